Context: an optimization exercise on an open-source flow, tuned for small area, a short achievable clock period and few clock cycles. The choices shown serve that exercise and are no tape-out recipe. RTL that was checked went through simulation tests only; none was proved equivalent to the original. Order is by start time. A run may have started before the one above it ended, and the first run may already hold edits. The series may have gaps, and a smaller design here may also do less where the tests do not look. Only the layout flow was run in run 2; the RTL was not checked for function there. The flow treats the clock pin as an ideal source. Dropping or thinning the clock tree relies on that and would not hold on a real chip. Power is estimated from default activity; no workload was simulated.

==> flow/design.v <==
module recognize_operands #(parameter bit EN_OUT_FF = 1'b0) (
  input                           CLK             ,
  input                           RSTn            ,
  input               [1:0][ 5:0] DI_TYPE         ,  
  input               [1:0][15:0] DI              ,
  input                           DVI             ,
  output logic signed [6:0]       LARGEST_EXPONENT,
  output logic                    LARGEST_SIGN    ,
  output logic        [6:0]       SHIFT           ,
  output logic        [1:0][10:0] SIGNIFICANDS
);
  logic signed [1:0][ 6:0] true_exponent   ;
  logic signed [1:0][ 6:0] foo             ;
  logic signed [6:0]       largest_exponent;
  logic        [1:0][10:0] significand     ;
  logic        [6:0]       shift           ;
  logic                    sign            ;
  always_comb begin
    true_exponent[0] = signed'({1'b0, DI[0][14:10]}) - 15;
    true_exponent[1] = signed'({1'b0, DI[1][14:10]}) - 15;
    foo[0] = signed'({1'b0, DI[0][14:10]}) - 14 - DI_TYPE[0][5];
    foo[1] = signed'({1'b0, DI[1][14:10]}) - 14 - DI_TYPE[1][5];
    if (signed'(true_exponent[0]) < signed'(true_exponent[1])) begin
      if (DI_TYPE[1][5])
        largest_exponent = true_exponent[1] + 1;
      else
        largest_exponent = true_exponent[1] + 2;
      sign = DI[1][15];
      shift          = foo[1] - foo[0];
      significand[0] = {DI_TYPE[1][5], DI[1][9:0]};
      significand[1] = {DI_TYPE[0][5], DI[0][9:0]};
    end else begin
      if (DI_TYPE[0][5])
        largest_exponent = true_exponent[0] + 1;
      else
        largest_exponent = true_exponent[0] + 2;
      sign = DI[0][15];
      shift          = foo[0] - foo[1];
      significand[0] = {DI_TYPE[0][5], DI[0][9:0]};
      significand[1] = {DI_TYPE[1][5], DI[1][9:0]};
    end
  end
  generate
    if (EN_OUT_FF)
      always_ff @( posedge CLK)
 begin
          if (DVI) begin
            LARGEST_EXPONENT <= largest_exponent;
            LARGEST_SIGN     <= sign;
            SHIFT            <= shift;
            SIGNIFICANDS     <= significand;
          end
        end
    else
      always_comb begin
        LARGEST_EXPONENT = largest_exponent;
        LARGEST_SIGN     = sign;
        SHIFT            = shift;
        SIGNIFICANDS     = significand;
      end
  endgenerate
endmodule
module pre_add_norm #(parameter bit EN_OUT_FF = 1'b0) (
  input                           CLK              ,
  input                           RSTn             ,
  input                           DVI              ,
  input               [1:0][10:0] SIGNIFICANDS     ,
  input               [6:0]       SHIFT            ,
  output logic signed [1:0][41:0] TRUE_SIGNIFICANDS
);
  logic signed [1:0][41:0] true_significands;
  always_comb begin
    true_significands[0][41]    = 1'b0;  
    true_significands[0][40]    = 1'b0;  
    true_significands[0][39:29] = SIGNIFICANDS[0];  
    true_significands[0][28:0]  = 'b0;
    true_significands[1][41]   = 1'b0;  
    true_significands[1][40]   = 1'b0;  
    true_significands[1][39:0] = {SIGNIFICANDS[1], 29'd0} >> SHIFT;  
  end
  generate
    if (EN_OUT_FF)
      always_ff @( posedge CLK)
 begin
          if (DVI)
            TRUE_SIGNIFICANDS <= true_significands;
        end
    else
      always_comb
        TRUE_SIGNIFICANDS = true_significands;
  endgenerate
endmodule
module sig_add_abs #(parameter bit EN_OUT_FF = 1'b0) (
  input                            CLK                ,
  input                            RSTn               ,
  input                            DVI                ,
  input                            LARGEST_SIGN       ,
  input               [ 1:0]       OP_SIGNS           ,
  input        signed [ 1:0][41:0] SIGNIFICANDS       ,
  output logic                     SIGN               ,
  output logic signed [41:0]       SUM_OF_SIGNIFICANDS
);
  logic signed [41:0] presum             ;
  logic signed [41:0] sum_of_significands;
  logic               final_sign         ;
  always_comb begin : sig_add_abs
    if (OP_SIGNS[0] ^ OP_SIGNS[1])
      presum = SIGNIFICANDS[0] - SIGNIFICANDS[1];
    else
      presum = SIGNIFICANDS[0] + SIGNIFICANDS[1];
    if (presum[41])
      sum_of_significands = -presum;
    else
      sum_of_significands = presum;
    final_sign = presum[41] ^ LARGEST_SIGN;
  end
  generate
    if (EN_OUT_FF)
      always_ff @( posedge CLK)
 begin
          if (DVI) begin
            SIGN                <= final_sign;
            SUM_OF_SIGNIFICANDS <= sum_of_significands;
          end
        end
    else
      always_comb begin
        SIGN = final_sign;
        SUM_OF_SIGNIFICANDS = sum_of_significands;
      end
  endgenerate
endmodule
module post_add_norm #(parameter bit EN_OUT_FF = 1'b0) (
  input                      CLK                ,
  input                      RSTn               ,
  input                      DVI                ,
  input        signed [ 6:0] LARGEST_EXPONENT   ,
  input        signed [41:0] SUM_OF_SIGNIFICANDS,
  output logic signed [ 6:0] ACTUAL_EXPONENT    ,
  output logic        [10:0] ACTUAL_SIGNIFICAND ,
  output logic        [ 9:0] ACTUAL_OUTPUT_DATA
);
  logic [ 3:0] skip1      ;
  logic [ 5:0] stage1_exp ;
  logic [19:0] stage1_data;
  logic [ 7:0] skip2      ;
  logic [ 5:0] stage2_exp ;
  logic [10:0] stage2_data;
  logic signed [ 6:0] actual_exponent   ;
  logic        [10:0] actual_significand;
  logic        [ 9:0] output_data       ;
  always_comb begin
    for (int i = 0; i < 4; i++)
      if (SUM_OF_SIGNIFICANDS[40 - i*8 -: 8] == {8{SUM_OF_SIGNIFICANDS[41]}})
        skip1[3-i] = 1'b1;
      else
        skip1[3-i] = 1'b0;
    casez (skip1)
      4'b1111: begin
        stage1_data = {SUM_OF_SIGNIFICANDS[9:0], {10{1'b0}}};
        stage1_exp = 6'd32;
      end
      4'b111?: begin
        stage1_data = {SUM_OF_SIGNIFICANDS[17:0], {2{1'b0}}};
        stage1_exp = 6'd24;
      end
      4'b11??: begin
        stage1_data = SUM_OF_SIGNIFICANDS[25 -: 20];
        stage1_exp = 6'd16;
      end
      4'b1???: begin
        stage1_data = SUM_OF_SIGNIFICANDS[33 -: 20];
        stage1_exp = 6'd8;
      end
      default: begin
        stage1_data = SUM_OF_SIGNIFICANDS[41 -: 20];
        stage1_exp = 6'd0;
      end
    endcase
  end
  for (genvar i = 1; i < 9; i++)
    always_comb
      if (stage1_data[18 -: i] == {i{stage1_data[19]}})
        skip2[8-i] = 1'b1;
      else
        skip2[8-i] = 1'b0;
  always_comb begin
    casez (skip2)
      8'b11111111: begin
        stage2_data = stage1_data[10 -: 11];
        stage2_exp = 8;
      end
      8'b1111111?: begin
        stage2_data = stage1_data[11 -: 11];
        stage2_exp = 7;
      end
      8'b111111??: begin
        stage2_data = stage1_data[12 -: 11];
        stage2_exp = 6;
      end
      8'b11111???: begin
        stage2_data = stage1_data[13 -: 11];
        stage2_exp = 5;
      end
      8'b1111????: begin
        stage2_data = stage1_data[14 -: 11];
        stage2_exp = 4;
      end
      8'b111?????: begin
        stage2_data = stage1_data[15 -: 11];
        stage2_exp = 3;
      end
      8'b11??????: begin
        stage2_data = stage1_data[16 -: 11];
        stage2_exp = 2;
      end
      8'b1???????: begin
        stage2_data = stage1_data[17 -: 11];
        stage2_exp = 1;
      end
      default: begin
        stage2_data = stage1_data[18 -: 11];
        stage2_exp = 0;
      end
    endcase
    actual_exponent = LARGEST_EXPONENT - stage1_exp - stage2_exp;
    actual_significand = stage2_data;
    case (actual_exponent)
      -7'd24 : output_data = actual_significand[10:1] >> 9;
      -7'd23 : output_data = actual_significand[10:1] >> 8;
      -7'd22 : output_data = actual_significand[10:1] >> 7;
      -7'd21 : output_data = actual_significand[10:1] >> 6;
      -7'd20 : output_data = actual_significand[10:1] >> 5;
      -7'd19 : output_data = actual_significand[10:1] >> 4;
      -7'd18 : output_data = actual_significand[10:1] >> 3;
      -7'd17 : output_data = actual_significand[10:1] >> 2;
      -7'd16 : output_data = actual_significand[10:1] >> 1;
      -7'd15 : output_data = actual_significand[10:1];
      default: output_data = actual_significand[ 9:0];
    endcase
  end
  generate
    if (EN_OUT_FF)
      always_ff @( posedge CLK)
 begin
          if (DVI) begin
            ACTUAL_EXPONENT    <= actual_exponent;
            ACTUAL_SIGNIFICAND <= actual_significand;
            ACTUAL_OUTPUT_DATA <= output_data;
          end
        end
    else
      always_comb begin
        ACTUAL_EXPONENT    = actual_exponent;
        ACTUAL_SIGNIFICAND = actual_significand;
        ACTUAL_OUTPUT_DATA = output_data;
      end
  endgenerate
endmodule
module final_result #(parameter bit EN_OUT_FF = 1'b0) (
  input                      CLK                ,
  input                      RSTn               ,
  input                      DVI                ,
  input               [ 2:0] EXTREME_TYPE       ,
  input                      EXTREME_SIGN       ,
  input                      ACTUAL_SIGN        ,
  input        signed [41:0] SUM_OF_SIGNIFICANDS,
  input        signed [ 6:0] ACTUAL_EXPONENT    ,
  input               [10:0] ACTUAL_SIGNIFICAND ,
  input               [ 9:0] ACTUAL_OUTPUT_DATA ,
  output logic        [15:0] DO                 ,
  output logic        [ 5:0] DO_TYPE
);
  logic overflow, zero, subnormal;
  logic [15:0] output_data ;
  logic [ 5:0] output_type ;
  always_comb begin
    if (((signed'(ACTUAL_EXPONENT) == 7'sd15) && (&ACTUAL_SIGNIFICAND) && |SUM_OF_SIGNIFICANDS[28:0]) || (signed'(ACTUAL_EXPONENT) > 7'sd15))
      overflow = 1'b1;
    else
      overflow = 1'b0;
    if (((signed'(ACTUAL_EXPONENT) == -7'sd24) && (ACTUAL_OUTPUT_DATA[9:0] == 'b0) && (SUM_OF_SIGNIFICANDS == 'b0)) || (signed'(ACTUAL_EXPONENT) < -7'sd24))
      zero = 1'b1;
    else
      zero = 1'b0;
    if (ACTUAL_EXPONENT < -14)
      subnormal = 1'b1;
    else
      subnormal = 1'b0;
    if (|EXTREME_TYPE)
      output_data[15] = EXTREME_SIGN;
    else
      output_data[15] = ACTUAL_SIGN;
    if (EXTREME_TYPE[0]) begin
      output_data[14:10] = 5'b11111;
      output_data[ 9: 0] = 10'hFFF;
      output_type = 6'b000001;
    end else if (EXTREME_TYPE[1]) begin
      output_data[14:10] = 5'b11111;
      output_data[    9] = 1'b1;
      output_data[ 8: 0] = 10'hFFF;
      output_type = 6'b000010;;
    end else if (overflow || EXTREME_TYPE[2]) begin
      output_data[14:10] = 5'b11111;
      output_data[ 9: 0] = 10'h000;
      output_type = 6'b000100;
    end else if (zero) begin
      output_data[14:0] = 15'h0000;
      output_type = 6'b001000;
    end else if (subnormal) begin
      output_data[14:10] = 5'b00000;
      output_data[ 9: 0] = ACTUAL_OUTPUT_DATA;
      output_type = 6'b010000;
    end else begin
      output_data[14:10] = ACTUAL_EXPONENT + 15;
      output_data[ 9: 0] = ACTUAL_OUTPUT_DATA;
      output_type = 6'b100000;
    end
  end
  generate
    if (EN_OUT_FF)
      always_ff @( posedge CLK)
 begin
          if (DVI) begin
            DO      <= output_data;
            DO_TYPE <= output_type;
          end
        end
    else
      always_comb begin
        DO      = output_data;
        DO_TYPE = output_type;
      end
  endgenerate
endmodule
module add #(parameter SYNC_STAGES = 0) (
  input                     CLK    ,
  input                     RSTn   ,
  input                     DVI    ,
  input        [ 1:0][ 5:0] DI_TYPE,  
  input        [ 1:0][15:0] DI     ,
  output logic              DVO    ,
  output logic [ 5:0]       DO_TYPE,
  output logic [15:0]       DO
);
  localparam EN_FINAL_FF = SYNC_STAGES > 0 ? 1'b1 : 1'b0;
  localparam EN_POST_FF  = SYNC_STAGES > 1 ? 1'b1 : 1'b0;
  localparam EN_ADD_FF   = SYNC_STAGES > 2 ? 1'b1 : 1'b0;
  localparam EN_PRE_FF   = SYNC_STAGES > 3 ? 1'b1 : 1'b0;
  localparam EN_RECON_FF = SYNC_STAGES > 4 ? 1'b1 : 1'b0;
  logic signed [ 6:0]       largest_exponent    ;
  logic        [ 1:0][10:0] significand         ;
  logic        [ 6:0]       shift               ;
  logic signed [ 1:0][41:0] true_significands   ;
  logic signed [41:0]       sum_of_significands ;
  logic signed [41:0]       sum_of_significands_;
  logic signed [ 6:0] actual_exponent   ;
  logic        [10:0] actual_significand;
  logic [1:0][1:0] op_signs ;
  logic [1:0]      op_signs_;
  logic sign_pp     ;
  logic sign        ;
  logic largest_sign;
  logic [9:0] output_data;
  logic       actual_sign;
  logic       final_sign ;
  logic [2:0]      extreme_type   ;
  logic [2:0]      extreme_type_  ;
  logic [3:0][2:0] extreme_type_pp;
  logic            extreme_sign   ;
  logic            extreme_sign_  ;
  logic [3:0]      extreme_sign_pp;
  logic signed [1:0][6:0] largest_exponent_pp;
  logic signed [6:0]      largest_exponent_  ;
  logic recon_dv;
  logic pre_dv  ;
  logic add_dv  ;
  logic post_dv ;
  logic final_dv;
  always_comb begin : extr_val_detect
    if (DI_TYPE[0][0] || DI_TYPE[1][0])
      extreme_type[0] = 1'b1;
    else
      extreme_type[0] = 1'b0;
    if ((DI_TYPE[0][1] || DI_TYPE[1][1]) || (DI_TYPE[0][2] && DI_TYPE[1][2] && (DI[0][15] ^ DI[1][15])))
      extreme_type[1] = 1'b1;
    else
      extreme_type[1] = 1'b0;
    if ((DI_TYPE[0][2] && DI_TYPE[1][2] && (DI[0][15] ~^ DI[1][15])) || (DI_TYPE[0][2] || DI_TYPE[1][2]))
      extreme_type[2] = 1'b1;
    else
      extreme_type[2] = 1'b0;
    if (|DI_TYPE[0][2:0])
      extreme_sign = DI[0][15];
    else
      extreme_sign = DI[1][15];
  end
  always_ff @(posedge CLK) begin
    extreme_type_pp <= {extreme_type_pp[2:0], extreme_type};
    extreme_sign_pp <= {extreme_sign_pp[2:0], extreme_sign};
  end
  always_ff @(posedge CLK)
    op_signs <= {op_signs[0], {DI[1][15], DI[0][15]}};
  recognize_operands #(EN_RECON_FF) op_recon (
    .CLK             (CLK             ),
    .RSTn            (RSTn            ),
    .DI_TYPE         (DI_TYPE         ),
    .DI              (DI              ),
    .DVI             (recon_dv        ),
    .LARGEST_EXPONENT(largest_exponent),
    .LARGEST_SIGN    (sign            ),
    .SHIFT           (shift           ),
    .SIGNIFICANDS    (significand     )
  );
  always_ff @(posedge CLK)
    sign_pp <= sign;
  always_ff @(posedge CLK)
    largest_exponent_pp <= {largest_exponent_pp[0], largest_exponent};
  pre_add_norm #(EN_PRE_FF) pre_norm (
    .CLK              (CLK              ),
    .RSTn             (RSTn             ),
    .DVI              (pre_dv           ),
    .SIGNIFICANDS     (significand      ),
    .SHIFT            (shift            ),
    .TRUE_SIGNIFICANDS(true_significands)
  );
  generate
    if (SYNC_STAGES > 4)
      always_comb begin
        op_signs_    = op_signs[1];
        largest_sign = sign_pp;
      end
    else if (SYNC_STAGES > 3)
      always_comb begin
        op_signs_    = op_signs[0];
        largest_sign = sign_pp;
      end
    else
      always_comb begin
        op_signs_    = {DI[1][15], DI[0][15]};
        largest_sign = sign;
      end
  endgenerate
  sig_add_abs #(EN_ADD_FF) add_abs (
    .CLK                (CLK                ),
    .RSTn               (RSTn               ),
    .DVI                (add_dv             ),
    .LARGEST_SIGN       (largest_sign       ),
    .OP_SIGNS           (op_signs_          ),
    .SIGNIFICANDS       (true_significands  ),
    .SIGN               (final_sign         ),
    .SUM_OF_SIGNIFICANDS(sum_of_significands)
  );
  generate
    if (SYNC_STAGES > 3)
      always_comb
        largest_exponent_ = largest_exponent_pp[1];
    else if (SYNC_STAGES > 2)
      always_comb
        largest_exponent_ = largest_exponent_pp[0];
    else
      always_comb
        largest_exponent_ = largest_exponent;
  endgenerate
  post_add_norm #(EN_POST_FF) post_norm (
    .CLK                (CLK                ),
    .RSTn               (RSTn               ),
    .DVI                (post_dv            ),
    .LARGEST_EXPONENT   (largest_exponent_  ),
    .SUM_OF_SIGNIFICANDS(sum_of_significands),
    .ACTUAL_EXPONENT    (actual_exponent    ),
    .ACTUAL_SIGNIFICAND (actual_significand ),
    .ACTUAL_OUTPUT_DATA (output_data        )
  );
  generate
    if (SYNC_STAGES > 1)
      always_ff @(posedge CLK)
        actual_sign <= final_sign;
    else
      always_comb
        actual_sign = final_sign;
  endgenerate
  generate
    if (SYNC_STAGES > 4)
      always_comb begin
        extreme_type_ = extreme_type_pp[3];
        extreme_sign_ = extreme_sign_pp[3];
      end
    else if (SYNC_STAGES > 3)
      always_comb begin
        extreme_type_ = extreme_type_pp[2];
        extreme_sign_ = extreme_sign_pp[2];
      end
    else if (SYNC_STAGES > 2)
      always_comb begin
        extreme_type_ = extreme_type_pp[1];
        extreme_sign_ = extreme_sign_pp[1];
      end
    else if (SYNC_STAGES > 1)
      always_comb begin
        extreme_type_ = extreme_type_pp[0];
        extreme_sign_ = extreme_sign_pp[0];
      end
    else
      always_comb begin
        extreme_type_ = extreme_type;
        extreme_sign_ = extreme_sign;
      end
  endgenerate
  generate
    if (SYNC_STAGES > 2)
      always_ff @(posedge CLK)
        sum_of_significands_ <= sum_of_significands;
    else
      always_comb
        sum_of_significands_ = sum_of_significands;
  endgenerate
  final_result #(EN_FINAL_FF) final_res (
    .CLK                (CLK                 ),
    .RSTn               (RSTn                ),
    .DVI                (final_dv            ),
    .EXTREME_TYPE       (extreme_type_       ),
    .EXTREME_SIGN       (extreme_sign_       ),
    .ACTUAL_SIGN        (actual_sign         ),
    .SUM_OF_SIGNIFICANDS(sum_of_significands_),
    .ACTUAL_EXPONENT    (actual_exponent     ),
    .ACTUAL_SIGNIFICAND (actual_significand  ),
    .ACTUAL_OUTPUT_DATA (output_data         ),
    .DO                 (DO                  ),
    .DO_TYPE            (DO_TYPE             )
  );
  logic [5:0] dv_pp;
  always_comb
    dv_pp[0] = DVI;
  always_ff @(negedge RSTn, posedge CLK)
    if (!RSTn)
      dv_pp[5:1] <= 'b0;
    else
      dv_pp[5:1] <= dv_pp[4:0];
  generate
    if (SYNC_STAGES > 4)
      always_comb begin
        DVO = dv_pp[5];
        recon_dv = dv_pp[0];
        pre_dv   = dv_pp[1];
        add_dv   = dv_pp[2];
        post_dv  = dv_pp[3];
        final_dv = dv_pp[4];
      end
    else if (SYNC_STAGES > 3)
      always_comb begin
        DVO = dv_pp[4];
        recon_dv = 1'b0;
        pre_dv   = dv_pp[0];
        add_dv   = dv_pp[1];
        post_dv  = dv_pp[2];
        final_dv = dv_pp[3];
      end
    else if (SYNC_STAGES > 2)
      always_comb begin
        DVO = dv_pp[3];
        recon_dv = 1'b0;
        pre_dv   = 1'b0;
        add_dv   = dv_pp[0];
        post_dv  = dv_pp[1];
        final_dv = dv_pp[2];
      end
    else if (SYNC_STAGES > 1)
      always_comb begin
        DVO = dv_pp[2];
        recon_dv = 1'b0;
        pre_dv   = 1'b0;
        add_dv   = 1'b0;
        post_dv  = dv_pp[0];
        final_dv = dv_pp[1];
      end
    else if (SYNC_STAGES > 0)
      always_comb begin
        DVO = dv_pp[1];
        recon_dv = 1'b0;
        pre_dv   = 1'b0;
        add_dv   = 1'b0;
        post_dv  = 1'b0;
        final_dv = dv_pp[0];
      end
    else
      always_comb begin
        DVO = dv_pp[0];
        recon_dv = 1'b0;
        pre_dv   = 1'b0;
        add_dv   = 1'b0;
        post_dv  = 1'b0;
        final_dv = 1'b0;
      end
  endgenerate
endmodule
module fadd (
  input               CLK   ,
  input               RSTn  ,
  input               DVI   ,
  input        [15:0] A     ,
  input        [15:0] B     ,
  output              DVO   ,
  output       [ 5:0] S_TYPE,  
  output       [15:0] S
);
  logic [1:0][15:0] di;
  logic [1:0][ 5:0] di_type;
  always_comb begin
    di[0] = A;
    di[1] = B;
    for (int i = 0; i < 2; i++) begin
      di_type[i][0] =  (&di[i][14:10]) & (|di[i][9:0]) & ~di[i][9];  
      di_type[i][1] =  (&di[i][14:10]) &   di[i][9];                 
      di_type[i][2] =  (&di[i][14:10]) & ~(|di[i][9:0]);             
      di_type[i][3] = ~(|di[i][14:10]) & ~(|di[i][9:0]);             
      di_type[i][4] = ~(|di[i][14:10]) &  (|di[i][9:0]);             
      di_type[i][5] = ~(&di[i][14:10]) &  (|di[i][14:10]);           
    end
  end
  add #(5) core (
    .CLK    (CLK    ),
    .RSTn   (RSTn   ),
    .DVI    (DVI    ),
    .DI_TYPE(di_type),
    .DI     (di     ),
    .DVO    (DVO    ),
    .DO_TYPE(S_TYPE ),
    .DO     (S      )
  );
endmodule
==> flow/run.sh <==
#!/bin/bash
# synth_recipe.tcl (not shown) runs the flow's synth.tcl, then flattens the netlist and writes it again
# the make line also repeats each setting of config.mk as NAME=value (left out here)
make -C /OpenROAD-flow-scripts/flow DESIGN_CONFIG=/design/flow/config.mk WORK_HOME=/design/flow/orfs CLKGATE_MAP_FILE= SYNTH_SCRIPT=/design/flow/synth_recipe.tcl finish
==> flow/config.mk <==
export PLATFORM = sky130hd
export DESIGN_NAME = fadd
export DESIGN_NICKNAME = fadd
export VERILOG_FILES = /design/flow/design.v
export SDC_FILE = /design/flow/constraint.sdc
export NUM_CORES = 8
export LEC_CHECK = 0
export CAP_MARGIN = 20
export CORE_MARGIN = 2
export CORE_UTILIZATION = 40
export SLEW_MARGIN = 20
==> flow/constraint.sdc <==
create_clock -name core_clock -period 6.5 [get_ports {CLK}]
set_input_delay 1.3000 -clock core_clock [delete_from_list [all_inputs] [get_ports {CLK}]]
set_output_delay 1.3000 -clock core_clock [all_outputs]
set_load 0.01 [all_outputs]
==> run_results.csv, run 1 <==
group,metric,value,unit
outcome,outcome,"no timing/DRC/antenna violations",
synthesis,yosysSeqAreaShare,42.90,%
clock_tree,cts_buffer_depth,3,
sta,setup-tns-final,0,ns
synthesis,synthCells,1720,
synthesis,synthTopCellsByCount,"edfxtp_1 (181), nor2_1 (149), nand2_1 (117)",
placed_design,placedCellCount,2306,
layout,fin_area,19250,um2
synthesis,yosysMostFrequentCell,"edfxtp_1",
floorplan,rows,74,
clock_tree,cts_tree,"done",
clock_tree,hold_buffers,0,
clock_tree,path_clk_slew,0.06,ns
grt,grt_overflow,0,
synthesis,yosysUniqueCellTypes,102,
clock_tree,cts-htree-levels,1,
worst_setup_path,crit_path_end_kind,"register",
routing,vias,13620,
synthesis,synthFlopType,"edfxtp_1",
synthesis,synth_edf_count,181,
sta,min_period,6.248,ns
grt,grt_pass1_wl,71630,um
sta,min_period_over_period,96.12,%
sta,rsz0062_at_grt,"false",
clock_tree,cts_made_buffers,29,
placed_design,numPortBuffers,57,
sta,fmax,0.1601,GHz
sta,tightest_slew,1.169,ns
job,cap_violations,0,
sta,relSlewSlack,22.09,%
worst_setup_path,start_kind,"register",
power_and_ir_drop,peakVddDrop,0.1888,mV
layout,antenna_cells,0,
worst_setup_path,slowest_delay,0.59,ns
synthesis,syn-num-nets,1828,
worst_setup_path,crit_type,"reg2reg",
worst_setup_path,cp_cell_sequence,"or4_4 -> or4_4 -> a222oi_1 -> buf_4 -> buf_4 -> a31oi_4 -> and2_4 -> nor4_4 -> o221a_2 -> inv_2 -> fa_1 -> ha_4 -> a21boi_1 -> o21ai_1 -> a21boi_2 -> or3b_4 -> a2111o_1 -> nor4_1 -> a221oi_1 -> a31oi_1",
synthesis,netlist.area_leader.share,32.74,%
clock_tree,cts.sinks,264,
grt,first_global_vias,13142,
power_and_ir_drop,p_leak,7.259,nW
layout,instances_no_fill,2368,
grt,grtUsageTotal,20.42,%
placed_design,placed_area,18110,um2
clock_tree,clockRootBuffer,"clkbuf_16",
layout,nets,1921,
sta,setup_violations,0,
routing,drc,0,
sta,timing.hold.ws,0.3262,ns
sta,final.setup_skew,0.01592,ns
floorplan,die_h,207.7,um
power_and_ir_drop,p_seq_share,39.1,%
floorplan,die_area,43150,um2
routing,wire_per_inst,19.21,um
clock_tree,clock_latency,0.58,ns
worst_setup_path,critPathMaxFanout,7,
placed_design,dpl.hpwl,34420,um
floorplan,start_util,40.56,%
layout,layout-drive-gt1-share,13.40,%
synthesis,synth_area_leaders,"edfxtp_1 (33%), dfxtp_1 (9.4%), ha_1 (5.1%)",
worst_hold_path,hold_path.class,"reg2reg",
power_and_ir_drop,powerDensity,326.2,nW/um2
worst_setup_path,crit_slowest_cell,"nor4_1",
synthesis,ys_ff_latch,264,
synthesis,yosysTopAreaCell,"edfxtp_1",
floorplan,pin_count,58,
power_and_ir_drop,p_clk_share,26.6,%
power_and_ir_drop,combPwrFrac,34.3,%
routing,antenna_left,0,
grt,grt_max_degree,53,
worst_setup_path,required,6.92,ns
floorplan,core_area,40920,um2
synthesis,synth_warnings,9,
sta,finalHoldViolCount,0,
sta,slew_viol_final,0,
placed_design,globalplace.congestion,0.9427,
synthesis,synth_area,16600,um2
layout,syn_to_final_growth,15.93,%
grt,antenna_found_initial,1,
power_and_ir_drop,power.switching,0.002266,W
power_and_ir_drop,switching_share,36.09,%
floorplan,die_w,207.7,um
routing,dr.pass1.iters,5,
synthesis,syn_avg_cell_area,9.652,um2
routing,wirelength,45480,um
routing,drtIter0Drc,961,
layout,postLayoutCoreUtil,47.03,%
worst_setup_path,cp.arrival,6.66,ns
synthesis,ys_async_sr_fraction,1.894,%
routing,viasPerCell,5.752,
power_and_ir_drop,p_int,0.004013,W
layout,fillers,3900,
[flip-flops by register name, summed over array words and instances, names as in the netlist]
name	flops
core.pre_norm.TRUE_SIGNIFICANDS	51
core.final_res.DO	16
core.op_recon.LARGEST_SIGN	1
core.dv_pp	5
core.actual_sign	1
core.op_recon.SHIFT	7
core.add_abs.SIGN	1
core.largest_exponent_pp	14
core.post_norm.ACTUAL_OUTPUT_DATA	10
core.post_norm.ACTUAL_EXPONENT	7
core.extreme_type_pp	12
core.op_signs	4
core.add_abs.SUM_OF_SIGNIFICANDS	42
core.extreme_sign_pp	4
core.sign_pp	1
core.sum_of_significands_	42
core.op_recon.SIGNIFICANDS	22
core.op_recon.LARGEST_EXPONENT	7
core.post_norm.ACTUAL_SIGNIFICAND	11
core.final_res.DO_TYPE	6
[worst paths after layout]
check	cells past startpoint	end	slack (ns)	from
max	20	core.post_norm.ACTUAL_OUTPUT_DATA[0]$_DFFE_PP_	0.25	core.add_abs.SUM_OF_SIGNIFICANDS[22]$_DFFE_PP_
min	0	core.extreme_type_pp[9]$_DFF_P_	0.33	core.extreme_type_pp[6]$_DFF_P_
max reg2reg	20	core.post_norm.ACTUAL_OUTPUT_DATA[0]$_DFFE_PP_	0.25	core.add_abs.SUM_OF_SIGNIFICANDS[22]$_DFFE_PP_
min reg2reg	0	core.extreme_type_pp[9]$_DFF_P_	0.33	core.extreme_type_pp[6]$_DFF_P_
max in group asynchronous	1	core.dv_pp[1]$_DFF_PN0_	5.30	RSTn
min in group asynchronous	1	core.dv_pp[4]$_DFF_PN0_	0.96	RSTn
[routing by layer]
metal | track usage (%) | vias up | part of all wire, %
met5 | 0 | - | 0.029
met4 | 8.902 | 2 | 4.1
met3 | 2.753 | 100 | 5.4
met2 | 34.61 | 463 | 48
met1 | 26.09 | 6442 | 42
li1 | - | 6613 | -
[cell usage in the layout, fill, tap and decap left out, types with 33 or more instances in the layout]
cell,Yosys,final
clkbuf_16,0,33
nand3_1,50,50
mux2i_1,43,43
inv_1,93,93
clkdlybuf4s50_1,0,56
a21oi_1,102,102
nor4_1,35,35
o21ai_0,78,74
edfxtp_1,181,181
nor2_1,149,148
buf_4,5,93
o22ai_1,36,36
mux2_2,37,37
dfxtp_1,78,78
xnor2_1,72,71
nand2_1,117,116
nor3_1,77,75
xor2_1,41,40
ha_1,68,67
[final cells by class]
class                      count  area, um2  share of cell area, %
tap                          532      665.6                  3.459
clock inverter                14      121.4                 0.6306
sequential                   264       7126                  37.02
inverter                      98      367.9                  1.911
clock buffer                  40      882.1                  4.583
multi-input combinational   1268       8803                  45.74
timing repair buffer         152       1280                  6.651
[power by group through the flow]
| stage | combinational [W] | sequential (W) | clock (W) |
|---|---|---|---|
| after floorplan | 0.00148 | 0.00238 | 0 |
| after global placement | 0.00209 | 0.00248 | 0 |
| after detailed placement | 0.00210 | 0.00249 | 0 |
| after CTS | 0.00211 | 0.00246 | 0.00171 |
| after global routing | 0.00235 | 0.00249 | 0.00177 |
| final | 0.00215 | 0.00245 | 0.00167 |
[through the flow]
step / setup slack, ns / power, W
2_1_floorplan: 0.001491 / 0.003858
3_3_place_gp: 0.02770 / 0.004573
3_5_place_dp: -0.02203 / 0.004586
4_1_cts: 0.02185 / 0.006274
5_1_grt: 0.03146 / 0.006614
6_report: 0.2524 / 0.006278
[cell families (layout without fill, tap and decap cells)]
family / after synthesis / count (layout) / share of synthesized area (%)
AND/OR/NAND/NOR: 564 / 564 / 17.36
AO/OA/AOI/OAI: 437 / 437 / 18.26
flip-flops: 264 / 264 / 42.90
buffers and inverters: 188 / 304 / 4.665
XOR/XNOR: 113 / 113 / 5.962
multiplexers: 80 / 80 / 5.102
adder cells (fa/ha/maj): 73 / 73 / 5.728
other: 1 / 1 / 0.02259
[critical path, delay by kind of cell, from the launching register on]
family	cells	cell delay [ns]
simple gates	6	2.46
compound gates	9	2.06
fa+ha+maj	2	0.78
buf+inv	3	0.41
flops	1	0.38
[repair_timing]
item / 4_1_cts / 5_1_grt
gates resized for setup: 1 / 21
setup endpoints to repair: 4 / 10
hold endpoints to repair: 0 / 0
buffers inserted: 4 / 3
pin swaps: 2 / 11
Testbench counts, summed over its fixed seeds: cycles 4,136.
==> inputs of run 2 (changes only) <==
==> flow/design.v (replaced) <==
module fadd (
  input               CLK   ,
  input               RSTn  ,
  input               DVI   ,
  input        [15:0] A     ,
  input        [15:0] B     ,
  output logic        DVO   ,
  output logic [ 5:0] S_TYPE,  
  output logic [15:0] S
);
  logic        ea_max, eb_max, a_nan, b_nan, a_snan, b_snan, a_inf, b_inf;
  logic [ 1:0] spec;        
  logic        swap;        
  logic [ 4:0] eff_a, eff_b, d_ab, d_ba, sh, eff_l;
  logic [10:0] sig_a, sig_b, sig_l, sig_s;
  logic [11:0] ys;
  logic        sticky, esub, sign;
  logic [13:0] x;
  always_comb begin
    ea_max = &A[14:10];
    eb_max = &B[14:10];
    a_nan  = ea_max & (|A[9:0]);
    b_nan  = eb_max & (|B[9:0]);
    a_snan = a_nan & ~A[9];
    b_snan = b_nan & ~B[9];
    a_inf  = ea_max & ~(|A[9:0]);
    b_inf  = eb_max & ~(|B[9:0]);
    if (a_snan | b_snan)
      spec = 2'b01;
    else if (a_nan | b_nan | (a_inf & b_inf & (A[15] ^ B[15])))
      spec = 2'b10;
    else if (a_inf | b_inf)
      spec = 2'b11;
    else
      spec = 2'b00;
    swap  = B[14:0] > A[14:0];
    eff_a = {A[14:11], A[10] | ~(|A[14:10])};
    eff_b = {B[14:11], B[10] | ~(|B[14:10])};
    d_ab  = eff_a - eff_b;
    d_ba  = eff_b - eff_a;
    sig_a = {|A[14:10], A[9:0]};
    sig_b = {|B[14:10], B[9:0]};
    if (swap) begin
      sh    = d_ba;
      eff_l = eff_b;
      sig_l = sig_b;
      sig_s = sig_a;
      sign  = B[15];
    end else begin
      sh    = d_ab;
      eff_l = eff_a;
      sig_l = sig_a;
      sig_s = sig_b;
      sign  = A[15];
    end
    if (spec != 2'b00)
      sign = ea_max ? A[15] : B[15];
    esub = A[15] ^ B[15];
    ys     = {sig_s, 1'b0} >> sh;
    sticky = 1'b0;
    for (int i = 0; i < 12; i++)
      if (i < sh)
        sticky = sticky | (i == 0 ? 1'b0 : sig_s[i-1]);
    if (esub)
      x = {1'b0, sig_l, 2'b00} - {1'b0, ys, sticky};
    else
      x = {1'b0, sig_l, 2'b00} + {1'b0, ys, sticky};
  end
  logic [13:0] x_r;
  logic [ 4:0] eff_r;
  logic [ 1:0] spec_r;
  logic        sign_r;
  always_ff @(posedge CLK) begin
    x_r    <= x;
    eff_r  <= eff_l;
    spec_r <= spec;
    sign_r <= sign;
  end
  always_ff @(negedge RSTn, posedge CLK)
    if (!RSTn)
      DVO <= 1'b0;
    else
      DVO <= DVI;
  logic [12:0] w, wm, n;
  logic [ 3:0] k;
  logic [ 4:0] e_n;
  logic        ovf, rem;
  always_comb begin
    w  = x_r[13:1];
    wm = w;
    for (int i = 0; i < 13; i++)
      if (eff_r == 5'(12 - i))
        wm[i] = 1'b1;
    k = 4'd13;
    for (int i = 0; i < 13; i++)
      if (wm[i])
        k = 4'(12 - i);
    n   = w << k;
    e_n = n[12] ? eff_r + 5'd1 - 5'(k) : 5'd0;
    rem = (|n[1:0]) | x_r[0];
    ovf = (eff_r == 5'd30 && x_r[13]) || (e_n == 5'd30 && (&n[11:2]) && rem);
    S[15] = sign_r;
    case (spec_r)
      2'b01: begin S[14:0] = 15'h7FFF; S_TYPE = 6'b000001; end
      2'b10: begin S[14:0] = 15'h7FFF; S_TYPE = 6'b000010; end
      2'b11: begin S[14:0] = 15'h7C00; S_TYPE = 6'b000100; end
      default:
        if (ovf) begin
          S[14:0] = 15'h7C00; S_TYPE = 6'b000100;
        end else begin
          S[14:0] = {e_n, n[11:2]};
          if (n[12])
            S_TYPE = 6'b100000;
          else if (|n[11:2])
            S_TYPE = 6'b010000;
          else
            S_TYPE = 6'b001000;
        end
    endcase
  end
endmodule
==> run_results.csv, run 2 <==
group,metric,value,unit
outcome,outcome,"no timing/DRC/antenna violations",
worst_setup_path,required,6.64,ns
grt,grtUsageTotal,24.00,%
synthesis,netlist.area_leader.share,14.20,%
routing,drc,0,
synthesis,synthTopCellsByCount,"nand2_1 (73), inv_1 (61), a21oi_1 (58)",
layout,multi_input_area,4272,um2
sta,tightest_slew,0.7284,ns
sta,finalHoldViolCount,0,
layout,antenna_cells,0,
worst_setup_path,crit_top_cell,"a21o_1",
sta,min_period,6.378,ns
worst_setup_path,crit_path_end_kind,"register",
layout,reg_top3,"x_r x14, eff_r x5, spec_r x2",
clock_tree,hold_buffers,0,
synthesis,synth_edf_count,0,
synthesis,syn_avg_cell_area,6.954,um2
layout,fillers,1132,
clock_tree,cts_tree,"done",
layout,postLayoutCoreUtil,56.70,%
worst_setup_path,critPathMaxFanout,3,
routing,vias,5659,
clock_tree,cts-htree-levels,1,
placed_design,dpl.hpwl,13500,um
synthesis,ys_ff_latch,23,
synthesis,yosysUniqueCellTypes,78,
synthesis,synth_area_leaders,"ha_1 (14%), dfxtp_1 (9.1%), a21oi_1 (6.0%)",
synthesis,yosysSeqAreaShare,9.602,%
power_and_ir_drop,p_seq_share,13.4,%
power_and_ir_drop,peakVddDrop,0.1202,mV
power_and_ir_drop,power.switching,0.0009791,W
layout,regMostFlops,"x_r",
power_and_ir_drop,totalPowerFinal,0.002059,W
grt,grt_pass1_wl,25760,um
job,cap_violations,0,
grt,grt_max_degree,21,
grt,antenna_found_initial,0,
worst_setup_path,cp_top_family,"compound AO/OA/AOI/OAI gates",
worst_setup_path,crit_slowest_cell,"or4_4",
floorplan,die_h,114.1,um
clock_tree,path_clk_slew,0.06,ns
sta,fmax,0.1568,GHz
clock_tree,cts.sinks,23,
worst_setup_path,crit_path_end,"x_r[12]$_DFF_P_",
layout,layout-drive-gt1-share,23.74,%
sta,setup_slack,0.1223,ns
routing,viasPerCell,5.670,
layout,final_common_cell,"buf_4",
floorplan,start_util,40.69,%
floorplan,die_w,114.1,um
floorplan,core_area,11910,um2
floorplan,die_area,13010,um2
power_and_ir_drop,combPwrFrac,80.1,%
sta,rsz0062_at_grt,"true",
layout,nets,946,
routing,drtIter0Drc,323,
worst_setup_path,crit_type,"in2reg",
worst_setup_path,crit_start,"B[13]",
synthesis,yosysTopAreaCell,"ha_1",
worst_setup_path,start_kind,"input port",
grt,first_global_vias,5406,
worst_setup_path,path_depth,31,
power_and_ir_drop,powerDensity,304.8,nW/um2
layout,regArea,465.4,um2
power_and_ir_drop,switching_share,47.56,%
layout,final_cell_mix,"buf_4 (120), nand2_1 (71), inv_1 (59), nor2_1 (51), clkdlybuf4s50_1 (51)",
synthesis,synthCells,697,
routing,wirelength,16120,um
placed_design,placedCellCount,989,
layout,largest_register_ffs,14,
sta,setup_violations,0,
synthesis,synth_area,4847,um2
power_and_ir_drop,p_clk_share,6.4,%
placed_design,numPortBuffers,57,
synthesis,ys_async_sr_fraction,4.348,%
layout,syn_to_final_growth,39.34,%
sta,setup-tns-final,0,ns
synthesis,synth_warnings,1,
placed_design,globalplace.congestion,0.9503,
floorplan,rows,40,
power_and_ir_drop,p_leak,3.083,nW
clock_tree,cts_made_buffers,3,
power_and_ir_drop,p_int,0.001080,W
routing,wire_per_inst,16.15,um
worst_setup_path,cp.arrival,6.51,ns
grt,grt_overflow,0,
synthesis,syn-num-nets,791,
worst_setup_path,crit_buf_inv,5,
placed_design,pre_cts_ws,-0.2363,ns
synthesis,yosysMostFrequentCell,"nand2_1",
synthesis,synthFlopType,"dfxtp_1",
sta,slew_viol_final,0,
routing,dr.pass1.iters,5,
sta,relSlewSlack,51.44,%
sta,min_period_over_period,98.12,%
worst_hold_path,hold_path.class,"in2async",
layout,instances_no_fill,998,
clock_tree,clockRootBuffer,"clkbuf_16",
floorplan,pin_count,58,
routing,antenna_left,0,
worst_setup_path,slowest_delay,0.57,ns
clock_tree,cts_buffer_depth,2,
## run 2: cell types whose count changed after synthesis, sizes merged, moves of 46 or more
cell    change
clkbuf     -46
dfxtp      -56
edfxtp    -181
nor2       -94
nor3       -62
xnor2      -57
## run 2: power groups by stage
stage                     Clock [W]  Combinational (W)  Sequential, W
after floorplan                   0           0.000980       0.000237
after global placement            0            0.00156       0.000275
after detailed placement          0            0.00157       0.000274
after CTS                  0.000136            0.00159       0.000271
after global routing       0.000143            0.00181       0.000282
final                      0.000132            0.00165       0.000276
## run 2: kinds of logic (layout without fill, tap and decap cells)
group | count (synthesis) | after routing | synth area share, %
flops | 23 | 23 | 9.602
fa+ha+maj | 59 | 59 | 15.85
buf+inv | 91 | 245 | 7.408
simple gates | 242 | 242 | 24.52
xor+xnor | 20 | 20 | 3.769
compound gates | 230 | 230 | 31.73
mux | 32 | 32 | 7.124
## run 2: final cells by class
| class | count | area share [%] |
|---|---|---|
| timing repair buffer | 179 | 22.47 |
| sequential | 23 | 6.891 |
| clock inverter | 1 | 0.1112 |
| clock buffer | 3 | 1.112 |
| multi-input combinational | 583 | 63.25 |
| inverter | 62 | 3.446 |
| tap | 147 | 2.723 |
## run 2: per-stage QoR
step	area, um2	hold WS (ns)
after floorplan	4847	1.004
after global placement	6366	1.449
after detailed placement	6366	1.451
after CTS	6472	1.179
after global routing	6754	1.185
final	6754	1.184
## run 2: how the worst min path moves through the flow
stage                    end  cells after the start
3_5_place_dp   DVO$_DFF_PN0_                      1
6_report       DVO$_DFF_PN0_                      1
4_1_cts        DVO$_DFF_PN0_                      1
2_1_floorplan  DVO$_DFF_PN0_                      0
3_3_place_gp   DVO$_DFF_PN0_                      1
5_1_grt        DVO$_DFF_PN0_                      1
## run 2: layer usage
layer  GRT usage [%]  vias to the layer above  part of all wire [%]
met2           42.82                      147                    48
met1           31.29                     2638                    46
met5               0                        -                     0
met3           1.906                       27                   3.6
li1                -                     2847                     -
met4           6.016                        0                   2.2
## run 2: repair_timing
action,CTS,global route
pin swaps,1,32
gates resized for setup,2,65
endpoints found under the hold margin,0,0
endpoints found under the setup margin,1,21
buffers inserted,1,4
==> inputs of run 3 (changes only) <==
==> flow/design.v (replaced) <==
module fadd (
  input               CLK   ,
  input               RSTn  ,
  input               DVI   ,
  input        [15:0] A     ,
  input        [15:0] B     ,
  output logic        DVO   ,
  output logic [ 5:0] S_TYPE,  
  output logic [15:0] S
);
  localparam logic [4:0] CUTS = 5'b10110;
  logic        ea_max, eb_max, a_nan, b_nan, a_inf, b_inf, swap;
  logic [ 1:0] s0_spec;       
  logic        s0_sign, s0_esub;
  logic [ 4:0] eff_a, eff_b, d_ab, d_ba, s0_sh, s0_eff;
  logic [10:0] sig_a, sig_b, s0_sigl, s0_sigs;
  always_comb begin
    ea_max = &A[14:10];
    eb_max = &B[14:10];
    a_nan  = ea_max & (|A[9:0]);
    b_nan  = eb_max & (|B[9:0]);
    a_inf  = ea_max & ~(|A[9:0]);
    b_inf  = eb_max & ~(|B[9:0]);
    if ((a_nan & ~A[9]) | (b_nan & ~B[9]))
      s0_spec = 2'b01;
    else if (a_nan | b_nan | (a_inf & b_inf & (A[15] ^ B[15])))
      s0_spec = 2'b10;
    else if (a_inf | b_inf)
      s0_spec = 2'b11;
    else
      s0_spec = 2'b00;
    swap  = B[14:0] > A[14:0];
    eff_a = {A[14:11], A[10] | ~(|A[14:10])};
    eff_b = {B[14:11], B[10] | ~(|B[14:10])};
    d_ab  = eff_a - eff_b;
    d_ba  = eff_b - eff_a;
    sig_a = {|A[14:10], A[9:0]};
    sig_b = {|B[14:10], B[9:0]};
    s0_sh   = swap ? d_ba  : d_ab;
    s0_eff  = swap ? eff_b : eff_a;
    s0_sigl = swap ? sig_b : sig_a;
    s0_sigs = swap ? sig_a : sig_b;
    if (s0_spec != 2'b00)
      s0_sign = ea_max ? A[15] : B[15];
    else
      s0_sign = swap ? B[15] : A[15];
    s0_esub = A[15] ^ B[15];
  end
  logic [ 1:0] c1_spec;
  logic        c1_sign, c1_esub;
  logic [ 4:0] c1_sh, c1_eff;
  logic [10:0] c1_sigl, c1_sigs;
  if (CUTS[0]) begin : g_c1
    always_ff @(posedge CLK) begin
      c1_spec <= s0_spec; c1_sign <= s0_sign; c1_esub <= s0_esub;
      c1_sh   <= s0_sh;   c1_eff  <= s0_eff;
      c1_sigl <= s0_sigl; c1_sigs <= s0_sigs;
    end
  end else begin : g_n1
    always_comb begin
      c1_spec = s0_spec; c1_sign = s0_sign; c1_esub = s0_esub;
      c1_sh   = s0_sh;   c1_eff  = s0_eff;
      c1_sigl = s0_sigl; c1_sigs = s0_sigs;
    end
  end
  logic [11:0] s1_ys;
  logic        s1_sticky;
  always_comb begin
    s1_ys     = {c1_sigs, 1'b0} >> c1_sh;
    s1_sticky = 1'b0;
    for (int i = 0; i < 11; i++)
      if (5'(i + 1) < c1_sh)
        s1_sticky = s1_sticky | c1_sigs[i];
  end
  logic [ 1:0] c2_spec;
  logic        c2_sign, c2_esub, c2_sticky;
  logic [ 4:0] c2_eff;
  logic [10:0] c2_sigl;
  logic [11:0] c2_ys;
  if (CUTS[1]) begin : g_c2
    always_ff @(posedge CLK) begin
      c2_spec <= c1_spec; c2_sign <= c1_sign; c2_esub <= c1_esub;
      c2_eff  <= c1_eff;  c2_sigl <= c1_sigl;
      c2_ys   <= s1_ys;   c2_sticky <= s1_sticky;
    end
  end else begin : g_n2
    always_comb begin
      c2_spec = c1_spec; c2_sign = c1_sign; c2_esub = c1_esub;
      c2_eff  = c1_eff;  c2_sigl = c1_sigl;
      c2_ys   = s1_ys;   c2_sticky = s1_sticky;
    end
  end
  logic [13:0] s2_x;
  always_comb
    if (c2_esub)
      s2_x = {1'b0, c2_sigl, 2'b00} - {1'b0, c2_ys, c2_sticky};
    else
      s2_x = {1'b0, c2_sigl, 2'b00} + {1'b0, c2_ys, c2_sticky};
  logic [ 1:0] c3_spec;
  logic        c3_sign;
  logic [ 4:0] c3_eff;
  logic [13:0] c3_x;
  if (CUTS[2]) begin : g_c3
    always_ff @(posedge CLK) begin
      c3_spec <= c2_spec; c3_sign <= c2_sign; c3_eff <= c2_eff; c3_x <= s2_x;
    end
  end else begin : g_n3
    always_comb begin
      c3_spec = c2_spec; c3_sign = c2_sign; c3_eff = c2_eff; c3_x = s2_x;
    end
  end
  logic [12:0] wm;
  logic [ 3:0] s3_k;
  always_comb begin
    wm = c3_x[13:1];
    for (int i = 0; i < 13; i++)
      if (c3_eff == 5'(12 - i))
        wm[i] = 1'b1;
    s3_k = 4'd13;
    for (int i = 0; i < 13; i++)
      if (wm[i])
        s3_k = 4'(12 - i);
  end
  logic [ 1:0] c4_spec;
  logic        c4_sign;
  logic [ 4:0] c4_eff;
  logic [13:0] c4_x;
  logic [ 3:0] c4_k;
  if (CUTS[3]) begin : g_c4
    always_ff @(posedge CLK) begin
      c4_spec <= c3_spec; c4_sign <= c3_sign; c4_eff <= c3_eff; c4_x <= c3_x; c4_k <= s3_k;
    end
  end else begin : g_n4
    always_comb begin
      c4_spec = c3_spec; c4_sign = c3_sign; c4_eff = c3_eff; c4_x = c3_x; c4_k = s3_k;
    end
  end
  logic [12:0] n;
  logic [ 4:0] e_n;
  logic        ovf;
  logic [15:0] s4_s;
  logic [ 5:0] s4_t;
  always_comb begin
    n   = c4_x[13:1] << c4_k;
    e_n = n[12] ? c4_eff + 5'd1 - 5'(c4_k) : 5'd0;
    ovf = (c4_eff == 5'd30 && c4_x[13]) ||
          (e_n == 5'd30 && (&n[11:2]) && ((|n[1:0]) | c4_x[0]));
    s4_s[15] = c4_sign;
    case (c4_spec)
      2'b01: begin s4_s[14:0] = 15'h7FFF; s4_t = 6'b000001; end
      2'b10: begin s4_s[14:0] = 15'h7FFF; s4_t = 6'b000010; end
      2'b11: begin s4_s[14:0] = 15'h7C00; s4_t = 6'b000100; end
      default:
        if (ovf) begin
          s4_s[14:0] = 15'h7C00; s4_t = 6'b000100;
        end else begin
          s4_s[14:0] = {e_n, n[11:2]};
          if (n[12])
            s4_t = 6'b100000;
          else if (|n[11:2])
            s4_t = 6'b010000;
          else
            s4_t = 6'b001000;
        end
    endcase
  end
  if (CUTS[4]) begin : g_c5
    always_ff @(posedge CLK) begin
      S <= s4_s; S_TYPE <= s4_t;
    end
  end else begin : g_n5
    always_comb begin
      S = s4_s; S_TYPE = s4_t;
    end
  end
  localparam int LAT = int'(CUTS[0]) + int'(CUTS[1]) + int'(CUTS[2]) + int'(CUTS[3]) + int'(CUTS[4]);
  logic [LAT:0] dv;
  always_comb dv[0] = DVI;
  always_ff @(negedge RSTn, posedge CLK)
    if (!RSTn)
      dv[LAT:1] <= '0;
    else
      dv[LAT:1] <= dv[LAT-1:0];
  always_comb DVO = dv[LAT];
endmodule
==> flow/flow/run.sh (new file) <==
#!/bin/bash
# The standard layout, with smaller, faster buffers (buf_2) on the ports.
set -o pipefail
bash standard.sh "BUFFER_PORTS_ARGS=-buffer_cell sky130_fd_sc_hd__buf_2" finish > orfs_flow.log 2>&1
==> flow/standard.sh (new file) <==
#!/bin/bash
# synth_recipe.tcl (not shown) runs the flow's synth.tcl, then flattens the netlist and writes it again
# the make line also repeats each setting of config.mk as NAME=value (left out here)
make -C /OpenROAD-flow-scripts/flow DESIGN_CONFIG=/design/flow/config.mk WORK_HOME=/design/flow/orfs CLKGATE_MAP_FILE= SYNTH_SCRIPT=/design/flow/synth_recipe.tcl "${@:-finish}"
--- a/flow/config.mk
+++ b/flow/config.mk
@@ -6,6 +6,9 @@
 export NUM_CORES = 8
 export LEC_CHECK = 0
+export ABC_AREA = 1
 export CAP_MARGIN = 20
 export CORE_MARGIN = 2
-export CORE_UTILIZATION = 40
+export CORE_UTILIZATION = 60
+export GPL_TIMING_DRIVEN = 0
+export SETUP_SLACK_MARGIN = 2.5
 export SLEW_MARGIN = 20
removed: flow/run.sh
==> run_results.csv, run 3 <==
group,metric,value,unit
sta,min_period_over_period,58.78,%
synthesis,netlist.area_leader.share,27.47,%
worst_setup_path,crit_slowest_cell,"ha_1",
worst_setup_path,start_kind,"input port",
grt,grt_overflow,0,
grt,grtUsageTotal,27.39,%
power_and_ir_drop,p_leak,3.330,nW
layout,largest_register_ffs,16,
routing,viasPerCell,5.388,
sta,fmax,0.2617,GHz
layout,syn_to_final_growth,12.15,%
layout,postLayoutCoreUtil,68.76,%
clock_tree,cts_setup_buffers,0,
placed_design,placedCellCount,979,
layout,antenna_cells,0,
routing,wire_per_inst,13.35,um
synthesis,synth_warnings,1,
layout,layout-drive-gt1-share,13.69,%
synthesis,syn-num-nets,905,
placed_design,dpl.hpwl,10970,um
floorplan,pin_count,58,
synthesis,synthTopCellsByCount,"nand2_1 (175), inv_1 (129), dfxtp_1 (77)",
sta,setup_slack,2.679,ns
synthesis,ys_ff_latch,80,
sta,timing.hold.ws,0.3093,ns
floorplan,die_area,10140,um2
layout,final_cell_mix,"nand2_1 (174), inv_1 (129), dfxtp_1 (73), o21ai_0 (64), buf_2 (61)",
layout,reg_top3,"S x16, c3_x x14, c2_ys x12",
routing,wirelength,13280,um
worst_setup_path,slowest_delay,0.30,ns
synthesis,yosysMostFrequentCell,"nand2_1",
worst_setup_path,crit_type,"in2reg",
grt,first_global_vias,5099,
floorplan,rows,35,
worst_setup_path,crit_path_end_kind,"register",
clock_tree,clock_latency,0.36,ns
layout,regMostFlops,"S",
grt,grt_max_degree,16,
sta,slew_viol_final,0,
worst_setup_path,required,6.76,ns
placed_design,numPortBuffers,57,
layout,regArea,1624,um2
sta,setup-tns-final,0,ns
sta,min_period,3.821,ns
worst_setup_path,r2r_cells,22,
routing,dr.pass1.iters,5,
sta,relSlewSlack,58.32,%
floorplan,core_area,9153,um2
clock_tree,path_clk_slew,0.09,ns
clock_tree,cts_tree,"done",
sta,setup_violations,0,
clock_tree,cts_buffer_depth,2,
clock_tree,clockRootBuffer,"clkbuf_8",
power_and_ir_drop,peakVddDrop,0.1710,mV
layout,fillers,825,
power_and_ir_drop,powerDensity,397.4,nW/um2
routing,drc,0,
synthesis,synth_area_leaders,"dfxtp_1 (27%), ha_1 (12%), nand2_1 (12%)",
sta,tightest_slew,0.6195,ns
job,cap_violations,0,
worst_setup_path,cp.arrival,4.08,ns
sta,final.setup_skew,0.02053,ns
synthesis,synthFlopType,"dfxtp_1",
sta,finalHoldViolCount,0,
placed_design,globalplace.congestion,0.9545,
synthesis,synthCells,811,
routing,vias,5361,
outcome,outcome,"no timing/DRC/antenna violations",
worst_setup_path,critPathMaxFanout,10,
placed_design,pre_cts_ws,2.127,ns
routing,antenna_left,0,
sta,rsz0062_at_grt,"true",
floorplan,die_w,100.7,um
synthesis,yosysUniqueCellTypes,46,
layout,multi_input_area,3407,um2
floorplan,die_h,100.7,um
clock_tree,cts-htree-levels,3,
worst_hold_path,hold_path.class,"reg2reg",
worst_setup_path,cp_cell_sequence,"buf_2 -> inv_1 -> ha_1 -> nand2_1 -> o21ai_0 -> a21oi_1 -> or2_2 -> a21boi_0 -> nor2_1 -> o21ai_1 -> nand2_1 -> buf_2 -> clkbuf_2 -> nand2_1 -> o21ai_0 -> o21ai_0 -> mux2i_1 -> o221ai_1",
synthesis,syn_avg_cell_area,6.919,um2
grt,grt_pass1_wl,22290,um
grt,antenna_found_initial,0,
worst_hold_path,holdPathStages,0,
floorplan,start_util,61.31,%
layout,instances_no_fill,995,
synthesis,yosysTopAreaCell,"dfxtp_1",
layout,nets,973,
synthesis,synth_edf_count,0,
clock_tree,cts_made_buffers,9,
routing,drtIter0Drc,202,
synthesis,synth_area,5612,um2
clock_tree,cts.sinks,80,
synthesis,ys_async_sr_fraction,3.750,%
synthesis,yosysSeqAreaShare,28.81,%
layout,final_common_cell,"nand2_1",
[run 3: changes by cell type in the layout (fill, tap and decap cells not counted), moves of 16 or more]
cell | previous run | this run
buf_2 | 0 | 61
mux2i_1 | 20 | 4
clkdlybuf4s50_1 | 51 | 0
a21o_1 | 21 | 1
dfxtp_1 | 22 | 73
inv_1 | 59 | 129
nand2_1 | 71 | 174
nand3_1 | 20 | 53
o21ai_0 | 47 | 64
buf_4 | 120 | 0
[run 3: final timing paths]
| kind | slack [ns] | to | from |
|---|---|---|---|
| min in group asynchronous | 0.71 | dv[1]$_DFF_PN0_ | RSTn |
| hold / removal | 0.31 | c3_eff[0]$_DFF_P_ | c2_eff[0]$_DFF_P_ |
| max in group asynchronous | 5.69 | dv[3]$_DFF_PN0_ | RSTn |
| setup reg to reg | 2.74 | S[8]$_DFF_P_ | c3_eff[4]$_DFF_P_ |
| setup / recovery | 2.68 | c2_ys[1]$_SDFF_PP0_ | A[2] |
| hold reg to reg | 0.31 | c3_eff[0]$_DFF_P_ | c2_eff[0]$_DFF_P_ |
[run 3: per-stage QoR]
stage | power [W] | cell area (um2)
after floorplan | 0.001750 | 5612
after global placement | 0.002048 | 6036
after detailed placement | 0.002080 | 6036
after CTS | 0.002491 | 6255
after global routing | 0.002751 | 6294
final | 0.002501 | 6294
[run 3: per-layer routing]
metal,wire length [um],vias up,track usage (%)
met2,6567,128,48.72
met1,5875,2436,33.12
met3,509,25,4.508
met5,0,-,0
met4,332,0,10.01
li1,-,2772,-
[run 3: critical path: cells and delay by family]
family / cells / cell delay (ns)
AOI/OAI and AO/OA: 7 / 1.16
and+or+nand+nor: 5 / 0.60
buffers and inverters: 4 / 0.56
adders and majority gates: 1 / 0.30
muxes: 1 / 0.16
[run 3: what timing repair did]
action,CTS,global route
pin swaps,0,1
resized for setup,1,24
hold buffers,0,0
endpoints found under the hold margin,0,0
setup endpoints to repair,1,40
[run 3: power breakdown]
group | switching [W] | internal, W | leakage [nW]
logic | 0.000872 | 0.000510 | 2.54
clock network | 0.000187 | 0.000219 | 0.107
registers | 0.0000747 | 0.000639 | 0.678
total | 0.00113 | 0.00137 | 3.33
[run 3: cell families (layout without fill, tap and decap cells)]
group	Yosys count	count (layout)	synth area share, %
and+or+nand+nor	338	338	27.25
buffers and inverters	156	229	10.93
AOI/OAI and AO/OA	154	154	15.50
DFF	80	80	28.81
adders and majority gates	59	59	13.69
xor gates and xnor gates	20	20	3.122
muxes	4	4	0.7135
[run 3: cell type report]
cell class / count / share of cell area (%)
plain buffers: 21 / 1.809
clock buffers: 10 / 2.028
clock inverters: 6 / 1.431
inverters: 135 / 8.052
multi-input cells: 575 / 54.14
flip-flops and latches: 80 / 25.81
well taps: 111 / 2.207
repair buffers: 57 / 4.533
Testbench counts for the RTL of run 3, summed over its fixed seeds: cycles 4,120.
==> inputs of run 4 (changes only) <==
--- a/flow/design.v
+++ b/flow/design.v
@@ -9,5 +9,5 @@
   output logic [15:0] S
 );
-  localparam logic [4:0] CUTS = 5'b10110;
+  localparam logic [4:0] CUTS = 5'b11111;
   logic        ea_max, eb_max, a_nan, b_nan, a_inf, b_inf, swap;
   logic [ 1:0] s0_spec;       
@@ -93,8 +93,5 @@
   logic [13:0] s2_x;
   always_comb
-    if (c2_esub)
-      s2_x = {1'b0, c2_sigl, 2'b00} - {1'b0, c2_ys, c2_sticky};
-    else
-      s2_x = {1'b0, c2_sigl, 2'b00} + {1'b0, c2_ys, c2_sticky};
+    s2_x = {1'b0, c2_sigl, 2'b00} + ({1'b0, c2_ys, c2_sticky} ^ {14{c2_esub}}) + 14'(c2_esub);
   logic [ 1:0] c3_spec;
   logic        c3_sign;
@@ -110,7 +107,13 @@
     end
   end
-  logic [12:0] wm;
+  logic [12:0] wm, lim;
   logic [ 3:0] s3_k;
+  logic        s3_sub, s3_ovf;
   always_comb begin
+    lim = '0;
+    for (int i = 0; i < 13; i++)
+      if (c3_eff >= 5'(12 - i))
+        lim[i] = 1'b1;
+    s3_sub = ~(|(c3_x[13:1] & lim));
     wm = c3_x[13:1];
     for (int i = 0; i < 13; i++)
@@ -121,29 +124,31 @@
       if (wm[i])
         s3_k = 4'(12 - i);
+    s3_ovf = (c3_x[13] & (c3_eff == 5'd30)) |
+             (c3_x[13] & (c3_eff == 5'd29) & (&c3_x[12:3]) & (|c3_x[2:0])) |
+             (~c3_x[13] & c3_x[12] & (c3_eff == 5'd30) & (&c3_x[11:2]) & (|c3_x[1:0]));
   end
   logic [ 1:0] c4_spec;
-  logic        c4_sign;
+  logic        c4_sign, c4_sub, c4_ovf;
   logic [ 4:0] c4_eff;
-  logic [13:0] c4_x;
+  logic [12:0] c4_w;
   logic [ 3:0] c4_k;
   if (CUTS[3]) begin : g_c4
     always_ff @(posedge CLK) begin
-      c4_spec <= c3_spec; c4_sign <= c3_sign; c4_eff <= c3_eff; c4_x <= c3_x; c4_k <= s3_k;
+      c4_spec <= c3_spec; c4_sign <= c3_sign; c4_eff <= c3_eff; c4_w <= c3_x[13:1];
+      c4_k <= s3_k; c4_sub <= s3_sub; c4_ovf <= s3_ovf;
     end
   end else begin : g_n4
     always_comb begin
-      c4_spec = c3_spec; c4_sign = c3_sign; c4_eff = c3_eff; c4_x = c3_x; c4_k = s3_k;
+      c4_spec = c3_spec; c4_sign = c3_sign; c4_eff = c3_eff; c4_w = c3_x[13:1];
+      c4_k = s3_k; c4_sub = s3_sub; c4_ovf = s3_ovf;
     end
   end
   logic [12:0] n;
   logic [ 4:0] e_n;
-  logic        ovf;
   logic [15:0] s4_s;
   logic [ 5:0] s4_t;
   always_comb begin
-    n   = c4_x[13:1] << c4_k;
-    e_n = n[12] ? c4_eff + 5'd1 - 5'(c4_k) : 5'd0;
-    ovf = (c4_eff == 5'd30 && c4_x[13]) ||
-          (e_n == 5'd30 && (&n[11:2]) && ((|n[1:0]) | c4_x[0]));
+    n   = c4_w << c4_k;
+    e_n = c4_sub ? 5'd0 : c4_eff + 5'd1 - {1'b0, c4_k};
     s4_s[15] = c4_sign;
     case (c4_spec)
@@ -152,9 +157,9 @@
       2'b11: begin s4_s[14:0] = 15'h7C00; s4_t = 6'b000100; end
       default:
-        if (ovf) begin
+        if (c4_ovf) begin
           s4_s[14:0] = 15'h7C00; s4_t = 6'b000100;
         end else begin
           s4_s[14:0] = {e_n, n[11:2]};
-          if (n[12])
+          if (!c4_sub)
             s4_t = 6'b100000;
           else if (|n[11:2])
==> flow/flow/run.sh (replaced) <==
#!/bin/bash
# The standard layout, except: no full/half-adder cell extraction before ABC
# (ADDER_MAP_FILE empty), smaller, faster buffers (buf_2) on the ports, and
# a clock tree of clkbuf_8 without dummy loads.
set -o pipefail
bash standard.sh ADDER_MAP_FILE= \
  "BUFFER_PORTS_ARGS=-buffer_cell sky130_fd_sc_hd__buf_2" \
  "CTS_ARGS=-sink_clustering_enable -repair_clock_nets -buf_list sky130_fd_sc_hd__clkbuf_8 -dont_use_dummy_load" \
  finish > orfs_flow.log 2>&1
--- a/flow/config.mk
+++ b/flow/config.mk
@@ -10,5 +10,5 @@
 export CORE_MARGIN = 2
 export CORE_UTILIZATION = 60
+export CTS_BUF_LIST = sky130_fd_sc_hd__clkbuf_8
 export GPL_TIMING_DRIVEN = 0
-export SETUP_SLACK_MARGIN = 2.5
 export SLEW_MARGIN = 20
==> run_results.csv, run 4 <==
group,metric,value,unit
worst_setup_path,required,6.81,ns
worst_hold_path,hold_path.class,"reg2reg",
synthesis,syn-num-nets,952,
sta,setup_slack,3.926,ns
floorplan,die_area,12040,um2
sta,setup_violations,0,
layout,reg_top3,"S x16, c3_x x14",
synthesis,synth_warnings,1,
grt,grt_max_degree,17,
floorplan,die_w,109.7,um
power_and_ir_drop,p_leak,3.620,nW
synthesis,synthTopCellsByCount,"nand2_1 (239), dfxtp_1 (139), inv_1 (107)",
clock_tree,cts_setup_buffers,0,
synthesis,ys_async_sr_fraction,3.472,%
synthesis,synthFlopType,"dfxtp_1",
worst_hold_path,holdPathStages,0,
power_and_ir_drop,totalPowerFinal,0.002845,W
floorplan,core_area,10890,um2
clock_tree,clock_latency,0.45,ns
routing,dr.pass1.iters,8,
sta,fmax,0.3885,GHz
worst_setup_path,crit_path_end_kind,"register",
grt,grt_overflow,0,
sta,final.setup_skew,0.02517,ns
routing,vias,5898,
clock_tree,cts-htree-levels,4,
routing,drtIter0Drc,414,
clock_tree,cts_made_buffers,17,
outcome,outcome,"no timing/DRC/antenna violations",
power_and_ir_drop,powerDensity,384.4,nW/um2
synthesis,ys_ff_latch,144,
sta,min_period,2.574,ns
grt,grt_pass1_wl,24940,um
grt,first_global_vias,5611,
job,cap_violations,0,
grt,antenna_found_initial,0,
clock_tree,path_clk_slew,0.08,ns
sta,slew_viol_final,0,
clock_tree,cts_buffer_depth,2,
synthesis,synthCells,917,
routing,viasPerCell,5.215,
synthesis,syn_avg_cell_area,7.315,um2
clock_tree,cts_resized,0,
worst_setup_path,cp.arrival,2.88,ns
sta,setup-tns-final,0,ns
synthesis,synth_edf_count,0,
power_and_ir_drop,peakVddDrop,0.2279,mV
routing,drc,0,
synthesis,netlist.area_leader.share,41.48,%
placed_design,globalplace.congestion,0.9575,
clock_tree,hold_buffers,0,
layout,nets,1028,
worst_setup_path,crit_type,"in2reg",
synthesis,synth_area,6708,um2
layout,largest_register_ffs,16,
synthesis,yosysMostFrequentCell,"nand2_1",
floorplan,pin_count,58,
worst_setup_path,start_kind,"input port",
routing,wire_per_inst,13.12,um
synthesis,yosysTopAreaCell,"dfxtp_1",
floorplan,start_util,61.61,%
sta,rsz0062_at_grt,"false",
worst_setup_path,r2r_cells,9,
layout,antenna_cells,0,
layout,syn_to_final_growth,10.35,%
clock_tree,cts_tree,"done",
clock_tree,cts.sinks,144,
placed_design,dpl.hpwl,11850,um
layout,layout-drive-gt1-share,16.85,%
grt,grtUsageTotal,26.77,%
sta,min_period_over_period,39.60,%
routing,wirelength,14840,um
routing,antenna_left,0,
placed_design,numPortBuffers,57,
layout,final_cell_mix,"nand2_1 (239), dfxtp_1 (139), inv_1 (107), nor2_1 (88), o21ai_0 (62)",
synthesis,yosysSeqAreaShare,43.35,%
placed_design,pre_cts_ws,3.522,ns
sta,relSlewSlack,58.86,%
floorplan,rows,38,
floorplan,die_h,109.7,um
layout,final_common_cell,"nand2_1",
worst_setup_path,critPathMaxFanout,10,
synthesis,yosysUniqueCellTypes,50,
clock_tree,clockRootBuffer,"clkbuf_8",
sta,finalHoldViolCount,0,
layout,regMostFlops,"S",
sta,tightest_slew,0.6115,ns
synthesis,synth_area_leaders,"dfxtp_1 (41%), nand2_1 (13%), inv_1 (6.0%)",
[run 4: cell count changes after synthesis, sizes merged, moves of 21 or more]
cell and change:
nand3 -24, dfxtp +62, ha -55, nand2 +71, nor2 +36, o21ai +21
[run 4: final timing paths]
path	startpoint	to	slack [ns]
worst max-delay path	A[6]	c1_sigs[9]$_DFF_P_	3.93
min in group asynchronous	RSTn	dv[4]$_DFF_PN0_	0.66
worst max register to register	c2_esub$_DFF_P_	c3_x[13]$_DFF_P_	4.57
worst min register to register	c1_eff[2]$_DFF_P_	c2_eff[2]$_DFF_P_	0.30
worst min-delay path	c1_eff[2]$_DFF_P_	c2_eff[2]$_DFF_P_	0.30
max in group asynchronous	RSTn	dv[3]$_DFF_PN0_	5.72
[run 4: cells by family after synthesis]
kind of cell	after synthesis	synth area share [%]
AOI/OAI and AO/OA	160	14.33
xor gates and xnor gates	31	4.719
and+or+nand+nor	435	27.98
DFF	144	43.35
muxes	2	0.2985
buffers and inverters	145	9.326
[run 4: routing by layer]
metal	part of all wire, %	vias to the layer above	track usage (%)
met1	45	2614	32.61
li1	-	3066	-
met3	4.7	33	5.513
met5	0	-	0
met2	48	185	46.12
met4	2.6	0	10.76
[run 4: through the flow]
stage | instance area (um2) | util, % | cells | hold WS, ns
2_1_floorplan | 6708 | - | 917 | 0.3096
3_3_place_gp | 7168 | 65.84 | 1114 | 0.3097
3_5_place_dp | 7168 | 65.84 | 1114 | 0.3121
4_1_cts | 7402 | 67.98 | 1131 | 0.3091
5_1_grt | 7402 | 67.98 | 1131 | 0.3198
6_report | 7402 | 67.98 | 1131 | 0.3041
[run 4: area by class of cell]
type	instances	area [um2]
plain buffers	22	156.4
multi-input cells	628	3174
flip-flops and latches	144	2908
clock buffers	17	234.0
repair buffers	57	285.3
well taps	140	175.2
fillers	924	3486
inverters	123	469.2
[run 4: report_power, final]
group	switching [W]	total (W)	internal, W
Combinational	0.000686	0.00110	0.000417
Clock	0.000270	0.000500	0.000229
Sequential	0.000130	0.00124	0.00111
[run 4: worst max-delay path, stage by stage]
cell and delay, ns:
buf_2 0.11, inv_1 0.07, nand2_1 0.08, nand2_1 0.08, nor3_1 0.42, nand2_1 0.10
nand2_1 0.09, nand2_1 0.05, nand2_1 0.07, nand2_2 0.06, buf_6 0.15, buf_6 0.16
nand2_1 0.07, o21ai_2 0.06
Testbench counts for the RTL of run 4, summed over its fixed seeds: cycles 4,136.
==> inputs of run 5 (changes only) <==
==> flow/design.v (replaced) <==
module fadd (
  input               CLK   ,
  input               RSTn  ,
  input               DVI   ,
  input        [15:0] A     ,
  input        [15:0] B     ,
  output logic        DVO   ,
  output logic [ 5:0] S_TYPE,  
  output logic [15:0] S
);
  localparam logic [4:0] CUTS = 5'b11111;
  logic        ea_max, eb_max, a_nan, b_nan, a_inf, b_inf;
  logic [ 1:0] s0_spec;       
  logic        s0_swap;       
  logic        s0_sign, s0_esub;
  always_comb begin
    ea_max = &A[14:10];
    eb_max = &B[14:10];
    a_nan  = ea_max & (|A[9:0]);
    b_nan  = eb_max & (|B[9:0]);
    a_inf  = ea_max & ~(|A[9:0]);
    b_inf  = eb_max & ~(|B[9:0]);
    if ((a_nan & ~A[9]) | (b_nan & ~B[9]))
      s0_spec = 2'b01;
    else if (a_nan | b_nan | (a_inf & b_inf & (A[15] ^ B[15])))
      s0_spec = 2'b10;
    else if (a_inf | b_inf)
      s0_spec = 2'b11;
    else
      s0_spec = 2'b00;
    s0_swap = B[14:0] > A[14:0];
    if (s0_spec != 2'b00)
      s0_sign = ea_max ? A[15] : B[15];
    else
      s0_sign = s0_swap ? B[15] : A[15];
    s0_esub = A[15] ^ B[15];
  end
  logic [ 1:0] c1_spec;
  logic        c1_sign, c1_esub, c1_swap;
  logic [14:0] c1_a, c1_b;
  if (CUTS[0]) begin : g_c1
    always_ff @(posedge CLK) begin
      c1_spec <= s0_spec; c1_sign <= s0_sign; c1_esub <= s0_esub;
      c1_swap <= s0_swap; c1_a <= A[14:0]; c1_b <= B[14:0];
    end
  end else begin : g_n1
    always_comb begin
      c1_spec = s0_spec; c1_sign = s0_sign; c1_esub = s0_esub;
      c1_swap = s0_swap; c1_a = A[14:0]; c1_b = B[14:0];
    end
  end
  logic [ 4:0] eff_a, eff_b, d_ab, d_ba, d_l, s1_eff;
  logic [ 3:0] sh;            
  logic [10:0] sig_a, sig_b, s1_sigl, sigs;
  logic [11:0] s1_ys;
  logic        s1_sticky;
  always_comb begin
    eff_a = {c1_a[14:11], c1_a[10] | ~(|c1_a[14:10])};
    eff_b = {c1_b[14:11], c1_b[10] | ~(|c1_b[14:10])};
    d_ab  = eff_a - eff_b;
    d_ba  = eff_b - eff_a;
    sig_a = {|c1_a[14:10], c1_a[9:0]};
    sig_b = {|c1_b[14:10], c1_b[9:0]};
    d_l     = c1_swap ? d_ba  : d_ab;
    sh      = d_l[3:0] | {4{d_l[4]}};
    s1_eff  = c1_swap ? eff_b : eff_a;
    s1_sigl = c1_swap ? sig_b : sig_a;
    sigs    = c1_swap ? sig_a : sig_b;
    s1_ys     = {sigs, 1'b0} >> sh;
    s1_sticky = 1'b0;
    for (int i = 0; i < 11; i++)
      if (4'(i + 1) < sh)
        s1_sticky = s1_sticky | sigs[i];
  end
  logic [ 1:0] c2_spec;
  logic        c2_sign, c2_esub, c2_sticky;
  logic [ 4:0] c2_eff;
  logic [10:0] c2_sigl;
  logic [11:0] c2_ys;
  if (CUTS[1]) begin : g_c2
    always_ff @(posedge CLK) begin
      c2_spec <= c1_spec; c2_sign <= c1_sign; c2_esub <= c1_esub;
      c2_eff  <= s1_eff;  c2_sigl <= s1_sigl;
      c2_ys   <= s1_ys;   c2_sticky <= s1_sticky;
    end
  end else begin : g_n2
    always_comb begin
      c2_spec = c1_spec; c2_sign = c1_sign; c2_esub = c1_esub;
      c2_eff  = s1_eff;  c2_sigl = s1_sigl;
      c2_ys   = s1_ys;   c2_sticky = s1_sticky;
    end
  end
  logic [14:0] s2_sum;
  logic [13:0] s2_x;
  logic [ 4:0] s2_effp1;
  always_comb begin
    s2_sum   = {1'b0, c2_sigl, 2'b00, 1'b1} + {c2_esub, {c2_ys, c2_sticky} ^ {13{c2_esub}}, c2_esub};
    s2_x     = s2_sum[14:1];
    s2_effp1 = c2_eff + 5'd1;
  end
  logic [ 1:0] c3_spec;
  logic        c3_sign;
  logic [ 4:0] c3_effp1;      
  logic [13:0] c3_x;
  if (CUTS[2]) begin : g_c3
    always_ff @(posedge CLK) begin
      c3_spec <= c2_spec; c3_sign <= c2_sign; c3_effp1 <= s2_effp1; c3_x <= s2_x;
    end
  end else begin : g_n3
    always_comb begin
      c3_spec = c2_spec; c3_sign = c2_sign; c3_effp1 = s2_effp1; c3_x = s2_x;
    end
  end
  logic [12:0] wm, lim;
  logic [ 3:0] s3_k;
  logic        s3_sub, s3_ovf, s3_zero;
  always_comb begin
    lim = '0;
    for (int i = 0; i < 13; i++)
      if (c3_effp1 >= 5'(13 - i))
        lim[i] = 1'b1;
    s3_sub = ~(|(c3_x[13:1] & lim));
    wm = c3_x[13:1];
    for (int i = 0; i < 13; i++)
      if (c3_effp1 == 5'(13 - i))
        wm[i] = 1'b1;
    s3_k = 4'd13;
    for (int i = 0; i < 13; i++)
      if (wm[i])
        s3_k = 4'(12 - i);
    s3_ovf = (c3_x[13] & (c3_effp1 == 5'd31)) |
             (c3_x[13] & (c3_effp1 == 5'd30) & (&c3_x[12:3]) & (|c3_x[2:0])) |
             (~c3_x[13] & c3_x[12] & (c3_effp1 == 5'd31) & (&c3_x[11:2]) & (|c3_x[1:0]));
    s3_zero = ~(|c3_x[13:1]);
  end
  logic [ 1:0] c4_spec;
  logic        c4_sign, c4_sub, c4_ovf, c4_zero;
  logic [ 4:0] c4_effp1;
  logic [12:0] c4_w;
  logic [ 3:0] c4_k;
  if (CUTS[3]) begin : g_c4
    always_ff @(posedge CLK) begin
      c4_spec <= c3_spec; c4_sign <= c3_sign; c4_effp1 <= c3_effp1; c4_w <= c3_x[13:1];
      c4_k <= s3_k; c4_sub <= s3_sub; c4_ovf <= s3_ovf; c4_zero <= s3_zero;
    end
  end else begin : g_n4
    always_comb begin
      c4_spec = c3_spec; c4_sign = c3_sign; c4_effp1 = c3_effp1; c4_w = c3_x[13:1];
      c4_k = s3_k; c4_sub = s3_sub; c4_ovf = s3_ovf; c4_zero = s3_zero;
    end
  end
  logic [12:0] n;
  logic [ 4:0] e_n;
  logic [15:0] s4_s;
  logic [ 5:0] s4_t;
  always_comb begin
    n   = c4_w << c4_k;
    e_n = c4_sub ? 5'd0 : c4_effp1 - {1'b0, c4_k};
    s4_s[15] = c4_sign;
    case (c4_spec)
      2'b01: begin s4_s[14:0] = 15'h7FFF; s4_t = 6'b000001; end
      2'b10: begin s4_s[14:0] = 15'h7FFF; s4_t = 6'b000010; end
      2'b11: begin s4_s[14:0] = 15'h7C00; s4_t = 6'b000100; end
      default:
        if (c4_ovf) begin
          s4_s[14:0] = 15'h7C00; s4_t = 6'b000100;
        end else begin
          s4_s[14:0] = {e_n, n[11:2]};
          if (!c4_sub)
            s4_t = 6'b100000;
          else if (!c4_zero)
            s4_t = 6'b010000;
          else
            s4_t = 6'b001000;
        end
    endcase
  end
  if (CUTS[4]) begin : g_c5
    always_ff @(posedge CLK) begin
      S <= s4_s; S_TYPE <= s4_t;
    end
  end else begin : g_n5
    always_comb begin
      S = s4_s; S_TYPE = s4_t;
    end
  end
  localparam int LAT = int'(CUTS[0]) + int'(CUTS[1]) + int'(CUTS[2]) + int'(CUTS[3]) + int'(CUTS[4]);
  logic [LAT:0] dv;
  always_comb dv[0] = DVI;
  always_ff @(negedge RSTn, posedge CLK)
    if (!RSTn)
      dv[LAT:1] <= '0;
    else
      dv[LAT:1] <= dv[LAT-1:0];
  always_comb DVO = dv[LAT];
endmodule
--- a/flow/config.mk
+++ b/flow/config.mk
@@ -12,3 +12,4 @@
 export CTS_BUF_LIST = sky130_fd_sc_hd__clkbuf_8
 export GPL_TIMING_DRIVEN = 0
+export SETUP_SLACK_MARGIN = 4.2
 export SLEW_MARGIN = 20
==> run_results.csv, run 5 <==
group,metric,value,unit
layout,nets,1045,
sta,final.setup_skew,0.02702,ns
worst_hold_path,hold_path.class,"reg2reg",
floorplan,rows,38,
worst_setup_path,cp.arrival,2.65,ns
floorplan,pin_count,58,
sta,min_period,2.310,ns
sta,min_period_over_period,35.53,%
worst_setup_path,cp_cell_sequence,"buf_2 -> inv_1 -> nand2_1 -> o21ai_0 -> nor3b_1 -> nand2_1 -> nor4_2 -> nand4_1 -> nand2_2 -> nand2_1 -> nand2_1 -> o21bai_1",
clock_tree,cts-htree-levels,4,
worst_setup_path,crit_path_end_kind,"register",
floorplan,core_area,10890,um2
layout,antenna_cells,0,
sta,setup_slack,4.190,ns
clock_tree,cts_made_buffers,17,
synthesis,synth_edf_count,0,
grt,first_global_vias,5699,
clock_tree,cts_tree,"done",
clock_tree,path_clk_slew,0.08,ns
placed_design,globalplace.congestion,0.9165,
grt,grtUsageTotal,28.00,%
floorplan,die_h,109.9,um
layout,fin_area,7537,um2
power_and_ir_drop,powerDensity,366.3,nW/um2
worst_setup_path,cp_top_family,"simple AND/OR/NAND/NOR gates",
worst_setup_path,required,6.84,ns
floorplan,die_area,12080,um2
routing,viasPerCell,5.399,
sta,finalHoldViolCount,0,
placed_design,placedCellCount,1130,
clock_tree,hold_buffers,0,
sta,tightest_slew,0.7213,ns
synthesis,synthTopCellsByCount,"nand2_1 (226), dfxtp_1 (139), inv_1 (131)",
worst_setup_path,crit_buf_inv,2,
synthesis,ys_async_sr_fraction,3.472,%
worst_setup_path,critPathMaxFanout,3,
job,cap_violations,0,
layout,largest_register_ffs,16,
grt,grt_max_degree,17,
sta,relSlewSlack,51.41,%
power_and_ir_drop,peakVddDrop,0.2492,mV
layout,layout-drive-gt1-share,14.48,%
power_and_ir_drop,p_leak,3.721,nW
synthesis,synthCells,933,
routing,drtIter0Drc,419,
sta,slew_viol_final,0,
synthesis,syn-num-nets,968,
worst_setup_path,crit_top_cell,"nand2_1",
layout,instances_no_fill,1148,
floorplan,die_w,109.9,um
clock_tree,cts_buffer_depth,2,
synthesis,yosysSeqAreaShare,43.22,%
synthesis,yosysUniqueCellTypes,50,
routing,wirelength,16120,um
synthesis,netlist.area_leader.share,41.36,%
layout,reg_top3,"S x16, c1_a x15, c1_b x15",
worst_setup_path,crit_type,"in2reg",
layout,final_common_cell,"nand2_1",
worst_setup_path,slowest_delay,0.29,ns
sta,setup-tns-final,0,ns
synthesis,synth_area_leaders,"dfxtp_1 (41%), nand2_1 (13%), inv_1 (7.3%)",
grt,grt_pass1_wl,25830,um
worst_setup_path,start_kind,"input port",
layout,syn_to_final_growth,12.03,%
sta,fmax,0.4330,GHz
synthesis,yosysMostFrequentCell,"nand2_1",
routing,wire_per_inst,14.05,um
placed_design,placed_area,7207,um2
layout,final_cell_mix,"nand2_1 (224), dfxtp_1 (133), inv_1 (130), nor2_1 (83), o21ai_0 (60)",
clock_tree,cts.sinks,144,
clock_tree,clock_latency,0.46,ns
sta,rsz0062_at_grt,"true",
clock_tree,clockRootBuffer,"clkbuf_8",
grt,antenna_found_initial,0,
routing,dr.pass1.iters,6,
synthesis,yosysTopAreaCell,"dfxtp_1",
outcome,outcome,"no timing/DRC/antenna violations",
placed_design,dpl.hpwl,12570,um
synthesis,synth_area,6728,um2
synthesis,syn_avg_cell_area,7.211,um2
placed_design,pre_cts_ws,3.622,ns
routing,drc,0,
floorplan,start_util,61.79,%
worst_setup_path,rrSetupSlack,4.35,ns
synthesis,ys_ff_latch,144,
sta,setup_violations,0,
routing,vias,6198,
routing,antenna_left,0,
grt,grt_overflow,0,
placed_design,numPortBuffers,57,
layout,regMostFlops,"S",
synthesis,synth_warnings,1,
synthesis,synthFlopType,"dfxtp_1",
worst_setup_path,crit_slowest_cell,"nor4_2",
run 5: cell count changes after synthesis, sizes merged, moves of 5 or more:
cell	delta
nand2	-23
o21ai	-27
o22ai	-5
o211ai	+15
or2	-5
a21oi	+5
inv	+15
xnor2	+11
nand3	+25
run 5: routing by layer:
metal  vias up  part of all wire (%)  global-route usage, %
met4         0                   4.4                  16.37
met2       234                    51                  50.44
met5         -                     0                      0
li1       3142                     -                      -
met1      2778                    39                  30.67
met3        44                   5.4                  4.742
run 5: worst reg2reg max path, delay by kind of cell, from the launching register on:
family | cells | cell delay [ns]
simple gates | 15 | 1.60
flops | 1 | 0.33
compound gates | 1 | 0.07
buf+inv | 1 | 0.09
run 5: cell families after synthesis:
family | after synthesis | share of synthesized area [%]
AOI/OAI and AO/OA | 148 | 13.28
xor gates and xnor gates | 39 | 5.077
buffers and inverters | 158 | 9.522
DFF | 144 | 43.22
muxes | 4 | 0.5952
and+or+nand+nor | 440 | 28.31
run 5: where the power goes:
group	internal (W)	total, W	switching, W
Sequential	0.00109	0.00121	0.000119
Combinational	0.000383	0.00105	0.000667
Clock	0.000230	0.000505	0.000275
Total	0.00170	0.00276	0.00106
run 5: repair_timing:
item | in CTS | in global routing
resized for setup | 2 | 30
endpoints found under the setup margin | 1 | 20
pin swaps | 0 | 7
buffers inserted | 0 | 1
run 5: path summary, 6_finish.rpt:
check | start | end | cells after the start
worst max-delay path | A[3] | c1_sign$_DFF_P_ | 12
worst min-delay path | c4_sign$_DFF_P_ | S[15]$_DFF_P_ | 0
worst max register to register | c1_b[12]$_DFF_P_ | c2_ys[0]$_DFF_P_ | 17
worst min register to register | c4_sign$_DFF_P_ | S[15]$_DFF_P_ | 0
max in group asynchronous | RSTn | dv[4]$_DFF_PN0_ | 1
min in group asynchronous | RSTn | dv[1]$_DFF_PN0_ | 1
run 5: area by class of cell:
type / count / area, um2
plain buffers: 22 / 133.9
clock buffers: 17 / 234.0
fillers: 884 / 3351
inverters: 136 / 510.5
multi-input cells: 631 / 3276
flip-flops and latches: 144 / 2915
well taps: 140 / 175.2
repair buffers: 58 / 292.8
run 5: stage by stage:
stage                     util (%)  total power [W]  hold slack, ns
after detailed placement     66.19         0.002249          0.3128
after global routing         69.23         0.002958          0.3348
after global placement       66.19         0.002223          0.3108
after CTS                    68.42         0.002747          0.3302
after floorplan                  -         0.001954          0.3096
final                        69.23         0.002761          0.3299
Testbench counts for the RTL of run 5, summed over its fixed seeds: cycles 4,136.
==> inputs of run 6 (changes only) <==
--- a/flow/design.v
+++ b/flow/design.v
@@ -10,44 +10,21 @@
 );
   localparam logic [4:0] CUTS = 5'b11111;
-  logic        ea_max, eb_max, a_nan, b_nan, a_inf, b_inf;
-  logic [ 1:0] s0_spec;       
   logic        s0_swap;       
-  logic        s0_sign, s0_esub;
-  always_comb begin
-    ea_max = &A[14:10];
-    eb_max = &B[14:10];
-    a_nan  = ea_max & (|A[9:0]);
-    b_nan  = eb_max & (|B[9:0]);
-    a_inf  = ea_max & ~(|A[9:0]);
-    b_inf  = eb_max & ~(|B[9:0]);
-    if ((a_nan & ~A[9]) | (b_nan & ~B[9]))
-      s0_spec = 2'b01;
-    else if (a_nan | b_nan | (a_inf & b_inf & (A[15] ^ B[15])))
-      s0_spec = 2'b10;
-    else if (a_inf | b_inf)
-      s0_spec = 2'b11;
-    else
-      s0_spec = 2'b00;
+  always_comb
     s0_swap = B[14:0] > A[14:0];
-    if (s0_spec != 2'b00)
-      s0_sign = ea_max ? A[15] : B[15];
-    else
-      s0_sign = s0_swap ? B[15] : A[15];
-    s0_esub = A[15] ^ B[15];
-  end
-  logic [ 1:0] c1_spec;
-  logic        c1_sign, c1_esub, c1_swap;
-  logic [14:0] c1_a, c1_b;
+  logic        c1_swap;
+  logic [15:0] c1_a, c1_b;
   if (CUTS[0]) begin : g_c1
     always_ff @(posedge CLK) begin
-      c1_spec <= s0_spec; c1_sign <= s0_sign; c1_esub <= s0_esub;
-      c1_swap <= s0_swap; c1_a <= A[14:0]; c1_b <= B[14:0];
+      c1_swap <= s0_swap; c1_a <= A; c1_b <= B;
     end
   end else begin : g_n1
     always_comb begin
-      c1_spec = s0_spec; c1_sign = s0_sign; c1_esub = s0_esub;
-      c1_swap = s0_swap; c1_a = A[14:0]; c1_b = B[14:0];
+      c1_swap = s0_swap; c1_a = A; c1_b = B;
     end
   end
+  logic        ea_max, eb_max, a_nan, b_nan, a_inf, b_inf;
+  logic [ 1:0] s1_spec;       
+  logic        s1_sign, s1_esub;
   logic [ 4:0] eff_a, eff_b, d_ab, d_ba, d_l, s1_eff;
   logic [ 3:0] sh;            
@@ -56,4 +33,23 @@
   logic        s1_sticky;
   always_comb begin
+    ea_max = &c1_a[14:10];
+    eb_max = &c1_b[14:10];
+    a_nan  = ea_max & (|c1_a[9:0]);
+    b_nan  = eb_max & (|c1_b[9:0]);
+    a_inf  = ea_max & ~(|c1_a[9:0]);
+    b_inf  = eb_max & ~(|c1_b[9:0]);
+    if ((a_nan & ~c1_a[9]) | (b_nan & ~c1_b[9]))
+      s1_spec = 2'b01;
+    else if (a_nan | b_nan | (a_inf & b_inf & (c1_a[15] ^ c1_b[15])))
+      s1_spec = 2'b10;
+    else if (a_inf | b_inf)
+      s1_spec = 2'b11;
+    else
+      s1_spec = 2'b00;
+    if (s1_spec != 2'b00)
+      s1_sign = ea_max ? c1_a[15] : c1_b[15];
+    else
+      s1_sign = c1_swap ? c1_b[15] : c1_a[15];
+    s1_esub = c1_a[15] ^ c1_b[15];
     eff_a = {c1_a[14:11], c1_a[10] | ~(|c1_a[14:10])};
     eff_b = {c1_b[14:11], c1_b[10] | ~(|c1_b[14:10])};
@@ -80,5 +76,5 @@
   if (CUTS[1]) begin : g_c2
     always_ff @(posedge CLK) begin
-      c2_spec <= c1_spec; c2_sign <= c1_sign; c2_esub <= c1_esub;
+      c2_spec <= s1_spec; c2_sign <= s1_sign; c2_esub <= s1_esub;
       c2_eff  <= s1_eff;  c2_sigl <= s1_sigl;
       c2_ys   <= s1_ys;   c2_sticky <= s1_sticky;
@@ -86,5 +82,5 @@
   end else begin : g_n2
     always_comb begin
-      c2_spec = c1_spec; c2_sign = c1_sign; c2_esub = c1_esub;
+      c2_spec = s1_spec; c2_sign = s1_sign; c2_esub = s1_esub;
       c2_eff  = s1_eff;  c2_sigl = s1_sigl;
       c2_ys   = s1_ys;   c2_sticky = s1_sticky;
==> run_results.csv, run 6 <==
group,metric,value,unit
clock_tree,clockRootBuffer,"clkbuf_8",
synthesis,synth_area,6649,um2
routing,wirelength,15470,um
sta,min_period,2.228,ns
clock_tree,cts_buffer_depth,2,
outcome,outcome,"no timing/DRC/antenna violations",
worst_setup_path,crit_path_end_kind,"register",
synthesis,synth_edf_count,0,
sta,slew_viol_final,0,
layout,layout-drive-gt1-share,16.42,%
clock_tree,path_clk_slew,0.08,ns
worst_setup_path,cp_cell_sequence,"nor2_4 -> nand3_2 -> nand2_2 -> nand3_2 -> nand2_1 -> nand2_2 -> nand2_2 -> nand2_4 -> nand2_4 -> nand2_4 -> nand2_8 -> nand2_8 -> buf_8 -> nand2_4 -> o21ai_2 -> nand2_1 -> o21ai_2 -> nand2_1 -> nand3_2",
worst_setup_path,rrSetupSlack,4.27,ns
synthesis,yosysSeqAreaShare,43.13,%
routing,wire_per_inst,13.44,um
floorplan,die_h,109.3,um
sta,relSlewSlack,41.38,%
synthesis,ys_async_sr_fraction,3.521,%
layout,instances_no_fill,1151,
clock_tree,cts.sinks,142,
floorplan,die_w,109.3,um
worst_setup_path,crit_top_cell,"nand2_4",
worst_hold_path,min_from,"c3_x[3]$_DFF_P_",
sta,setup_violations,0,
floorplan,start_util,61.33,%
grt,grt_max_degree,17,
worst_setup_path,r2r_cells,19,
routing,drc,0,
power_and_ir_drop,p_leak,3.718,nW
worst_setup_path,crit_slowest_cell,"dfxtp_2",
sta,fmax,0.4488,GHz
sta,tightest_slew,0.8701,ns
worst_setup_path,r2r_start,"c1_b[13]$_DFF_P_",
sta,final.setup_skew,0.02808,ns
sta,setup-tns-final,0,ns
synthesis,yosysMostFrequentCell,"nand2_1",
worst_hold_path,holdPathEnd,"c4_w[2]$_DFF_P_",
layout,final_common_cell,"nand2_1",
grt,grt_pass1_wl,25140,um
clock_tree,cts_made_buffers,17,
layout,antenna_cells,0,
placed_design,pre_cts_ws,3.978,ns
routing,dr.pass1.iters,5,
job,cap_violations,0,
worst_setup_path,start_kind,"register",
synthesis,synthTopCellsByCount,"nand2_1 (239), dfxtp_1 (137), inv_1 (114)",
sta,setup_slack,4.272,ns
floorplan,core_area,10840,um2
worst_setup_path,slowest_delay,0.36,ns
worst_setup_path,required,6.81,ns
placed_design,numPortBuffers,57,
synthesis,yosysTopAreaCell,"dfxtp_1",
floorplan,rows,38,
layout,syn_to_final_growth,13.83,%
floorplan,pin_count,58,
worst_setup_path,critPathMaxFanout,6,
power_and_ir_drop,peakVddDrop,0.2444,mV
routing,drtIter0Drc,461,
clock_tree,cts_tree,"done",
sta,rsz0062_at_grt,"true",
routing,viasPerCell,5.331,
power_and_ir_drop,powerDensity,366.4,nW/um2
worst_setup_path,crit_type,"reg2reg",
placed_design,globalplace.congestion,0.9511,
sta,min_period_over_period,34.28,%
worst_setup_path,cp.arrival,2.54,ns
synthesis,synth_warnings,1,
placed_design,placedCellCount,1122,
routing,vias,6136,
synthesis,syn_avg_cell_area,7.188,um2
grt,antenna_found_initial,0,
clock_tree,clock_latency,0.45,ns
layout,final_cell_mix,"nand2_1 (235), dfxtp_1 (130), inv_1 (114), nor2_1 (84), o21ai_0 (61)",
sta,finalHoldViolCount,0,
synthesis,yosysUniqueCellTypes,43,
grt,grt_overflow,0,
grt,first_global_vias,5616,
floorplan,die_area,11940,um2
placed_design,dpl.hpwl,12190,um
synthesis,synth_area_leaders,"dfxtp_1 (41%), nand2_1 (13%), inv_1 (6.4%)",
synthesis,synthCells,925,
synthesis,syn-num-nets,960,
worst_hold_path,hold_path.class,"reg2reg",
routing,antenna_left,0,
synthesis,synthFlopType,"dfxtp_1",
layout,nets,1048,
worst_hold_path,holdPathStages,0,
clock_tree,cts-htree-levels,4,
worst_setup_path,worstReg2RegEnd,"c2_ys[1]$_DFF_P_",
grt,grtUsageTotal,27.33,%
synthesis,netlist.area_leader.share,41.25,%
layout,reg_top3,"S x16, c1_a x16, c1_b x16",
synthesis,ys_ff_latch,142,
==> run 6: cell count changes after synthesis, sizes merged, moves of 3 or more <==
| cell | delta |
|---|---|
| nand3b | +3 |
| inv | -13 |
| a21oi | -5 |
| nor3 | -4 |
| nand2 | +22 |
| or2 | +4 |
| o211ai | -5 |
| a211oi | -3 |
==> run 6: final cells by class <==
type                            count  area, um2
Clock buffer                       17      234.0
Multi-Input combinational cell    639       3304
Buffer                             21      121.4
Fill cell                         910       3272
Timing Repair Buffer               69      392.9
Sequential cell                   142       2879
Tap cell                          140      175.2
Inverter                          123      461.7
==> run 6: worst max path at each step <==
stage / from / end / slack (ns) / cells past startpoint
2_1_floorplan: B[1] / c1_swap$_DFF_P_ / 4.21 / 10
3_3_place_gp: A[1] / c1_swap$_DFF_P_ / 3.99 / 10
3_5_place_dp: A[1] / c1_swap$_DFF_P_ / 3.98 / 10
4_1_cts: c1_b[12]$_DFF_P_ / c2_ys[1]$_DFF_P_ / 4.23 / 19
5_1_grt: c1_b[13]$_DFF_P_ / c2_ys[0]$_DFF_P_ / 4.11 / 18
6_report: c1_b[13]$_DFF_P_ / c2_ys[1]$_DFF_P_ / 4.27 / 19
==> run 6: kinds of logic (layout without fill, tap and decap cells) <==
logic type | after synthesis | in the layout | synth area share (%)
AND/OR/NAND/NOR | 461 | 461 | 30.62
XOR/XNOR | 40 | 40 | 5.269
flip-flops | 142 | 142 | 43.13
buffers and inverters | 144 | 230 | 8.675
AO/OA/AOI/OAI | 134 | 134 | 11.69
multiplexers | 4 | 4 | 0.6210
==> run 6: stage by stage <==
step                      instance area (um2)  utilization (%)  hold slack (ns)  power (W)
after floorplan                          6649                -           0.3096   0.001947
after global placement                   7109            65.58           0.3099   0.002210
after detailed placement                 7109            65.58           0.3121   0.002238
after CTS                                7367            67.96           0.3210   0.002736
after global routing                     7569            69.82           0.3252   0.002972
final                                    7569            69.82           0.3194   0.002773
==> run 6: per-layer routing <==
layer | global-route usage, % | routed length [um]
met1 | 31.37 | 6315
met2 | 49.65 | 7955
met3 | 6.216 | 852
met4 | 9.584 | 345
met5 | 0 | 0
==> run 6: where the power goes <==
part,internal [W],switching (W),leakage [nW]
Clock,0.000229,0.000264,0.122
Combinational,0.000400,0.000687,2.39
Sequential,0.00107,0.000118,1.20
==> run 6: worst max-delay path: cells and delay by family (launching register included) <==
family	cells	cell delay, ns
AO/OA/AOI/OAI	2	0.14
buffers and inverters	1	0.14
flip-flops	1	0.36
AND/OR/NAND/NOR	16	1.45
==> run 6: timing repair <==
action | CTS | global route
endpoints found under the setup margin | 2 | 14
cloned | 0 | 1
pin swaps | 2 | 17
buffers inserted | 2 | 9
hold buffers | 0 | 0
gates resized for setup | 3 | 32
Testbench counts for the RTL of run 6, summed over its fixed seeds: cycles 4,136.
==> inputs of run 7 (changes only) <==
==> flow/design.v (replaced) <==
module fadd_compare (
  input        [15:0] A   ,
  input        [15:0] B   ,
  output logic        SWAP   
);
  always_comb
    SWAP = B[14:0] > A[14:0];
endmodule
module fadd_align (
  input        [15:0] A     ,
  input        [15:0] B     ,
  input               SWAP  ,  
  output logic [ 1:0] SPEC  ,  
  output logic        SIGN  ,  
  output logic        ESUB  ,  
  output logic [ 4:0] EFF   ,  
  output logic [10:0] SIGL  ,  
  output logic [11:0] YS    ,  
  output logic        STICKY
);
  logic        ea_max, eb_max, a_nan, b_nan, a_inf, b_inf;
  logic [ 4:0] eff_a, eff_b, d_ab, d_ba, d_l;
  logic [ 3:0] sh;              
  logic [10:0] sig_a, sig_b, sigs;
  always_comb begin
    ea_max = &A[14:10];
    eb_max = &B[14:10];
    a_nan  = ea_max & (|A[9:0]);
    b_nan  = eb_max & (|B[9:0]);
    a_inf  = ea_max & ~(|A[9:0]);
    b_inf  = eb_max & ~(|B[9:0]);
    if ((a_nan & ~A[9]) | (b_nan & ~B[9]))
      SPEC = 2'b01;
    else if (a_nan | b_nan | (a_inf & b_inf & (A[15] ^ B[15])))
      SPEC = 2'b10;
    else if (a_inf | b_inf)
      SPEC = 2'b11;
    else
      SPEC = 2'b00;
    if (SPEC != 2'b00)
      SIGN = ea_max ? A[15] : B[15];
    else
      SIGN = SWAP ? B[15] : A[15];
    ESUB = A[15] ^ B[15];
    eff_a = {A[14:11], A[10] | ~(|A[14:10])};
    eff_b = {B[14:11], B[10] | ~(|B[14:10])};
    d_ab  = eff_a - eff_b;
    d_ba  = eff_b - eff_a;
    sig_a = {|A[14:10], A[9:0]};
    sig_b = {|B[14:10], B[9:0]};
    d_l   = SWAP ? d_ba  : d_ab;
    sh    = d_l[3:0] | {4{d_l[4]}};
    EFF   = SWAP ? eff_b : eff_a;
    SIGL  = SWAP ? sig_b : sig_a;
    sigs  = SWAP ? sig_a : sig_b;
    YS     = {sigs, 1'b0} >> sh;
    STICKY = 1'b0;
    for (int i = 0; i < 11; i++)
      if (4'(i + 1) < sh)
        STICKY = STICKY | sigs[i];
  end
endmodule
module fadd_sum (
  input        [10:0] SIGL  ,
  input        [11:0] YS    ,
  input               STICKY,
  input               ESUB  ,
  input        [ 4:0] EFF   ,
  output logic [13:0] X     ,
  output logic [ 4:0] EFFP1    
);
  logic [14:0] sum;
  always_comb begin
    sum   = {1'b0, SIGL, 2'b00, 1'b1} + {ESUB, {YS, STICKY} ^ {13{ESUB}}, ESUB};
    X     = sum[14:1];
    EFFP1 = EFF + 5'd1;
  end
endmodule
module fadd_count (
  input        [13:0] X     ,
  input        [ 4:0] EFFP1 ,  
  output logic [ 3:0] K     ,  
  output logic        SUB   ,  
  output logic        OVF   ,  
  output logic        ZERO     
);
  logic [12:0] wm, lim;
  always_comb begin
    lim = '0;
    for (int i = 0; i < 13; i++)
      if (EFFP1 >= 5'(13 - i))
        lim[i] = 1'b1;
    SUB  = ~(|(X[13:1] & lim));
    ZERO = ~(|X[13:1]);
    wm = X[13:1];
    for (int i = 0; i < 13; i++)
      if (EFFP1 == 5'(13 - i))
        wm[i] = 1'b1;
    K = 4'd13;
    for (int i = 0; i < 13; i++)
      if (wm[i])
        K = 4'(12 - i);
    OVF = (X[13] & (EFFP1 == 5'd31)) |
          (X[13] & (EFFP1 == 5'd30) & (&X[12:3]) & (|X[2:0])) |
          (~X[13] & X[12] & (EFFP1 == 5'd31) & (&X[11:2]) & (|X[1:0]));
  end
endmodule
module fadd_pack (
  input        [12:0] W     ,  
  input        [ 3:0] K     ,
  input        [ 4:0] EFFP1 ,
  input               SUB   ,
  input               OVF   ,
  input               ZERO  ,
  input        [ 1:0] SPEC  ,
  input               SIGN  ,
  output logic [15:0] S     ,
  output logic [ 5:0] S_TYPE
);
  logic [12:0] n;
  logic [ 4:0] e_n;
  always_comb begin
    n   = W << K;
    e_n = SUB ? 5'd0 : EFFP1 - {1'b0, K};
    S[15] = SIGN;
    case (SPEC)
      2'b01: begin S[14:0] = 15'h7FFF; S_TYPE = 6'b000001; end
      2'b10: begin S[14:0] = 15'h7FFF; S_TYPE = 6'b000010; end
      2'b11: begin S[14:0] = 15'h7C00; S_TYPE = 6'b000100; end
      default:
        if (OVF) begin
          S[14:0] = 15'h7C00; S_TYPE = 6'b000100;
        end else begin
          S[14:0] = {e_n, n[11:2]};
          if (!SUB)
            S_TYPE = 6'b100000;
          else if (!ZERO)
            S_TYPE = 6'b010000;
          else
            S_TYPE = 6'b001000;
        end
    endcase
  end
endmodule
module fadd (
  input               CLK   ,
  input               RSTn  ,
  input               DVI   ,
  input        [15:0] A     ,
  input        [15:0] B     ,
  output logic        DVO   ,
  output logic [ 5:0] S_TYPE,  
  output logic [15:0] S
);
  logic        s0_swap;
  logic        c1_swap;
  logic [15:0] c1_a, c1_b;
  fadd_compare u_compare (.A(A), .B(B), .SWAP(s0_swap));
  always_ff @(posedge CLK) begin
    c1_swap <= s0_swap;
    c1_a    <= A;
    c1_b    <= B;
  end
  logic [ 1:0] s1_spec, c2_spec;
  logic        s1_sign, c2_sign, s1_esub, c2_esub, s1_sticky, c2_sticky;
  logic [ 4:0] s1_eff, c2_eff;
  logic [10:0] s1_sigl, c2_sigl;
  logic [11:0] s1_ys, c2_ys;
  fadd_align u_align (
    .A(c1_a), .B(c1_b), .SWAP(c1_swap),
    .SPEC(s1_spec), .SIGN(s1_sign), .ESUB(s1_esub), .EFF(s1_eff),
    .SIGL(s1_sigl), .YS(s1_ys), .STICKY(s1_sticky)
  );
  always_ff @(posedge CLK) begin
    c2_spec   <= s1_spec;
    c2_sign   <= s1_sign;
    c2_esub   <= s1_esub;
    c2_eff    <= s1_eff;
    c2_sigl   <= s1_sigl;
    c2_ys     <= s1_ys;
    c2_sticky <= s1_sticky;
  end
  logic [13:0] s2_x, c3_x;
  logic [ 4:0] s2_effp1, c3_effp1;
  logic [ 1:0] c3_spec;
  logic        c3_sign;
  fadd_sum u_sum (
    .SIGL(c2_sigl), .YS(c2_ys), .STICKY(c2_sticky), .ESUB(c2_esub), .EFF(c2_eff),
    .X(s2_x), .EFFP1(s2_effp1)
  );
  always_ff @(posedge CLK) begin
    c3_spec  <= c2_spec;
    c3_sign  <= c2_sign;
    c3_effp1 <= s2_effp1;
    c3_x     <= s2_x;
  end
  logic [ 3:0] s3_k, c4_k;
  logic        s3_sub, c4_sub, s3_ovf, c4_ovf, s3_zero, c4_zero, c4_sign;
  logic [ 1:0] c4_spec;
  logic [ 4:0] c4_effp1;
  logic [12:0] c4_w;
  fadd_count u_count (
    .X(c3_x), .EFFP1(c3_effp1),
    .K(s3_k), .SUB(s3_sub), .OVF(s3_ovf), .ZERO(s3_zero)
  );
  always_ff @(posedge CLK) begin
    c4_spec  <= c3_spec;
    c4_sign  <= c3_sign;
    c4_effp1 <= c3_effp1;
    c4_w     <= c3_x[13:1];
    c4_k     <= s3_k;
    c4_sub   <= s3_sub;
    c4_ovf   <= s3_ovf;
    c4_zero  <= s3_zero;
  end
  logic [15:0] s4_s;
  logic [ 5:0] s4_t;
  fadd_pack u_pack (
    .W(c4_w), .K(c4_k), .EFFP1(c4_effp1), .SUB(c4_sub), .OVF(c4_ovf), .ZERO(c4_zero),
    .SPEC(c4_spec), .SIGN(c4_sign), .S(s4_s), .S_TYPE(s4_t)
  );
  always_ff @(posedge CLK) begin
    S      <= s4_s;
    S_TYPE <= s4_t;
  end
  logic [5:1] dv;
  always_ff @(negedge RSTn, posedge CLK)
    if (!RSTn)
      dv <= '0;
    else
      dv <= {dv[4:1], DVI};
  always_comb DVO = dv[5];
endmodule
==> flow/flow/run.sh (replaced) <==
#!/bin/bash
# The standard layout (standard.sh), except:
#  - no full/half-adder cell extraction before ABC (ADDER_MAP_FILE empty);
#  - the ports are buffered by flow/pre_gpl.tcl at the start of global
#    placement: buf_1 on the inputs, buf_2 on the outputs;
#  - the clock tree is built of clkbuf_8, with a clkbuf_16 at its root and
#    no dummy loads.
set -o pipefail
bash standard.sh ADDER_MAP_FILE= \
  DONT_BUFFER_PORTS=1 "PRE_GLOBAL_PLACE_TCL=$PWD/flow/pre_gpl.tcl" \
  "CTS_ARGS=-sink_clustering_enable -repair_clock_nets -buf_list sky130_fd_sc_hd__clkbuf_8 -root_buf sky130_fd_sc_hd__clkbuf_16 -dont_use_dummy_load" \
  finish > orfs_flow.log 2>&1
==> flow/flow/pre_gpl.tcl (new file) <==
# Buffer every port: the inputs with buf_1, the outputs with buf_2.
buffer_ports -inputs -buffer_cell sky130_fd_sc_hd__buf_1
buffer_ports -outputs -buffer_cell sky130_fd_sc_hd__buf_2
==> run_results.csv, run 7 <==
group,metric,value,unit
sta,setup_violations,0,
power_and_ir_drop,powerDensity,362.1,nW/um2
grt,grt_max_degree,17,
sta,final.setup_skew,0.02126,ns
layout,final_cell_mix,"nand2_1 (227), inv_1 (132), dfxtp_1 (129), nor2_1 (88), o21ai_0 (78)",
layout,antenna_cells,0,
worst_setup_path,cp_top_family,"flip-flops",
grt,grt_overflow,0,
routing,wirelength,14950,um
layout,layout-drive-gt1-share,13.88,%
synthesis,yosysUniqueCellTypes,50,
placed_design,placedCellCount,1143,
placed_design,placed_area,7169,um2
worst_setup_path,cp.arrival,0.88,ns
synthesis,ys_ff_latch,142,
synthesis,yosysMostFrequentCell,"nand2_1",
power_and_ir_drop,peakVddDrop,0.3014,mV
sta,setup-tns-final,0,ns
synthesis,ys_async_sr_fraction,3.521,%
synthesis,synth_warnings,6,
floorplan,die_w,110.1,um
grt,first_global_vias,5189,
placed_design,numPortBuffers,57,
layout,reg_top3,"S x16, c1_a x16, c1_b x16",
worst_setup_path,crit_type,"reg2out",
synthesis,synth_edf_count,0,
clock_tree,cts_tree,"done",
sta,rsz0062_at_grt,"true",
worst_setup_path,critPathMaxFanout,1,
floorplan,rows,38,
clock_tree,cts_made_buffers,17,
sta,min_period,2.177,ns
synthesis,synthFlopType,"dfxtp_1",
routing,vias,6040,
placed_design,dpl.hpwl,11680,um
routing,viasPerCell,5.193,
power_and_ir_drop,p_leak,3.681,nW
sta,relSlewSlack,55.35,%
synthesis,synthCells,946,
sta,finalHoldViolCount,0,
layout,final_common_cell,"nand2_1",
worst_setup_path,slowest_delay,0.37,ns
clock_tree,cts-htree-levels,4,
synthesis,yosysTopAreaCell,"dfxtp_1",
synthesis,synth_area,6751,um2
worst_setup_path,crit_slowest_cell,"dfrtp_1",
sta,slew_viol_final,0,
routing,drtIter0Drc,422,
sta,fmax,0.4593,GHz
placed_design,globalplace.congestion,0.9806,
routing,antenna_left,0,
layout,fillers,927,
floorplan,pin_count,58,
layout,instances_no_fill,1163,
worst_setup_path,crit_path_end_kind,"primary output",
synthesis,syn_avg_cell_area,7.137,um2
layout,nets,1060,
worst_setup_path,start_kind,"register",
routing,drc,0,
synthesis,syn-num-nets,981,
synthesis,netlist.area_leader.share,40.62,%
routing,wire_per_inst,12.85,um
layout,syn_to_final_growth,12.44,%
floorplan,die_h,110.1,um
worst_setup_path,crit_buf_inv,1,
outcome,outcome,"no timing/DRC/antenna violations",
grt,grtUsageTotal,26.06,%
synthesis,synthTopCellsByCount,"nand2_1 (238), dfxtp_1 (137), inv_1 (135)",
clock_tree,clockRootBuffer,"clkbuf_16",
worst_hold_path,hold_path.class,"reg2reg",
floorplan,core_area,10890,um2
job,cap_violations,0,
grt,grt_pass1_wl,24210,um
clock_tree,cts.sinks,142,
grt,antenna_found_initial,0,
worst_setup_path,required,5.20,ns
worst_setup_path,cp_cell_sequence,"buf_2",
floorplan,start_util,62.01,%
sta,min_period_over_period,33.49,%
sta,tightest_slew,0.6627,ns
clock_tree,cts_buffer_depth,2,
routing,dr.pass1.iters,5,
clock_tree,path_clk_slew,0.07,ns
clock_tree,clock_latency,0.38,ns
floorplan,die_area,12120,um2
synthesis,yosysSeqAreaShare,42.48,%
layout,fin_area,7591,um2
synthesis,synth_area_leaders,"dfxtp_1 (41%), nand2_1 (13%), inv_1 (7.5%)",
==> run 7: report_power, final <==
group / internal, W / leakage (nW) / switching, W
clock network: 0.000246 / 0.127 / 0.000273
logic: 0.000382 / 2.35 / 0.000665
registers: 0.00107 / 1.21 / 0.000112
==> run 7: cell families after synthesis <==
kind of cell	after synthesis	synth area share, %
buf+inv	163	9.730
xor+xnor	34	4.689
simple gates	448	29.24
flops	142	42.48
mux	2	0.2965
compound gates	157	13.57
==> run 7: layer usage <==
layer	global-route usage, %	up-vias	part of all wire [%]
li1	-	3156	-
met2	43.56	173	48
met3	6.937	26	5.5
met5	0	-	0
met4	8.590	0	1.7
met1	32.58	2685	44
==> run 7: per-stage QoR <==
| stage | utilization, % | power (W) | hold WS [ns] | setup slack (ns) |
|---|---|---|---|---|
| after floorplan | - | 0.001942 | 0.3096 | 4.278 |
| after global placement | 65.85 | 0.002212 | 0.3096 | 3.994 |
| after detailed placement | 65.85 | 0.002218 | 0.3121 | 3.979 |
| after CTS | 68.10 | 0.002734 | 0.3161 | 4.254 |
| after global routing | 69.72 | 0.002959 | 0.3192 | 4.180 |
| final | 69.72 | 0.002749 | 0.3135 | 4.323 |
==> run 7: final timing paths <==
check	startpoint	endpoint	slack [ns]	depth (start not counted)
worst min-delay path	c2_sign$_DFF_P_	c3_sign$_DFF_P_	0.31	0
max in group asynchronous	RSTn	dv[5]$_DFF_PN0_	5.53	1
worst min register to register	c2_sign$_DFF_P_	c3_sign$_DFF_P_	0.31	0
min in group asynchronous	RSTn	dv[1]$_DFF_PN0_	0.75	1
worst max-delay path	dv[5]$_DFF_PN0_	DVO	4.32	1
worst max register to register	c1_a[14]$_DFF_P_	c2_ys[3]$_DFF_P_	4.36	19
==> run 7: what timing repair did <==
item / in CTS / in global routing
hold buffers: 0 / 0
gates resized for setup: 0 / 57
endpoints found under the setup margin: 0 / 10
setup buffers: 0 / 3
==> run 7: cell type report <==
| type | count | area (um2) | area share (%) |
|---|---|---|---|
| well taps | 140 | 175.2 | 2.308 |
| flip-flops and latches | 142 | 2883 | 37.98 |
| clock buffers | 17 | 245.2 | 3.231 |
| plain buffers | 21 | 125.1 | 1.648 |
| inverters | 142 | 540.5 | 7.120 |
| repair buffers | 60 | 301.5 | 3.972 |
| multi-input cells | 641 | 3321 | 43.74 |
Testbench counts for the RTL of run 7, summed over its fixed seeds: cycles 4,136.
==> inputs of run 8 (changes only) <==
==> flow/design.v (replaced) <==
module fadd (
  input               CLK   ,
  input               RSTn  ,
  input               DVI   ,
  input        [15:0] A     ,
  input        [15:0] B     ,
  output logic        DVO   ,
  output logic [ 5:0] S_TYPE,  
  output logic [15:0] S
);
  localparam logic [3:0] CUTS = 4'b1111;
  logic        s0_swap;       
  always_comb
    s0_swap = B[14:0] > A[14:0];
  logic        c1_swap;
  logic [15:0] c1_a, c1_b;
  if (CUTS[0]) begin : g_c1
    always_ff @(posedge CLK) begin
      c1_swap <= s0_swap; c1_a <= A; c1_b <= B;
    end
  end else begin : g_n1
    always_comb begin
      c1_swap = s0_swap; c1_a = A; c1_b = B;
    end
  end
  logic        ea_max, eb_max, a_nan, b_nan, a_inf, b_inf;
  logic [ 1:0] s1_spec;       
  logic        s1_sign, s1_esub;
  logic [ 4:0] eff_a, eff_b, d_ab, d_ba, d_l, s1_eff;
  logic [ 3:0] sh;            
  logic [10:0] sig_a, sig_b, s1_sigl, sigs;
  logic [11:0] s1_ys;
  logic        s1_sticky;
  always_comb begin
    ea_max = &c1_a[14:10];
    eb_max = &c1_b[14:10];
    a_nan  = ea_max & (|c1_a[9:0]);
    b_nan  = eb_max & (|c1_b[9:0]);
    a_inf  = ea_max & ~(|c1_a[9:0]);
    b_inf  = eb_max & ~(|c1_b[9:0]);
    if ((a_nan & ~c1_a[9]) | (b_nan & ~c1_b[9]))
      s1_spec = 2'b01;
    else if (a_nan | b_nan | (a_inf & b_inf & (c1_a[15] ^ c1_b[15])))
      s1_spec = 2'b10;
    else if (a_inf | b_inf)
      s1_spec = 2'b11;
    else
      s1_spec = 2'b00;
    if (s1_spec != 2'b00)
      s1_sign = ea_max ? c1_a[15] : c1_b[15];
    else
      s1_sign = c1_swap ? c1_b[15] : c1_a[15];
    s1_esub = c1_a[15] ^ c1_b[15];
    eff_a = {c1_a[14:11], c1_a[10] | ~(|c1_a[14:10])};
    eff_b = {c1_b[14:11], c1_b[10] | ~(|c1_b[14:10])};
    d_ab  = eff_a - eff_b;
    d_ba  = eff_b - eff_a;
    sig_a = {|c1_a[14:10], c1_a[9:0]};
    sig_b = {|c1_b[14:10], c1_b[9:0]};
    d_l     = c1_swap ? d_ba  : d_ab;
    sh      = d_l[3:0] | {4{d_l[4]}};
    s1_eff  = c1_swap ? eff_b : eff_a;
    s1_sigl = c1_swap ? sig_b : sig_a;
    sigs    = c1_swap ? sig_a : sig_b;
    s1_ys     = {sigs, 1'b0} >> sh;
    s1_sticky = 1'b0;
    for (int i = 0; i < 11; i++)
      if (4'(i + 1) < sh)
        s1_sticky = s1_sticky | sigs[i];
  end
  logic [ 1:0] c2_spec;
  logic        c2_sign, c2_esub, c2_sticky;
  logic [ 4:0] c2_eff;
  logic [10:0] c2_sigl;
  logic [11:0] c2_ys;
  if (CUTS[1]) begin : g_c2
    always_ff @(posedge CLK) begin
      c2_spec <= s1_spec; c2_sign <= s1_sign; c2_esub <= s1_esub;
      c2_eff  <= s1_eff;  c2_sigl <= s1_sigl;
      c2_ys   <= s1_ys;   c2_sticky <= s1_sticky;
    end
  end else begin : g_n2
    always_comb begin
      c2_spec = s1_spec; c2_sign = s1_sign; c2_esub = s1_esub;
      c2_eff  = s1_eff;  c2_sigl = s1_sigl;
      c2_ys   = s1_ys;   c2_sticky = s1_sticky;
    end
  end
  logic [14:0] s2_sum;
  logic [13:0] s2_x;
  logic [ 4:0] s2_effp1;
  logic [11:0] p, q, f;
  logic [ 3:0] s2_kp;
  always_comb begin
    s2_sum   = {1'b0, c2_sigl, 2'b00, 1'b1} + {c2_esub, {c2_ys, c2_sticky} ^ {13{c2_esub}}, c2_esub};
    s2_x     = s2_sum[14:1];
    s2_effp1 = c2_eff + 5'd1;
    p = {c2_sigl, 1'b0};
    q = c2_ys;
    for (int i = 0; i < 12; i++)
      f[i] = (p[i] ^ q[i]) & (i == 0 ? 1'b1 : (p[i-1] | ~q[i-1]));
    for (int i = 0; i < 12; i++)
      if (c2_eff == 5'(12 - i))
        f[i] = 1'b1;
    s2_kp = 4'd13;
    for (int i = 0; i < 12; i++)
      if (f[i])
        s2_kp = 4'(12 - i);
    if (!c2_esub)
      s2_kp = {3'd0, ~c2_sigl[10]};
  end
  logic [ 1:0] c3_spec;
  logic        c3_sign;
  logic [ 4:0] c3_effp1;      
  logic [13:0] c3_x;
  logic [ 3:0] c3_kp;
  if (CUTS[2]) begin : g_c3
    always_ff @(posedge CLK) begin
      c3_spec <= c2_spec; c3_sign <= c2_sign; c3_effp1 <= s2_effp1; c3_x <= s2_x; c3_kp <= s2_kp;
    end
  end else begin : g_n3
    always_comb begin
      c3_spec = c2_spec; c3_sign = c2_sign; c3_effp1 = s2_effp1; c3_x = s2_x; c3_kp = s2_kp;
    end
  end
  logic [12:0] w, lim, n;
  logic        sub, ovf, zero, corr;
  logic [ 4:0] e_n;
  logic [15:0] s3_s;
  logic [ 5:0] s3_t;
  always_comb begin
    w = c3_x[13:1];
    lim = '0;
    for (int i = 0; i < 13; i++)
      if (c3_effp1 >= 5'(13 - i))
        lim[i] = 1'b1;
    sub  = ~(|(w & lim));
    zero = ~(|w);
    ovf  = (c3_x[13] & (c3_effp1 == 5'd31)) |
           (c3_x[13] & (c3_effp1 == 5'd30) & (&c3_x[12:3]) & (|c3_x[2:0])) |
           (~c3_x[13] & c3_x[12] & (c3_effp1 == 5'd31) & (&c3_x[11:2]) & (|c3_x[1:0]));
    n    = w << c3_kp;
    corr = ~n[12] & ~sub;
    if (corr)
      n = {n[11:0], 1'b0};
    e_n = sub ? 5'd0 : c3_effp1 + {1'b1, ~c3_kp} + {4'd0, ~corr};
    s3_s[15] = c3_sign;
    case (c3_spec)
      2'b01: begin s3_s[14:0] = 15'h7FFF; s3_t = 6'b000001; end
      2'b10: begin s3_s[14:0] = 15'h7FFF; s3_t = 6'b000010; end
      2'b11: begin s3_s[14:0] = 15'h7C00; s3_t = 6'b000100; end
      default:
        if (ovf) begin
          s3_s[14:0] = 15'h7C00; s3_t = 6'b000100;
        end else begin
          s3_s[14:0] = {e_n, n[11:2]};
          if (!sub)
            s3_t = 6'b100000;
          else if (!zero)
            s3_t = 6'b010000;
          else
            s3_t = 6'b001000;
        end
    endcase
  end
  if (CUTS[3]) begin : g_c4
    always_ff @(posedge CLK) begin
      S <= s3_s; S_TYPE <= s3_t;
    end
  end else begin : g_n4
    always_comb begin
      S = s3_s; S_TYPE = s3_t;
    end
  end
  localparam int LAT = int'(CUTS[0]) + int'(CUTS[1]) + int'(CUTS[2]) + int'(CUTS[3]);
  logic [LAT:0] dv;
  always_comb dv[0] = DVI;
  always_ff @(negedge RSTn, posedge CLK)
    if (!RSTn)
      dv[LAT:1] <= '0;
    else
      dv[LAT:1] <= dv[LAT-1:0];
  always_comb DVO = dv[LAT];
endmodule
--- a/flow/config.mk
+++ b/flow/config.mk
@@ -12,4 +12,4 @@
 export CTS_BUF_LIST = sky130_fd_sc_hd__clkbuf_8
 export GPL_TIMING_DRIVEN = 0
-export SETUP_SLACK_MARGIN = 4.2
+export SETUP_SLACK_MARGIN = 4.0
 export SLEW_MARGIN = 20
==> run_results.csv, run 8 <==
group,metric,value,unit
grt,antenna_found_initial,0,
synthesis,synthCells,1031,
worst_setup_path,cp.arrival,2.44,ns
synthesis,synth_edf_count,0,
layout,fillers,1047,
synthesis,syn-num-nets,1066,
synthesis,yosysSeqAreaShare,35.71,%
worst_setup_path,required,6.73,ns
layout,final_cell_mix,"nand2_1 (323), inv_1 (134), dfxtp_1 (114), nor2_1 (98), o21ai_0 (70)",
power_and_ir_drop,totalPowerFinal,0.002459,W
placed_design,numPortBuffers,57,
worst_setup_path,rrSetupSlack,4.30,ns
routing,wire_per_inst,12.83,um
clock_tree,clockRootBuffer,"clkbuf_16",
grt,grtUsageTotal,28.84,%
grt,grt_util_met3,6.046,%
synthesis,ys_ff_latch,118,
worst_hold_path,holdPathEnd,"S[15]$_DFF_P_",
clock_tree,cts_made_buffers,17,
sta,min_period_over_period,33.92,%
floorplan,rows,38,
floorplan,die_area,11980,um2
routing,viasPerCell,5.182,
outcome,outcome,"no timing/DRC/antenna violations",
grt,first_global_vias,5926,
synthesis,synth_warnings,1,
power_and_ir_drop,power.switching,0.0009870,W
grt,grt_max_degree,17,
synthesis,synth_area,6671,um2
clock_tree,cts.sinks,118,
worst_setup_path,crit_top_cell,"nand2_2",
grt,met1_usage,33.32,%
layout,antenna_cells,0,
routing,drtIter0Drc,379,
routing,antenna_left,0,
placed_design,globalplace.congestion,0.9495,
power_and_ir_drop,p_seq_share,40.1,%
floorplan,die_w,109.4,um
sta,tightest_slew,0.7568,ns
grt,grt_overflow,0,
sta,setup_violations,0,
sta,finalHoldViolCount,0,
layout,final_common_cell,"nand2_1",
sta,relSlewSlack,49.08,%
routing,drc,0,
routing,dr.pass1.iters,5,
synthesis,syn_avg_cell_area,6.471,um2
routing,vias,6451,
synthesis,synthTopCellsByCount,"nand2_1 (323), inv_1 (134), dfxtp_1 (114)",
worst_setup_path,critPathMaxFanout,10,
synthesis,netlist.area_leader.share,34.21,%
sta,rsz0062_at_grt,"false",
synthesis,yosysUniqueCellTypes,51,
worst_setup_path,crit_slowest_cell,"dfxtp_1",
floorplan,die_h,109.4,um
power_and_ir_drop,p_clk_share,19.8,%
sta,timing.hold.ws,0.3291,ns
grt,grt_pass1_wl,26650,um
synthesis,yosysTopAreaCell,"dfxtp_1",
synthesis,synth_area_leaders,"dfxtp_1 (34%), nand2_1 (18%), inv_1 (7.5%)",
sta,final.setup_skew,0.03238,ns
synthesis,synthFlopType,"dfxtp_1",
placed_design,pre_cts_ws,3.971,ns
worst_setup_path,slowest_delay,0.30,ns
clock_tree,clock_latency,0.37,ns
worst_setup_path,r2r_cells,13,
clock_tree,cts_setup_buffers,0,
worst_setup_path,r2r_start,"c1_swap$_DFF_P_",
worst_setup_path,worstReg2RegEnd,"c2_ys[0]$_DFF_P_",
sta,setup-tns-final,0,ns
placed_design,dpl.hpwl,12860,um
sta,fmax,0.4536,GHz
grt,grt.busiest_layer,"met2",
clock_tree,cts_buffer_depth,2,
worst_hold_path,min_from,"c3_sign$_DFF_P_",
clock_tree,path_clk_slew,0.07,ns
sta,setup_slack,4.295,ns
worst_hold_path,holdPathStages,0,
clock_tree,cts_tree,"done",
power_and_ir_drop,powerDensity,335.0,nW/um2
floorplan,core_area,10840,um2
power_and_ir_drop,combPwrFrac,40.1,%
floorplan,pin_count,58,
power_and_ir_drop,switching_share,40.14,%
layout,reg_top3,"S x16, c1_a x16, c1_b x16",
power_and_ir_drop,p_int,0.001472,W
sta,slew_viol_final,0,
grt,grt_use_met2,50.49,%
job,cap_violations,0,
worst_setup_path,crit_path_end_kind,"register",
worst_setup_path,cp_cell_sequence,"buf_2 -> clkinvlp_4 -> a21oi_1 -> nand2_2 -> nand2_1 -> nand2_2 -> nand2_4 -> nand2_4 -> buf_6 -> nand2_2 -> o21ai_0 -> o21ai_0 -> nand3_1",
synthesis,yosysMostFrequentCell,"nand2_1",
worst_setup_path,start_kind,"register",
layout,layout-drive-gt1-share,9.321,%
power_and_ir_drop,p_leak,3.739,nW
sta,min_period,2.205,ns
floorplan,start_util,61.54,%
routing,wirelength,15970,um
worst_hold_path,hold_path.class,"reg2reg",
power_and_ir_drop,peakVddDrop,0.2009,mV
clock_tree,cts-htree-levels,4,
worst_setup_path,crit_type,"reg2reg",
layout,syn_to_final_growth,9.996,%
synthesis,ys_async_sr_fraction,3.390,%
layout,nets,1142,
==> run 8: layer usage <==
layer | vias to the layer above | share of wire, %
met5 | - | 0
met3 | 43 | 4.6
met1 | 2812 | 44
met4 | 0 | 3.4
li1 | 3421 | -
met2 | 175 | 49
==> run 8: area by class of cell <==
cell class              count  area [um2]  share of cell area (%)
clock buffers              17       245.2                   3.342
plain buffers              23       128.9                   1.756
well taps                 140       175.2                   2.387
flip-flops and latches    118        2382                   32.46
inverters                 142       539.3                   7.349
repair buffers             57       242.7                   3.308
multi-input cells         748        3625                   49.39
==> run 8: worst max-delay path, delay by kind of cell, from the launching register on <==
family                 cells  cell delay (ns)
DFF                        1             0.30
AOI/OAI and AO/OA          3             0.48
buffers and inverters      3             0.66
and+or+nand+nor            7             0.62
==> run 8: metrics by stage <==
step                      utilization [%]  instance area (um2)  instances
after CTS                           67.66                 7335       1245
after floorplan                         -                 6671       1031
after global routing                67.69                 7338       1245
after detailed placement            65.40                 7089       1228
final                               67.69                 7338       1245
after global placement              65.40                 7089       1228
==> run 8: cell families after synthesis <==
| logic type | count (synthesis) | share of synthesized area, % |
|---|---|---|
| muxes | 1 | 0.1500 |
| DFF | 118 | 35.71 |
| AOI/OAI and AO/OA | 155 | 13.73 |
| and+or+nand+nor | 563 | 36.53 |
| xor gates and xnor gates | 29 | 3.920 |
| buffers and inverters | 165 | 9.958 |
==> run 8: worst max path at each step <==
stage                              startpoint          endpoint  slack (ns)  cells past startpoint
after detailed placement                 B[2]   c1_swap$_DFF_P_        3.97                     11
after global routing      c3_effp1[3]$_DFF_P_     S[14]$_DFF_P_        4.01                     18
after CTS                     c1_swap$_DFF_P_  c2_ys[0]$_DFF_P_        4.25                     13
final                         c1_swap$_DFF_P_  c2_ys[0]$_DFF_P_        4.30                     13
after global placement                   B[2]   c1_swap$_DFF_P_        3.99                     11
after floorplan                          B[1]   c1_swap$_DFF_P_        4.21                     10
==> run 8: power groups by stage <==
stage | combinational [W] | clock, W | sequential (W)
floorplan | 0.000730 | 0 | 0.000984
global placement | 0.000969 | 0 | 0.000997
detailed placement | 0.000978 | 0 | 0.000999
CTS | 0.000982 | 0.000493 | 0.000984
global route | 0.00115 | 0.000523 | 0.00100
finish | 0.000987 | 0.000487 | 0.000985
==> run 8: what timing repair did <==
| item | CTS | global route |
|---|---|---|
| resized for setup | 0 | 1 |
| setup endpoints to repair | 0 | 2 |
| hold buffers | 0 | 0 |
Testbench counts for the RTL of run 8, summed over its fixed seeds: cycles 4,128.
==> inputs of run 9 (changes only) <==
==> flow/design.v (replaced) <==
module fadd_compare (
  input        [15:0] A   ,
  input        [15:0] B   ,
  output logic        SWAP   
);
  always_comb
    SWAP = B[14:0] > A[14:0];
endmodule
module fadd_align (
  input        [15:0] A     ,
  input        [15:0] B     ,
  input               SWAP  ,  
  output logic        SIGN  ,  
  output logic        ESUB  ,  
  output logic [ 4:0] EFF   ,  
  output logic [10:0] SIGL  ,  
  output logic [11:0] YS    ,  
  output logic        STICKY   
);
  logic        ea_max, eb_max, a_nan, b_nan, a_inf, b_inf, special, out, st;
  logic [ 1:0] spec;
  logic [ 4:0] eff_a, eff_b, d_ab, d_ba, d_l;
  logic [10:0] sig_a, sig_b, sigl, sigs;
  always_comb begin
    ea_max = &A[14:10];
    eb_max = &B[14:10];
    a_nan  = ea_max & (|A[9:0]);
    b_nan  = eb_max & (|B[9:0]);
    a_inf  = ea_max & ~(|A[9:0]);
    b_inf  = eb_max & ~(|B[9:0]);
    special = ea_max | eb_max;
    if ((a_nan & ~A[9]) | (b_nan & ~B[9]))
      spec = 2'b01;
    else if (a_nan | b_nan | (a_inf & b_inf & (A[15] ^ B[15])))
      spec = 2'b10;
    else
      spec = 2'b11;
    if (special)
      SIGN = ea_max ? A[15] : B[15];
    else
      SIGN = SWAP ? B[15] : A[15];
    ESUB = (A[15] ^ B[15]) & ~special;
    eff_a = {A[14:11], A[10] | ~(|A[14:10])};
    eff_b = {B[14:11], B[10] | ~(|B[14:10])};
    d_ab  = eff_a - eff_b;
    d_ba  = eff_b - eff_a;
    sig_a = {|A[14:10], A[9:0]};
    sig_b = {|B[14:10], B[9:0]};
    d_l   = SWAP ? d_ba  : d_ab;
    EFF   = (SWAP ? eff_b : eff_a) | {5{special}};
    sigl  = SWAP ? sig_b : sig_a;
    SIGL  = {special ? spec : sigl[10:9], sigl[8:0]};
    sigs  = SWAP ? sig_a : sig_b;
    out   = d_l[4] | special;
    YS    = ({sigs, 1'b0} >> d_l[3:0]) & ~{12{out}};
    st    = 1'b0;
    for (int i = 0; i < 11; i++)
      if (4'(i + 1) < d_l[3:0])
        st = st | sigs[i];
    STICKY = out ? |sigs : st;
  end
endmodule
module fadd_sum (
  input        [10:0] SIGL  ,
  input        [11:0] YS    ,
  input               STICKY,
  input               ESUB  ,
  input        [ 4:0] EFF   ,
  output logic [13:0] X     ,
  output logic [ 4:0] EFFP1 ,  
  output logic [ 3:0] KP
);
  logic [14:0] sum;
  logic [ 3:0] k_sub;
  fadd_lza u_lza (.P({SIGL, 1'b0}), .Q(YS), .LIM(EFF), .K(k_sub));
  always_comb begin
    sum   = {1'b0, SIGL, 2'b00, 1'b1} + {ESUB, {YS, STICKY} ^ {13{ESUB}}, ESUB};
    X     = sum[14:1];
    EFFP1 = EFF + 5'd1;
    KP    = ESUB ? k_sub : {3'd0, ~SIGL[10]};
  end
endmodule
module fadd_lza (
  input        [11:0] P  ,
  input        [11:0] Q  ,
  input        [ 4:0] LIM,
  output logic [ 3:0] K
);
  logic [11:0] f;
  always_comb begin
    for (int i = 0; i < 12; i++)
      f[i] = (P[i] ^ Q[i]) & (i == 0 ? 1'b1 : (P[i-1] | ~Q[i-1]));
    for (int i = 0; i < 12; i++)
      if (LIM == 5'(12 - i))
        f[i] = 1'b1;
    K = 4'd13;
    for (int i = 0; i < 12; i++)
      if (f[i])
        K = 4'(12 - i);
  end
endmodule
module fadd_pack (
  input        [13:0] X     ,
  input        [ 4:0] EFFP1 ,  
  input        [ 3:0] KP    ,
  input               SIGN  ,
  output logic [15:0] S     ,
  output logic [ 5:0] S_TYPE
);
  logic [12:0] w, lim, n;
  logic        special, sub, ovf, zero, corr;
  logic [ 4:0] e_n;
  always_comb begin
    w = X[13:1];
    special = EFFP1 == 5'd0;
    lim = '0;
    for (int i = 0; i < 13; i++)
      if (EFFP1 >= 5'(13 - i))
        lim[i] = 1'b1;
    sub  = ~(|(w & lim));
    zero = ~(|w);
    ovf  = (X[13] & (EFFP1 == 5'd31)) |
           (X[13] & (EFFP1 == 5'd30) & (&X[12:3]) & (|X[2:0])) |
           (~X[13] & X[12] & (EFFP1 == 5'd31) & (&X[11:2]) & (|X[1:0]));
    n    = w << KP;
    corr = ~n[12] & ~sub;
    if (corr)
      n = {n[11:0], 1'b0};
    e_n = sub ? 5'd0 : EFFP1 + {1'b1, ~KP} + {4'd0, ~corr};
    S[15] = SIGN;
    if (special)
      case (X[12:11])
        2'b01:   begin S[14:0] = 15'h7FFF; S_TYPE = 6'b000001; end
        2'b10:   begin S[14:0] = 15'h7FFF; S_TYPE = 6'b000010; end
        default: begin S[14:0] = 15'h7C00; S_TYPE = 6'b000100; end
      endcase
    else if (ovf) begin
      S[14:0] = 15'h7C00; S_TYPE = 6'b000100;
    end else begin
      S[14:0] = {e_n, n[11:2]};
      if (!sub)
        S_TYPE = 6'b100000;
      else if (!zero)
        S_TYPE = 6'b010000;
      else
        S_TYPE = 6'b001000;
    end
  end
endmodule
module fadd (
  input               CLK   ,
  input               RSTn  ,
  input               DVI   ,
  input        [15:0] A     ,
  input        [15:0] B     ,
  output logic        DVO   ,
  output logic [ 5:0] S_TYPE,  
  output logic [15:0] S
);
  logic        s0_swap, c1_swap;
  logic [15:0] c1_a, c1_b;
  fadd_compare u_compare (.A(A), .B(B), .SWAP(s0_swap));
  always_ff @(posedge CLK) begin
    c1_swap <= s0_swap;
    c1_a    <= A;
    c1_b    <= B;
  end
  logic        s1_sign, c2_sign, s1_esub, c2_esub, s1_sticky, c2_sticky;
  logic [ 4:0] s1_eff, c2_eff;
  logic [10:0] s1_sigl, c2_sigl;
  logic [11:0] s1_ys, c2_ys;
  fadd_align u_align (
    .A(c1_a), .B(c1_b), .SWAP(c1_swap),
    .SIGN(s1_sign), .ESUB(s1_esub), .EFF(s1_eff),
    .SIGL(s1_sigl), .YS(s1_ys), .STICKY(s1_sticky)
  );
  always_ff @(posedge CLK) begin
    c2_sign   <= s1_sign;
    c2_esub   <= s1_esub;
    c2_eff    <= s1_eff;
    c2_sigl   <= s1_sigl;
    c2_ys     <= s1_ys;
    c2_sticky <= s1_sticky;
  end
  logic [13:0] s2_x, c3_x;
  logic [ 4:0] s2_effp1, c3_effp1;
  logic [ 3:0] s2_kp, c3_kp;
  logic        c3_sign;
  fadd_sum u_sum (
    .SIGL(c2_sigl), .YS(c2_ys), .STICKY(c2_sticky), .ESUB(c2_esub), .EFF(c2_eff),
    .X(s2_x), .EFFP1(s2_effp1), .KP(s2_kp)
  );
  always_ff @(posedge CLK) begin
    c3_sign  <= c2_sign;
    c3_effp1 <= s2_effp1;
    c3_x     <= s2_x;
    c3_kp    <= s2_kp;
  end
  logic [15:0] s3_s;
  logic [ 5:0] s3_t;
  fadd_pack u_pack (
    .X(c3_x), .EFFP1(c3_effp1), .KP(c3_kp), .SIGN(c3_sign),
    .S(s3_s), .S_TYPE(s3_t)
  );
  always_ff @(posedge CLK) begin
    S      <= s3_s;
    S_TYPE <= s3_t;
  end
  logic [4:1] dv;
  always_ff @(negedge RSTn, posedge CLK)
    if (!RSTn)
      dv <= '0;
    else
      dv <= {dv[3:1], DVI};
  always_comb DVO = dv[4];
endmodule
--- a/flow/config.mk
+++ b/flow/config.mk
@@ -12,4 +12,4 @@
 export CTS_BUF_LIST = sky130_fd_sc_hd__clkbuf_8
 export GPL_TIMING_DRIVEN = 0
-export SETUP_SLACK_MARGIN = 4.0
+export SETUP_SLACK_MARGIN = 4.2
 export SLEW_MARGIN = 20
==> run_results.csv, run 9 <==
group,metric,value,unit
sta,min_period_over_period,32.96,%
synthesis,yosysSeqAreaShare,34.21,%
routing,dr.pass1.iters,5,
synthesis,synthTopCellsByCount,"nand2_1 (282), inv_1 (129), dfxtp_1 (110)",
grt,grt_max_degree,17,
synthesis,synth_edf_count,0,
layout,layout-drive-gt1-share,13.86,%
clock_tree,cts_made_buffers,17,
clock_tree,clock_latency,0.36,ns
power_and_ir_drop,p_int,0.001502,W
routing,drc,0,
routing,vias,6570,
routing,wire_per_inst,13.25,um
clock_tree,cts.sinks,114,
worst_setup_path,crit_path_end_kind,"register",
layout,nets,1134,
synthesis,synth_area_leaders,"dfxtp_1 (33%), nand2_1 (16%), inv_1 (7.2%)",
power_and_ir_drop,power.switching,0.001078,W
sta,tightest_slew,0.6947,ns
power_and_ir_drop,switching_share,41.79,%
sta,setup-tns-final,0,ns
sta,fmax,0.4668,GHz
sta,relSlewSlack,53.51,%
routing,antenna_left,0,
placed_design,globalplace.congestion,0.9795,
synthesis,netlist.area_leader.share,32.72,%
clock_tree,cts_tree,"done",
worst_setup_path,cp.arrival,2.43,ns
floorplan,rows,38,
synthesis,yosysTopAreaCell,"dfxtp_1",
power_and_ir_drop,combPwrFrac,43.6,%
synthesis,syn_avg_cell_area,6.579,um2
floorplan,pin_count,58,
synthesis,syn-num-nets,1058,
layout,final_cell_mix,"nand2_1 (281), inv_1 (129), dfxtp_1 (110), nor2_1 (97), o21ai_0 (74)",
layout,reg_top3,"S x16, c1_a x16, c1_b x16",
synthesis,synthFlopType,"dfxtp_1",
power_and_ir_drop,p_clk_share,18.4,%
grt,grtUsageTotal,30.11,%
clock_tree,cts_resized,0,
synthesis,synth_area,6730,um2
grt,grt_pass1_wl,28150,um
worst_setup_path,critPathMaxFanout,2,
power_and_ir_drop,p_leak,3.699,nW
layout,syn_to_final_growth,10.17,%
clock_tree,cts_setup_buffers,0,
floorplan,die_w,109.9,um
grt,grt_overflow,0,
sta,final.setup_skew,0.01680,ns
worst_setup_path,start_kind,"input port",
placed_design,numPortBuffers,57,
routing,wirelength,16390,um
clock_tree,path_clk_slew,0.06,ns
floorplan,die_area,12080,um2
sta,rsz0062_at_grt,"false",
synthesis,ys_ff_latch,114,
job,cap_violations,0,
sta,min_period,2.142,ns
worst_hold_path,hold_path.class,"reg2reg",
outcome,outcome,"no timing/DRC/antenna violations",
synthesis,ys_async_sr_fraction,3.509,%
worst_setup_path,required,6.79,ns
clock_tree,cts-htree-levels,4,
sta,setup_violations,0,
grt,antenna_found_initial,0,
floorplan,core_area,10890,um2
sta,setup_slack,4.358,ns
placed_design,dpl.hpwl,13190,um
power_and_ir_drop,peakVddDrop,0.2732,mV
clock_tree,clockRootBuffer,"clkbuf_16",
worst_setup_path,crit_type,"in2reg",
sta,slew_viol_final,0,
sta,finalHoldViolCount,0,
floorplan,start_util,61.81,%
power_and_ir_drop,p_seq_share,38.0,%
clock_tree,cts_buffer_depth,2,
layout,final_common_cell,"nand2_1",
routing,viasPerCell,5.311,
routing,drtIter0Drc,486,
power_and_ir_drop,powerDensity,347.9,nW/um2
synthesis,synth_warnings,6,
grt,first_global_vias,6147,
synthesis,yosysMostFrequentCell,"nand2_1",
synthesis,yosysUniqueCellTypes,56,
placed_design,pre_cts_ws,3.972,ns
layout,antenna_cells,0,
synthesis,synthCells,1023,
clock_tree,hold_buffers,0,
floorplan,die_h,109.9,um
-- run 9: metrics by stage --
step / hold slack, ns / utilization [%] / cell area, um2 / instances / power (W)
after CTS: 0.3355 / 67.90 / 7393 / 1237 / 0.002583
after global routing: 0.3371 / 68.10 / 7415 / 1237 / 0.002805
after detailed placement: 0.3204 / 65.65 / 7148 / 1220 / 0.002106
after floorplan: 0.3096 / - / 6730 / 1023 / 0.001818
final: 0.3330 / 68.10 / 7415 / 1237 / 0.002580
after global placement: 0.3143 / 65.65 / 7148 / 1220 / 0.002097
-- run 9: kinds of logic after synthesis --
logic type,count (synthesis),synth area share [%]
and+or+nand+nor,555,38.15
DFF,114,34.21
AOI/OAI and AO/OA,160,13.79
xor gates and xnor gates,25,3.588
muxes,1,0.1487
buffers and inverters,168,10.11
-- run 9: final timing paths --
check	from	endpoint	slack [ns]	cells after the start
worst max-delay path	B[2]	c1_swap$_DFF_P_	4.36	12
worst min-delay path	c3_sign$_DFF_P_	S[15]$_DFF_P_	0.33	0
worst max register to register	c3_x[12]$_DFF_P_	S[4]$_DFF_P_	4.46	10
worst min register to register	c3_sign$_DFF_P_	S[15]$_DFF_P_	0.33	0
max in group asynchronous	RSTn	dv[1]$_DFF_PN0_	5.57	1
min in group asynchronous	RSTn	dv[3]$_DFF_PN0_	0.76	1
-- run 9: area by class of cell --
cell class | count | area (um2)
fill | 1001 | 3473
buffer | 20 | 121.4
sequential | 114 | 2302
tap | 140 | 175.2
clock buffer | 17 | 245.2
multi-input combinational | 741 | 3766
inverter | 148 | 560.5
timing repair buffer | 57 | 244.0
-- run 9: power groups by stage --
| stage | clock network [W] | logic, W | registers (W) |
|---|---|---|---|
| floorplan | 0 | 0.000843 | 0.000975 |
| global route | 0.000511 | 0.00130 | 0.000994 |
| finish | 0.000475 | 0.00112 | 0.000980 |
| detailed placement | 0 | 0.00111 | 0.000991 |
| CTS | 0.000487 | 0.00112 | 0.000977 |
| global placement | 0 | 0.00111 | 0.000990 |
-- run 9: critical path: stages --
cell,delay (ns)
buf_1,0.08
inv_1,0.05
or2_2,0.29
nand3_2,0.08
nand3_1,0.07
nand3_1,0.07
nand3_1,0.08
nand3_1,0.08
nand3_2,0.07
a21oi_2,0.11
nor2_1,0.05
nor2_1,0.10
-- run 9: layer usage --
layer | up-vias | part of all wire (%) | GRT usage [%]
li1 | 3425 | - | -
met1 | 2881 | 41 | 33.14
met2 | 210 | 49 | 52.67
met3 | 54 | 4.3 | 6.106
met4 | 0 | 5.1 | 18.81
met5 | - | 0 | 0
Testbench counts for the RTL of run 9, summed over its fixed seeds: cycles 4,128.
==> inputs of run 10 (changes only) <==
--- a/flow/design.v
+++ b/flow/design.v
@@ -4,6 +4,29 @@
   output logic        SWAP   
 );
-  always_comb
-    SWAP = B[14:0] > A[14:0];
+  logic [15:0] gt0, eq0;
+  logic [ 7:0] gt1, eq1;
+  logic [ 3:0] gt2, eq2;
+  logic [ 1:0] gt3, eq3;
+  always_comb begin
+    for (int i = 0; i < 15; i++) begin
+      gt0[i] = B[i] & ~A[i];
+      eq0[i] = ~(B[i] ^ A[i]);
+    end
+    gt0[15] = 1'b0;
+    eq0[15] = 1'b1;
+    for (int i = 0; i < 8; i++) begin
+      gt1[i] = gt0[2*i+1] | (eq0[2*i+1] & gt0[2*i]);
+      eq1[i] = eq0[2*i+1] & eq0[2*i];
+    end
+    for (int i = 0; i < 4; i++) begin
+      gt2[i] = gt1[2*i+1] | (eq1[2*i+1] & gt1[2*i]);
+      eq2[i] = eq1[2*i+1] & eq1[2*i];
+    end
+    for (int i = 0; i < 2; i++) begin
+      gt3[i] = gt2[2*i+1] | (eq2[2*i+1] & gt2[2*i]);
+      eq3[i] = eq2[2*i+1] & eq2[2*i];
+    end
+    SWAP = gt3[1] | (eq3[1] & gt3[0]);
+  end
 endmodule
 module fadd_align (
@@ -18,5 +41,6 @@
   output logic        STICKY   
 );
-  logic        ea_max, eb_max, a_nan, b_nan, a_inf, b_inf, special, out, st;
+  logic        ea_max, eb_max, a_nan, b_nan, a_inf, b_inf, special, out, s2, s4, s8;
+  logic [11:0] y1, y2, y4, y8;
   logic [ 1:0] spec;
   logic [ 4:0] eff_a, eff_b, d_ab, d_ba, d_l;
@@ -52,11 +76,14 @@
     SIGL  = {special ? spec : sigl[10:9], sigl[8:0]};
     sigs  = SWAP ? sig_a : sig_b;
-    out   = d_l[4] | special;
-    YS    = ({sigs, 1'b0} >> d_l[3:0]) & ~{12{out}};
-    st    = 1'b0;
-    for (int i = 0; i < 11; i++)
-      if (4'(i + 1) < d_l[3:0])
-        st = st | sigs[i];
-    STICKY = out ? |sigs : st;
+    out = d_l[4] | special;
+    y1  = d_l[0] ? {1'b0, sigs} : {sigs, 1'b0};
+    y2  = d_l[1] ? {2'b0, y1[11:2]} : y1;
+    s2  = d_l[1] & (|y1[1:0]);
+    y4  = d_l[2] ? {4'b0, y2[11:4]} : y2;
+    s4  = s2 | (d_l[2] & (|y2[3:0]));
+    y8  = d_l[3] ? {8'b0, y4[11:8]} : y4;
+    s8  = s4 | (d_l[3] & (|y4[7:0]));
+    YS     = y8 & ~{12{out}};
+    STICKY = out ? |sigs : s8;
   end
 endmodule
==> run_results.csv, run 10 <==
group,metric,value,unit
layout,reg_top3,"S x16, c1_a x16, c1_b x16",
worst_setup_path,cp.arrival,0.87,ns
sta,relSlewSlack,53.56,%
worst_setup_path,crit_buf_inv,1,
placed_design,globalplace.congestion,1.004,
synthesis,syn_avg_cell_area,6.512,um2
worst_setup_path,cp_cell_sequence,"buf_2",
clock_tree,path_clk_slew,0.07,ns
grt,grtUsageTotal,29.38,%
routing,viasPerCell,5.347,
layout,fin_area,7199,um2
worst_setup_path,required,5.20,ns
clock_tree,cts-htree-levels,4,
sta,final.setup_skew,0.02471,ns
power_and_ir_drop,powerDensity,344.5,nW/um2
synthesis,synthCells,991,
worst_setup_path,cp_top_family,"flip-flops",
synthesis,yosysTopAreaCell,"dfxtp_1",
worst_setup_path,start_kind,"register",
layout,syn_to_final_growth,11.55,%
routing,dr.pass1.iters,5,
routing,vias,6443,
sta,fmax,0.4613,GHz
layout,postLayoutCoreUtil,69.43,%
clock_tree,cts.sinks,114,
floorplan,pin_count,58,
routing,antenna_left,0,
routing,wirelength,16060,um
job,cap_violations,0,
routing,drc,0,
grt,grt_max_degree,17,
worst_setup_path,crit_type,"reg2out",
power_and_ir_drop,peakVddDrop,0.2126,mV
power_and_ir_drop,p_leak,3.626,nW
worst_setup_path,crit_path_end_kind,"primary output",
floorplan,start_util,62.23,%
synthesis,synth_edf_count,0,
synthesis,synthTopCellsByCount,"nand2_1 (308), inv_1 (126), dfxtp_1 (110)",
sta,setup_violations,0,
synthesis,netlist.area_leader.share,34.12,%
clock_tree,cts_buffer_depth,2,
sta,min_period,2.168,ns
grt,grt_overflow,0,
grt,antenna_found_initial,0,
worst_setup_path,slowest_delay,0.38,ns
clock_tree,clock_latency,0.37,ns
floorplan,die_area,11600,um2
floorplan,core_area,10370,um2
synthesis,synth_warnings,6,
synthesis,yosysSeqAreaShare,35.67,%
synthesis,yosysUniqueCellTypes,49,
layout,layout-drive-gt1-share,10.57,%
synthesis,synth_area,6454,um2
layout,final_cell_mix,"nand2_1 (306), inv_1 (124), dfxtp_1 (109), nor2_1 (92), nand3_1 (71)",
synthesis,syn-num-nets,1026,
worst_hold_path,hold_path.class,"reg2reg",
placed_design,dpl.hpwl,12830,um
synthesis,yosysMostFrequentCell,"nand2_1",
grt,grt_pass1_wl,26650,um
synthesis,ys_async_sr_fraction,3.509,%
sta,slew_viol_final,0,
synthesis,ys_ff_latch,114,
grt,first_global_vias,6039,
floorplan,rows,37,
sta,tightest_slew,0.6940,ns
floorplan,die_w,107.7,um
layout,nets,1106,
synthesis,synthFlopType,"dfxtp_1",
sta,rsz0062_at_grt,"true",
placed_design,placed_area,6877,um2
sta,finalHoldViolCount,0,
layout,antenna_cells,0,
clock_tree,clockRootBuffer,"clkbuf_16",
routing,wire_per_inst,13.33,um
sta,min_period_over_period,33.35,%
floorplan,die_h,107.7,um
clock_tree,cts_tree,"done",
outcome,outcome,"no timing/DRC/antenna violations",
routing,drtIter0Drc,370,
layout,final_common_cell,"nand2_1",
worst_setup_path,crit_slowest_cell,"dfrtp_1",
synthesis,synth_area_leaders,"dfxtp_1 (34%), nand2_1 (18%), inv_1 (7.3%)",
clock_tree,cts_made_buffers,17,
placed_design,numPortBuffers,57,
worst_setup_path,critPathMaxFanout,1,
sta,setup-tns-final,0,ns
## run 10: final cells by class
type,instances,area [um2]
flip-flops and latches,114,2303
repair buffers,61,280.3
fillers,986,3171
inverters,133,513.0
multi-input cells,722,3572
clock buffers,17,245.2
plain buffers,22,115.1
well taps,136,170.2
## run 10: cell families (layout without fill, tap and decap cells)
logic type             after synthesis  in the layout  share of synthesized area [%]
AO/OA/AOI/OAI                      146            146                          13.22
XOR/XNOR                            25             25                          3.684
buffers and inverters              155            233                          9.500
flip-flops                         114            114                          35.67
multiplexers                         2              2                         0.3102
AND/OR/NAND/NOR                    549            549                          37.61
## run 10: routing by layer
layer | global-route usage, % | up-vias | wire [um] | share of wire (%)
li1 | - | 3332 | - | -
met1 | 30.66 | 2826 | 6481 | 40
met2 | 52.83 | 210 | 7955 | 50
met3 | 5.751 | 75 | 709 | 4.4
met4 | 19.87 | 0 | 917 | 5.7
met5 | 0 | - | 0 | 0
## run 10: repair_timing
action | CTS | global route
hold buffers | 0 | 0
hold endpoints to repair | 0 | 0
pin swaps | 0 | 5
resized for setup | 2 | 20
endpoints found under the setup margin | 2 | 26
buffers inserted | 0 | 4
## run 10: final timing paths
kind                             startpoint           endpoint  slack [ns]  cells past startpoint
setup / recovery            dv[4]$_DFF_PN0_                DVO        4.33                      1
hold / removal              c2_sign$_DFF_P_    c3_sign$_DFF_P_        0.33                      0
setup reg to reg           c1_a[14]$_DFF_P_  c2_sticky$_DFF_P_        4.34                     18
hold reg to reg             c2_sign$_DFF_P_    c3_sign$_DFF_P_        0.33                      0
max in group asynchronous              RSTn    dv[4]$_DFF_PN0_        5.52                      1
min in group asynchronous              RSTn    dv[1]$_DFF_PN0_        0.76                      1
## run 10: power breakdown
| group | internal (W) | switching (W) | total, W |
|---|---|---|---|
| logic | 0.000369 | 0.000663 | 0.00103 |
| clock network | 0.000244 | 0.000231 | 0.000475 |
| registers | 0.000854 | 0.000120 | 0.000973 |
## run 10: metrics by stage
step | hold slack, ns | power (W) | setup WS, ns | std cells
2_1_floorplan | 0.3096 | 0.001710 | 4.200 | 991
3_3_place_gp | 0.3109 | 0.001974 | 3.804 | 1184
3_5_place_dp | 0.3136 | 0.001991 | 3.811 | 1184
4_1_cts | 0.3305 | 0.002461 | 4.250 | 1201
5_1_grt | 0.3453 | 0.002678 | 4.141 | 1205
6_report | 0.3289 | 0.002480 | 4.332 | 1205
Testbench counts for the RTL of run 10, summed over its fixed seeds: cycles 4,128.
==> inputs of run 11 (changes only) <==
--- a/flow/flow/run.sh
+++ b/flow/flow/run.sh
@@ -5,8 +5,10 @@
 #    placement: buf_1 on the inputs, buf_2 on the outputs;
 #  - the clock tree is built of clkbuf_8, with a clkbuf_16 at its root and
-#    no dummy loads.
+#    no dummy loads; after clock tree synthesis flow/merge_leaves.tcl merges
+#    pairs of nearby leaf buffers that together drive at most 22 flip-flops.
 set -o pipefail
 bash standard.sh ADDER_MAP_FILE= \
   DONT_BUFFER_PORTS=1 "PRE_GLOBAL_PLACE_TCL=$PWD/flow/pre_gpl.tcl" \
   "CTS_ARGS=-sink_clustering_enable -repair_clock_nets -buf_list sky130_fd_sc_hd__clkbuf_8 -root_buf sky130_fd_sc_hd__clkbuf_16 -dont_use_dummy_load" \
+  "POST_CTS_TCL=$PWD/flow/merge_leaves.tcl" \
   finish > orfs_flow.log 2>&1
==> flow/flow/merge_leaves.tcl (new file) <==
# Merge pairs of clock-tree leaf buffers: the flip-flops of one leaf move to
# a nearby leaf when the two together drive at most MAX_LEAF_FANOUT of them,
# and the emptied leaf buffer is removed.
set max_fo 22
set block [ord::get_db_block]
proc leaf_info {inst} {
  set oterm [$inst findITerm X]
  set net [$oterm getNet]
  set sinks {}
  set ff 1
  foreach it [$net getITerms] {
    if {[$it isOutputSignal]} { continue }
    set m [[$it getInst] getMaster]
    if {![string match "*df*" [$m getName]]} { set ff 0 }
    lappend sinks $it
  }
  return [list $net $sinks $ff]
}
set leaves {}
foreach inst [$block getInsts] {
  if {[[$inst getMaster] getName] ne "sky130_fd_sc_hd__clkbuf_8"} { continue }
  set info [leaf_info $inst]
  if {[lindex $info 2] && [llength [lindex $info 1]] > 0} { lappend leaves $inst }
}
puts "merge_leaves: [llength $leaves] leaves"
set merged 0
set done {}
while 1 {
  # closest pair of leaves that may merge
  set best {}
  set bestd 1e18
  foreach a $leaves {
    if {[lsearch $done $a] >= 0} { continue }
    set ia [leaf_info $a]
    set na [llength [lindex $ia 1]]
    lassign [$a getLocation] ax ay
    foreach b $leaves {
      if {$a eq $b || [lsearch $done $b] >= 0} { continue }
      set nb [llength [lindex [leaf_info $b] 1]]
      if {$na + $nb > $max_fo} { continue }
      lassign [$b getLocation] bx by
      set d [expr {abs($ax - $bx) + abs($ay - $by)}]
      if {$d < $bestd} { set bestd $d; set best [list $a $b] }
    }
  }
  if {$best eq {}} { break }
  lassign $best a b
  set neta [lindex [leaf_info $a] 0]
  lassign [leaf_info $b] netb sinksb
  foreach it $sinksb { $it disconnect; $it connect $neta }
  set in_b [$b findITerm A]
  $in_b disconnect
  odb::dbInst_destroy $b
  odb::dbNet_destroy $netb
  set leaves [lsearch -all -inline -not -exact $leaves $b]
  lappend done $a
  incr merged
}
puts "merge_leaves: merged $merged pairs"
==> run_results.csv, run 11 <==
group,metric,value,unit
outcome,outcome,"no timing/DRC/antenna violations",
grt,grtUsageTotal,28.95,%
sta,setup_slack,4.314,ns
sta,fmax,0.4575,GHz
routing,antenna_left,0,
synthesis,synthFlopType,"dfxtp_1",
floorplan,die_w,107.7,um
worst_setup_path,worstReg2RegEnd,"c2_sticky$_DFF_P_",
synthesis,synth-simple-area-share,37.61,%
synthesis,ys_async_sr_fraction,3.509,%
job,cap_violations,0,
synthesis,syn-num-nets,1026,
synthesis,synth_compound_area_share,13.22,%
layout,final_common_cell,"nand2_1",
floorplan,core_area,10370,um2
placed_design,globalplace.congestion,1.004,
synthesis,yosysUniqueCellTypes,49,
power_and_ir_drop,totalPowerFinal,0.002349,W
synthesis,synth_area,6454,um2
clock_tree,clock_latency,0.35,ns
synthesis,yosysTopAreaCell,"dfxtp_1",
synthesis,synth_edf_count,0,
grt,antenna_found_initial,0,
synthesis,synthTopCellsByCount,"nand2_1 (308), inv_1 (126), dfxtp_1 (110)",
sta,min_period_over_period,33.63,%
layout,nets,1100,
synthesis,synthCells,991,
worst_setup_path,required,6.71,ns
layout,multi_input_area,3568,um2
sta,rsz0062_at_grt,"true",
worst_setup_path,crit_path_end_kind,"register",
grt,first_global_vias,5971,
grt,grt_overflow,0,
worst_setup_path,critPathMaxFanout,10,
synthesis,synthMuxAreaShare,0.3102,%
floorplan,rows,37,
synthesis,synth_warnings,6,
floorplan,start_util,62.23,%
synthesis,netlist.area_leader.share,34.12,%
layout,reg_top3,"S x16, c1_a x16, c1_b x16",
clock_tree,cts.sinks,114,
synthesis,synth_top_family_by_area,"simple AND/OR/NAND/NOR gates",
synthesis,ys_ff_latch,114,
worst_setup_path,crit_path_end,"c2_sticky$_DFF_P_",
sta,slew_viol_final,0,
floorplan,die_h,107.7,um
synthesis,yosysMostFrequentCell,"nand2_1",
worst_setup_path,start_kind,"register",
worst_setup_path,rrSetupSlack,4.31,ns
sta,min_period,2.186,ns
layout,layout-drive-gt1-share,9.972,%
sta,setup-tns-final,0,ns
routing,wirelength,16090,um
layout,regArea,2303,um2
layout,fillers,994,
placed_design,numPortBuffers,57,
synthesis,yosysSeqAreaShare,35.67,%
synthesis,synthAdderAreaFrac,0,%
sta,finalHoldViolCount,0,
power_and_ir_drop,peakVddDrop,0.2156,mV
worst_setup_path,crit_type,"reg2reg",
layout,syn_to_final_growth,10.12,%
placed_design,dpl.hpwl,12830,um
worst_setup_path,crit_start,"c1_a[13]$_DFF_P_",
sta,relSlewSlack,52.49,%
floorplan,die_area,11600,um2
worst_setup_path,cp.arrival,2.40,ns
routing,wire_per_inst,13.42,um
grt,grt_max_degree,23,
layout,antenna_cells,0,
layout,final_cell_mix,"nand2_1 (306), inv_1 (124), dfxtp_1 (109), nor2_1 (92), nand3_1 (71)",
routing,drtIter0Drc,384,
worst_setup_path,r2r_start,"c1_a[13]$_DFF_P_",
routing,drc,0,
sta,tightest_slew,0.7100,ns
floorplan,pin_count,58,
routing,viasPerCell,5.331,
routing,vias,6392,
worst_hold_path,hold_path.class,"reg2reg",
sta,timing.hold.ws,0.3385,ns
synthesis,synth_area_leaders,"dfxtp_1 (34%), nand2_1 (18%), inv_1 (7.3%)",
clock_tree,path_clk_slew,0.11,ns
sta,setup_violations,0,
grt,grt_pass1_wl,26500,um
sta,final.setup_skew,0.03504,ns
routing,dr.pass1.iters,9,
synthesis,syn_avg_cell_area,6.512,um2
placed_design,pre_cts_ws,3.811,ns
worst_setup_path,r2r_cells,18,
power_and_ir_drop,powerDensity,330.6,nW/um2
power_and_ir_drop,p_leak,3.578,nW
synthesis,synthXorXnorAreaFrac,3.684,%
run 11: cell counts after synthesis:
No cell type changed its count.
run 11: layer usage:
metal | share of wire [%] | global-route usage (%) | wire length, um | vias up
li1 | - | - | - | 3320
met1 | 40 | 30.35 | 6476 | 2789
met2 | 49 | 53.23 | 7959 | 205
met3 | 4.5 | 5.266 | 718 | 78
met4 | 5.8 | 17.40 | 932 | 0
met5 | 0 | 0 | 0 | -
run 11: how the worst min path moves through the flow:
stage / cells past startpoint / start / endpoint / slack, ns
detailed placement: 0 / c2_sign$_DFF_P_ / c3_sign$_DFF_P_ / 0.31
global placement: 0 / c2_sign$_DFF_P_ / c3_sign$_DFF_P_ / 0.31
finish: 0 / c2_sign$_DFF_P_ / c3_sign$_DFF_P_ / 0.34
floorplan: 0 / c3_sign$_DFF_P_ / S[15]$_DFF_P_ / 0.31
global route: 0 / c2_sign$_DFF_P_ / c3_sign$_DFF_P_ / 0.35
run 11: power by group:
part	total (W)	internal, W	switching [W]
clock	0.000344	0.000139	0.000205
sequential	0.000971	0.000852	0.000120
combinational	0.00103	0.000369	0.000665
run 11: final cells by class:
cell class	instances	area share, %
clock buffer	9	1.901
tap	136	2.394
timing repair buffer	63	4.208
inverter	133	7.218
sequential	114	32.41
buffer	22	1.655
multi-input combinational	722	50.21
run 11: critical path: stages, from the launching register on:
cell	delay [ns]
dfxtp_1	0.36
nor2_2	0.15
nand3_2	0.16
nand2_4	0.13
inv_2	0.07
nand2_4	0.09
nand2_1	0.08
nand3_2	0.10
nand2_1	0.09
nand2_4	0.13
nand2_4	0.11
inv_4	0.12
nand2_2	0.06
nand2_1	0.06
nand2_1	0.05
nor2_1	0.08
nand2_1	0.07
nand2_1	0.08
a21oi_2	0.06
run 11: kinds of logic (layout without fill, tap and decap cells):
kind of cell           after synthesis  count (layout)
XOR/XNOR                            25              25
flip-flops                         114             114
AO/OA/AOI/OAI                      146             146
multiplexers                         2               2
AND/OR/NAND/NOR                    549             549
buffers and inverters              155             227
run 11: stage by stage:
step / cell area (um2) / util, % / std cells
after floorplan: 6464 / - / 991
after global placement: 6877 / 66.31 / 1184
after detailed placement: 6877 / 66.31 / 1184
after global routing: 7107 / 68.53 / 1199
final: 7107 / 68.53 / 1199
==> inputs of run 12 (changes only) <==
--- a/flow/design.v
+++ b/flow/design.v
@@ -186,17 +186,17 @@
 );
   logic        s0_swap, c1_swap;
-  logic [15:0] c1_a, c1_b;
+  logic [15:0] c1_a_n, c1_b;
   fadd_compare u_compare (.A(A), .B(B), .SWAP(s0_swap));
   always_ff @(posedge CLK) begin
     c1_swap <= s0_swap;
-    c1_a    <= A;
+    c1_a_n  <= ~A;
     c1_b    <= B;
   end
   logic        s1_sign, c2_sign, s1_esub, c2_esub, s1_sticky, c2_sticky;
   logic [ 4:0] s1_eff, c2_eff;
-  logic [10:0] s1_sigl, c2_sigl;
-  logic [11:0] s1_ys, c2_ys;
+  logic [10:0] s1_sigl, c2_sigl_n;
+  logic [11:0] s1_ys, c2_ys_n;
   fadd_align u_align (
-    .A(c1_a), .B(c1_b), .SWAP(c1_swap),
+    .A(~c1_a_n), .B(c1_b), .SWAP(c1_swap),
     .SIGN(s1_sign), .ESUB(s1_esub), .EFF(s1_eff),
     .SIGL(s1_sigl), .YS(s1_ys), .STICKY(s1_sticky)
@@ -206,14 +206,14 @@
     c2_esub   <= s1_esub;
     c2_eff    <= s1_eff;
-    c2_sigl   <= s1_sigl;
-    c2_ys     <= s1_ys;
+    c2_sigl_n <= ~s1_sigl;
+    c2_ys_n   <= ~s1_ys;
     c2_sticky <= s1_sticky;
   end
-  logic [13:0] s2_x, c3_x;
+  logic [13:0] s2_x, c3_x_n;
   logic [ 4:0] s2_effp1, c3_effp1;
   logic [ 3:0] s2_kp, c3_kp;
   logic        c3_sign;
   fadd_sum u_sum (
-    .SIGL(c2_sigl), .YS(c2_ys), .STICKY(c2_sticky), .ESUB(c2_esub), .EFF(c2_eff),
+    .SIGL(~c2_sigl_n), .YS(~c2_ys_n), .STICKY(c2_sticky), .ESUB(c2_esub), .EFF(c2_eff),
     .X(s2_x), .EFFP1(s2_effp1), .KP(s2_kp)
   );
@@ -221,5 +221,5 @@
     c3_sign  <= c2_sign;
     c3_effp1 <= s2_effp1;
-    c3_x     <= s2_x;
+    c3_x_n   <= ~s2_x;
     c3_kp    <= s2_kp;
   end
@@ -227,5 +227,5 @@
   logic [ 5:0] s3_t;
   fadd_pack u_pack (
-    .X(c3_x), .EFFP1(c3_effp1), .KP(c3_kp), .SIGN(c3_sign),
+    .X(~c3_x_n), .EFFP1(c3_effp1), .KP(c3_kp), .SIGN(c3_sign),
     .S(s3_s), .S_TYPE(s3_t)
   );
--- a/flow/flow/merge_leaves.tcl
+++ b/flow/flow/merge_leaves.tcl
@@ -1,4 +1,4 @@
 # Merge pairs of clock-tree leaf buffers: the flip-flops of one leaf move to
-# a nearby leaf when the two together drive at most MAX_LEAF_FANOUT of them,
+# a nearby leaf when the two together drive at most 22 of them,
 # and the emptied leaf buffer is removed.
 set max_fo 22
==> run_results.csv, run 12 <==
group,metric,value,unit
placed_design,pre_cts_ws,3.967,ns
layout,nets,1103,
worst_setup_path,cp_cell_sequence,"buf_1 -> inv_1 -> nand2_1 -> nand2_1 -> o221ai_1 -> a21oi_1 -> o22ai_1 -> a21oi_1 -> nor2_1 -> o21a_1 -> o21ai_0",
worst_setup_path,r2r_start,"c1_a_n[11]$_DFF_P_",
synthesis,synth_warnings,6,
layout,syn_to_final_growth,9.084,%
routing,antenna_left,0,
floorplan,rows,37,
routing,wire_per_inst,12.61,um
layout,antenna_cells,0,
power_and_ir_drop,peakVddDrop,0.1811,mV
routing,drtIter0Drc,300,
floorplan,die_w,107.5,um
sta,tightest_slew,0.6331,ns
routing,viasPerCell,5.205,
synthesis,synthFlopType,"dfxtp_1",
routing,drc,0,
synthesis,synth_area_leaders,"dfxtp_1 (34%), nand2_1 (18%), inv_1 (7.0%)",
synthesis,synth_edf_count,0,
synthesis,syn-num-nets,1033,
worst_setup_path,crit_slowest_cell,"o21a_1",
grt,grt_pass1_wl,24670,um
worst_setup_path,crit_path_end_kind,"register",
floorplan,pin_count,58,
power_and_ir_drop,power.switching,0.0009761,W
sta,setup_slack,4.352,ns
grt,grtUsageTotal,27.08,%
power_and_ir_drop,combPwrFrac,44.4,%
routing,vias,6256,
layout,final_common_cell,"nand2_1",
sta,final.setup_skew,0.02414,ns
sta,relSlewSlack,57.64,%
worst_setup_path,cp.arrival,2.42,ns
synthesis,synthTopCellsByCount,"nand2_1 (310), inv_1 (120), dfxtp_1 (110)",
synthesis,yosysSeqAreaShare,35.79,%
power_and_ir_drop,switching_share,41.76,%
worst_setup_path,rrSetupSlack,4.36,ns
layout,postLayoutCoreUtil,67.66,%
power_and_ir_drop,p_clk_share,14.8,%
worst_setup_path,start_kind,"input port",
worst_setup_path,worstReg2RegEnd,"c2_sticky$_DFF_P_",
power_and_ir_drop,p_leak,3.554,nW
worst_hold_path,hold_path.class,"reg2reg",
sta,finalHoldViolCount,0,
sta,slew_viol_final,0,
grt,first_global_vias,5684,
worst_hold_path,holdPathEnd,"c3_sign$_DFF_P_",
worst_setup_path,r2r_cells,18,
floorplan,die_h,107.5,um
floorplan,start_util,62.03,%
placed_design,globalplace.congestion,0.9744,
worst_setup_path,critPathMaxFanout,3,
clock_tree,path_clk_slew,0.10,ns
worst_hold_path,holdPathStages,0,
clock_tree,cts.sinks,114,
synthesis,synth_area,6432,um2
grt,antenna_found_initial,0,
synthesis,syn_avg_cell_area,6.445,um2
worst_setup_path,crit_buf_inv,2,
synthesis,netlist.area_leader.share,34.23,%
placed_design,dpl.hpwl,12200,um
worst_setup_path,slowest_delay,0.18,ns
synthesis,ys_async_sr_fraction,3.509,%
layout,final_cell_mix,"nand2_1 (308), inv_1 (120), dfxtp_1 (109), nor2_1 (97), o21ai_0 (84)",
synthesis,yosysTopAreaCell,"dfxtp_1",
routing,dr.pass1.iters,4,
sta,min_period,2.148,ns
grt,grt_overflow,0,
floorplan,core_area,10370,um2
worst_setup_path,required,6.77,ns
power_and_ir_drop,powerDensity,333.2,nW/um2
sta,min_period_over_period,33.04,%
job,cap_violations,0,
layout,layout-drive-gt1-share,9.287,%
sta,setup-tns-final,0,ns
sta,rsz0062_at_grt,"true",
power_and_ir_drop,p_int,0.001362,W
power_and_ir_drop,p_seq_share,40.8,%
synthesis,ys_ff_latch,114,
synthesis,synthCells,998,
routing,wirelength,15160,um
placed_design,numPortBuffers,57,
sta,fmax,0.4656,GHz
worst_setup_path,path_depth,11,
synthesis,yosysUniqueCellTypes,52,
worst_setup_path,crit_type,"in2reg",
floorplan,die_area,11560,um2
synthesis,yosysMostFrequentCell,"nand2_1",
outcome,outcome,"no timing/DRC/antenna violations",
worst_setup_path,cp_top_family,"compound AO/OA/AOI/OAI gates",
worst_hold_path,min_from,"c2_sign$_DFF_P_",
sta,setup_violations,0,
layout,reg_top3,"S x16, c1_a_n x16, c1_b x16",
clock_tree,clock_latency,0.34,ns
grt,grt_max_degree,19,
-- run 12: cell count changes after synthesis, sizes merged, moves of 5 or more --
cell,delta
o21ai,+19
nand4,-6
buf,+6
inv,-5
nand3,-8
xnor2,-10
a31oi,+5
-- run 12: how the worst max path moves through the flow --
stage                    start                  to  slack [ns]
6_report                  A[1]     c1_swap$_DFF_P_        4.35
5_1_grt        c2_esub$_DFF_P_  c3_x_n[11]$_DFF_P_        4.17
3_5_place_dp              A[1]     c1_swap$_DFF_P_        3.97
3_3_place_gp              A[1]     c1_swap$_DFF_P_        4.03
2_1_floorplan             A[1]     c1_swap$_DFF_P_        4.27
-- run 12: logic make-up (layout without fill, tap and decap cells) --
group                  after synthesis  in the layout  synth area share, %
flip-flops                         114            114                35.79
buffers and inverters              152            220                9.726
AO/OA/AOI/OAI                      175            175                15.62
AND/OR/NAND/NOR                    538            538                35.99
XOR/XNOR                            19             19                2.879
-- run 12: power groups by stage --
stage          clock (W)  sequential (W)  combinational, W
2_1_floorplan          0        0.000963          0.000745
3_3_place_gp           0        0.000964          0.000999
3_5_place_dp           0        0.000967           0.00101
5_1_grt         0.000380        0.000968           0.00118
6_report        0.000346        0.000953           0.00104
-- run 12: layer usage --
| layer | routed length [um] | GRT usage (%) | vias to the layer above |
|---|---|---|---|
| met5 | 0 | 0 | - |
| met4 | 708 | 16.39 | 0 |
| met3 | 555 | 4.358 | 51 |
| met2 | 7936 | 51.98 | 152 |
| met1 | 5954 | 26.89 | 2707 |
| li1 | - | - | 3346 |
-- run 12: area by class of cell --
type	instances	area (um2)
Buffer	24	145.1
Clock buffer	9	135.1
Sequential cell	114	2303
Inverter	128	483.0
Timing Repair Buffer	59	257.7
Tap cell	136	170.2
Fill cell	979	3353
Multi-Input combinational cell	732	3522
-- run 12: through the flow --
step                      cells  power (W)  hold WS [ns]  area (um2)
after floorplan             998   0.001708        0.3096        6432
after global placement     1191   0.001963        0.3103        6845
after detailed placement   1191   0.001979        0.3164        6845
after global routing       1202   0.002526        0.3539        7017
final                      1202   0.002338        0.3393        7017
Testbench counts for the RTL of run 12, summed over its fixed seeds: cycles 4,128.
==> inputs of run 13 (changes only) <==
--- a/flow/flow/run.sh
+++ b/flow/flow/run.sh
@@ -3,5 +3,5 @@
 #  - no full/half-adder cell extraction before ABC (ADDER_MAP_FILE empty);
 #  - the ports are buffered by flow/pre_gpl.tcl at the start of global
-#    placement: buf_1 on the inputs, buf_2 on the outputs;
+#    placement, with buf_1;
 #  - the clock tree is built of clkbuf_8, with a clkbuf_16 at its root and
 #    no dummy loads; after clock tree synthesis flow/merge_leaves.tcl merges
==> flow/flow/pre_gpl.tcl (replaced) <==
# Buffer every port with buf_1.
buffer_ports -inputs -buffer_cell sky130_fd_sc_hd__buf_1
buffer_ports -outputs -buffer_cell sky130_fd_sc_hd__buf_1
--- a/flow/config.mk
+++ b/flow/config.mk
@@ -12,4 +12,4 @@
 export CTS_BUF_LIST = sky130_fd_sc_hd__clkbuf_8
 export GPL_TIMING_DRIVEN = 0
-export SETUP_SLACK_MARGIN = 4.2
+export SETUP_SLACK_MARGIN = 4.3
 export SLEW_MARGIN = 20
==> run_results.csv, run 13 <==
group,metric,value,unit
worst_setup_path,critPathMaxFanout,1,
synthesis,synth_edf_count,0,
grt,grt_overflow,0,
synthesis,yosysUniqueCellTypes,52,
synthesis,synthTopCellsByCount,"nand2_1 (310), inv_1 (120), dfxtp_1 (110)",
sta,tightest_slew,0.5949,ns
floorplan,rows,37,
grt,grtUsageTotal,26.76,%
outcome,outcome,"no timing/DRC/antenna violations",
worst_setup_path,cp_cell_sequence,"buf_1",
sta,setup_violations,0,
routing,wirelength,15150,um
synthesis,synth_warnings,6,
floorplan,die_area,11560,um2
placed_design,placed_area,6817,um2
synthesis,netlist.area_leader.share,34.23,%
synthesis,ys_ff_latch,114,
routing,vias,6297,
layout,final_cell_mix,"nand2_1 (307), inv_1 (118), dfxtp_1 (98), nor2_1 (95), o21ai_0 (81)",
worst_setup_path,cp_top_family,"flip-flops",
placed_design,numPortBuffers,57,
layout,layout-drive-gt1-share,10.53,%
floorplan,start_util,62.03,%
synthesis,syn_avg_cell_area,6.445,um2
grt,antenna_found_initial,0,
routing,viasPerCell,5.208,
synthesis,synth_area,6432,um2
layout,fin_area,7128,um2
layout,syn_to_final_growth,10.82,%
synthesis,yosysMostFrequentCell,"nand2_1",
layout,reg_top3,"S x16, c1_a_n x16, c1_b x16",
routing,dr.pass1.iters,6,
layout,nets,1110,
sta,rsz0062_at_grt,"true",
worst_hold_path,holdPathEnd,"S[15]$_DFF_P_",
floorplan,pin_count,58,
sta,setup-tns-final,0,ns
routing,drtIter0Drc,344,
worst_setup_path,required,5.20,ns
clock_tree,cts.sinks,114,
worst_setup_path,r2r_cells,12,
placed_design,dpl.hpwl,12100,um
worst_setup_path,worstReg2RegEnd,"S[1]$_DFF_P_",
worst_setup_path,slowest_delay,0.36,ns
layout,antenna_cells,0,
sta,finalHoldViolCount,0,
routing,antenna_left,0,
sta,relSlewSlack,60.01,%
clock_tree,path_clk_slew,0.09,ns
grt,grt_pass1_wl,24630,um
placed_design,globalplace.congestion,0.9966,
power_and_ir_drop,peakVddDrop,0.1891,mV
grt,first_global_vias,5659,
grt,grt_util_met3,4.116,%
worst_setup_path,crit_buf_inv,1,
sta,slew_viol_final,0,
routing,wire_per_inst,12.53,um
synthesis,ys_async_sr_fraction,3.509,%
worst_hold_path,hold_path.class,"reg2reg",
worst_setup_path,crit_type,"reg2out",
placed_design,placedCellCount,1191,
floorplan,die_w,107.5,um
routing,drc,0,
grt,met1_usage,27.20,%
power_and_ir_drop,p_leak,3.546,nW
worst_setup_path,rrSetupSlack,4.43,ns
layout,final_common_cell,"nand2_1",
sta,fmax,0.4749,GHz
job,cap_violations,0,
synthesis,synthCells,998,
worst_setup_path,cp.arrival,0.81,ns
worst_hold_path,holdPathStages,0,
worst_setup_path,crit_path_end_kind,"primary output",
synthesis,yosysTopAreaCell,"dfxtp_1",
grt,grt.busiest_layer,"met2",
worst_setup_path,crit_slowest_cell,"dfrtp_1",
grt,grt_max_degree,19,
floorplan,die_h,107.5,um
worst_setup_path,r2r_start,"c3_effp1[2]$_DFF_P_",
power_and_ir_drop,totalPowerFinal,0.002343,W
grt,grt_use_met2,51.89,%
layout,instances_no_fill,1209,
clock_tree,clock_latency,0.33,ns
power_and_ir_drop,powerDensity,328.7,nW/um2
sta,final.setup_skew,0.01705,ns
floorplan,core_area,10370,um2
sta,min_period_over_period,32.39,%
synthesis,synth_area_leaders,"dfxtp_1 (34%), nand2_1 (18%), inv_1 (7.0%)",
worst_hold_path,min_from,"c3_sign$_DFF_P_",
synthesis,synthFlopType,"dfxtp_1",
synthesis,yosysSeqAreaShare,35.79,%
worst_setup_path,start_kind,"register",
synthesis,syn-num-nets,1033,
sta,min_period,2.106,ns
layout,postLayoutCoreUtil,68.74,%
==> run 13: worst max-delay path by stage <==
stage	endpoint	from	slack, ns	cells past startpoint
global placement	c1_swap$_DFF_P_	A[1]	4.03	11
finish	DVO	dv[4]$_DFF_PN0_	4.39	1
detailed placement	c1_swap$_DFF_P_	A[1]	4.03	11
global route	S[14]$_SDFF_PP1_	c3_x_n[11]$_DFF_P_	4.23	16
floorplan	c1_swap$_DFF_P_	A[1]	4.27	10
==> run 13: kinds of logic (layout without fill, tap and decap cells) <==
| group | after synthesis | in the layout | synth area share [%] |
|---|---|---|---|
| AOI/OAI and AO/OA | 175 | 175 | 15.62 |
| and+or+nand+nor | 538 | 538 | 35.99 |
| DFF | 114 | 114 | 35.79 |
| buffers and inverters | 152 | 227 | 9.726 |
| xor gates and xnor gates | 19 | 19 | 2.879 |
==> run 13: per-stage QoR <==
step / hold slack, ns / setup slack, ns
2_1_floorplan: 0.3096 / 4.273
3_3_place_gp: 0.3096 / 4.032
3_5_place_dp: 0.3135 / 4.025
5_1_grt: 0.3367 / 4.228
6_report: 0.3256 / 4.394
==> run 13: layer usage <==
layer / routed length [um] / up-vias
li1: - / 3375
met1: 5947 / 2728
met2: 7942 / 150
met3: 570 / 44
met4: 686 / 0
met5: 0 / -
==> run 13: power breakdown <==
group	total [W]	internal (W)	leakage [nW]	switching (W)
logic	0.00104	0.000371	2.51	0.000672
clock network	0.000344	0.000139	0.0698	0.000205
registers	0.000956	0.000852	0.969	0.000103
total	0.00234	0.00136	3.55	0.000981
==> run 13: layout make-up <==
class	instances	area, um2
flip-flops and latches	114	2317
fillers	967	3242
repair buffers	66	284.0
inverters	128	485.5
multi-input cells	732	3582
clock buffers	9	135.1
plain buffers	24	153.9
well taps	136	170.2

-- afterwards: timing with drivers on the ports --
Ports are ideal in the flow. The routed layouts listed here were re-timed in OpenROAD. Step 1 (the two cells are an assumption about what drives the block):
set clk [get_ports {CLK}]
set_driving_cell -lib_cell sky130_fd_sc_hd__clkbuf_16 $clk
set_driving_cell -lib_cell sky130_fd_sc_hd__buf_2 [delete_from_list [all_inputs] $clk]
Step 2 moves the port delays by t, midway between the first and last clock arrival at a register: inputs arrive t later, outputs are due t later. That takes back most of the time a late clock gives input paths. Slacks: ideal ports / drivers / drivers and shift; pairs: ideal ports / drivers.
run | t (ns) | setup WS [ns] | worst setup path after step 2 | worst slew at a driven data input, ns | pins driven straight from the clock port
run 1 | 0.626 | 0.252 / 0.252 / 0.252 | register to register | 0.03 | 1
run 2 | 0.286 | 0.122 / 0.132 / -0.154 | input to register | 0.05 | 1
run 3 | 0.381 | 2.679 / 2.689 / 2.308 | input to register | 0.03 | 1
run 4 | 0.468 | 3.926 / 3.936 / 3.469 | input to register | 0.03 | 1
run 5 | 0.477 | 4.190 / 4.204 / 3.728 | input to register | 0.04 | 1
run 6 | 0.479 | 4.272 / 4.233 / 3.947 | input to register | 0.03 | 1
run 7 | 0.409 | 4.323 / 4.282 / 3.911 | input to register | 0.06 | 1
run 8 | 0.395 | 4.295 / 4.295 / 3.956 | input to register | 0.04 | 1
run 9 | 0.394 | 4.358 / 4.331 / 3.984 | input to register | 0.03 | 1
run 10 | 0.394 | 4.332 / 4.293 / 3.958 | input to register | 0.04 | 1
run 11 | 0.368 | 4.314 / 4.295 / 3.939 | input to register | 0.06 | 1
run 12 | 0.368 | 4.352 / 4.332 / 4.004 | input to register | 0.03 | 1
run 13 | 0.362 | 4.394 / 4.356 / 4.065 | input to register | 0.03 | 1
With both steps, setup timing fails in run 2, where it was met with ideal ports. For run 5, which loses most, drivers alone change the setup slack by +0.014 ns; drivers and shift together by -0.462 ns.
